Context: an optimization exercise on an open-source flow, tuned for small area. The choices shown serve that exercise and are no tape-out recipe. The RTL was checked by simulation tests, not by an equivalence proof against the original design. Order is by start time. A run may have started before the one above it ended, and the first run may already hold edits. Not every run is shown, and edits may drop behaviour that the tests do not exercise. In runs 8 and 9 the design's own scripts or RTL, not TritonCTS, make the clock network. The clock input has no modelled driver; a real chip could not lean on it and would need a root buffer or a full tree. No activity file was given, so power comes from the tool's default toggle rates.

===== flow/config.mk =====
export PLATFORM = sky130hd
export DESIGN_NAME = TrafficLight
export DESIGN_NICKNAME = TrafficLight
export VERILOG_FILES = /design/flow/design.v
export SDC_FILE = /design/flow/constraint.sdc
export NUM_CORES = 4
export LEC_CHECK = 0
export CAP_MARGIN = 20
export CORE_MARGIN = 2
export CORE_UTILIZATION = 40
export SLEW_MARGIN = 20

===== flow/constraint.sdc =====
create_clock -name core_clock -period 10.0 [get_ports {clk}]
set_input_delay 2.0000 -clock core_clock [delete_from_list [all_inputs] [get_ports {clk}]]
set_output_delay 2.0000 -clock core_clock [all_outputs]
set_load 0.01 [all_outputs]

===== flow/design.v =====
module Oneshot_Universal(clk, rst, btn, btn_trig);
parameter WIDTH = 1;
input clk, rst;
input [WIDTH-1:0] btn;
reg [WIDTH-1:0] btn_reg;
output reg [WIDTH-1:0] btn_trig;
always @(negedge rst or posedge clk) begin
    if(!rst) begin
        btn_reg <= {WIDTH{1'b0}};
        btn_trig <= {WIDTH{1'b0}};
    end
    else begin
        btn_reg <= btn;
        btn_trig <= btn & ~btn_reg;
    end
end
endmodule
`timescale 1ns / 1ps
module Watch(
rst, clk, timescale, add_hour, day_or_night, watch_H_ten,watch_H_one,watch_M_ten,watch_M_one,watch_S_ten,watch_S_one,IT_to_sec_for_TL, dot_five_sec_for_TL 
    );
input rst, clk;
input add_hour;
input [1:0] timescale;
output reg day_or_night;
output reg dot_five_sec_for_TL;
output reg IT_to_sec_for_TL;
output reg [3:0] 
watch_H_ten,
watch_H_one,
watch_M_ten,
watch_M_one,
watch_S_ten,
watch_S_one;
reg  IT_to_sec, dot_five_sec, 
Sec_one_to_Sec_ten, Sec_ten_to_Min_one, 
Min_one_to_Min_ten, Min_ten_to_Hr_one, 
Hr_one_to_Hr_ten, Hr_clear;
wire IT_to_sec_t, dot_five_sec_t,
Sec_one_to_Sec_ten_t, Sec_ten_to_Min_one_t, 
Min_one_to_Min_ten_t, Min_ten_to_Hr_one_t,
Hr_one_to_Hr_ten_t, Hr_clear_t;
reg [16:0] Internal_Time;
parameter 
    one = 2'b00,
    ten = 2'b01,
    hundred = 2'b10,
    twohundred = 2'b11;
Oneshot_Universal #(.WIDTH(8)) OU1(clk, rst, 
{IT_to_sec, dot_five_sec,
Sec_one_to_Sec_ten, Sec_ten_to_Min_one, 
Min_one_to_Min_ten, Min_ten_to_Hr_one, 
Hr_one_to_Hr_ten, Hr_clear}, 
{IT_to_sec_t, dot_five_sec_t,
Sec_one_to_Sec_ten_t, Sec_ten_to_Min_one_t, 
Min_one_to_Min_ten_t, Min_ten_to_Hr_one_t,
Hr_one_to_Hr_ten_t, Hr_clear_t});
always @(negedge rst or posedge clk) begin   
    if(!rst) begin
    Internal_Time = 0;
    IT_to_sec = 0;
    end
    else begin
        case(timescale)
        one:
        if(Internal_Time >= 10000) begin
            IT_to_sec <= 1;
            Internal_Time <= 0;
            dot_five_sec <= 0;
        end 
        else if(Internal_Time >= 5000) begin
            IT_to_sec <= 0;
            dot_five_sec <= 1;
            Internal_Time <= Internal_Time +1;
        end else begin
            Internal_Time <= Internal_Time + 1;
            IT_to_sec <= 0;
        end
        ten:
        if(Internal_Time >= 1000) begin
            IT_to_sec <= 1;
            Internal_Time <= 0;
            dot_five_sec <= 0;
        end 
        else if(Internal_Time >= 500) begin
            IT_to_sec <= 0;
            dot_five_sec <= 1;
            Internal_Time <= Internal_Time +1;
        end else begin
            Internal_Time <= Internal_Time + 1;
            IT_to_sec <= 0;
        end
        hundred:
        if(Internal_Time >= 100) begin
            IT_to_sec <= 1;
            Internal_Time <= 0;
            dot_five_sec <= 0;
        end
        else if(Internal_Time >= 50) begin
            IT_to_sec <= 0;
            dot_five_sec <= 1;
            Internal_Time <= Internal_Time +1;
        end else begin
            Internal_Time <= Internal_Time + 1;
            IT_to_sec <= 0;
        end
        twohundred: 
        if(Internal_Time >= 50) begin
            IT_to_sec <= 1;
            Internal_Time <= 0;
            dot_five_sec <= 0;
        end
        else if(Internal_Time >= 25) begin
            IT_to_sec <= 0;
            dot_five_sec <= 1;
            Internal_Time <= Internal_Time +1;
        end else begin
            Internal_Time <= Internal_Time + 1;
            IT_to_sec <= 0;
        end
        endcase
    end
end
always @(negedge rst or posedge clk) begin
    if(!rst) begin
    IT_to_sec_for_TL = 0;
    dot_five_sec_for_TL = 0;
    end
    else begin
        if(IT_to_sec_t) begin
            IT_to_sec_for_TL <= 1;
        end
            else if (!IT_to_sec_t) begin
                IT_to_sec_for_TL <= 0;
        end
        if(dot_five_sec) begin
            dot_five_sec_for_TL <= 1;
        end
            else if (!dot_five_sec) begin
                dot_five_sec_for_TL <= 0;
            end
        end
    end
always @(negedge rst or posedge clk) begin
    if (!rst) begin
        watch_S_one = 4'b0000;
        Sec_one_to_Sec_ten = 0;
    end
    else begin
        if(IT_to_sec_t) begin
            if(watch_S_one == 4'b1001) begin
                watch_S_one <= 0;
                Sec_one_to_Sec_ten <= 1;
            end
            else begin
                watch_S_one <= watch_S_one + 1;
                Sec_one_to_Sec_ten <= 0;
            end
        end
    end
end
always @(negedge rst or posedge clk) begin
    if (!rst) begin
        watch_S_ten = 4'b0000;
        Sec_ten_to_Min_one = 0;
    end
    else begin
        if(Sec_one_to_Sec_ten_t) begin
            if(watch_S_ten == 4'b0101) begin
                watch_S_ten <= 0;
                Sec_ten_to_Min_one <= 1;
            end
            else begin
                watch_S_ten <= watch_S_ten + 1;
                Sec_ten_to_Min_one <= 0;
            end
        end
    end
end
always @(negedge rst or posedge clk) begin
    if (!rst) begin
        watch_M_one = 4'b0000;
        Min_one_to_Min_ten = 0;
    end
    else begin
        if(Sec_ten_to_Min_one_t) begin
            if(watch_M_one == 4'b1001) begin
                watch_M_one <= 0;
                Min_one_to_Min_ten <= 1;
            end
            else begin
                watch_M_one <= watch_M_one + 1;
                Min_one_to_Min_ten <= 0;
            end
        end
    end
end
always @(negedge rst or posedge clk) begin
    if (!rst) begin
        watch_M_ten = 4'b0000;
        Min_ten_to_Hr_one = 0;
    end
    else begin
        if(Min_one_to_Min_ten_t) begin
            if(watch_M_ten == 4'b0101) begin
                watch_M_ten <= 0;
                Min_ten_to_Hr_one <= 1;
            end
            else begin
                watch_M_ten <= watch_M_ten + 1;
                Min_ten_to_Hr_one <= 0;
            end
        end
    end
end
always @(negedge rst or posedge clk) begin
    if (!rst) begin
        watch_H_one = 4'b0000;
        Hr_one_to_Hr_ten = 0;
        Hr_clear = 0;
    end
    else begin
        if(Min_ten_to_Hr_one_t | add_hour) begin
            if(watch_H_one == 4'b1001) begin
                watch_H_one <= 0;
                Hr_clear <= 0;
                Hr_one_to_Hr_ten <= 1;
            end
            else begin
                if((watch_H_ten == 4'b0010) & (watch_H_one == 4'b0011)) begin
                    watch_H_one <= 0;
                    Hr_clear <= 1;
                    Hr_one_to_Hr_ten <=1;
                end
                else begin
                    watch_H_one <= watch_H_one +1;
                    Hr_clear <= 0;
                    Hr_one_to_Hr_ten <=0;
                end
            end
        end
    end
end
always @(negedge rst or posedge clk) begin
    if (!rst) begin
        watch_H_ten = 4'b0000;
    end
    else begin
        if(Hr_one_to_Hr_ten_t & Hr_clear == 1) begin
                watch_H_ten <= 0;
        end
        else if(Hr_one_to_Hr_ten_t & Hr_clear == 0) begin
                watch_H_ten <= watch_H_ten +1;
            end
        end
    end
always @(negedge rst or posedge clk) begin
    if (!rst) begin
        day_or_night = 1;  
    end
        else begin
            if((watch_H_ten == 0) & (watch_H_one >= 8)) begin
                day_or_night <= 0;
            end
            else if((watch_H_ten == 1) & (watch_H_one >=0)) begin
                day_or_night <= 0;
            end
            else if((watch_H_ten) == 2 & (watch_H_one <=2)) begin
                day_or_night <= 0;
            end
            else begin  
                day_or_night <= 1;
            end
        end
    end
endmodule
`timescale 1ns / 1ps
module LCD(rst, clk, watch_H_ten,
watch_H_one,
watch_M_ten,
watch_M_one,
watch_S_ten,
watch_S_one, day_or_night, t_state, LCD_RS, LCD_RW, LCD_DATA);
input rst, clk, day_or_night;
input [3:0] t_state;  
input [3:0]  
watch_H_ten,
watch_H_one,
watch_M_ten,
watch_M_one,
watch_S_ten,
watch_S_one;
output LCD_RS, LCD_RW;
output reg [7:0] LCD_DATA;
reg LCD_text;
reg LCD_RS, LCD_RW;
reg [3:0] state; 
parameter DELAY = 3'b000,
          FUNCTION_SET = 3'b001,
          ENTRY_MODE = 3'b010,
          DISP_ONOFF = 3'b011,
          LINE1 = 3'b100,
          LINE2 = 3'b101,
          DELAY_T = 3'b110,
          CLEAR_DISP = 3'b111;
integer cnt;
always @(posedge clk or negedge rst)
begin
    if(!rst) begin
        state <= DELAY;
        cnt <= 0;
    end
    else
    begin
        case(state)
            DELAY : begin
                if(cnt >= 70) begin
                    state <= FUNCTION_SET;
                    cnt <= 0;
                end
                else cnt <= cnt + 1;
            end
            FUNCTION_SET : begin
                if(cnt >= 30) begin
                    state <= DISP_ONOFF;
                    cnt <= 0;
                end
                else cnt <= cnt + 1;
            end
            DISP_ONOFF : begin
                if(cnt >= 30) begin
                    state <= ENTRY_MODE;
                    cnt <= 0;
                end
                else cnt <= cnt + 1;
            end
            ENTRY_MODE : begin
                if(cnt >= 30) begin
                    state <= LINE1;
                    cnt <= 0;
                end
                else cnt <= cnt + 1;
            end
            LINE1 : begin
                if(cnt >= 25) begin
                    state <= LINE2;
                    cnt <= 0;
                end
                else cnt <= cnt + 1;
            end
            LINE2 : begin
                if(cnt >= 25) begin
                    state <= DELAY_T;
                    cnt <= 0;
                end
                else cnt <= cnt + 1;
            end
            DELAY_T : begin
                if(cnt >= 800) begin
                    state <= CLEAR_DISP;
                    cnt <= 0;
                end
                else cnt <= cnt + 1;
            end
            CLEAR_DISP : begin
                if(cnt >= 15) begin
                    state <= LINE1;
                    cnt <= 0;
                end
                else cnt <= cnt + 1;
            end
            default : state <= DELAY;
        endcase
    end
end
always @(posedge clk or negedge rst)
begin
    if(!rst) 
        {LCD_RS, LCD_RW, LCD_DATA} <= 10'b1_1_00000000;
    else begin
        case(state)
            FUNCTION_SET :
                {LCD_RS, LCD_RW, LCD_DATA} <= 10'b0_0_0011_1000;
            DISP_ONOFF :
                {LCD_RS, LCD_RW, LCD_DATA} <= 10'b0_0_0000_1100;
            ENTRY_MODE :
                {LCD_RS, LCD_RW, LCD_DATA} <= 10'b0_0_0000_0110;
            LINE1 :
                begin
                    case(cnt)
                    00 : {LCD_RS, LCD_RW, LCD_DATA} <= 10'b0_0_1000_0000; 
                    01 : {LCD_RS, LCD_RW, LCD_DATA} <= 10'b1_0_0101_0100;  
                    02 : {LCD_RS, LCD_RW, LCD_DATA} <= 10'b1_0_0110_1001;  
                    03 : {LCD_RS, LCD_RW, LCD_DATA} <= 10'b1_0_0110_1101;  
                    04 : {LCD_RS, LCD_RW, LCD_DATA} <= 10'b1_0_0110_0101;  
                    05 : {LCD_RS, LCD_RW, LCD_DATA} <= 10'b1_0_0010_0000; 
                    06 : {LCD_RS, LCD_RW, LCD_DATA} <= 10'b1_0_0011_1010;  
                    07 : {LCD_RS, LCD_RW, LCD_DATA} <= 10'b1_0_0010_0000;
                    08 : case(watch_H_ten) 
                            0 : {LCD_RS, LCD_RW, LCD_DATA} <= 10'b1_0_0011_0000; 
                            1 : {LCD_RS, LCD_RW, LCD_DATA} <= 10'b1_0_0011_0001; 
                            2 : {LCD_RS, LCD_RW, LCD_DATA} <= 10'b1_0_0011_0010;
                            3 : {LCD_RS, LCD_RW, LCD_DATA} <= 10'b1_0_0011_0011;
                            4 : {LCD_RS, LCD_RW, LCD_DATA} <= 10'b1_0_0011_0100;
                            5 : {LCD_RS, LCD_RW, LCD_DATA} <= 10'b1_0_0011_0101;
                            6 : {LCD_RS, LCD_RW, LCD_DATA} <= 10'b1_0_0011_0110;
                            7 : {LCD_RS, LCD_RW, LCD_DATA} <= 10'b1_0_0011_0111;
                            8 : {LCD_RS, LCD_RW, LCD_DATA} <= 10'b1_0_0011_1000;
                            9 : {LCD_RS, LCD_RW, LCD_DATA} <= 10'b1_0_0011_1001;
                        endcase
                    09 : case(watch_H_one) 
                            0 : {LCD_RS, LCD_RW, LCD_DATA} <= 10'b1_0_0011_0000;
                            1 : {LCD_RS, LCD_RW, LCD_DATA} <= 10'b1_0_0011_0001;
                            2 : {LCD_RS, LCD_RW, LCD_DATA} <= 10'b1_0_0011_0010;
                            3 : {LCD_RS, LCD_RW, LCD_DATA} <= 10'b1_0_0011_0011;
                            4 : {LCD_RS, LCD_RW, LCD_DATA} <= 10'b1_0_0011_0100;
                            5 : {LCD_RS, LCD_RW, LCD_DATA} <= 10'b1_0_0011_0101;
                            6 : {LCD_RS, LCD_RW, LCD_DATA} <= 10'b1_0_0011_0110;
                            7 : {LCD_RS, LCD_RW, LCD_DATA} <= 10'b1_0_0011_0111;
                            8 : {LCD_RS, LCD_RW, LCD_DATA} <= 10'b1_0_0011_1000;
                            9 : {LCD_RS, LCD_RW, LCD_DATA} <= 10'b1_0_0011_1001;
                        endcase
                    10 : {LCD_RS, LCD_RW, LCD_DATA} <= 10'b1_0_0011_1010;  
                    11 : case(watch_M_ten) 
                            0 : {LCD_RS, LCD_RW, LCD_DATA} <= 10'b1_0_0011_0000;
                            1 : {LCD_RS, LCD_RW, LCD_DATA} <= 10'b1_0_0011_0001;
                            2 : {LCD_RS, LCD_RW, LCD_DATA} <= 10'b1_0_0011_0010;
                            3 : {LCD_RS, LCD_RW, LCD_DATA} <= 10'b1_0_0011_0011;
                            4 : {LCD_RS, LCD_RW, LCD_DATA} <= 10'b1_0_0011_0100;
                            5 : {LCD_RS, LCD_RW, LCD_DATA} <= 10'b1_0_0011_0101;
                            6 : {LCD_RS, LCD_RW, LCD_DATA} <= 10'b1_0_0011_0110;
                            7 : {LCD_RS, LCD_RW, LCD_DATA} <= 10'b1_0_0011_0111;
                            8 : {LCD_RS, LCD_RW, LCD_DATA} <= 10'b1_0_0011_1000;
                            9 : {LCD_RS, LCD_RW, LCD_DATA} <= 10'b1_0_0011_1001;
                        endcase
                    12 : case(watch_M_one) 
                            0 : {LCD_RS, LCD_RW, LCD_DATA} <= 10'b1_0_0011_0000;
                            1 : {LCD_RS, LCD_RW, LCD_DATA} <= 10'b1_0_0011_0001;
                            2 : {LCD_RS, LCD_RW, LCD_DATA} <= 10'b1_0_0011_0010;
                            3 : {LCD_RS, LCD_RW, LCD_DATA} <= 10'b1_0_0011_0011;
                            4 : {LCD_RS, LCD_RW, LCD_DATA} <= 10'b1_0_0011_0100;
                            5 : {LCD_RS, LCD_RW, LCD_DATA} <= 10'b1_0_0011_0101;
                            6 : {LCD_RS, LCD_RW, LCD_DATA} <= 10'b1_0_0011_0110;
                            7 : {LCD_RS, LCD_RW, LCD_DATA} <= 10'b1_0_0011_0111;
                            8 : {LCD_RS, LCD_RW, LCD_DATA} <= 10'b1_0_0011_1000;
                            9 : {LCD_RS, LCD_RW, LCD_DATA} <= 10'b1_0_0011_1001;
                         endcase
                     13 : {LCD_RS, LCD_RW, LCD_DATA} <= 10'b1_0_0011_1010;  
                     14 : case(watch_S_ten) 
                            0 : {LCD_RS, LCD_RW, LCD_DATA} <= 10'b1_0_0011_0000;
                            1 : {LCD_RS, LCD_RW, LCD_DATA} <= 10'b1_0_0011_0001;
                            2 : {LCD_RS, LCD_RW, LCD_DATA} <= 10'b1_0_0011_0010;
                            3 : {LCD_RS, LCD_RW, LCD_DATA} <= 10'b1_0_0011_0011;
                            4 : {LCD_RS, LCD_RW, LCD_DATA} <= 10'b1_0_0011_0100;
                            5 : {LCD_RS, LCD_RW, LCD_DATA} <= 10'b1_0_0011_0101;
                            6 : {LCD_RS, LCD_RW, LCD_DATA} <= 10'b1_0_0011_0110;
                            7 : {LCD_RS, LCD_RW, LCD_DATA} <= 10'b1_0_0011_0111;
                            8 : {LCD_RS, LCD_RW, LCD_DATA} <= 10'b1_0_0011_1000;
                            9 : {LCD_RS, LCD_RW, LCD_DATA} <= 10'b1_0_0011_1001;
                            10 : {LCD_RS, LCD_RW, LCD_DATA} <= 10'b1_0_0001_0110;
                        endcase
                    15 : case(watch_S_one) 
                            0 : {LCD_RS, LCD_RW, LCD_DATA} <= 10'b1_0_0011_0000;
                            1 : {LCD_RS, LCD_RW, LCD_DATA} <= 10'b1_0_0011_0001;
                            2 : {LCD_RS, LCD_RW, LCD_DATA} <= 10'b1_0_0011_0010;
                            3 : {LCD_RS, LCD_RW, LCD_DATA} <= 10'b1_0_0011_0011;
                            4 : {LCD_RS, LCD_RW, LCD_DATA} <= 10'b1_0_0011_0100;
                            5 : {LCD_RS, LCD_RW, LCD_DATA} <= 10'b1_0_0011_0101;
                            6 : {LCD_RS, LCD_RW, LCD_DATA} <= 10'b1_0_0011_0110;
                            7 : {LCD_RS, LCD_RW, LCD_DATA} <= 10'b1_0_0011_0111;
                            8 : {LCD_RS, LCD_RW, LCD_DATA} <= 10'b1_0_0011_1000;
                            9 : {LCD_RS, LCD_RW, LCD_DATA} <= 10'b1_0_0011_1001;
                        endcase
                    default : {LCD_RS, LCD_RW, LCD_DATA} <= 10'b1_0_0010_0000; 
                endcase
           end
           LINE2 :
                begin
                    case(cnt)
                    00 : {LCD_RS, LCD_RW, LCD_DATA} <= 10'b0_0_1100_0000; 
                    01 : {LCD_RS, LCD_RW, LCD_DATA} <= 10'b1_0_0101_0011;  
                    02 : {LCD_RS, LCD_RW, LCD_DATA} <= 10'b1_0_0111_0100;  
                    03 : {LCD_RS, LCD_RW, LCD_DATA} <= 10'b1_0_0110_0001;  
                    04 : {LCD_RS, LCD_RW, LCD_DATA} <= 10'b1_0_0111_0100;  
                    05 : {LCD_RS, LCD_RW, LCD_DATA} <= 10'b1_0_0110_0101;  
                    06 : {LCD_RS, LCD_RW, LCD_DATA} <= 10'b1_0_0010_0000; 
                    07 : {LCD_RS, LCD_RW, LCD_DATA} <= 10'b1_0_0011_1010;  
                    08 : {LCD_RS, LCD_RW, LCD_DATA} <= 10'b1_0_0010_0000; 
                    09 : case(t_state)
                            0 : {LCD_RS, LCD_RW, LCD_DATA} <= 10'b1_0_0100_0001;  
                            1 : {LCD_RS, LCD_RW, LCD_DATA} <= 10'b1_0_0100_0010;  
                            2 : {LCD_RS, LCD_RW, LCD_DATA} <= 10'b1_0_0100_0011;  
                            3 : {LCD_RS, LCD_RW, LCD_DATA} <= 10'b1_0_0100_0100;  
                            4 : {LCD_RS, LCD_RW, LCD_DATA} <= 10'b1_0_0100_0101;  
                            5 : {LCD_RS, LCD_RW, LCD_DATA} <= 10'b1_0_0100_0110;  
                            6 : {LCD_RS, LCD_RW, LCD_DATA} <= 10'b1_0_0100_0111;  
                            7 : {LCD_RS, LCD_RW, LCD_DATA} <= 10'b1_0_0100_1000;  
                            8 : {LCD_RS, LCD_RW, LCD_DATA} <= 10'b1_0_0100_0001;  
                        endcase
                    10 : {LCD_RS, LCD_RW, LCD_DATA} <= 10'b1_0_0010_1000;  
                    11 : {LCD_RS, LCD_RW, LCD_DATA} <= day_or_night? 10'b1_0_0100_1110 : 10'b1_0_0100_0100; 
                    12 : {LCD_RS, LCD_RW, LCD_DATA} <= day_or_night? 10'b1_0_0110_1001 : 10'b1_0_0110_0001; 
                    13 : {LCD_RS, LCD_RW, LCD_DATA} <= day_or_night? 10'b1_0_0110_0111 : 10'b1_0_0111_1001; 
                    14 : {LCD_RS, LCD_RW, LCD_DATA} <= day_or_night? 10'b1_0_0110_1000 : 10'b1_0_0010_1001; 
                    15 : {LCD_RS, LCD_RW, LCD_DATA} <= day_or_night? 10'b1_0_0111_0100 : 10'b1_0_0010_0000; 
                    16 : {LCD_RS, LCD_RW, LCD_DATA} <= day_or_night? 10'b1_0_0010_1001 : 10'b1_0_0010_0000; 
                    default : {LCD_RS, LCD_RW, LCD_DATA} <= 10'b1_0_0010_0000; 
                endcase
           end
            DELAY_T : 
                {LCD_RS, LCD_RW, LCD_DATA} <= 10'b0_0_0000_0010;
            CLEAR_DISP :
                {LCD_RS, LCD_RW, LCD_DATA} <= 10'b0_0_0000_0001;
            default :
                {LCD_RS, LCD_RW, LCD_DATA} <= 10'b1_1_0010_0000;
         endcase
     end
end
endmodule
module TrafficLight(
rst, clk, timescale, add_hour, emergency, LCD_RS, LCD_RW, LCD_DATA, pedestrian, E_T, W_T, S_T, N_T
    );
input rst, clk;  
input add_hour, emergency;  
input [1:0] timescale; 
output LCD_RS, LCD_RW;
output wire [7:0] LCD_DATA;
output reg [3:0] E_T, W_T, S_T, N_T;  
output reg [7:0] pedestrian;  
wire day_or_night;  
wire add_hour_t, emergency_t;  
wire [3:0] watch_H_one,watch_H_ten,watch_M_one,watch_M_ten,watch_S_one,watch_S_ten; 
reg [3:0] t_state;  
reg [2:0] t_state_for_saving_previous;  
reg [6:0] time_cnt;  
reg emergency_active;  
integer emergency_cnt;  
wire emergency_trigger, IT_to_sec_for_TL, dot_five_sec_for_TL;
parameter 
A = 4'b0000,
B = 4'b0001,
C = 4'b0010,
D = 4'b0011,
E = 4'b0100,
F = 4'b0101,
G = 4'b0110,
H = 4'b0111,
emergency_A = 4'b1000,
TL_A     = 24'b01_10_01_10_1000_0001_1000_0001,
TL_A_F   = 24'b01_00_01_00_1000_0001_1000_0001,
TL_A_Y   = 24'b01_10_01_10_1010_0011_1010_0011,
TL_A_Y_F = 24'b01_00_01_00_1010_0011_1010_0011,
TL_B     = 24'b01_10_01_01_1100_0001_0001_0001,
TL_B_F   = 24'b01_00_01_01_1100_0001_0001_0001,
TL_B_Y   = 24'b01_10_01_01_1110_0011_0011_0011,
TL_B_Y_F = 24'b01_00_01_01_1110_0011_0011_0011,
TL_C     = 24'b01_01_01_10_0001_0001_1100_0001,
TL_C_F   = 24'b01_01_01_00_0001_0001_1100_0001,
TL_C_Y   = 24'b01_01_01_10_0011_0011_1110_0011,
TL_C_Y_F = 24'b01_01_01_00_0011_0011_1110_0011,
TL_D     = 24'b01_01_01_01_0100_0001_0100_0001,
TL_D_Y   = 24'b01_01_01_01_0110_0011_0110_0011,
TL_E     = 24'b10_01_10_01_0001_1000_0001_1000,
TL_E_F   = 24'b00_01_00_01_0001_1000_0001_1000,
TL_E_Y   = 24'b10_01_10_01_0011_1010_0011_1010,
TL_E_Y_F = 24'b00_01_00_01_0011_1010_0011_1010,
TL_F     = 24'b10_01_01_01_0001_1100_0001_0001,
TL_F_F   = 24'b00_01_01_01_0001_1100_0001_0001,
TL_F_Y   = 24'b10_01_01_01_0011_1110_0011_0011,
TL_F_Y_F = 24'b00_01_01_01_0011_1110_0011_0011,
TL_G     = 24'b01_01_10_01_0001_1100_0001_0001,
TL_G_F   = 24'b01_01_00_01_0001_1100_0001_0001,
TL_G_Y   = 24'b01_01_10_01_0011_1110_0011_0011,
TL_G_Y_F = 24'b01_01_00_01_0011_1110_0011_0011,
TL_H     = 24'b01_01_01_01_0001_0100_0001_0100,
TL_H_Y   = 24'b01_01_01_01_0011_0110_0011_0110;
Oneshot_Universal #(.WIDTH(2)) OU2(clk,rst,{add_hour,emergency}, {add_hour_t, emergency_trigger});
Watch C1(rst, clk, timescale, add_hour_t, day_or_night, watch_H_ten,watch_H_one,watch_M_ten,watch_M_one,watch_S_ten,watch_S_one,IT_to_sec_for_TL, dot_five_sec_for_TL);
LCD l1(rst, clk,watch_H_ten,watch_H_one,watch_M_ten,watch_M_one,watch_S_ten,watch_S_one, day_or_night, t_state, LCD_RS,LCD_RW,LCD_DATA);
always @(posedge clk or negedge rst) begin  
    if(!rst) begin
        t_state = B;
        time_cnt = 0;
        emergency_cnt = 0;
        emergency_active = 0;
    end else begin
        if ( day_or_night & emergency_active ==0 ) begin
        if(time_cnt >= 0 & time_cnt < 10) begin
            t_state <= B;
        end
        if(time_cnt >= 10 & time_cnt < 20) begin
            t_state <= A;
        end
        if(time_cnt >= 20 & time_cnt < 30) begin
            t_state <= C;
        end
        if(time_cnt >= 30 & time_cnt < 40) begin
            t_state <= A;
        end
        if(time_cnt >= 40 & time_cnt < 50) begin
            t_state <= E;
        end
        if(time_cnt >= 50 & time_cnt < 60) begin
            t_state <= H;
        end
        if(time_cnt == 60) begin
            t_state <= B;
            time_cnt <= 0;
        end
        end
        if ( !day_or_night & emergency_active ==0 ) begin
        if(time_cnt >= 0 & time_cnt < 5) begin
            t_state <= A;
        end
        if(time_cnt >= 5 & time_cnt < 10) begin
            t_state <= D;
        end
        if(time_cnt >= 10 & time_cnt < 15) begin
            t_state <= F;
        end
        if(time_cnt >= 15 & time_cnt < 20) begin
            t_state <= E;
        end
        if(time_cnt >= 20 & time_cnt < 25) begin
            t_state <= G;
        end
        if(time_cnt >= 25 & time_cnt < 30) begin
            t_state <= E;
        end
        if(time_cnt == 30) begin
            t_state <= A;
            time_cnt <= 0;
        end
        end
        if(IT_to_sec_for_TL & emergency_active == 0) begin
        time_cnt <= time_cnt +1;
        end
        if( ({watch_H_ten,watch_H_one,watch_M_ten,watch_M_one,watch_S_ten,watch_S_one} == 24'b0000_1000_0000_0000_0000_0000) |
    {watch_H_ten,watch_H_one,watch_M_ten,watch_M_one,watch_S_ten,watch_S_one} == 24'b0010_0011_0000_0000_0000_0000) begin
        time_cnt <= 0;  
    end
        if((watch_H_ten == 4'b0000 & watch_H_one == 4'b0111) | watch_H_ten == 4'b0010 & watch_H_one == 4'b0010  ) begin
        if(add_hour_t) begin
            time_cnt <=0;  
        end
    end
    if (emergency_trigger == 1 && !emergency_active) begin
            emergency_active <= 1;  
            t_state_for_saving_previous <= t_state;  
            t_state <= emergency_A;  
        end
        if (emergency_active == 1) begin
            if(IT_to_sec_for_TL) begin
                if (emergency_cnt < 15) begin
                    emergency_cnt <= emergency_cnt + 1;
                end else begin
                    emergency_active <= 0;  
                    emergency_cnt <= 0;  
                    t_state <= t_state_for_saving_previous;
                end
            end
        end 
end
end
always @(posedge clk or negedge rst)
begin
    if(!rst) begin
        {pedestrian, E_T, W_T, S_T, N_T} <= 24'b10_00_00_00_1000_0000_0000_0000;
    end else begin
            if(day_or_night & !emergency_active ) begin  
                if((time_cnt <=5))  {pedestrian, E_T, W_T, S_T, N_T} <= TL_B;
                else if((time_cnt ==5 & dot_five_sec_for_TL == 1))  {pedestrian, E_T, W_T, S_T, N_T} <= TL_B_F;
                else if((time_cnt ==6 & dot_five_sec_for_TL == 0))  {pedestrian, E_T, W_T, S_T, N_T} <= TL_B;
                else if((time_cnt ==6 & dot_five_sec_for_TL == 1))  {pedestrian, E_T, W_T, S_T, N_T} <= TL_B_F;
                else if((time_cnt ==7 & dot_five_sec_for_TL == 0))  {pedestrian, E_T, W_T, S_T, N_T} <= TL_B;
                else if((time_cnt ==7 & dot_five_sec_for_TL == 1))  {pedestrian, E_T, W_T, S_T, N_T} <= TL_B_F;
                else if((time_cnt ==8 & dot_five_sec_for_TL == 0))  {pedestrian, E_T, W_T, S_T, N_T} <= TL_B;
                else if((time_cnt ==8 & dot_five_sec_for_TL == 1))  {pedestrian, E_T, W_T, S_T, N_T} <= TL_B_F;
                else if((time_cnt ==9 & dot_five_sec_for_TL == 0))  {pedestrian, E_T, W_T, S_T, N_T} <= TL_B_Y;
                else if((time_cnt ==9 & dot_five_sec_for_TL == 1))  {pedestrian, E_T, W_T, S_T, N_T} <= TL_B_Y_F;
                else if((time_cnt <=15 & time_cnt >= 10))  {pedestrian, E_T, W_T, S_T, N_T} <= TL_A;
                else if((time_cnt ==15 & dot_five_sec_for_TL == 1))  {pedestrian, E_T, W_T, S_T, N_T} <= TL_A_F;
                else if((time_cnt ==16 & dot_five_sec_for_TL == 0))  {pedestrian, E_T, W_T, S_T, N_T} <= TL_A;
                else if((time_cnt ==16 & dot_five_sec_for_TL == 1))  {pedestrian, E_T, W_T, S_T, N_T} <= TL_A_F;
                else if((time_cnt ==17 & dot_five_sec_for_TL == 0))  {pedestrian, E_T, W_T, S_T, N_T} <= TL_A;
                else if((time_cnt ==17 & dot_five_sec_for_TL == 1))  {pedestrian, E_T, W_T, S_T, N_T} <= TL_A_F;
                else if((time_cnt ==18 & dot_five_sec_for_TL == 0))  {pedestrian, E_T, W_T, S_T, N_T} <= TL_A;
                else if((time_cnt ==18 & dot_five_sec_for_TL == 1))  {pedestrian, E_T, W_T, S_T, N_T} <= TL_A_F;
                else if((time_cnt ==19 & dot_five_sec_for_TL == 0))  {pedestrian, E_T, W_T, S_T, N_T} <= TL_A_Y;
                else if((time_cnt ==19 & dot_five_sec_for_TL == 1))  {pedestrian, E_T, W_T, S_T, N_T} <= TL_A_Y_F;
                else if((time_cnt <=25 & time_cnt >= 20))  {pedestrian, E_T, W_T, S_T, N_T} <= TL_C;
                else if((time_cnt ==25 & dot_five_sec_for_TL == 1))  {pedestrian, E_T, W_T, S_T, N_T} <= TL_C_F;
                else if((time_cnt ==26 & dot_five_sec_for_TL == 0))  {pedestrian, E_T, W_T, S_T, N_T} <= TL_C;
                else if((time_cnt ==26 & dot_five_sec_for_TL == 1))  {pedestrian, E_T, W_T, S_T, N_T} <= TL_C_F;
                else if((time_cnt ==27 & dot_five_sec_for_TL == 0))  {pedestrian, E_T, W_T, S_T, N_T} <= TL_C;
                else if((time_cnt ==27 & dot_five_sec_for_TL == 1))  {pedestrian, E_T, W_T, S_T, N_T} <= TL_C_F;
                else if((time_cnt ==28 & dot_five_sec_for_TL == 0))  {pedestrian, E_T, W_T, S_T, N_T} <= TL_C;
                else if((time_cnt ==28 & dot_five_sec_for_TL == 1))  {pedestrian, E_T, W_T, S_T, N_T} <= TL_C_F;
                else if((time_cnt ==29 & dot_five_sec_for_TL == 0))  {pedestrian, E_T, W_T, S_T, N_T} <= TL_C_Y;
                else if((time_cnt ==29 & dot_five_sec_for_TL == 1))  {pedestrian, E_T, W_T, S_T, N_T} <= TL_C_Y_F;
                else if((time_cnt <=35 & time_cnt >= 30))  {pedestrian, E_T, W_T, S_T, N_T} <= TL_A;
                else if((time_cnt ==35 & dot_five_sec_for_TL == 1))  {pedestrian, E_T, W_T, S_T, N_T} <= TL_A_F;
                else if((time_cnt ==36 & dot_five_sec_for_TL == 0))  {pedestrian, E_T, W_T, S_T, N_T} <= TL_A;
                else if((time_cnt ==36 & dot_five_sec_for_TL == 1))  {pedestrian, E_T, W_T, S_T, N_T} <= TL_A_F;
                else if((time_cnt ==37 & dot_five_sec_for_TL == 0))  {pedestrian, E_T, W_T, S_T, N_T} <= TL_A;
                else if((time_cnt ==37 & dot_five_sec_for_TL == 1))  {pedestrian, E_T, W_T, S_T, N_T} <= TL_A_F;
                else if((time_cnt ==38 & dot_five_sec_for_TL == 0))  {pedestrian, E_T, W_T, S_T, N_T} <= TL_A;
                else if((time_cnt ==38 & dot_five_sec_for_TL == 1))  {pedestrian, E_T, W_T, S_T, N_T} <= TL_A_F;
                else if((time_cnt ==39 & dot_five_sec_for_TL == 0))  {pedestrian, E_T, W_T, S_T, N_T} <= TL_A_Y;
                else if((time_cnt ==39 & dot_five_sec_for_TL == 1))  {pedestrian, E_T, W_T, S_T, N_T} <= TL_A_Y_F;
                else if((time_cnt <=45 & time_cnt >= 40))  {pedestrian, E_T, W_T, S_T, N_T} <= TL_E;
                else if((time_cnt ==45 & dot_five_sec_for_TL == 1))  {pedestrian, E_T, W_T, S_T, N_T} <= TL_E_F;
                else if((time_cnt ==46 & dot_five_sec_for_TL == 0))  {pedestrian, E_T, W_T, S_T, N_T} <= TL_E;
                else if((time_cnt ==46 & dot_five_sec_for_TL == 1))  {pedestrian, E_T, W_T, S_T, N_T} <= TL_E_F;
                else if((time_cnt ==47 & dot_five_sec_for_TL == 0))  {pedestrian, E_T, W_T, S_T, N_T} <= TL_E;
                else if((time_cnt ==47 & dot_five_sec_for_TL == 1))  {pedestrian, E_T, W_T, S_T, N_T} <= TL_E_F;
                else if((time_cnt ==48 & dot_five_sec_for_TL == 0))  {pedestrian, E_T, W_T, S_T, N_T} <= TL_E;
                else if((time_cnt ==48 & dot_five_sec_for_TL == 1))  {pedestrian, E_T, W_T, S_T, N_T} <= TL_E_F;
                else if((time_cnt ==49 & dot_five_sec_for_TL == 0))  {pedestrian, E_T, W_T, S_T, N_T} <= TL_E_Y;
                else if((time_cnt ==49 & dot_five_sec_for_TL == 1))  {pedestrian, E_T, W_T, S_T, N_T} <= TL_E_Y_F;
                else if((time_cnt <=55 & time_cnt >= 50))  {pedestrian, E_T, W_T, S_T, N_T} <= TL_H;
                else if((time_cnt ==55 & dot_five_sec_for_TL == 1))  {pedestrian, E_T, W_T, S_T, N_T} <= TL_H;
                else if((time_cnt ==56 & dot_five_sec_for_TL == 0))  {pedestrian, E_T, W_T, S_T, N_T} <= TL_H;
                else if((time_cnt ==56 & dot_five_sec_for_TL == 1))  {pedestrian, E_T, W_T, S_T, N_T} <= TL_H;
                else if((time_cnt ==57 & dot_five_sec_for_TL == 0))  {pedestrian, E_T, W_T, S_T, N_T} <= TL_H;
                else if((time_cnt ==57 & dot_five_sec_for_TL == 1))  {pedestrian, E_T, W_T, S_T, N_T} <= TL_H;
                else if((time_cnt ==58 & dot_five_sec_for_TL == 0))  {pedestrian, E_T, W_T, S_T, N_T} <= TL_H;
                else if((time_cnt ==58 & dot_five_sec_for_TL == 1))  {pedestrian, E_T, W_T, S_T, N_T} <= TL_H;
                else if((time_cnt ==59 & dot_five_sec_for_TL == 0))  {pedestrian, E_T, W_T, S_T, N_T} <= TL_H_Y;
                else if((time_cnt ==59 & dot_five_sec_for_TL == 1))  {pedestrian, E_T, W_T, S_T, N_T} <= TL_H_Y;
                end
            if (!day_or_night & !emergency_active) begin  
                if((time_cnt <=2)) {pedestrian, E_T, W_T, S_T, N_T} <= TL_A;
                else if((time_cnt ==2) & dot_five_sec_for_TL == 1) {pedestrian, E_T, W_T, S_T, N_T} <= TL_A_F;
                else if((time_cnt ==3) & dot_five_sec_for_TL == 0) {pedestrian, E_T, W_T, S_T, N_T} <= TL_A;
                else if((time_cnt ==3) & dot_five_sec_for_TL == 1) {pedestrian, E_T, W_T, S_T, N_T} <= TL_A_F;
                else if((time_cnt ==4) & dot_five_sec_for_TL == 0) {pedestrian, E_T, W_T, S_T, N_T} <= TL_A_Y;
                else if((time_cnt ==4) & dot_five_sec_for_TL == 1) {pedestrian, E_T, W_T, S_T, N_T} <= TL_A_Y_F;
                else if((time_cnt <=7 & time_cnt >= 5)) {pedestrian, E_T, W_T, S_T, N_T} <= TL_D;
                else if((time_cnt ==7) & dot_five_sec_for_TL == 1) {pedestrian, E_T, W_T, S_T, N_T} <= TL_D;
                else if((time_cnt ==8) & dot_five_sec_for_TL == 0) {pedestrian, E_T, W_T, S_T, N_T} <= TL_D;
                else if((time_cnt ==8) & dot_five_sec_for_TL == 1) {pedestrian, E_T, W_T, S_T, N_T} <= TL_D;
                else if((time_cnt ==9) & dot_five_sec_for_TL == 0) {pedestrian, E_T, W_T, S_T, N_T} <= TL_D_Y;
                else if((time_cnt ==9) & dot_five_sec_for_TL == 1) {pedestrian, E_T, W_T, S_T, N_T} <= TL_D_Y;
                else if((time_cnt <=12 & time_cnt >= 10)) {pedestrian, E_T, W_T, S_T, N_T} <= TL_F;
                else if((time_cnt ==12) & dot_five_sec_for_TL == 1) {pedestrian, E_T, W_T, S_T, N_T} <= TL_F_F;
                else if((time_cnt ==13) & dot_five_sec_for_TL == 0) {pedestrian, E_T, W_T, S_T, N_T} <= TL_F;
                else if((time_cnt ==13) & dot_five_sec_for_TL == 1) {pedestrian, E_T, W_T, S_T, N_T} <= TL_F_F;
                else if((time_cnt ==14) & dot_five_sec_for_TL == 0) {pedestrian, E_T, W_T, S_T, N_T} <= TL_F_Y;
                else if((time_cnt ==14) & dot_five_sec_for_TL == 1) {pedestrian, E_T, W_T, S_T, N_T} <= TL_F_Y_F;
                else if((time_cnt <=17 & time_cnt >= 15)) {pedestrian, E_T, W_T, S_T, N_T} <= TL_E;
                else if((time_cnt ==17) & dot_five_sec_for_TL == 1) {pedestrian, E_T, W_T, S_T, N_T} <= TL_E_F;
                else if((time_cnt ==18) & dot_five_sec_for_TL == 0) {pedestrian, E_T, W_T, S_T, N_T} <= TL_E;
                else if((time_cnt ==18) & dot_five_sec_for_TL == 1) {pedestrian, E_T, W_T, S_T, N_T} <= TL_E_F;
                else if((time_cnt ==19) & dot_five_sec_for_TL == 0) {pedestrian, E_T, W_T, S_T, N_T} <= TL_E_Y;
                else if((time_cnt ==19) & dot_five_sec_for_TL == 1) {pedestrian, E_T, W_T, S_T, N_T} <= TL_E_Y_F;
                else if((time_cnt <=22 & time_cnt >= 20)) {pedestrian, E_T, W_T, S_T, N_T} <= TL_G;
                else if((time_cnt ==22) & dot_five_sec_for_TL == 1) {pedestrian, E_T, W_T, S_T, N_T} <= TL_G_F;
                else if((time_cnt ==23) & dot_five_sec_for_TL == 0) {pedestrian, E_T, W_T, S_T, N_T} <= TL_G;
                else if((time_cnt ==23) & dot_five_sec_for_TL == 1) {pedestrian, E_T, W_T, S_T, N_T} <= TL_G_F;
                else if((time_cnt ==24) & dot_five_sec_for_TL == 0) {pedestrian, E_T, W_T, S_T, N_T} <= TL_G_Y;
                else if((time_cnt ==24) & dot_five_sec_for_TL == 1) {pedestrian, E_T, W_T, S_T, N_T} <= TL_G_Y_F;
                else if((time_cnt <=27 & time_cnt >= 25)) {pedestrian, E_T, W_T, S_T, N_T} <= TL_E;
                else if((time_cnt ==27) & dot_five_sec_for_TL == 1) {pedestrian, E_T, W_T, S_T, N_T} <= TL_E_F;
                else if((time_cnt ==28) & dot_five_sec_for_TL == 0) {pedestrian, E_T, W_T, S_T, N_T} <= TL_E;
                else if((time_cnt ==28) & dot_five_sec_for_TL == 1) {pedestrian, E_T, W_T, S_T, N_T} <= TL_E_F;
                else if((time_cnt ==29) & dot_five_sec_for_TL == 0) {pedestrian, E_T, W_T, S_T, N_T} <= TL_E_Y;
                else if((time_cnt ==29) & dot_five_sec_for_TL == 1) {pedestrian, E_T, W_T, S_T, N_T} <= TL_E_Y_F;
        end
        if (emergency_active) begin  
            if(emergency_cnt <= 7) {pedestrian, E_T, W_T, S_T, N_T} <= TL_A;
            else if ((emergency_cnt == 7) & (dot_five_sec_for_TL == 1)) {pedestrian, E_T, W_T, S_T, N_T} <= TL_A;
            else if ((emergency_cnt == 8) & (dot_five_sec_for_TL == 0)) {pedestrian, E_T, W_T, S_T, N_T} <= TL_A;
            else if ((emergency_cnt == 8) & (dot_five_sec_for_TL == 1)) {pedestrian, E_T, W_T, S_T, N_T} <= TL_A_F;
            else if ((emergency_cnt == 9) & (dot_five_sec_for_TL == 0)) {pedestrian, E_T, W_T, S_T, N_T} <= TL_A;
            else if ((emergency_cnt == 9) & (dot_five_sec_for_TL == 1)) {pedestrian, E_T, W_T, S_T, N_T} <= TL_A_F;
            else if ((emergency_cnt == 10) & (dot_five_sec_for_TL == 0)) {pedestrian, E_T, W_T, S_T, N_T} <= TL_A;
            else if ((emergency_cnt == 10) & (dot_five_sec_for_TL == 1)) {pedestrian, E_T, W_T, S_T, N_T} <= TL_A_F;
            else if ((emergency_cnt == 11) & (dot_five_sec_for_TL == 0)) {pedestrian, E_T, W_T, S_T, N_T} <= TL_A;
            else if ((emergency_cnt == 11) & (dot_five_sec_for_TL == 1)) {pedestrian, E_T, W_T, S_T, N_T} <= TL_A_F;
            else if ((emergency_cnt == 12) & (dot_five_sec_for_TL == 0)) {pedestrian, E_T, W_T, S_T, N_T} <= TL_A;
            else if ((emergency_cnt == 12) & (dot_five_sec_for_TL == 1)) {pedestrian, E_T, W_T, S_T, N_T} <= TL_A_F;
            else if ((emergency_cnt == 13) & (dot_five_sec_for_TL == 0)) {pedestrian, E_T, W_T, S_T, N_T} <= TL_A;
            else if ((emergency_cnt == 13) & (dot_five_sec_for_TL == 1)) {pedestrian, E_T, W_T, S_T, N_T} <= TL_A_F;
            else if ((emergency_cnt == 14) & (dot_five_sec_for_TL == 0)) {pedestrian, E_T, W_T, S_T, N_T} <= TL_A_Y;
            else if ((emergency_cnt == 14) & (dot_five_sec_for_TL == 1)) {pedestrian, E_T, W_T, S_T, N_T} <= TL_A_Y_F;
        end
end
end
endmodule

===== flow/run.sh =====
#!/bin/bash
# synth_recipe.tcl (not shown) runs the flow's synth.tcl, then flattens the netlist and writes it again
# the make line also repeats each setting of config.mk as NAME=value (left out here)
make -C /OpenROAD-flow-scripts/flow DESIGN_CONFIG=/design/flow/config.mk WORK_HOME=/design/flow/orfs CLKGATE_MAP_FILE= SYNTH_SCRIPT=/design/flow/synth_recipe.tcl finish

==> impl_results.rst, run 1 <==
.. list-table::
   :header-rows: 1

   * - Metric
     - Value
   * - Count of cell types in the netlist
     - 80
   * - Global router's overall resource usage
     - 21.8%
   * - Reg-to-Reg Start
     - time_cnt[1]
   * - Number of maximum-capacitance violations
     - 0
   * - Number of gates given a new drive strength after cts
     - 0
   * - Static Leakage
     - 5.40 nW
   * - Core region area
     - 29600 sq um
   * - Die Y
     - 177 microns
   * - Number of filler cells placed in the layout
     - approximately 3.0k
   * - Cell Pwr Density
     - 160 nW/um^2
   * - Maximum count of clock buffers along a single path
     - 2
   * - Clk Latency, worst-skew pair
     - 0.45 ns
   * - CTS hold repair buffers
     - 0
   * - Min cycle time layout
     - 3.96 ns
   * - Routed wire per std cell
     - 18.4 microns
   * - Endpoint of the worst hold path
     - C1.OU1.btn_reg[6]
   * - Total wire length after detailed routing
     - approximately 34000 microns
   * - Final hold violations
     - 0
   * - Critical path class
     - reg -> reg
   * - Row count
     - 63
   * - Fin cells
     - 1836
   * - Number of cells produced by synthesis
     - 1456
   * - Leading cell types in the layout, fill and taps excluded
     - 174 x sky130_fd_sc_hd__dfrtp_1, 165 x sky130_fd_sc_hd__nor2_1, 129 x sky130_fd_sc_hd__nand2_1
   * - Vias in the first global route
     - 10.4k
   * - Clock skew
     - 0.0139 ns
   * - Worst R2R Path Depth
     - 9
   * - Share of the yosys chip area belonging to registers
     - 38.5%
   * - Top FF cell, synth
     - sky130_fd_sc_hd__dfrtp_1
   * - Commonest non-fill, non-tap cell in the layout
     - sky130_fd_sc_hd__dfrtp_1
   * - Total negative slack for setup checks
     - 0 ns
   * - Number of pins exceeding their max-slew limit in the final report
     - 0
   * - Ys Warns
     - 5
   * - Achievable clock frequency
     - roughly 250 MHz
   * - Total power
     - between 2 and 2.5 mW
   * - Average instance area after synthesis
     - about 8.3 sq um
   * - Regs by FF count
     - emergency_cnt: 32 flops, l1.cnt: 32 flops, C1.Internal_Time: 17 flops
   * - Antenna viol nets, final
     - 0
   * - Crit path DAT
     - around 4.3 ns
   * - TritonRoute pass-1 iters
     - 6
   * - Async S/R FF share, synth
     - 97.8%
   * - IO Pins
     - 40
   * - Number of port buffers
     - 39
   * - Total clock buffers created by CTS
     - 17
   * - Number of flops mapped to enable cells by yosys
     - 4
   * - Startpoint of the tightest hold check path
     - C1.dot_five_sec
   * - Cell type with the highest aggregate area in the netlist
     - sky130_fd_sc_hd__dfrtp_1
   * - Antenna violations before repair
     - 0
   * - Starting DRC count in detailed routing
     - roughly 1.2k
   * - Required time of the critical path
     - 10.32 ns
   * - Die X
     - ~180 microns
   * - Number of cells traversed by the worst hold path
     - 0
   * - Clock-pin slew of the registers on the worst-case setup and hold paths
     - 0.07 ns
   * - CTS tree
     - yes
   * - Worst-path maximum fanout
     - 23
   * - Combined area of all synthesized cells
     - 12000 sq um
   * - First-pass GRT wire length
     - 55200 microns
   * - Setup-violating endpoint count in the final report
     - 0
   * - Critical Path End Type
     - register
   * - Max-slew headroom at the worst pin
     - between 30% and 40%
   * - Final Cycle Share
     - 39.6%
   * - Startpoint class of the critical path
     - register
   * - Total number of clock tree sinks
     - 184
   * - Status
     - finished clean
   * - Overall die area
     - 31400 sq um
   * - Yosys top cell area share
     - 36.2%
   * - Area taken by flip-flops and latches
     - 4630 sq um
   * - Average via count per standard cell
     - around 6
   * - Actual slew at the worst max-slew pin
     - 1.00 ns
   * - Overall via count from detail_route
     - 11.0k
   * - Signed area change from the synthesized netlist to the final layout
     - 9.59%
   * - Diode insertion count for antenna repair
     - 0
   * - Clock Root Buffer
     - sky130_fd_sc_hd__clkbuf_16
   * - Peak supply drop
     - 0.118 mV
   * - Share of post-route cells with drive strength above 1
     - 5.74%
   * - Post-route DRC
     - 0
   * - Largest net degree at the start of global routing
     - 68
   * - Weighted congestion reported at the end of routability-driven placement
     - 0.956
   * - Share of the core filled with cells in the final layout
     - between 40% and 50%
   * - Synth top area cells
     - sky130_fd_sc_hd__dfrtp_1 36%, sky130_fd_sc_hd__nor2_1 5.2%, sky130_fd_sc_hd__nand2_1 4.0%, sky130_fd_sc_hd__o21ai_0 3.9%, sky130_fd_sc_hd__nand3_1 3.7%
   * - FF-to-FF setup slack
     - between 6 and 7 ns
   * - DP Cell Count
     - 1804
   * - Min-Delay Path Class
     - reg -> reg
   * - Endpoint of the worst-slack reg-to-reg timing path
     - W_T[0]
   * - Starting density of the core
     - 40.5%
   * - H-tree depth
     - 4
   * - Seq cells post-synth
     - 184
   * - HPWL after detailed placement
     - 23700 microns
   * - GR Overflow Total
     - 0
   * - # nets final
     - 1463
   * - Unrepaired setup endpoints after global routing
     - false
   * - Multi-input gate area in the final layout
     - 6850 sq um
   * - Minimum hold slack
     - 0.346 ns
   * - Post-CTS Repair Setup Buffers
     - 0
final cells by class:
cell class | count | area share [%]
clock buffer | 23 | 3.55
multi-input combinational | 1135 | 52.0
inverter | 46 | 1.31
sequential | 184 | 35.2
tap | 390 | 3.71
timing repair buffer | 49 | 3.56
clock inverter | 9 | 0.684
metrics by stage:
step | worst slack (ns) | area [sq um]
after floorplan | 6.59 | 12000
final | 6.04 | 13200
after detailed placement | 6.05 | 12600
after global routing | 5.87 | 13200
after global placement | 6.09 | 12600
after CTS | 6.15 | 13200
logic make-up (layout without fill, tap and decap cells):
family          count (synthesis)  in the layout  share of synthesized area, %
buf+inv                       139            127                          4.57
flops                         184            184                          38.5
other cells                     1              3                        0.0312
simple gates                  665            665                          28.1
fa+ha+maj                      24             24                          2.50
mux                            15             15                          1.30
xor+xnor                       78             78                          5.69
compound gates                350            350                          19.3
worst max path at each step:
stage	depth (start not counted)	endpoint	from	slack [ns]
after global routing	9	N_T[0]	time_cnt[1]	5.87
after detailed placement	5	C1.dot_five_sec	timescale[0]	6.05
after global placement	5	C1.dot_five_sec	timescale[0]	6.09
after floorplan	4	C1.dot_five_sec	timescale[0]	6.59
after CTS	9	W_T[0]	time_cnt[1]	6.15
final	9	W_T[0]	time_cnt[1]	6.04
synthesized netlist by cell type (10+ instances only):
| cell type | n |
|---|---|
| sky130_fd_sc_hd__a21oi_1 | 66 |
| sky130_fd_sc_hd__or2_2 | 18 |
| sky130_fd_sc_hd__nor2b_1 | 24 |
| sky130_fd_sc_hd__o21ai_0 | 93 |
| sky130_fd_sc_hd__nand3b_1 | 10 |
| sky130_fd_sc_hd__nor4_1 | 29 |
| sky130_fd_sc_hd__o31ai_1 | 11 |
| sky130_fd_sc_hd__nand2_1 | 129 |
| sky130_fd_sc_hd__and3_1 | 27 |
| sky130_fd_sc_hd__and2_1 | 15 |
| sky130_fd_sc_hd__nor3_1 | 51 |
| sky130_fd_sc_hd__inv_1 | 46 |
| sky130_fd_sc_hd__nor2_1 | 165 |
| sky130_fd_sc_hd__or3_1 | 12 |
| sky130_fd_sc_hd__nand2b_1 | 14 |
| sky130_fd_sc_hd__nor3b_1 | 10 |
| sky130_fd_sc_hd__mux2i_1 | 10 |
| sky130_fd_sc_hd__xor2_1 | 49 |
| sky130_fd_sc_hd__ha_1 | 24 |
| sky130_fd_sc_hd__nand4_1 | 33 |
| sky130_fd_sc_hd__a31oi_1 | 29 |
| sky130_fd_sc_hd__a21o_1 | 23 |
| sky130_fd_sc_hd__dfrtp_1 | 174 |
| sky130_fd_sc_hd__nand3_1 | 90 |
| sky130_fd_sc_hd__clkbuf_1 | 80 |
| sky130_fd_sc_hd__o211ai_1 | 16 |
| sky130_fd_sc_hd__xnor2_1 | 29 |
critical path: stages (launching register included):
cell and delay (ns):
sky130_fd_sc_hd__dfrtp_1 0.79, sky130_fd_sc_hd__inv_1 0.23, sky130_fd_sc_hd__ha_1 0.52, sky130_fd_sc_hd__or3_1 0.52
sky130_fd_sc_hd__nand3_1 0.15, sky130_fd_sc_hd__nand3_1 0.20, sky130_fd_sc_hd__or4_1 0.67, sky130_fd_sc_hd__nor2_1 0.29
sky130_fd_sc_hd__nand2_1 0.12, sky130_fd_sc_hd__a311o_1 0.35
power by group:
part           switching, mW  total (mW)  internal, mW
clock                  0.304       0.663         0.359
sequential             0.143       0.963         0.819
combinational          0.292       0.478         0.186
per-layer routing:
metal | up-vias | track usage, % | share of wire, %
li1 | 5228 | - | -
met1 | 5314 | 29.5 | 44
met2 | 403 | 34.9 | 47
met3 | 64 | 4.05 | 5.9
met4 | 0 | 7.82 | 2.8
met5 | - | 0 | 0
==> inputs of run 2 (changes only) <==
==> flow/design.v (replaced) <==
module Oneshot_Universal(clk, rst, btn, btn_trig);
parameter WIDTH = 1;
input clk, rst;
input [WIDTH-1:0] btn;
reg [WIDTH-1:0] btn_reg;
output reg [WIDTH-1:0] btn_trig;
always @(negedge rst or posedge clk) begin
    if(!rst) begin
        btn_reg <= {WIDTH{1'b0}};
        btn_trig <= {WIDTH{1'b0}};
    end
    else begin
        btn_reg <= btn;
        btn_trig <= btn & ~btn_reg;
    end
end
endmodule
`timescale 1ns / 1ps
module Watch(rst, clk, timescale, add_hour, day_or_night,
             watch_H_ten, watch_H_one, watch_M_ten, watch_M_one, watch_S_ten, watch_S_one,
             sec_tick, half_sec);
input rst, clk;
input add_hour;               
input [1:0] timescale;
output reg day_or_night;      
output reg [3:0] watch_H_ten, watch_H_one, watch_M_one, watch_S_one;
output reg [2:0] watch_M_ten, watch_S_ten;
output sec_tick;
output reg half_sec;
reg [13:0] it;
reg ticked;
reg dot;
reg hc1, hc2;                 
reg tick, half;
always @* begin
    case (timescale)
    2'd0: begin tick = it >= 14'd10000; half = it >= 14'd5000; end
    2'd1: begin tick = it >= 14'd1000;  half = it >= 14'd500;  end
    2'd2: begin tick = it >= 14'd100;   half = it >= 14'd50;   end
    default: begin tick = it >= 14'd50; half = it >= 14'd25;   end
    endcase
end
wire lo = ticked & (it[13:4] == 10'd0);
wire p1 = lo & (it[3:0] == 4'd1);
assign sec_tick = lo & (it[3:0] == 4'd2);
wire s0  = (watch_S_one == 4'd0);
wire s00 = s0 & (watch_S_ten == 3'd0);
wire m0  = (watch_M_one == 4'd0);
wire p3 = lo & (it[3:0] == 4'd3) & s0;
wire p5 = lo & (it[3:0] == 4'd5) & s00;
wire p7 = lo & (it[3:0] == 4'd7) & s00 & m0;
wire p9 = lo & (it[3:0] == 4'd9) & s00 & m0 & (watch_M_ten == 3'd0);
wire hev = p9 | add_hour;
wire h23 = (watch_H_ten == 4'd2) & (watch_H_one == 4'd3);
wire hwrap = (watch_H_one == 4'd9) | h23;
always @(negedge rst or posedge clk) begin
    if (!rst) begin
        it <= 14'd0;
        ticked <= 1'b0;
        watch_S_one <= 4'd0;
        watch_S_ten <= 3'd0;
        watch_M_one <= 4'd0;
        watch_M_ten <= 3'd0;
        watch_H_one <= 4'd0;
        watch_H_ten <= 4'd0;
        hc1 <= 1'b0;
        hc2 <= 1'b0;
        day_or_night <= 1'b1;
    end else begin
        if (tick) begin
            it <= 14'd0;
            ticked <= 1'b1;
        end else
            it <= it + 14'd1;
        if (p1) watch_S_one <= (watch_S_one == 4'd9) ? 4'd0 : watch_S_one + 4'd1;
        if (p3) watch_S_ten <= (watch_S_ten == 3'd5) ? 3'd0 : watch_S_ten + 3'd1;
        if (p5) watch_M_one <= (watch_M_one == 4'd9) ? 4'd0 : watch_M_one + 4'd1;
        if (p7) watch_M_ten <= (watch_M_ten == 3'd5) ? 3'd0 : watch_M_ten + 3'd1;
        if (hev) watch_H_one <= hwrap ? 4'd0 : watch_H_one + 4'd1;
        hc1 <= hev & hwrap;
        hc2 <= hc1;
        if (hc2) watch_H_ten <= ((watch_H_ten == 4'd2) & ~watch_H_one[0]) ? 4'd0 : watch_H_ten + 4'd1;
        day_or_night <= ~(((watch_H_ten == 4'd0) & (watch_H_one >= 4'd8)) |
                          (watch_H_ten == 4'd1) |
                          ((watch_H_ten == 4'd2) & (watch_H_one <= 4'd2)));
    end
end
always @(posedge clk) begin
    if (tick) dot <= 1'b0;
    else if (half) dot <= 1'b1;
    half_sec <= dot;
end
endmodule
`timescale 1ns / 1ps
module LCD(rst, clk, watch_H_ten, watch_H_one, watch_M_ten, watch_M_one, watch_S_ten, watch_S_one,
           day_or_night, t_state, LCD_RS, LCD_RW, LCD_DATA, in_reset);
input rst, clk, day_or_night;
input [2:0] t_state;
input [3:0] watch_H_ten, watch_H_one, watch_M_one, watch_S_one;
input [2:0] watch_M_ten, watch_S_ten;
output reg LCD_RS, LCD_RW;
output reg [7:0] LCD_DATA;
output in_reset;
localparam DELAY = 3'b000,
           FUNCTION_SET = 3'b001,
           ENTRY_MODE = 3'b010,
           DISP_ONOFF = 3'b011,
           LINE1 = 3'b100,
           LINE2 = 3'b101,
           DELAY_T = 3'b110,
           CLEAR_DISP = 3'b111;
reg [2:0] state;
reg [9:0] cnt;
reg [3:0] cap;
wire end71  = cnt[6] & cnt[2] & cnt[1] & cnt[0];
wire end30  = cnt[4] & cnt[3] & cnt[2] & cnt[1];
wire end25  = cnt[4] & cnt[3] & cnt[0];
wire end800 = cnt[9] & cnt[8] & cnt[5];
wire end15  = cnt[3] & cnt[2] & cnt[1] & cnt[0];
reg done;
reg [2:0] next;
always @* begin
    case (state)
    DELAY:        begin done = end71;  next = FUNCTION_SET; end
    FUNCTION_SET: begin done = end30;  next = DISP_ONOFF; end
    DISP_ONOFF:   begin done = end30;  next = ENTRY_MODE; end
    ENTRY_MODE:   begin done = end30;  next = LINE1; end
    LINE1:        begin done = end25;  next = LINE2; end
    LINE2:        begin done = end25;  next = DELAY_T; end
    DELAY_T:      begin done = end800; next = CLEAR_DISP; end
    default:      begin done = end15;  next = LINE1; end
    endcase
end
always @(posedge clk or negedge rst) begin
    if (!rst) begin
        state <= DELAY;
        cnt <= 10'd0;
    end else if (done) begin
        state <= next;
        cnt <= 10'd0;
    end else
        cnt <= cnt + 10'd1;
end
always @(posedge clk) begin
    if (state[0]) begin
        if (cnt[4:0] == 5'd8) cap <= {1'b0, t_state} + 4'd1;
        else cap <= {3'b000, day_or_night};
    end else begin
        case (cnt[4:0])
        5'd7:  cap <= watch_H_ten;
        5'd8:  cap <= watch_H_one;
        5'd10: cap <= {1'b0, watch_M_ten};
        5'd11: cap <= watch_M_one;
        5'd13: cap <= {1'b0, watch_S_ten};
        default: cap <= watch_S_one;
        endcase
    end
end
assign in_reset = (state == DELAY) & (cnt == 10'd0);
wire n = cap[0];
always @* begin
    case (state)
    DELAY:        {LCD_RS, LCD_RW, LCD_DATA} = in_reset ? 10'b1_1_0000_0000 : 10'b1_1_0010_0000;
    FUNCTION_SET: {LCD_RS, LCD_RW, LCD_DATA} = 10'b0_0_0011_1000;
    DISP_ONOFF:   {LCD_RS, LCD_RW, LCD_DATA} = 10'b0_0_0000_1100;
    ENTRY_MODE:   {LCD_RS, LCD_RW, LCD_DATA} = 10'b0_0_0000_0110;
    LINE1:
        case (cnt[4:0])
        5'd0:  {LCD_RS, LCD_RW, LCD_DATA} = 10'b0_0_1000_0000;
        5'd1:  {LCD_RS, LCD_RW, LCD_DATA} = 10'b1_0_0101_0100;  
        5'd2:  {LCD_RS, LCD_RW, LCD_DATA} = 10'b1_0_0110_1001;  
        5'd3:  {LCD_RS, LCD_RW, LCD_DATA} = 10'b1_0_0110_1101;  
        5'd4:  {LCD_RS, LCD_RW, LCD_DATA} = 10'b1_0_0110_0101;  
        5'd6:  {LCD_RS, LCD_RW, LCD_DATA} = 10'b1_0_0011_1010;  
        5'd8:  {LCD_RS, LCD_RW, LCD_DATA} = (cap[3] & (cap[2] | cap[1])) ? 10'b1_0_0010_0000
                                                                         : {6'b1_0_0011, cap};
        5'd9, 5'd11, 5'd12, 5'd14, 5'd15:
               {LCD_RS, LCD_RW, LCD_DATA} = {6'b1_0_0011, cap};
        5'd10, 5'd13:
               {LCD_RS, LCD_RW, LCD_DATA} = 10'b1_0_0011_1010;  
        default: {LCD_RS, LCD_RW, LCD_DATA} = 10'b1_0_0010_0000;
        endcase
    LINE2:
        case (cnt[4:0])
        5'd0:  {LCD_RS, LCD_RW, LCD_DATA} = 10'b0_0_1100_0000;
        5'd1:  {LCD_RS, LCD_RW, LCD_DATA} = 10'b1_0_0101_0011;  
        5'd2:  {LCD_RS, LCD_RW, LCD_DATA} = 10'b1_0_0111_0100;  
        5'd3:  {LCD_RS, LCD_RW, LCD_DATA} = 10'b1_0_0110_0001;  
        5'd4:  {LCD_RS, LCD_RW, LCD_DATA} = 10'b1_0_0111_0100;  
        5'd5:  {LCD_RS, LCD_RW, LCD_DATA} = 10'b1_0_0110_0101;  
        5'd7:  {LCD_RS, LCD_RW, LCD_DATA} = 10'b1_0_0011_1010;  
        5'd9:  {LCD_RS, LCD_RW, LCD_DATA} = {6'b1_0_0100, cap};  
        5'd10: {LCD_RS, LCD_RW, LCD_DATA} = 10'b1_0_0010_1000;  
        5'd11: {LCD_RS, LCD_RW, LCD_DATA} = n ? 10'b1_0_0100_1110 : 10'b1_0_0100_0100;
        5'd12: {LCD_RS, LCD_RW, LCD_DATA} = n ? 10'b1_0_0110_1001 : 10'b1_0_0110_0001;
        5'd13: {LCD_RS, LCD_RW, LCD_DATA} = n ? 10'b1_0_0110_0111 : 10'b1_0_0111_1001;
        5'd14: {LCD_RS, LCD_RW, LCD_DATA} = n ? 10'b1_0_0110_1000 : 10'b1_0_0010_1001;
        5'd15: {LCD_RS, LCD_RW, LCD_DATA} = n ? 10'b1_0_0111_0100 : 10'b1_0_0010_0000;
        5'd16: {LCD_RS, LCD_RW, LCD_DATA} = n ? 10'b1_0_0010_1001 : 10'b1_0_0010_0000;
        default: {LCD_RS, LCD_RW, LCD_DATA} = 10'b1_0_0010_0000;
        endcase
    DELAY_T:      {LCD_RS, LCD_RW, LCD_DATA} = 10'b0_0_0000_0010;
    default:      {LCD_RS, LCD_RW, LCD_DATA} = 10'b0_0_0000_0001;
    endcase
end
endmodule
module TrafficLight(
rst, clk, timescale, add_hour, emergency, LCD_RS, LCD_RW, LCD_DATA, pedestrian, E_T, W_T, S_T, N_T
    );
input rst, clk;
input add_hour, emergency;
input [1:0] timescale;
output LCD_RS, LCD_RW;
output [7:0] LCD_DATA;
output [3:0] E_T, W_T, S_T, N_T;
output [7:0] pedestrian;
localparam A = 3'd0, B = 3'd1, C = 3'd2, D = 3'd3,
           E = 3'd4, F = 3'd5, G = 3'd6, H = 3'd7;
wire day_or_night;                  
wire add_hour_t, emergency_trigger;
wire [3:0] watch_H_ten, watch_H_one, watch_M_one, watch_S_one;
wire [2:0] watch_M_ten, watch_S_ten;
wire sec_tick, half_sec, in_reset;
reg [2:0] t_state;
reg [2:0] t_state_for_saving_previous;
reg [6:0] time_cnt;
reg [3:0] emergency_cnt;
reg emergency_active;
reg [2:0] l_phase;
reg l_yellow, l_flash;
Oneshot_Universal #(.WIDTH(2)) OU2(clk, rst, {add_hour, emergency}, {add_hour_t, emergency_trigger});
Watch C1(rst, clk, timescale, add_hour_t, day_or_night,
         watch_H_ten, watch_H_one, watch_M_ten, watch_M_one, watch_S_ten, watch_S_one,
         sec_tick, half_sec);
LCD l1(rst, clk, watch_H_ten, watch_H_one, watch_M_ten, watch_M_one, watch_S_ten, watch_S_one,
       day_or_night, t_state, LCD_RS, LCD_RW, LCD_DATA, in_reset);
wire at_0800_2300 = ({watch_H_ten, watch_H_one} == 8'h08 | {watch_H_ten, watch_H_one} == 8'h23) &
                    ({watch_M_ten, watch_M_one, watch_S_ten, watch_S_one} == 14'd0);
wire at_07_22 = ({watch_H_ten, watch_H_one} == 8'h07) | ({watch_H_ten, watch_H_one} == 8'h22);
reg [2:0] night_phase, day_phase;
always @* begin
    if (time_cnt < 10) night_phase = B;
    else if (time_cnt < 20) night_phase = A;
    else if (time_cnt < 30) night_phase = C;
    else if (time_cnt < 40) night_phase = A;
    else if (time_cnt < 50) night_phase = E;
    else night_phase = H;
    if (time_cnt < 5) day_phase = A;
    else if (time_cnt < 10) day_phase = D;
    else if (time_cnt < 15) day_phase = F;
    else if (time_cnt < 20) day_phase = E;
    else if (time_cnt < 25) day_phase = G;
    else day_phase = E;
end
always @(posedge clk or negedge rst) begin
    if (!rst) begin
        time_cnt <= 7'd0;
        emergency_cnt <= 4'd0;
        emergency_active <= 1'b0;
    end else begin
        if (day_or_night & !emergency_active & (time_cnt == 7'd60)) time_cnt <= 7'd0;
        if (!day_or_night & !emergency_active & (time_cnt == 7'd30)) time_cnt <= 7'd0;
        if (sec_tick & !emergency_active) time_cnt <= time_cnt + 7'd1;
        if (at_0800_2300) time_cnt <= 7'd0;
        if (at_07_22 & add_hour_t) time_cnt <= 7'd0;
        if (emergency_trigger & !emergency_active) emergency_active <= 1'b1;
        if (emergency_active & sec_tick) begin
            if (emergency_cnt != 4'd15) emergency_cnt <= emergency_cnt + 4'd1;
            else begin
                emergency_active <= 1'b0;
                emergency_cnt <= 4'd0;
            end
        end
    end
end
always @(posedge clk) begin
    if (day_or_night & !emergency_active) begin
        if (time_cnt < 60) t_state <= night_phase;
        if (time_cnt == 60) t_state <= B;
    end
    if (!day_or_night & !emergency_active) begin
        if (time_cnt < 30) t_state <= day_phase;
        if (time_cnt == 30) t_state <= A;
    end
    if (emergency_trigger & !emergency_active) begin
        t_state_for_saving_previous <= t_state;
        t_state <= A;
    end
    if (emergency_active & sec_tick & (emergency_cnt == 4'd15))
        t_state <= t_state_for_saving_previous;
end
reg [3:0] tn;    
reg [2:0] td;    
always @* begin
    tn = time_cnt % 10;
    td = time_cnt % 5;
end
always @(posedge clk) begin
    if (emergency_active) begin
        if (emergency_cnt != 4'd15) begin
            l_phase <= A;
            l_yellow <= emergency_cnt == 4'd14;
            l_flash <= half_sec & (emergency_cnt >= 4'd8);
        end
    end else if (day_or_night) begin
        if (time_cnt < 60) begin
            l_phase <= night_phase;
            l_yellow <= tn == 4'd9;
            l_flash <= half_sec & (tn >= 4'd6);
        end
    end else begin
        if (time_cnt < 30) begin
            l_phase <= day_phase;
            l_yellow <= td == 3'd4;
            l_flash <= half_sec & (td >= 3'd3);
        end
    end
end
wire pA = l_phase == A, pB = l_phase == B, pC = l_phase == C, pD = l_phase == D,
     pE = l_phase == E, pF = l_phase == F, pG = l_phase == G, pH = l_phase == H;
wire r = in_reset, nr = ~in_reset;
wire y = l_yellow & nr;
wire fl = l_flash;
assign E_T = {(pA | pB) | r, (pB | pD) & nr, y, (pC | pE | pF | pG | pH) & nr};
assign W_T = {(pE | pF | pG) & nr, (pF | pG | pH) & nr, y, (pA | pB | pC | pD) & nr};
assign S_T = {(pA | pC) & nr, (pC | pD) & nr, y, (pB | pE | pF | pG | pH) & nr};
assign N_T = {pE & nr, pH & nr, y, (pA | pB | pC | pD | pF | pG) & nr};
assign pedestrian = {((pE | pF) & ~fl) | r, ~(pE | pF) & nr,
                     (pA | pB) & ~fl & nr, ~(pA | pB) & nr,
                     (pE | pG) & ~fl & nr, ~(pE | pG) & nr,
                     (pA | pC) & ~fl & nr, ~(pA | pC) & nr};
endmodule
==> impl_results.rst, run 2 <==
.. list-table::
   :header-rows: 1

   * - Metric
     - Value
   * - Ranking of synthesized cells by instance count
     - 91 x sky130_fd_sc_hd__nor2_1, 87 x sky130_fd_sc_hd__nand2_1, 68 x sky130_fd_sc_hd__dfrtp_1, 60 x sky130_fd_sc_hd__o21ai_0, 46 x sky130_fd_sc_hd__a21oi_1
   * - Routed wire per std cell
     - 15.7 microns
   * - Die Y
     - 134 microns
   * - Cell with the most instances after synthesis
     - sky130_fd_sc_hd__nor2_1
   * - Fraction of met3 tracks used by global routing
     - roughly 4.5%
   * - Average via count per standard cell
     - 5.76
   * - Share of post-route cells with drive strength above 1
     - between 6 and 7%
   * - Min-Delay Path Class
     - reg -> reg
   * - CTS tree
     - yes
   * - Met2 track demand over resource in global routing
     - 28.1%
   * - Synth top area cells
     - sky130_fd_sc_hd__dfrtp_1 25%, sky130_fd_sc_hd__ha_1 5.8%, sky130_fd_sc_hd__nor2_1 5.1%, sky130_fd_sc_hd__nand2_1 4.8%, sky130_fd_sc_hd__o21ai_0 4.5%
   * - GR peak layer
     - met2
   * - Worst-case setup slack after placement
     - 4.52 ns
   * - Row count
     - 47
   * - Total power
     - 1.16 mW
   * - Share of the yosys chip area belonging to registers
     - 31.9%
   * - Maximum count of clock buffers along a single path
     - 2
   * - Number of filler cells placed in the layout
     - 1672
   * - Clock-pin slew of the registers on the worst-case setup and hold paths
     - 0.07 ns
   * - Number of cells produced by synthesis
     - 835
   * - Setup-violating endpoint count in the final report
     - 0
   * - Number of maximum-capacitance violations
     - 0
   * - Number of port buffers
     - 39
   * - Overall die area
     - ~18000 sq um
   * - Vias in the first global route
     - between 5k and 6k
   * - H-tree depth
     - 3
   * - IO Pins
     - 40
   * - Max-slew headroom at the worst pin
     - around 41%
   * - Total negative slack for setup checks
     - 0 ns
   * - Clk Latency, worst-skew pair
     - 0.35 ns
   * - Antenna violations before repair
     - 0
   * - Commonest non-fill, non-tap cell in the layout
     - sky130_fd_sc_hd__nor2_1
   * - Top FF cell, synth
     - sky130_fd_sc_hd__dfrtp_1
   * - Antenna viol nets, final
     - 0
   * - Cell Pwr Density
     - 155 nW/um^2
   * - Core region area
     - 16500 sq um
   * - Startpoint class of the critical path
     - register
   * - Async S/R FF share, synth
     - 80.2%
   * - Peak supply drop
     - roughly 0.15 mV
   * - HPWL after detailed placement
     - about 12000 microns
   * - Number of pins exceeding their max-slew limit in the final report
     - 0
   * - Top reg by flops
     - C1.it
   * - Status
     - finished clean
   * - Ys Warns
     - 4
   * - Final hold violations
     - 0
   * - Starting density of the core
     - ~41%
   * - Starting DRC count in detailed routing
     - ~750
   * - First-pass GRT wire length
     - 27800 microns
   * - Number of flops mapped to enable cells by yosys
     - 8
   * - Diode insertion count for antenna repair
     - 0
   * - TritonRoute pass-1 iters
     - 5
   * - GR Overflow Total
     - 0
   * - Minimum setup slack in the final design
     - 4.39 ns
   * - Seq cells post-synth
     - 86
   * - Weighted congestion reported at the end of routability-driven placement
     - 0.909
   * - Cell type with the highest aggregate area in the netlist
     - sky130_fd_sc_hd__dfrtp_1
   * - Final Cycle Share
     - a little under three fifths
   * - Static Leakage
     - a little over 3 nW
   * - Number of flip-flops in the largest register
     - 14
   * - Count of cell types in the netlist
     - 88
   * - Clock Root Buffer
     - sky130_fd_sc_hd__clkbuf_16
   * - Signed area change from the synthesized netlist to the final layout
     - 11.0%
   * - CTS hold repair buffers
     - 0
   * - Actual slew at the worst max-slew pin
     - slightly below 0.9 ns
   * - Number of gates given a new drive strength after cts
     - 0
   * - Worst-path maximum fanout
     - 8
   * - Min cycle time layout
     - 5.61 ns
   * - # nets final
     - ~870
   * - Clock skew
     - 0.00913 ns
   * - Die X
     - 134 microns
   * - Post-CTS Repair Setup Buffers
     - 0
   * - Critical Path End Type
     - output port
   * - Post-route DRC
     - 0
   * - Overall via count from detail_route
     - 6096
   * - Leading cell types in the layout, fill and taps excluded
     - 91 x sky130_fd_sc_hd__nor2_1, 87 x sky130_fd_sc_hd__nand2_1, 68 x sky130_fd_sc_hd__dfrtp_1
   * - Total number of clock tree sinks
     - 86
   * - Achievable clock frequency
     - roughly 180 MHz
   * - Unrepaired setup endpoints after global routing
     - false
   * - Total wire length after detailed routing
     - around 17000 microns
   * - Crit path DAT
     - 3.61 ns
   * - Average instance area after synthesis
     - between 8 and 9 sq um
   * - Combined area of all synthesized cells
     - 6740 sq um
   * - Total clock buffers created by CTS
     - 9
   * - Required time of the critical path
     - 8.00 ns
   * - Critical path class
     - reg -> out
   * - Global-route met1 utilization
     - around 28%
   * - Global router's overall resource usage
     - 18.9%
   * - Minimum hold slack
     - between 0.3 and 0.4 ns
   * - Largest net degree at the start of global routing
     - 70
   * - Yosys top cell area share
     - 25.2%
   * - Regs by FF count
     - C1.it: 14 flops, l1.cnt: 10 flops, time_cnt: 7 flops
run 2: cell count changes after synthesis, sizes merged, moves of 25 or more:
cell | previous run | this run
dfrtp | 174 | 68
nor2 | 165 | 92
nand3 | 90 | 32
nand2 | 129 | 87
clkbuf | 80 | 39
xor2 | 49 | 15
o21ai | 95 | 62
nand4 | 33 | 8
run 2: kinds of logic (layout without fill, tap and decap cells):
family | Yosys count | after routing | synth area share (%)
buf+inv | 91 | 95 | 5.92
flops | 86 | 86 | 31.9
compound gates | 235 | 235 | 24.2
mux | 13 | 13 | 2.13
fa+ha+maj | 33 | 33 | 6.05
xor+xnor | 35 | 35 | 4.55
simple gates | 342 | 342 | 25.3
run 2: area by class of cell:
class	count	area [sq um]	area share, %
sequential	86	2150	28.7
tap	220	275	3.68
timing repair buffer	42	410	5.48
inverter	37	139	1.86
clock buffer	10	229	3.06
clock inverter	6	86.3	1.15
multi-input combinational	658	4200	56.1
run 2: stage by stage:
step / utilization (%) / std cells / cell area (sq um)
2_1_floorplan: - / 835 / 6740
3_3_place_gp: 43.4 / 1043 / 7170
3_5_place_dp: 43.4 / 1043 / 7170
4_1_cts: 45.3 / 1059 / 7480
5_1_grt: 45.3 / 1059 / 7480
6_report: 45.3 / 1059 / 7480
run 2: metal layers:
metal	wire length [microns]	vias to the layer above
met5	0	-
met4	304	0
met3	1080	27
met2	7120	221
met1	8080	2832
li1	-	3016
run 2: power by group:
group	internal (mW)	switching, mW	leakage (nW)
combinational	0.117	0.144	1.86
clock	0.218	0.139	0.152
sequential	0.424	0.117	1.06
total	0.759	0.400	3.07
run 2: final timing paths:
kind | depth (start not counted) | slack, ns | start | end
max | 11 | 4.39 | l1.cnt[0] | LCD_DATA[3]
max reg2reg | 20 | 4.44 | time_cnt[4] | l_yellow
max in group asynchronous | 1 | 7.64 | rst | time_cnt[3]
min | 0 | 0.35 | C1.hc1 | C1.hc2
min reg2reg | 0 | 0.35 | C1.hc1 | C1.hc2
min in group asynchronous | 1 | 1.76 | rst | l1.cnt[8]
run 2: critical path: stages (launching register included):
cell                              delay (ns)
sky130_fd_sc_hd__dfrtp_1                0.43
sky130_fd_sc_hd__inv_1                  0.12
sky130_fd_sc_hd__ha_1                   0.33
sky130_fd_sc_hd__nand2b_1               0.17
sky130_fd_sc_hd__o31a_1                 0.25
sky130_fd_sc_hd__a21o_1                 0.11
sky130_fd_sc_hd__a21o_1                 0.20
sky130_fd_sc_hd__nor3_1                 0.09
sky130_fd_sc_hd__a211oi_1               0.68
sky130_fd_sc_hd__o21ai_0                0.22
sky130_fd_sc_hd__nand3_1                0.12
sky130_fd_sc_hd__clkdlybuf4s50_1        0.54
==> inputs of run 3 (changes only) <==
--- a/flow/design.v
+++ b/flow/design.v
@@ -225,3 +225,4 @@
 reg [2:0] t_state_for_saving_previous;
-reg [6:0] time_cnt;
+reg [3:0] tq;
+reg [2:0] tr;
 reg [3:0] emergency_cnt;
@@ -239,20 +240,37 @@
 wire at_07_22 = ({watch_H_ten, watch_H_one} == 8'h07) | ({watch_H_ten, watch_H_one} == 8'h22);
+wire tr0 = ~tr[0] & ~tr[2];         
+wire tr4 = tr[2] & ~tr[1];          
+wire tr_ge1 = tr[0] | tr[2];
+wire tr_ge3 = tr[2];
+wire tc_is60 = tq[3] & tq[2] & tr0;
+wire tc_lt60 = ~(tq[3] & tq[2]);
+wire tc_is30 = tq[2] & tq[1] & ~tq[0] & tr0;
+wire tc_lt30 = ~tq[3] & ~(tq[2] & tq[1]);
 reg [2:0] night_phase, day_phase;
 always @* begin
-    if (time_cnt < 10) night_phase = B;
-    else if (time_cnt < 20) night_phase = A;
-    else if (time_cnt < 30) night_phase = C;
-    else if (time_cnt < 40) night_phase = A;
-    else if (time_cnt < 50) night_phase = E;
-    else night_phase = H;
-    if (time_cnt < 5) day_phase = A;
-    else if (time_cnt < 10) day_phase = D;
-    else if (time_cnt < 15) day_phase = F;
-    else if (time_cnt < 20) day_phase = E;
-    else if (time_cnt < 25) day_phase = G;
-    else day_phase = E;
+    case (tq[3:1])
+    3'd0: night_phase = B;
+    3'd1: night_phase = A;
+    3'd2: night_phase = C;
+    3'd3: night_phase = A;
+    3'd4: night_phase = E;
+    default: night_phase = H;
+    endcase
+    case (tq)
+    4'd0: day_phase = A;
+    4'd1: day_phase = D;
+    4'd2: day_phase = F;
+    4'd3: day_phase = E;
+    4'd4: day_phase = G;
+    default: day_phase = E;
+    endcase
 end
+wire night = day_or_night & !emergency_active;
+wire day = !day_or_night & !emergency_active;
+wire tc_inc = sec_tick & !emergency_active;
+wire tc_clr = (night & tc_is60) | (day & tc_is30) | at_0800_2300 | (at_07_22 & add_hour_t);
 always @(posedge clk or negedge rst) begin
     if (!rst) begin
-        time_cnt <= 7'd0;
+        tq <= 4'd0;
+        tr <= 3'd0;
         emergency_cnt <= 4'd0;
@@ -260,14 +278,13 @@
     end else begin
-        if (day_or_night & !emergency_active & (time_cnt == 7'd60)) time_cnt <= 7'd0;
-        if (!day_or_night & !emergency_active & (time_cnt == 7'd30)) time_cnt <= 7'd0;
-        if (sec_tick & !emergency_active) time_cnt <= time_cnt + 7'd1;
-        if (at_0800_2300) time_cnt <= 7'd0;
-        if (at_07_22 & add_hour_t) time_cnt <= 7'd0;
+        if (tc_clr & !(tc_inc & !at_0800_2300 & !(at_07_22 & add_hour_t))) begin
+            tq <= 4'd0;
+            tr <= 3'd0;
+        end else if (tc_inc) begin
+            tr <= {tr[1], tr[0], ~tr[2] & ~tr[1]};
+            if (tr4) tq <= tq + 4'd1;
+        end
         if (emergency_trigger & !emergency_active) emergency_active <= 1'b1;
         if (emergency_active & sec_tick) begin
-            if (emergency_cnt != 4'd15) emergency_cnt <= emergency_cnt + 4'd1;
-            else begin
-                emergency_active <= 1'b0;
-                emergency_cnt <= 4'd0;
-            end
+            emergency_cnt <= emergency_cnt + 4'd1;
+            if (emergency_cnt == 4'd15) emergency_active <= 1'b0;
         end
@@ -276,9 +293,9 @@
 always @(posedge clk) begin
-    if (day_or_night & !emergency_active) begin
-        if (time_cnt < 60) t_state <= night_phase;
-        if (time_cnt == 60) t_state <= B;
+    if (night) begin
+        if (tc_lt60) t_state <= night_phase;
+        if (tc_is60) t_state <= B;
     end
-    if (!day_or_night & !emergency_active) begin
-        if (time_cnt < 30) t_state <= day_phase;
-        if (time_cnt == 30) t_state <= A;
+    if (day) begin
+        if (tc_lt30) t_state <= day_phase;
+        if (tc_is30) t_state <= A;
     end
@@ -291,8 +308,2 @@
 end
-reg [3:0] tn;    
-reg [2:0] td;    
-always @* begin
-    tn = time_cnt % 10;
-    td = time_cnt % 5;
-end
 always @(posedge clk) begin
@@ -302,15 +313,15 @@
             l_yellow <= emergency_cnt == 4'd14;
-            l_flash <= half_sec & (emergency_cnt >= 4'd8);
+            l_flash <= half_sec & emergency_cnt[3];
         end
     end else if (day_or_night) begin
-        if (time_cnt < 60) begin
+        if (tc_lt60) begin
             l_phase <= night_phase;
-            l_yellow <= tn == 4'd9;
-            l_flash <= half_sec & (tn >= 4'd6);
+            l_yellow <= tq[0] & tr4;
+            l_flash <= half_sec & tq[0] & tr_ge1;
         end
     end else begin
-        if (time_cnt < 30) begin
+        if (tc_lt30) begin
             l_phase <= day_phase;
-            l_yellow <= td == 3'd4;
-            l_flash <= half_sec & (td >= 3'd3);
+            l_yellow <= tr4;
+            l_flash <= half_sec & tr_ge3;
         end
@@ -318,15 +329,16 @@
 end
-wire pA = l_phase == A, pB = l_phase == B, pC = l_phase == C, pD = l_phase == D,
-     pE = l_phase == E, pF = l_phase == F, pG = l_phase == G, pH = l_phase == H;
-wire r = in_reset, nr = ~in_reset;
+wire p2 = l_phase[2], p1 = l_phase[1], p0 = l_phase[0];
+wire nr = ~in_reset;
 wire y = l_yellow & nr;
 wire fl = l_flash;
-assign E_T = {(pA | pB) | r, (pB | pD) & nr, y, (pC | pE | pF | pG | pH) & nr};
-assign W_T = {(pE | pF | pG) & nr, (pF | pG | pH) & nr, y, (pA | pB | pC | pD) & nr};
-assign S_T = {(pA | pC) & nr, (pC | pD) & nr, y, (pB | pE | pF | pG | pH) & nr};
-assign N_T = {pE & nr, pH & nr, y, (pA | pB | pC | pD | pF | pG) & nr};
-assign pedestrian = {((pE | pF) & ~fl) | r, ~(pE | pF) & nr,
-                     (pA | pB) & ~fl & nr, ~(pA | pB) & nr,
-                     (pE | pG) & ~fl & nr, ~(pE | pG) & nr,
-                     (pA | pC) & ~fl & nr, ~(pA | pC) & nr};
+wire e_g = ~p2 & ~p1, s_g = ~p2 & ~p0;
+wire ep_w = p2 & ~p1, sp_w = p2 & ~p0;
+assign E_T = {e_g | in_reset, ~p2 & p0 & nr, y, (p2 | (p1 & ~p0)) & nr};
+assign W_T = {p2 & ~(p1 & p0) & nr, p2 & (p1 | p0) & nr, y, ~p2 & nr};
+assign S_T = {s_g & nr, ~p2 & p1 & nr, y, (p2 | (~p1 & p0)) & nr};
+assign N_T = {p2 & ~p1 & ~p0 & nr, p2 & p1 & p0 & nr, y, (~p2 | (p1 ^ p0)) & nr};
+assign pedestrian = {(ep_w & ~fl) | in_reset, ~ep_w & nr,
+                     e_g & ~fl & nr, ~e_g & nr,
+                     sp_w & ~fl & nr, ~sp_w & nr,
+                     s_g & ~fl & nr, ~s_g & nr};
 endmodule
==> flow/flow/run.sh (new file) <==
#!/bin/bash
# Own layout flow: the standard flow with three changes that cut cell area.
#  1. Synthesis is the standard flow's (synth_recipe.tcl) with a stronger area-only ABC
#     script (area.abc) for the combinational logic; flip-flops are mapped
#     before ABC runs, so registers, their names and cells are unchanged.
#  2. Port buffers are buf_1 cells.
#  3. Clock tree built from small clock buffers, without dummy loads.
# Each step's full output goes to a log file in the work folder.
set -euo pipefail
W=$PWD
export MY_ABC_SCRIPT=$W/flow/area.abc
export BUFFER_PORTS_ARGS="-buffer_cell sky130_fd_sc_hd__buf_1"
export CTS_ARGS="-sink_clustering_enable -repair_clock_nets -buf_list {sky130_fd_sc_hd__clkbuf_4 sky130_fd_sc_hd__clkbuf_8} -sink_clustering_size 16 -sink_clustering_max_diameter 50 -dont_use_dummy_load"
sed -e "s#SYNTH_SCRIPT=[^ ]*#SYNTH_SCRIPT=$W/flow/my_synth.tcl #" standard.sh > own_synth.sh
bash own_synth.sh synth > synth.log 2>&1
bash standard.sh > layout.log 2>&1
==> flow/flow/area.abc (new file) <==
strash
&get -n
&deepsyn -T 60
&put
dch -f
map -a
topo
==> flow/flow/my_synth.tcl (new file) <==
proc synth {args} { yosys synth -nofsm -noshare {*}$args }
proc abc {args} {
  set out {}
  set skip 0
  foreach a $args {
    if {$skip} { set skip 0; continue }
    if {$a eq "-script"} { lappend out -script $::env(MY_ABC_SCRIPT); set skip 1; continue }
    lappend out $a
  }
  yosys abc {*}$out
}
source $::env(SCRIPTS_DIR)/synth.tcl
# left out here: clear keep_hierarchy, flatten, clean up, hide names made inside functions, write 1_2_yosys.v
==> flow/standard.sh (new file) <==
#!/bin/bash
# synth_recipe.tcl (not shown) runs the flow's synth.tcl, then flattens the netlist and writes it again
# the make line also repeats each setting of config.mk as NAME=value (left out here)
make -C /OpenROAD-flow-scripts/flow DESIGN_CONFIG=/design/flow/config.mk WORK_HOME=/design/flow/orfs CLKGATE_MAP_FILE= SYNTH_SCRIPT=/design/flow/synth_recipe.tcl "${@:-finish}"
--- a/flow/config.mk
+++ b/flow/config.mk
@@ -7,2 +7,3 @@
 export LEC_CHECK = 0
+export ABC_AREA = 1
 export CAP_MARGIN = 20
removed: flow/run.sh
==> impl_results.rst, run 3 <==
.. list-table::
   :header-rows: 1

   * - Metric
     - Value
   * - H-tree depth
     - 3
   * - Number of gates given a new drive strength after cts
     - 0
   * - IO Pins
     - 40
   * - Cell with the most instances after synthesis
     - sky130_fd_sc_hd__clkinv_1
   * - Number of port buffers
     - 39
   * - Ys Warns
     - 4
   * - Post-layout instance area
     - 5560 sq um
   * - Crit path DAT
     - 3.10 ns
   * - Peak supply drop
     - roughly 0.05 mV
   * - Clk Latency, worst-skew pair
     - 0.37 ns
   * - Unrepaired setup endpoints after global routing
     - false
   * - Seq cells post-synth
     - 86
   * - TritonRoute pass-1 iters
     - 5
   * - Minimum setup slack in the final design
     - 4.90 ns
   * - Number of cells produced by synthesis
     - 662
   * - Max-slew headroom at the worst pin
     - 40.0%
   * - Leading cell types in the layout, fill and taps excluded
     - 120 x sky130_fd_sc_hd__clkinv_1, 119 x sky130_fd_sc_hd__nor2_1, 69 x sky130_fd_sc_hd__nand2_1
   * - FF-to-FF setup slack
     - between 6 and 7 ns
   * - Routed wire per std cell
     - 14.3 microns
   * - Cell Pwr Density
     - 118 nW/um^2
   * - Antenna violations before repair
     - 0
   * - Average via count per standard cell
     - 5.24
   * - Startpoint class of the critical path
     - register
   * - Min cycle time layout
     - slightly above 5 ns
   * - Number of maximum-capacitance violations
     - 0
   * - Overall via count from detail_route
     - 4602
   * - Total power
     - 658 uW
   * - Multi-input gate area in the final layout
     - 2460 sq um
   * - Reg-to-Reg Start
     - C1.it[11]
   * - Top FF cell, synth
     - sky130_fd_sc_hd__dfrtp_1
   * - Number of pins exceeding their max-slew limit in the final report
     - 0
   * - Combined area of all synthesized cells
     - 5090 sq um
   * - Synth top area cells
     - sky130_fd_sc_hd__dfrtp_1 33%, sky130_fd_sc_hd__clkinv_1 8.8%, sky130_fd_sc_hd__nor2_1 8.8%, sky130_fd_sc_hd__ha_1 7.1%, sky130_fd_sc_hd__a21oi_1 5.2%
   * - Final hold violations
     - 0
   * - Number of flops mapped to enable cells by yosys
     - 8
   * - Row count
     - between 40 and 50
   * - Critical Path End Type
     - output port
   * - Async S/R FF share, synth
     - between 80% and 90%
   * - Regs by FF count
     - C1.it: 14 flops, l1.cnt: 10 flops
   * - Setup-violating endpoint count in the final report
     - 0
   * - Die Y
     - 117 microns
   * - Count of cell types in the netlist
     - 39
   * - HPWL after detailed placement
     - 9840 microns
   * - Status
     - finished clean
   * - Signed area change from the synthesized netlist to the final layout
     - 9.11%
   * - Overall die area
     - 13700 sq um
   * - CTS tree
     - yes
   * - Worst-path maximum fanout
     - 6
   * - Share of the core filled with cells in the final layout
     - 44.4%
   * - Top reg by flops
     - C1.it
   * - Post-route DRC
     - 0
   * - GR Overflow Total
     - 0
   * - Actual slew at the worst max-slew pin
     - approximately 0.90 ns
   * - Weighted congestion reported at the end of routability-driven placement
     - 0.945
   * - Post-CTS Repair Setup Buffers
     - 0
   * - Global router's overall resource usage
     - 19.3%
   * - Fin cells
     - 879
   * - Total negative slack for setup checks
     - 0 ns
   * - Clock skew
     - 0.0276 ns
   * - # nets final
     - 744
   * - End point of the critical path
     - LCD_DATA[3]
   * - Number of flip-flops in the largest register
     - 14
   * - Worst-case setup slack after placement
     - 5.34 ns
   * - Total number of clock tree sinks
     - 86
   * - Largest net degree at the start of global routing
     - 70
   * - Share of the yosys chip area belonging to registers
     - 42.2%
   * - Total clock buffers created by CTS
     - 9
   * - Vias in the first global route
     - 4283
   * - Cell type with the highest aggregate area in the netlist
     - sky130_fd_sc_hd__dfrtp_1
   * - Yosys top cell area share
     - 33.4%
   * - Endpoint of the worst-slack reg-to-reg timing path
     - tq[3]
   * - Achievable clock frequency
     - around 200 MHz
   * - Worst R2R Path Depth
     - 16
   * - Clock-pin slew of the registers on the worst-case setup and hold paths
     - around 0.08 ns
   * - Area taken by flip-flops and latches
     - 2150 sq um
   * - Clock Root Buffer
     - sky130_fd_sc_hd__clkbuf_8
   * - Critical path class
     - reg -> out
   * - Min-Delay Path Class
     - reg -> reg
   * - Diode insertion count for antenna repair
     - 0
   * - Core region area
     - 12500 sq um
   * - Starting density of the core
     - 40.7%
   * - Minimum hold slack
     - between 0.3 and 0.4 ns
   * - Average instance area after synthesis
     - a little under 8 sq um
   * - Static Leakage
     - 2.21 nW
   * - DP Cell Count
     - 870
   * - Number of filler cells placed in the layout
     - 1323
   * - Maximum count of clock buffers along a single path
     - 2
   * - Starting DRC count in detailed routing
     - between 200 and 300
   * - Commonest non-fill, non-tap cell in the layout
     - sky130_fd_sc_hd__clkinv_1
   * - Required time of the critical path
     - 8.00 ns
   * - Ranking of synthesized cells by instance count
     - 120 x sky130_fd_sc_hd__clkinv_1, 119 x sky130_fd_sc_hd__nor2_1, 69 x sky130_fd_sc_hd__nand2_1, 68 x sky130_fd_sc_hd__dfrtp_1, 53 x sky130_fd_sc_hd__a21oi_1
   * - First-pass GRT wire length
     - between 20000 and 25000 microns
   * - CTS hold repair buffers
     - 0
   * - Antenna viol nets, final
     - 0
   * - Crit. Startpoint
     - l1.cnt[0]
   * - Placed instance area
     - 5430 sq um
   * - Share of post-route cells with drive strength above 1
     - 2.69%
   * - Final Cycle Share
     - 51.0%
   * - Die X
     - about 120 microns
   * - Total wire length after detailed routing
     - between 10000 and 15000 microns
-- run 3: cell count changes in the layout (fill, tap and decap cells not counted), sizes merged, moves of 18 or more --
cell	before	now
buf	4	40
clkinv	3	120
nor2b	20	0
inv	37	0
clkdlybuf4s50	38	0
nand2	87	69
o21ai	62	38
nor2	92	119
-- run 3: area by class of cell --
class	count	share of cell area, %
Timing Repair Buffer	40	2.79
Multi-Input combinational cell	452	44.3
Sequential cell	86	38.7
Clock buffer	9	2.23
Tap cell	172	3.87
Inverter	120	8.10
-- run 3: cell families (layout without fill, tap and decap cells) --
kind of cell / Yosys count / count (layout) / share of synthesized area [%]
AOI/OAI and AO/OA: 148 / 148 / 17.4
xor gates and xnor gates: 11 / 11 / 1.89
adders and majority gates: 29 / 29 / 7.12
buffers and inverters: 124 / 169 / 9.43
DFF: 86 / 86 / 42.2
and+or+nand+nor: 264 / 264 / 22.0
-- run 3: worst min path at each step --
stage | to | cells after the start | start
after floorplan | C1.half_sec | 0 | C1.dot
after global placement | C1.hc2 | 0 | C1.hc1
after detailed placement | C1.hc2 | 0 | C1.hc1
after CTS | C1.hc2 | 0 | C1.hc1
after global routing | C1.half_sec | 0 | C1.dot
final | C1.hc2 | 0 | C1.hc1
-- run 3: power by group --
group,switching [mW],total [mW],internal (mW)
clock,0.113,0.194,0.0806
sequential,0.0213,0.392,0.371
combinational,0.0483,0.0726,0.0242
total,0.183,0.658,0.476
-- run 3: worst max-delay path, cell delays in order (launching register included) --
cell and delay (ns):
sky130_fd_sc_hd__dfrtp_1 0.45, sky130_fd_sc_hd__ha_1 0.24, sky130_fd_sc_hd__clkinv_1 0.16, sky130_fd_sc_hd__nor2_1 0.20
sky130_fd_sc_hd__clkinv_1 0.12, sky130_fd_sc_hd__nor3_1 0.42, sky130_fd_sc_hd__clkinv_1 0.27, sky130_fd_sc_hd__nand2_1 0.16
sky130_fd_sc_hd__nor3_1 0.06, sky130_fd_sc_hd__o2111ai_1 0.10, sky130_fd_sc_hd__a21oi_1 0.10, sky130_fd_sc_hd__a311oi_1 0.27
sky130_fd_sc_hd__buf_1 0.21
-- run 3: routing by layer --
| layer | global-route usage [%] | up-vias | share of wire, % |
|---|---|---|---|
| met2 | 31.4 | 129 | 46 |
| met5 | 0 | - | 0 |
| met1 | 25.2 | 2127 | 46 |
| met4 | 9.41 | 0 | 3.2 |
| met3 | 3.30 | 29 | 4.9 |
| li1 | - | 2317 | - |
==> inputs of run 4 (changes only) <==
--- a/flow/design.v
+++ b/flow/design.v
@@ -29,3 +29,6 @@
 output reg half_sec;
-reg [13:0] it;
+reg [4:0] d0;
+reg d1, d2, d4;
+reg [2:0] d3, d5;
+reg [1:0] d6;
 reg ticked;
@@ -33,2 +36,8 @@
 reg hc1, hc2;                 
+wire z6 = d6[1] | d6[0];                  
+wire z5 = z6 | d5[0] | d5[2];             
+wire z4 = z5 | d4;                        
+wire z3 = z4 | d3[0] | d3[2];             
+wire z2 = z3 | d2;                        
+wire z1 = z2 | d1;                        
 reg tick, half;
@@ -36,11 +45,17 @@
     case (timescale)
-    2'd0: begin tick = it >= 14'd10000; half = it >= 14'd5000; end
-    2'd1: begin tick = it >= 14'd1000;  half = it >= 14'd500;  end
-    2'd2: begin tick = it >= 14'd100;   half = it >= 14'd50;   end
-    default: begin tick = it >= 14'd50; half = it >= 14'd25;   end
+    2'd0: begin tick = d6[1]; half = z6; end
+    2'd1: begin tick = z5;    half = z4; end
+    2'd2: begin tick = z3;    half = z2; end
+    default: begin tick = z2; half = z1; end
     endcase
 end
-wire lo = ticked & (it[13:4] == 10'd0);
-wire p1 = lo & (it[3:0] == 4'd1);
-assign sec_tick = lo & (it[3:0] == 4'd2);
+wire c0 = d0[4] & d0[3];                  
+wire c1 = c0 & d1;
+wire c2 = c1 & d2;
+wire c3 = c2 & d3[2] & ~d3[1];            
+wire c4 = c3 & d4;
+wire c5 = c4 & d5[2] & ~d5[1];
+wire lo = ticked & ~z1;
+wire p1 = lo & (d0 == 5'd1);
+assign sec_tick = lo & (d0 == 5'd2);
 wire s0  = (watch_S_one == 4'd0);
@@ -48,6 +63,6 @@
 wire m0  = (watch_M_one == 4'd0);
-wire p3 = lo & (it[3:0] == 4'd3) & s0;
-wire p5 = lo & (it[3:0] == 4'd5) & s00;
-wire p7 = lo & (it[3:0] == 4'd7) & s00 & m0;
-wire p9 = lo & (it[3:0] == 4'd9) & s00 & m0 & (watch_M_ten == 3'd0);
+wire p3 = lo & (d0 == 5'd3) & s0;
+wire p5 = lo & (d0 == 5'd5) & s00;
+wire p7 = lo & (d0 == 5'd7) & s00 & m0;
+wire p9 = lo & (d0 == 5'd9) & s00 & m0 & (watch_M_ten == 3'd0);
 wire hev = p9 | add_hour;
@@ -57,3 +72,3 @@
     if (!rst) begin
-        it <= 14'd0;
+        d0 <= 5'd0; d1 <= 1'b0; d2 <= 1'b0; d3 <= 3'd0; d4 <= 1'b0; d5 <= 3'd0; d6 <= 2'd0;
         ticked <= 1'b0;
@@ -70,6 +85,13 @@
         if (tick) begin
-            it <= 14'd0;
+            d0 <= 5'd0; d1 <= 1'b0; d2 <= 1'b0; d3 <= 3'd0; d4 <= 1'b0; d5 <= 3'd0; d6 <= 2'd0;
             ticked <= 1'b1;
-        end else
-            it <= it + 14'd1;
+        end else begin
+            d0 <= c0 ? 5'd0 : d0 + 5'd1;
+            if (c0) d1 <= ~d1;
+            if (c1) d2 <= ~d2;
+            if (c2) d3 <= {d3[1], d3[0], ~d3[2] & ~d3[1]};
+            if (c3) d4 <= ~d4;
+            if (c4) d5 <= {d5[1], d5[0], ~d5[2] & ~d5[1]};
+            if (c5) d6 <= d6 + 2'd1;
+        end
         if (p1) watch_S_one <= (watch_S_one == 4'd9) ? 4'd0 : watch_S_one + 4'd1;
@@ -223,4 +245,3 @@
 wire sec_tick, half_sec, in_reset;
-reg [2:0] t_state;
-reg [2:0] t_state_for_saving_previous;
+reg [2:0] t_saved;
 reg [3:0] tq;
@@ -229,2 +250,3 @@
 reg emergency_active;
+wire [2:0] t_state = emergency_active ? A : t_saved;
 reg [2:0] l_phase;
@@ -293,16 +315,11 @@
 always @(posedge clk) begin
-    if (night) begin
-        if (tc_lt60) t_state <= night_phase;
-        if (tc_is60) t_state <= B;
-    end
-    if (day) begin
-        if (tc_lt30) t_state <= day_phase;
-        if (tc_is30) t_state <= A;
-    end
-    if (emergency_trigger & !emergency_active) begin
-        t_state_for_saving_previous <= t_state;
-        t_state <= A;
+    if (!(emergency_trigger | emergency_active)) begin
+        if (day_or_night) begin
+            if (tc_lt60) t_saved <= night_phase;
+            if (tc_is60) t_saved <= B;
+        end else begin
+            if (tc_lt30) t_saved <= day_phase;
+            if (tc_is30) t_saved <= A;
+        end
     end
-    if (emergency_active & sec_tick & (emergency_cnt == 4'd15))
-        t_state <= t_state_for_saving_previous;
 end
==> flow/flow/run.sh (replaced) <==
#!/bin/bash
# Own layout flow: the standard flow with these changes to cut cell area.
#  2. Port buffers are buf_1 cells.
#  3. Clock tree built from small clock buffers, without dummy loads.
# Each step's full output goes to a log file in the work folder.
set -euo pipefail
W=$PWD
export MY_ABC_SCRIPT=$W/flow/area.abc
export BUFFER_PORTS_ARGS="-buffer_cell sky130_fd_sc_hd__buf_1"
export CTS_ARGS="-sink_clustering_enable -repair_clock_nets -buf_list {sky130_fd_sc_hd__clkbuf_4 sky130_fd_sc_hd__clkbuf_8} -sink_clustering_size 10 -sink_clustering_max_diameter 30 -dont_use_dummy_load"
RES=orfs/results/${FLOW_PLATFORM}/TrafficLight/base
REF=ref/results/${FLOW_PLATFORM}/TrafficLight/base
flops() { grep -oE "sky130_fd_sc_hd__(df|edf|sdf|dl)[a-z0-9_]+ +[^ ]+" "$1" | sed -E 's/_[0-9]+ / /' | sort; }
# The standard flow's own synthesis, for reference
sed -e "s#WORK_HOME=[^ ]*#WORK_HOME=$W/ref #" standard.sh > ref_synth.sh
bash ref_synth.sh synth > ref_synth.log 2>&1
# own synthesis
sed -e "s#SYNTH_SCRIPT=[^ ]*#SYNTH_SCRIPT=$W/flow/my_synth.tcl #" standard.sh > own_synth.sh
bash own_synth.sh synth > synth.log 2>&1
if ! diff <(flops $REF/1_2_yosys.v) <(flops $RES/1_2_yosys.v) > flops.diff; then
  echo "registers differ from bench's synthesis; using bench's synthesis" | tee -a synth.log
  rm -rf orfs
  bash standard.sh synth > synth_fallback.log 2>&1
fi
bash standard.sh > layout.log 2>&1
==> flow/flow/area.abc (replaced) <==
strash
&get -n
&deepsyn -T 60
&nf -a -R 1000
&put
topo
--- a/flow/flow/my_synth.tcl
+++ b/flow/flow/my_synth.tcl
@@ -1 +1,5 @@
+# synth_recipe.tcl with two changes for area:
+#  - abc runs area.abc (MY_ABC_SCRIPT) in place of ORFS's abc script
+#  - full/half adders are not extracted, so abc optimises adder logic too
+# Flip-flops are mapped before abc, so registers and their cells are unchanged.
 proc synth {args} { yosys synth -nofsm -noshare {*}$args }
@@ -11,2 +15,3 @@
 }
+proc extract_fa {args} { puts "extract_fa skipped" }
 source $::env(SCRIPTS_DIR)/synth.tcl
==> impl_results.rst, run 4 <==
.. list-table::
   :header-rows: 1

   * - Metric
     - Value
   * - Post-route DRC
     - 0
   * - Starting DRC count in detailed routing
     - 269
   * - Critical path class
     - reg -> out
   * - Number of port buffers
     - 39
   * - Total clock buffers created by CTS
     - 9
   * - GR Overflow Total
     - 0
   * - Static Leakage
     - 1.96 nW
   * - IO Pins
     - 40
   * - TritonRoute pass-1 iters
     - 5
   * - Minimum hold slack
     - around 0.34 ns
   * - Startpoint class of the critical path
     - register
   * - Clock skew
     - 0.0257 ns
   * - First-pass GRT wire length
     - 17000 microns
   * - Ys Warns
     - 4
   * - Cell Pwr Density
     - about 180 nW/um^2
   * - Largest net degree at the start of global routing
     - 72
   * - Core region area
     - 10700 sq um
   * - Fin cells
     - 670
   * - Row count
     - 38
   * - Required time of the critical path
     - roughly 8 ns
   * - Count of cell types in the netlist
     - 57
   * - Status
     - finished clean
   * - # nets final
     - 538
   * - Clock-pin slew of the registers on the worst-case setup and hold paths
     - 0.09 ns
   * - Share of the core filled with cells in the final layout
     - 44.7%
   * - Total number of clock tree sinks
     - 85
   * - Peak supply drop
     - 0.0944 mV
   * - Actual slew at the worst max-slew pin
     - 0.931 ns
   * - CTS tree
     - yes
   * - Maximum count of clock buffers along a single path
     - 2
   * - Antenna violations before repair
     - 0
   * - Share of post-route cells with drive strength above 1
     - 2.45%
   * - Overall via count from detail_route
     - about 3.8k
   * - Yosys top cell area share
     - 40.0%
   * - Regs by FF count
     - l1.cnt: 10 flops, C1.d0: 5 flops
   * - Combined area of all synthesized cells
     - roughly 4400 sq um
   * - Number of flip-flops in the largest register
     - 10
   * - Number of filler cells placed in the layout
     - between 1k and 1.5k
   * - Seq cells post-synth
     - 85
   * - Weighted congestion reported at the end of routability-driven placement
     - 0.873
   * - Clock Root Buffer
     - sky130_fd_sc_hd__clkbuf_8
   * - Overall die area
     - 11800 sq um
   * - Critical Path End Type
     - output port
   * - Worst-path maximum fanout
     - 16
   * - Final hold violations
     - 0
   * - Cell type with the highest aggregate area in the netlist
     - sky130_fd_sc_hd__dfrtp_1
   * - Async S/R FF share, synth
     - 83.5%
   * - Ranking of synthesized cells by instance count
     - 75 x sky130_fd_sc_hd__nor2_1, 70 x sky130_fd_sc_hd__dfrtp_1, 48 x sky130_fd_sc_hd__a21oi_1, 37 x sky130_fd_sc_hd__nand2_1, 36 x sky130_fd_sc_hd__nor3_1
   * - Routed wire per std cell
     - ~15 microns
   * - Leading cell types in the layout, fill and taps excluded
     - 75 x sky130_fd_sc_hd__nor2_1, 70 x sky130_fd_sc_hd__dfrtp_1, 48 x sky130_fd_sc_hd__a21oi_1
   * - Diode insertion count for antenna repair
     - 0
   * - Signed area change from the synthesized netlist to the final layout
     - 9.87%
   * - Number of maximum-capacitance violations
     - 0
   * - Cell with the most instances after synthesis
     - sky130_fd_sc_hd__nor2_1
   * - Synth top area cells
     - sky130_fd_sc_hd__dfrtp_1 40%, sky130_fd_sc_hd__nor2_1 6.4%, sky130_fd_sc_hd__a21oi_1 5.5%, sky130_fd_sc_hd__edfxtp_1 5.5%, sky130_fd_sc_hd__nor3_1 4.1%
   * - Min-Delay Path Class
     - reg -> reg
   * - Die Y
     - 109 microns
   * - Number of gates given a new drive strength after cts
     - 0
   * - Average via count per standard cell
     - 5.64
   * - Number of flops mapped to enable cells by yosys
     - 8
   * - Top reg by flops
     - l1.cnt
   * - Max-slew headroom at the worst pin
     - between 30 and 40%
   * - Placed instance area
     - ~4700 sq um
   * - Final Cycle Share
     - 53.6%
   * - Share of the yosys chip area belonging to registers
     - 48.9%
   * - Setup-violating endpoint count in the final report
     - 0
   * - Clk Latency, worst-skew pair
     - 0.37 ns
   * - Average instance area after synthesis
     - 9.04 sq um
   * - Crit path DAT
     - 3.36 ns
   * - Achievable clock frequency
     - 187 MHz
   * - H-tree depth
     - 3
   * - Commonest non-fill, non-tap cell in the layout
     - sky130_fd_sc_hd__nor2_1
   * - HPWL after detailed placement
     - 7010 microns
   * - Top FF cell, synth
     - sky130_fd_sc_hd__dfrtp_1
   * - Antenna viol nets, final
     - 0
   * - Die X
     - 109 microns
   * - Post-layout instance area
     - 4810 sq um
   * - Total wire length after detailed routing
     - 9870 microns
   * - DP Cell Count
     - around 660
   * - Number of cells produced by synthesis
     - a little under 500
   * - Min cycle time layout
     - between 5 and 6 ns
   * - Unrepaired setup endpoints after global routing
     - false
   * - Starting density of the core
     - between 40% and 50%
   * - Total negative slack for setup checks
     - 0 ns
   * - Vias in the first global route
     - 3618
   * - Number of pins exceeding their max-slew limit in the final report
     - 0
   * - Post-CTS Repair Setup Buffers
     - 0
   * - Global router's overall resource usage
     - approximately 18%
   * - CTS hold repair buffers
     - 0
## run 4: changes by cell type after synthesis, moves of 13 or more
cell / delta
sky130_fd_sc_hd__clkinv_1: -106
sky130_fd_sc_hd__nor2_1: -44
sky130_fd_sc_hd__nand2_1: -32
sky130_fd_sc_hd__ha_1: -29
sky130_fd_sc_hd__o21ai_0: -25
sky130_fd_sc_hd__and3_1: +15
sky130_fd_sc_hd__nor2b_1: +13
## run 4: cell type report
type | instances | area, sq um | share of cell area, %
Clock buffer | 9 | 124 | 2.58
Multi-Input combinational cell | 381 | 2150 | 44.8
Inverter | 14 | 52.6 | 1.09
Tap cell | 140 | 175 | 3.64
Sequential cell | 85 | 2140 | 44.5
Timing Repair Buffer | 41 | 163 | 3.38
## run 4: through the flow
stage / worst slack, ns / total power, mW
floorplan: 5.33 / 0.625
global placement: 5.13 / 0.681
detailed placement: 5.04 / 0.687
CTS: 4.63 / 0.883
global route: 4.33 / 0.937
finish: 4.64 / 0.871
## run 4: kinds of logic (layout without fill, tap and decap cells)
family                    after synthesis  after routing  synth area share (%)
and+or+nand+nor                       241            241                  27.3
muxes                                   3              3                 0.715
xor gates and xnor gates               15             15                  3.00
AOI/OAI and AO/OA                     122            122                  18.2
DFF                                    85             85                  48.9
buffers and inverters                  18             64                  1.89
## run 4: final timing paths
check	start	cells past startpoint	to	slack, ns
worst max-delay path	l1.cnt[2]	10	E_T[0]	4.64
worst min register to register	C1.dot	0	C1.half_sec	0.34
worst min-delay path	C1.dot	0	C1.half_sec	0.34
max in group asynchronous	rst	2	l1.state[1]	7.51
min in group asynchronous	rst	2	l1.cnt[5]	1.83
worst max register to register	C1.d6[0]	11	tq[3]	6.54
## run 4: report_power, final
group | internal, mW | leakage [nW] | switching, mW
clock network | 0.0806 | 0.0647 | 0.110
logic | 0.0800 | 0.839 | 0.0935
registers | 0.418 | 1.06 | 0.0887
## run 4: critical path, cell delays in order (launching register included)
cell	delay (ns)
sky130_fd_sc_hd__dfrtp_1	0.54
sky130_fd_sc_hd__nor3_1	0.57
sky130_fd_sc_hd__nand2_1	0.18
sky130_fd_sc_hd__or4_1	0.57
sky130_fd_sc_hd__or3_1	0.41
sky130_fd_sc_hd__nand2b_1	0.18
sky130_fd_sc_hd__clkinv_1	0.10
sky130_fd_sc_hd__nand2_1	0.12
sky130_fd_sc_hd__clkinv_1	0.08
sky130_fd_sc_hd__nor2_1	0.08
sky130_fd_sc_hd__buf_1	0.15
## run 4: metal layers
layer,vias up,track usage (%),wire length (microns)
met1,1774,23.7,4700
li1,1877,-,-
met4,0,7.42,184
met5,-,0,0
met3,18,4.82,563
met2,111,28.7,4420
==> inputs of run 5 (changes only) <==
--- a/flow/design.v
+++ b/flow/design.v
@@ -24,3 +24,3 @@
 input [1:0] timescale;
-output reg day_or_night;      
+output day_or_night;          
 output reg [3:0] watch_H_ten, watch_H_one, watch_M_one, watch_S_one;
@@ -30,14 +30,15 @@
 reg [4:0] d0;
-reg d1, d2, d4;
-reg [2:0] d3, d5;
-reg [1:0] d6;
+reg [8:0] u;
 reg ticked;
+reg is_day;                   
+assign day_or_night = ~is_day;
 reg dot;
 reg hc1, hc2;                 
-wire z6 = d6[1] | d6[0];                  
-wire z5 = z6 | d5[0] | d5[2];             
-wire z4 = z5 | d4;                        
-wire z3 = z4 | d3[0] | d3[2];             
-wire z2 = z3 | d2;                        
-wire z1 = z2 | d1;                        
+wire z1 = |u;                                     
+wire z2 = |u[8:1];                                
+wire z3 = |u[8:2];                                
+wire z4 = |u[8:5] | (u[4] & (u[3] | u[2]));       
+wire z5 = |u[8:6] | (u[5] & (u[4] | u[3]));       
+wire z6 = u[8] | (u[7] & u[6] & (u[5] | u[4] | u[3]));   
+wire z7 = u[8] & u[7] & u[4];                     
 reg tick, half;
@@ -45,5 +46,5 @@
     case (timescale)
-    2'd0: begin tick = d6[1]; half = z6; end
-    2'd1: begin tick = z5;    half = z4; end
-    2'd2: begin tick = z3;    half = z2; end
+    2'd0: begin tick = z7; half = z6; end
+    2'd1: begin tick = z5; half = z4; end
+    2'd2: begin tick = z3; half = z2; end
     default: begin tick = z2; half = z1; end
@@ -52,7 +53,2 @@
 wire c0 = d0[4] & d0[3];                  
-wire c1 = c0 & d1;
-wire c2 = c1 & d2;
-wire c3 = c2 & d3[2] & ~d3[1];            
-wire c4 = c3 & d4;
-wire c5 = c4 & d5[2] & ~d5[1];
 wire lo = ticked & ~z1;
@@ -72,3 +68,3 @@
     if (!rst) begin
-        d0 <= 5'd0; d1 <= 1'b0; d2 <= 1'b0; d3 <= 3'd0; d4 <= 1'b0; d5 <= 3'd0; d6 <= 2'd0;
+        d0 <= 5'd0; u <= 9'd0;
         ticked <= 1'b0;
@@ -82,6 +78,6 @@
         hc2 <= 1'b0;
-        day_or_night <= 1'b1;
+        is_day <= 1'b0;
     end else begin
         if (tick) begin
-            d0 <= 5'd0; d1 <= 1'b0; d2 <= 1'b0; d3 <= 3'd0; d4 <= 1'b0; d5 <= 3'd0; d6 <= 2'd0;
+            d0 <= 5'd0; u <= 9'd0;
             ticked <= 1'b1;
@@ -89,8 +85,3 @@
             d0 <= c0 ? 5'd0 : d0 + 5'd1;
-            if (c0) d1 <= ~d1;
-            if (c1) d2 <= ~d2;
-            if (c2) d3 <= {d3[1], d3[0], ~d3[2] & ~d3[1]};
-            if (c3) d4 <= ~d4;
-            if (c4) d5 <= {d5[1], d5[0], ~d5[2] & ~d5[1]};
-            if (c5) d6 <= d6 + 2'd1;
+            if (c0) u <= u + 9'd1;
         end
@@ -104,5 +95,5 @@
         if (hc2) watch_H_ten <= ((watch_H_ten == 4'd2) & ~watch_H_one[0]) ? 4'd0 : watch_H_ten + 4'd1;
-        day_or_night <= ~(((watch_H_ten == 4'd0) & (watch_H_one >= 4'd8)) |
-                          (watch_H_ten == 4'd1) |
-                          ((watch_H_ten == 4'd2) & (watch_H_one <= 4'd2)));
+        is_day <= ((watch_H_ten == 4'd0) & (watch_H_one >= 4'd8)) |
+                  (watch_H_ten == 4'd1) |
+                  ((watch_H_ten == 4'd2) & (watch_H_one <= 4'd2));
     end
@@ -134,9 +125,10 @@
 reg [2:0] state;
-reg [9:0] cnt;
+reg [4:0] lo, hi;
 reg [3:0] cap;
-wire end71  = cnt[6] & cnt[2] & cnt[1] & cnt[0];
-wire end30  = cnt[4] & cnt[3] & cnt[2] & cnt[1];
-wire end25  = cnt[4] & cnt[3] & cnt[0];
-wire end800 = cnt[9] & cnt[8] & cnt[5];
-wire end15  = cnt[3] & cnt[2] & cnt[1] & cnt[0];
+wire [9:0] cnt = {5'd0, lo};
+wire end71  = hi[1] & lo[2] & lo[1] & lo[0];           
+wire end30  = lo[4] & lo[3] & lo[2] & lo[1];
+wire end25  = lo[4] & lo[3] & lo[0];
+wire end800 = (hi == 5'b01001);                       
+wire end15  = lo[3] & lo[2] & lo[1] & lo[0];
 reg done;
@@ -158,8 +150,12 @@
         state <= DELAY;
-        cnt <= 10'd0;
+        lo <= 5'd0;
+        hi <= 5'd0;
     end else if (done) begin
         state <= next;
-        cnt <= 10'd0;
-    end else
-        cnt <= cnt + 10'd1;
+        lo <= 5'd0;
+        hi <= 5'd0;
+    end else begin
+        lo <= lo + 5'd1;
+        if (&lo) hi <= {hi[3:0], ~(hi[4] ^ hi[2])};
+    end
 end
@@ -180,3 +176,3 @@
 end
-assign in_reset = (state == DELAY) & (cnt == 10'd0);
+assign in_reset = (state == DELAY) & (lo == 5'd0) & (hi == 5'd0);
 wire n = cap[0];
==> impl_results.rst, run 5 <==
.. list-table::
   :header-rows: 1

   * - Metric
     - Value
   * - Status
     - finished clean
   * - Number of flops mapped to enable cells by yosys
     - 8
   * - Total number of clock tree sinks
     - 83
   * - IO Pins
     - 40
   * - Number of cells produced by synthesis
     - around 480
   * - Commonest non-fill, non-tap cell in the layout
     - sky130_fd_sc_hd__dfrtp_1
   * - First-pass GRT wire length
     - 16900 microns
   * - TritonRoute pass-1 iters
     - 5
   * - Max-slew headroom at the worst pin
     - ~37%
   * - Core region area
     - approximately 11000 sq um
   * - Post-layout instance area
     - 4780 sq um
   * - Share of the yosys chip area belonging to registers
     - 48.1%
   * - Total clock buffers created by CTS
     - 9
   * - Antenna viol nets, final
     - 0
   * - Overall via count from detail_route
     - 3764
   * - Post-CTS Repair Setup Buffers
     - 0
   * - Clock-pin slew of the registers on the worst-case setup and hold paths
     - approximately 0.080 ns
   * - Setup-violating endpoint count in the final report
     - 0
   * - Average via count per standard cell
     - about 5.7
   * - Combined area of all synthesized cells
     - 4340 sq um
   * - Count of cell types in the netlist
     - 52
   * - Clk Latency, worst-skew pair
     - 0.36 ns
   * - Crit path top cell by count
     - sky130_fd_sc_hd__clkinv_1
   * - Global router's overall resource usage
     - 18.1%
   * - Antenna violations before repair
     - 0
   * - Post-route DRC
     - 0
   * - H-tree depth
     - 3
   * - Top reg by flops
     - C1.u
   * - Achievable clock frequency
     - about 210 MHz
   * - Actual slew at the worst max-slew pin
     - 0.939 ns
   * - GR Overflow Total
     - 0
   * - Total wire length after detailed routing
     - about 10000 microns
   * - Weighted congestion reported at the end of routability-driven placement
     - 0.909
   * - HPWL after detailed placement
     - approximately 7000 microns
   * - Synth top area cells
     - sky130_fd_sc_hd__dfrtp_1 40%, sky130_fd_sc_hd__edfxtp_1 5.5%, sky130_fd_sc_hd__nor2_1 5.5%, sky130_fd_sc_hd__a21oi_1 5.2%, sky130_fd_sc_hd__xnor2_1 3.6%
   * - Overall die area
     - between 10000 and 15000 sq um
   * - Routed wire per std cell
     - 15.1 microns
   * - Leading cell types in the layout, fill and taps excluded
     - 69 x sky130_fd_sc_hd__dfrtp_1, 64 x sky130_fd_sc_hd__nor2_1, 45 x sky130_fd_sc_hd__a21oi_1
   * - Share of the core filled with cells in the final layout
     - about 45%
   * - Unrepaired setup endpoints after global routing
     - false
   * - Number of maximum-capacitance violations
     - 0
   * - Clock skew
     - 0.0218 ns
   * - CP top delay family
     - simple AND/OR/NAND/NOR gates
   * - Final hold violations
     - 0
   * - Signed area change from the synthesized netlist to the final layout
     - 10.1%
   * - Critical path class
     - reg -> out
   * - Internal power summed over all cells
     - ~470 uW
   * - Cell Pwr Density
     - 135 nW/um^2
   * - Number of flip-flops in the largest register
     - 9
   * - Die Y
     - about 110 microns
   * - Diode insertion count for antenna repair
     - 0
   * - Switching power summed over all nets
     - between 150 and 200 uW
   * - Yosys top cell area share
     - a little under 40%
   * - Final Cycle Share
     - 48.1%
   * - Static Leakage
     - approximately 1.9 nW
   * - Clock Root Buffer
     - sky130_fd_sc_hd__clkbuf_8
   * - Worst-path maximum fanout
     - 22
   * - Number of gates given a new drive strength after cts
     - 0
   * - Number of port buffers
     - 39
   * - Number of pins exceeding their max-slew limit in the final report
     - 0
   * - Largest net degree at the start of global routing
     - 70
   * - Die X
     - 108 microns
   * - CTS hold repair buffers
     - 0
   * - Ranking of synthesized cells by instance count
     - 69 x sky130_fd_sc_hd__dfrtp_1, 64 x sky130_fd_sc_hd__nor2_1, 45 x sky130_fd_sc_hd__a21oi_1, 30 x sky130_fd_sc_hd__nor3_1, 28 x sky130_fd_sc_hd__nand2_1
   * - Number of filler cells placed in the layout
     - 1069
   * - Crit path DAT
     - 2.81 ns
   * - Maximum count of clock buffers along a single path
     - 2
   * - Cell type with the highest aggregate area in the netlist
     - sky130_fd_sc_hd__dfrtp_1
   * - Proportion of power drawn by flip-flops and latches
     - ~62%
   * - Startpoint class of the critical path
     - register
   * - Clock power frac
     - 29.0%
   * - Multi-input gate area in the final layout
     - 2170 sq um
   * - Area taken by flip-flops and latches
     - ~2100 sq um
   * - Buffers and inverters on the worst path
     - 4
   * - # nets final
     - between 500 and 600
   * - Critical path's largest stage delay
     - 0.63 ns
   * - Cell with the most instances after synthesis
     - sky130_fd_sc_hd__dfrtp_1
   * - Top FF cell, synth
     - sky130_fd_sc_hd__dfrtp_1
   * - Average instance area after synthesis
     - just over 9 sq um
   * - Critical-path cell list
     - nor3_1, nand3_1, nor4_1, buf_4, or2_0, clkinv_1, nand2_1, clkinv_1, nor2_1, buf_1
   * - Min cycle time layout
     - 4.81 ns
   * - CTS tree
     - yes
   * - Min-Delay Path Class
     - reg -> reg
   * - Ys Warns
     - 4
   * - Required time of the critical path
     - 8.00 ns
   * - Starting DRC count in detailed routing
     - approximately 290
   * - Power share of the combinational group
     - about a tenth
   * - Vias in the first global route
     - 3454
   * - Async S/R FF share, synth
     - 83.1%
   * - Share of post-route cells with drive strength above 1
     - 2.49%
   * - Placed instance area
     - 4650 sq um
   * - Critical Path End Type
     - output port
   * - Seq cells post-synth
     - 83
   * - Starting density of the core
     - 40.6%
   * - Total negative slack for setup checks
     - 0 ns
   * - Row count
     - 38
   * - Slowest library cell on the worst path
     - sky130_fd_sc_hd__dfrtp_1
   * - Peak supply drop
     - about 0.062 mV
   * - Switching fraction of total power
     - 27.2%
==> run 5: changes by cell type after synthesis, sizes merged, moves of 4 or more <==
cell / change
a221oi: +4
and2: -6
nand2: -9
nor4: +5
xnor2: +7
nor2: -11
nor3: -6
a22o: +4
nand3b: +5
o21ai: +6
or4: -6
nor2b: +5
==> run 5: layout make-up <==
type,count,share of cell area (%)
inverter,14,1.10
tap,140,3.67
multi-input combinational,374,45.4
sequential,83,43.7
timing repair buffer,42,3.56
clock buffer,9,2.59
==> run 5: layer usage <==
layer,vias to the layer above,wire length (microns),global-route usage (%)
met3,17,503,3.74
met2,113,4650,28.0
met5,-,0,0
met1,1777,4640,24.7
met4,0,201,7.60
li1,1857,-,-
==> run 5: power groups by stage <==
| stage | Combinational [mW] | Sequential (mW) | Clock, mW |
|---|---|---|---|
| 6_report | 0.0603 | 0.398 | 0.187 |
| 5_1_grt | 0.0678 | 0.402 | 0.210 |
| 4_1_cts | 0.0613 | 0.397 | 0.195 |
| 3_5_place_dp | 0.0610 | 0.404 | 0 |
| 3_3_place_gp | 0.0592 | 0.403 | 0 |
| 2_1_floorplan | 0.0464 | 0.391 | 0 |
==> run 5: cells by family (layout without fill, tap and decap cells) <==
| logic type | Yosys count | after routing | synth area share (%) |
|---|---|---|---|
| AOI/OAI and AO/OA | 131 | 131 | 19.5 |
| xor gates and xnor gates | 21 | 21 | 4.24 |
| buffers and inverters | 18 | 65 | 1.90 |
| DFF | 83 | 83 | 48.1 |
| muxes | 3 | 3 | 0.721 |
| and+or+nand+nor | 219 | 219 | 25.6 |
==> run 5: worst paths after layout <==
check | cells past startpoint | from | end | slack, ns
worst min register to register | 0 | C1.dot | C1.half_sec | 0.35
worst min-delay path | 0 | C1.dot | C1.half_sec | 0.35
worst max-delay path | 10 | l1.state[0] | E_T[0] | 5.19
min in group asynchronous | 2 | rst | l1.hi[1] | 1.85
max in group asynchronous | 2 | rst | l1.lo[2] | 7.56
worst max register to register | 10 | C1.u[6] | tq[3] | 7.18
==> run 5: metrics by stage <==
stage          hold WS, ns  instances  worst slack, ns  power, mW
2_1_floorplan        0.328        475             5.44      0.437
3_3_place_gp         0.336        653             5.70      0.462
3_5_place_dp         0.337        653             5.65      0.465
4_1_cts              0.348        662             5.24      0.653
5_1_grt              0.355        662             4.91      0.679
6_report             0.350        662             5.19      0.645
==> inputs of run 6 (changes only) <==
==> flow/flow/area.abc (replaced) <==
strash
&get -n
&deepsyn -T 60
&dch -f -r
&nf -a -R 1000 -E 10
&put
topo
--- a/flow/config.mk
+++ b/flow/config.mk
@@ -10,3 +10,4 @@
 export CORE_MARGIN = 2
-export CORE_UTILIZATION = 40
+export CORE_UTILIZATION = 60
+export PLACE_DENSITY = 0.72
 export SLEW_MARGIN = 20
==> impl_results.rst, run 6 <==
.. list-table::
   :header-rows: 1

   * - Metric
     - Value
   * - # nets final
     - 544
   * - Overall die area
     - 7910 sq um
   * - Clk Latency, worst-skew pair
     - 0.36 ns
   * - Yosys top cell area share
     - 39.9%
   * - Ranking of synthesized cells by instance count
     - 74 x sky130_fd_sc_hd__nor2_1, 69 x sky130_fd_sc_hd__dfrtp_1, 42 x sky130_fd_sc_hd__a21oi_1, 42 x sky130_fd_sc_hd__nand2_1, 36 x sky130_fd_sc_hd__nor3_1
   * - Total wire length after detailed routing
     - 9780 microns
   * - Number of flops mapped to enable cells by yosys
     - 8
   * - Critical path's largest stage delay
     - 0.53 ns
   * - CTS hold repair buffers
     - 0
   * - Antenna viol nets, final
     - 0
   * - Number of filler cells placed in the layout
     - 577
   * - Final hold violations
     - 0
   * - Status
     - finished clean
   * - Number of maximum-capacitance violations
     - 0
   * - Diode insertion count for antenna repair
     - 0
   * - Total clock buffers created by CTS
     - 9
   * - GR Overflow Total
     - 0
   * - Total negative slack for setup checks
     - 0 ns
   * - Global router's overall resource usage
     - 25.8%
   * - Starting density of the core
     - 62.7%
   * - Average instance area after synthesis
     - 8.84 sq um
   * - Total number of clock tree sinks
     - between 80 and 90
   * - Row count
     - 30
   * - Number of port buffers
     - 39
   * - Core region area
     - 6910 sq um
   * - Overall via count from detail_route
     - 3888
   * - Crit path DAT
     - approximately 2.8 ns
   * - Largest net degree at the start of global routing
     - 70
   * - Synth top area cells
     - sky130_fd_sc_hd__dfrtp_1 40%, sky130_fd_sc_hd__nor2_1 6.4%, sky130_fd_sc_hd__edfxtp_1 5.5%, sky130_fd_sc_hd__a21oi_1 4.9%, sky130_fd_sc_hd__nor3_1 4.2%
   * - Average via count per standard cell
     - 6.15
   * - Area taken by flip-flops and latches
     - 2090 sq um
   * - Critical path class
     - reg -> out
   * - Worst-path maximum fanout
     - 17
   * - Post-route DRC
     - 0
   * - Startpoint class of the critical path
     - register
   * - IO Pins
     - 40
   * - Seq cells post-synth
     - 83
   * - First-pass GRT wire length
     - 15800 microns
   * - Achievable clock frequency
     - 211 MHz
   * - Routed wire per std cell
     - between 15 and 20 microns
   * - Worst-case setup slack after placement
     - 5.63 ns
   * - Static Leakage
     - 1.87 nW
   * - Ys Warns
     - 4
   * - Unrepaired setup endpoints after global routing
     - false
   * - Actual slew at the worst max-slew pin
     - 0.857 ns
   * - Clock skew
     - 0.0235 ns
   * - Number of flip-flops in the largest register
     - 9
   * - Leading cell types in the layout, fill and taps excluded
     - 74 x sky130_fd_sc_hd__nor2_1, 69 x sky130_fd_sc_hd__dfrtp_1, 42 x sky130_fd_sc_hd__nand2_1, 42 x sky130_fd_sc_hd__a21oi_1, 38 x sky130_fd_sc_hd__buf_1
   * - Final Cycle Share
     - 47.5%
   * - Share of post-route cells with drive strength above 1
     - 2.24%
   * - Clock-pin slew of the registers on the worst-case setup and hold paths
     - 0.07 ns
   * - Number of cells produced by synthesis
     - just under 500
   * - Number of gates given a new drive strength after cts
     - 0
   * - H-tree depth
     - 3
   * - Slowest library cell on the worst path
     - sky130_fd_sc_hd__dfrtp_1
   * - Top FF cell, synth
     - sky130_fd_sc_hd__dfrtp_1
   * - Critical Path End Type
     - output port
   * - Number of pins exceeding their max-slew limit in the final report
     - 0
   * - Antenna violations before repair
     - 0
   * - Clock Root Buffer
     - sky130_fd_sc_hd__clkbuf_8
   * - Signed area change from the synthesized netlist to the final layout
     - 8.70%
   * - Weighted congestion reported at the end of routability-driven placement
     - 0.970
   * - Worst R2R Path Depth
     - 9
   * - Peak supply drop
     - 0.117 mV
   * - CTS tree
     - yes
   * - Commonest non-fill, non-tap cell in the layout
     - sky130_fd_sc_hd__nor2_1
   * - Critical-path cell list
     - or3_1, nor3_1, nand4_1, nand2b_1, clkinv_1, nand2_1, clkinv_1, nor2_1, buf_1
   * - Async S/R FF share, synth
     - 83.1%
   * - Combined area of all synthesized cells
     - 4330 sq um
   * - Vias in the first global route
     - 3442
   * - Multi-input gate area in the final layout
     - 2160 sq um
   * - Min-Delay Path Class
     - reg -> reg
   * - Count of cell types in the netlist
     - 48
   * - Min cycle time layout
     - 4.75 ns
   * - Top reg by flops
     - C1.u
   * - Setup-violating endpoint count in the final report
     - 0
   * - Starting DRC count in detailed routing
     - 227
   * - Max-slew headroom at the worst pin
     - a little over two fifths
   * - HPWL after detailed placement
     - 7050 microns
   * - Post-CTS Repair Setup Buffers
     - 0
   * - Cell with the most instances after synthesis
     - sky130_fd_sc_hd__nor2_1
   * - TritonRoute pass-1 iters
     - 7
   * - Cell type with the highest aggregate area in the netlist
     - sky130_fd_sc_hd__dfrtp_1
   * - Number of cells traversed by the worst hold path
     - 0
   * - Minimum setup slack in the final design
     - 5.25 ns
   * - Die Y
     - a little under 90 microns
   * - Die X
     - 88.9 microns
   * - Maximum count of clock buffers along a single path
     - 2
   * - Required time of the critical path
     - 8.00 ns
   * - Cell Pwr Density
     - 136 nW/um^2
   * - Crit path top cell by count
     - sky130_fd_sc_hd__clkinv_1
   * - Share of the yosys chip area belonging to registers
     - 48.2%
==> run 6: cell count changes after synthesis, moves of 5 or more <==
cell,delta
sky130_fd_sc_hd__nand2_1,+14
sky130_fd_sc_hd__nor2_1,+10
sky130_fd_sc_hd__and2_0,+6
sky130_fd_sc_hd__nor3_1,+6
sky130_fd_sc_hd__o21ai_0,+6
sky130_fd_sc_hd__nor2b_1,-5
==> run 6: report_power, final <==
group	leakage, nW	total (mW)	internal, mW	switching [mW]
logic	0.773	0.0666	0.0297	0.0369
registers	1.03	0.392	0.359	0.0328
clock network	0.0647	0.183	0.0805	0.103
total	1.87	0.642	0.469	0.172
==> run 6: final timing paths <==
kind                                   start          end  slack (ns)
hold / removal                        C1.hc1       C1.hc2        0.36
hold reg to reg                       C1.hc1       C1.hc2        0.36
min in group asynchronous                rst     l1.lo[1]        1.83
max in group asynchronous                rst  l1.state[0]        7.58
setup / recovery                    l1.lo[2]       E_T[0]        5.25
setup reg to reg           C1.watch_S_one[1]        tr[0]        7.02
==> run 6: kinds of logic (layout without fill, tap and decap cells) <==
logic type	after synthesis	after routing	synth area share [%]
XOR/XNOR	19	19	3.84
AO/OA/AOI/OAI	129	129	19.1
AND/OR/NAND/NOR	242	242	27.1
flip-flops	83	83	48.2
buffers and inverters	17	63	1.82
==> run 6: final cells by class <==
| type | count | share of cell area [%] |
|---|---|---|
| tap | 96 | 2.55 |
| multi-input combinational | 390 | 46.0 |
| sequential | 83 | 44.3 |
| clock buffer | 9 | 2.63 |
| inverter | 13 | 1.04 |
| timing repair buffer | 41 | 3.46 |
==> run 6: metrics by stage <==
step           total power [mW]  hold slack, ns  instance area [sq um]  util [%]  std cells
3_5_place_dp              0.464           0.340                   4580      66.3        623
4_1_cts                   0.645           0.367                   4710      68.1        632
3_3_place_gp              0.462           0.336                   4580      66.3        623
6_report                  0.642           0.362                   4710      68.1        632
5_1_grt                   0.672           0.370                   4710      68.1        632
2_1_floorplan             0.438           0.328                   4330         -        490
==> run 6: worst max-delay path, delay by kind of cell, from the launching register on <==
kind                   cells  cell delay [ns]
and+or+nand+nor            6             1.53
buffers and inverters      3             0.35
DFF                        1             0.53
==> run 6: metal layers <==
metal / global-route usage (%) / part of all wire (%)
met1: 35.7 / 44
met4: 10.9 / 2.1
met3: 4.80 / 6.0
met2: 40.6 / 48
met5: 0 / 0
==> inputs of run 7 (changes only) <==
--- a/flow/flow/run.sh
+++ b/flow/flow/run.sh
@@ -9,3 +9,3 @@
 export BUFFER_PORTS_ARGS="-buffer_cell sky130_fd_sc_hd__buf_1"
-export CTS_ARGS="-sink_clustering_enable -repair_clock_nets -buf_list {sky130_fd_sc_hd__clkbuf_4 sky130_fd_sc_hd__clkbuf_8} -sink_clustering_size 10 -sink_clustering_max_diameter 30 -dont_use_dummy_load"
+export CTS_ARGS="-sink_clustering_enable -repair_clock_nets -buf_list {sky130_fd_sc_hd__clkbuf_8} -sink_clustering_size 20 -sink_clustering_max_diameter 60 -dont_use_dummy_load"
 RES=orfs/results/${FLOW_PLATFORM}/TrafficLight/base
==> impl_results.rst, run 7 <==
.. list-table::
   :header-rows: 1

   * - Metric
     - Value
   * - Achievable clock frequency
     - between 200 and 250 MHz
   * - Commonest non-fill, non-tap cell in the layout
     - sky130_fd_sc_hd__nor2_1
   * - Clock Root Buffer
     - sky130_fd_sc_hd__clkbuf_8
   * - Count of cell types in the netlist
     - 48
   * - IO Pins
     - 40
   * - Top FF cell, synth
     - sky130_fd_sc_hd__dfrtp_1
   * - Vias in the first global route
     - 3442
   * - Total clock buffers created by CTS
     - 9
   * - Crit path DAT
     - 2.75 ns
   * - Switching power summed over all nets
     - 172 uW
   * - TritonRoute pass-1 iters
     - 7
   * - Worst-path maximum fanout
     - 17
   * - Antenna violations before repair
     - 0
   * - Switching fraction of total power
     - 26.9%
   * - Weighted congestion reported at the end of routability-driven placement
     - 0.970
   * - Area taken by flip-flops and latches
     - 2090 sq um
   * - Synth top area cells
     - sky130_fd_sc_hd__dfrtp_1 40%, sky130_fd_sc_hd__nor2_1 6.4%, sky130_fd_sc_hd__edfxtp_1 5.5%, sky130_fd_sc_hd__a21oi_1 4.9%, sky130_fd_sc_hd__nor3_1 4.2%
   * - Global router's overall resource usage
     - 25.8%
   * - Seq cells post-synth
     - 83
   * - Leading cell types in the layout, fill and taps excluded
     - 74 x sky130_fd_sc_hd__nor2_1, 69 x sky130_fd_sc_hd__dfrtp_1, 42 x sky130_fd_sc_hd__nand2_1, 42 x sky130_fd_sc_hd__a21oi_1, 38 x sky130_fd_sc_hd__buf_1
   * - H-tree depth
     - 3
   * - Min cycle time layout
     - 4.75 ns
   * - Clock-pin slew of the registers on the worst-case setup and hold paths
     - 0.07 ns
   * - CTS tree
     - yes
   * - GR Overflow Total
     - 0
   * - Row count
     - 30
   * - Unrepaired setup endpoints after global routing
     - false
   * - Overall via count from detail_route
     - 3888
   * - Final Cycle Share
     - 47.5%
   * - Total power
     - 642 uW
   * - Number of flops mapped to enable cells by yosys
     - 8
   * - FF-to-FF setup slack
     - 7.02 ns
   * - CTS hold repair buffers
     - 0
   * - Required time of the critical path
     - 8.00 ns
   * - Average instance area after synthesis
     - 8.84 sq um
   * - Min-Delay Path Class
     - reg -> reg
   * - Proportion of power drawn by flip-flops and latches
     - 61.1%
   * - Startpoint class of the critical path
     - register
   * - Ys Warns
     - 4
   * - First-pass GRT wire length
     - ~16000 microns
   * - Maximum count of clock buffers along a single path
     - 2
   * - Cell Pwr Density
     - between 100 and 150 nW/um^2
   * - Overall die area
     - ~7900 sq um
   * - Number of gates given a new drive strength after cts
     - 0
   * - Combined area of all synthesized cells
     - 4330 sq um
   * - Internal power summed over all cells
     - 469 uW
   * - Number of port buffers
     - 39
   * - Critical Path End Type
     - output port
   * - Share of post-route cells with drive strength above 1
     - 2.24%
   * - Top reg by flops
     - C1.u
   * - Core region area
     - 6910 sq um
   * - Async S/R FF share, synth
     - 83.1%
   * - # nets final
     - 544
   * - Diode insertion count for antenna repair
     - 0
   * - Yosys top cell area share
     - 39.9%
   * - Status
     - finished clean
   * - Clock skew
     - between 0.02 and 0.025 ns
   * - Clk Latency, worst-skew pair
     - around 0.36 ns
   * - Average via count per standard cell
     - 6.15
   * - Final hold violations
     - 0
   * - Static Leakage
     - about 1.9 nW
   * - Die Y
     - roughly 89 microns
   * - Max-slew headroom at the worst pin
     - 42.9%
   * - Starting DRC count in detailed routing
     - 227
   * - Number of filler cells placed in the layout
     - 577
   * - Actual slew at the worst max-slew pin
     - 0.857 ns
   * - Cell with the most instances after synthesis
     - sky130_fd_sc_hd__nor2_1
   * - Total negative slack for setup checks
     - 0 ns
   * - Post-route DRC
     - 0
   * - Number of maximum-capacitance violations
     - 0
   * - Multi-input gate area in the final layout
     - 2160 sq um
   * - Post-layout instance area
     - 4710 sq um
   * - HPWL after detailed placement
     - 7050 microns
   * - Post-CTS Repair Setup Buffers
     - 0
   * - Power share of the combinational group
     - a little over a tenth
   * - Critical path class
     - reg -> out
   * - Ranking of synthesized cells by instance count
     - 74 x sky130_fd_sc_hd__nor2_1, 69 x sky130_fd_sc_hd__dfrtp_1, 42 x sky130_fd_sc_hd__a21oi_1, 42 x sky130_fd_sc_hd__nand2_1, 36 x sky130_fd_sc_hd__nor3_1
   * - Cell type with the highest aggregate area in the netlist
     - sky130_fd_sc_hd__dfrtp_1
   * - Total number of clock tree sinks
     - 83
   * - Signed area change from the synthesized netlist to the final layout
     - 8.70%
   * - Largest net degree at the start of global routing
     - 70
   * - Routed wire per std cell
     - 15.5 microns
   * - Number of cells produced by synthesis
     - 490
   * - Starting density of the core
     - 62.7%
   * - Setup-violating endpoint count in the final report
     - 0
   * - Number of pins exceeding their max-slew limit in the final report
     - 0
   * - Number of flip-flops in the largest register
     - 9
   * - Antenna viol nets, final
     - 0
   * - Peak supply drop
     - 0.117 mV
   * - Die X
     - 88.9 microns
   * - Share of the yosys chip area belonging to registers
     - 48.2%
   * - Clock power frac
     - 28.5%
   * - Total wire length after detailed routing
     - between 9000 and 10000 microns
   * - Placed instance area
     - ~4600 sq um
[run 7: cell counts in the layout (fill, tap and decap cells not counted)]
Identical to the previous run, type by type.
[run 7: worst paths after layout]
check / startpoint / end / cells past startpoint
worst max-delay path: l1.lo[2] / E_T[0] / 9
worst min-delay path: C1.hc1 / C1.hc2 / 0
worst max register to register: C1.watch_S_one[1] / tr[0] / 9
worst min register to register: C1.hc1 / C1.hc2 / 0
max in group asynchronous: rst / l1.state[0] / 2
min in group asynchronous: rst / l1.lo[1] / 2
[run 7: power by group through the flow]
| stage | clock [mW] | sequential, mW | combinational (mW) |
|---|---|---|---|
| 3_3_place_gp | 0 | 0.397 | 0.0646 |
| 2_1_floorplan | 0 | 0.388 | 0.0503 |
| 5_1_grt | 0.199 | 0.396 | 0.0767 |
| 4_1_cts | 0.187 | 0.391 | 0.0672 |
| 6_report | 0.183 | 0.392 | 0.0666 |
| 3_5_place_dp | 0 | 0.398 | 0.0664 |
[run 7: cell type report]
class	instances	share of cell area, %
repair buffers	41	3.46
multi-input cells	390	46.0
inverters	13	1.04
clock buffers	9	2.63
well taps	96	2.55
flip-flops and latches	83	44.3
[run 7: through the flow]
stage | setup WS, ns | hold WS, ns | util, % | instances
detailed placement | 5.63 | 0.340 | 66.3 | 623
finish | 5.25 | 0.362 | 68.1 | 632
CTS | 5.26 | 0.367 | 68.1 | 632
global route | 4.97 | 0.370 | 68.1 | 632
floorplan | 5.86 | 0.328 | - | 490
global placement | 5.69 | 0.336 | 66.3 | 623
[run 7: kinds of logic (layout without fill, tap and decap cells)]
family | Yosys count | in the layout | share of synthesized area [%]
simple gates | 242 | 242 | 27.1
flops | 83 | 83 | 48.2
compound gates | 129 | 129 | 19.1
xor+xnor | 19 | 19 | 3.84
buf+inv | 17 | 63 | 1.82
[run 7: critical path: stages, from the launching register on]
cell and delay, ns:
sky130_fd_sc_hd__dfrtp_1 0.53, sky130_fd_sc_hd__or3_1 0.52, sky130_fd_sc_hd__nor3_1 0.26, sky130_fd_sc_hd__nand4_1 0.29, sky130_fd_sc_hd__nand2b_1 0.27, sky130_fd_sc_hd__clkinv_1 0.11, sky130_fd_sc_hd__nand2_1 0.11, sky130_fd_sc_hd__clkinv_1 0.08
sky130_fd_sc_hd__nor2_1 0.08, sky130_fd_sc_hd__buf_1 0.16
[run 7: routing by layer]
layer  vias to the layer above  wire length, microns  GRT usage (%)
met5                         -                     0              0
met4                         0                   201           10.9
met3                        21                   589           4.80
met2                       149                  4670           40.6
met1                      1833                  4320           35.7
li1                       1885                     -              -
==> inputs of run 8 (changes only) <==
--- a/flow/flow/run.sh
+++ b/flow/flow/run.sh
@@ -3,3 +3,5 @@
 #  2. Port buffers are buf_1 cells.
-#  3. Clock tree built from small clock buffers, without dummy loads.
+#  3. Clock tree: after CTS, the tree is replaced by four buffers fed from the
+#     clock port, each driving one cluster of flip-flops (clock_fix.tcl), if
+#     the estimated clock-pin slew stays well under the limit.
 # Each step's full output goes to a log file in the work folder.
@@ -7,5 +9,5 @@
 W=$PWD
-export MY_ABC_SCRIPT=$W/flow/area.abc
+export MY_ABC_SCRIPTS="$W/flow/area1.abc $W/flow/area2.abc $W/flow/area3.abc"
 export BUFFER_PORTS_ARGS="-buffer_cell sky130_fd_sc_hd__buf_1"
-export CTS_ARGS="-sink_clustering_enable -repair_clock_nets -buf_list {sky130_fd_sc_hd__clkbuf_8} -sink_clustering_size 20 -sink_clustering_max_diameter 60 -dont_use_dummy_load"
+export CTS_ARGS="-sink_clustering_enable -repair_clock_nets -buf_list {sky130_fd_sc_hd__clkbuf_4 sky130_fd_sc_hd__clkbuf_8} -sink_clustering_size 10 -sink_clustering_max_diameter 30 -dont_use_dummy_load"
 RES=orfs/results/${FLOW_PLATFORM}/TrafficLight/base
@@ -24,2 +26,6 @@
 fi
+bash standard.sh cts > cts.log 2>&1
+RES=$W/$RES LIB=$(ls $FLOW_HOME/platforms/$FLOW_PLATFORM/lib/sky130_fd_sc_hd__tt_025C_1v80.lib) \
+  PLATFORM_DIR=$FLOW_HOME/platforms/$FLOW_PLATFORM FLOWDIR=$W/flow NB=4 BUF=sky130_fd_sc_hd__buf_12 MAX_SLEW_NS=0.110 \
+  openroad -no_init -exit $W/flow/clock_fix.tcl > clock_fix.log 2>&1 || echo "clock_fix failed; keeping the CTS tree" >> clock_fix.log
 bash standard.sh > layout.log 2>&1
==> flow/flow/area1.abc (new file) <==
strash
&get -n
&deepsyn -T 60
&dch -f -r
&nf -a -R 1000 -E 10
&put
topo
==> flow/flow/area2.abc (new file) <==
strash
&get -n
&deepsyn -T 60
&put
amap
topo
==> flow/flow/area3.abc (new file) <==
strash
&get -n
&deepsyn -T 60
&dch -f
&nf -a -R 1000
&put
topo
==> flow/flow/clock_fix.tcl (new file) <==
set res $::env(RES)
read_liberty $::env(LIB)
read_db $res/4_cts.odb
read_sdc $res/4_cts.sdc
source $::env(PLATFORM_DIR)/setRC.tcl
source $::env(FLOWDIR)/clock_tree.tcl
manual_clock_tree $::env(NB) $::env(BUF)
detailed_placement
check_placement
set_propagated_clock [all_clocks]
estimate_parasitics -placement
set mx 0
foreach pin [get_pins -hierarchical */CLK] {
  set s [get_property $pin slew_max]
  if {$s > $mx} { set mx $s }
}
puts "clock_fix: worst flip-flop clock slew $mx ns"
report_clock_skew
if {$mx < $::env(MAX_SLEW_NS)} {
  write_db $res/4_cts.odb
  puts "clock_fix: written"
} else {
  puts "clock_fix: kept the CTS tree"
}
==> flow/flow/clock_tree.tcl (new file) <==
# Replace the clock tree with NB buffers of type BUF, each driving one
# k-means cluster of the clock sinks; the clock port drives the buffers.
proc manual_clock_tree {nb buf {root ""}} {
  set block [ord::get_db_block]
  set clk_net [$block findNet clk]
  # sinks: flip-flop clock pins reachable through the existing tree
  set sinks {}
  set tree_insts {}
  set todo [list $clk_net]
  while {[llength $todo]} {
    set n [lindex $todo 0]; set todo [lrange $todo 1 end]
    foreach it [$n getITerms] {
      if {![$it isInputSignal]} { continue }
      set inst [$it getInst]
      set m [$inst getMaster]
      if {[string match "*clkbuf*" [$m getName]] || [string match "*clkinv*" [$m getName]]} {
        lappend tree_insts $inst
        foreach o [$inst getITerms] { if {[$o isOutputSignal]} { lappend todo [$o getNet] } }
      } else {
        lappend sinks $it
      }
    }
  }
  # remove the old tree
  foreach inst $tree_insts {
    foreach o [$inst getITerms] {
      if {[$o isOutputSignal]} { set on [$o getNet]; foreach it [$on getITerms] { $it disconnect } ; odb::dbNet_destroy $on }
    }
    odb::dbInst_destroy $inst
  }
  # sink locations
  set pts {}
  foreach it $sinks {
    set inst [$it getInst]
    set bb [$inst getBBox]
    lappend pts [list [expr {([$bb xMin]+[$bb xMax])/2}] [expr {([$bb yMin]+[$bb yMax])/2}]]
  }
  # k-means, seeds spread along the sorted x+y order
  set n [llength $pts]
  set order [lsort -integer -indices [lmap p $pts {expr {[lindex $p 0]+[lindex $p 1]}}]]
  set cents {}
  for {set k 0} {$k < $nb} {incr k} { lappend cents [lindex $pts [lindex $order [expr {int(($k+0.5)*$n/$nb)}]]] }
  for {set iter 0} {$iter < 50} {incr iter} {
    set asg {}
    foreach p $pts {
      set best 0; set bd 1e30
      for {set k 0} {$k < $nb} {incr k} {
        set c [lindex $cents $k]
        set d [expr {abs([lindex $p 0]-[lindex $c 0]) + abs([lindex $p 1]-[lindex $c 1])}]
        if {$d < $bd} { set bd $d; set best $k }
      }
      lappend asg $best
    }
    set new {}
    for {set k 0} {$k < $nb} {incr k} {
      set sx 0; set sy 0; set c 0
      foreach p $pts a $asg { if {$a == $k} { set sx [expr {$sx+[lindex $p 0]}]; set sy [expr {$sy+[lindex $p 1]}]; incr c } }
      if {$c} { lappend new [list [expr {$sx/$c}] [expr {$sy/$c}]] } else { lappend new [lindex $cents $k] }
    }
    set cents $new
  }
  set master [[ord::get_db] findMaster $buf]
  set drv_net $clk_net
  if {$root ne ""} {
    set rinst [odb::dbInst_create $block [[ord::get_db] findMaster $root] "clkbuf_man_root"]
    set sx 0; set sy 0
    foreach c $cents { set sx [expr {$sx+[lindex $c 0]}]; set sy [expr {$sy+[lindex $c 1]}] }
    $rinst setLocation [expr {int($sx/$nb)}] [expr {int($sy/$nb)}]
    $rinst setPlacementStatus PLACED
    set drv_net [odb::dbNet_create $block "clknet_man_root"]
    $drv_net setSigType CLOCK
    [$rinst findITerm A] connect $clk_net
    [$rinst findITerm X] connect $drv_net
  }
  for {set k 0} {$k < $nb} {incr k} {
    set inst [odb::dbInst_create $block $master "clkbuf_man_$k"]
    set c [lindex $cents $k]
    $inst setLocation [expr {int([lindex $c 0])}] [expr {int([lindex $c 1])}]
    $inst setPlacementStatus PLACED
    set net [odb::dbNet_create $block "clknet_man_$k"]
    $net setSigType CLOCK
    [$inst findITerm A] connect $drv_net
    [$inst findITerm X] connect $net
    foreach it $sinks a $asg { if {$a == $k} { $it disconnect; $it connect $net } }
  }
}
--- a/flow/flow/my_synth.tcl
+++ b/flow/flow/my_synth.tcl
@@ -1,3 +1,4 @@
 # synth_recipe.tcl with two changes for area:
-#  - abc runs area.abc (MY_ABC_SCRIPT) in place of ORFS's abc script
+#  - abc runs each script in MY_ABC_SCRIPTS in place of ORFS's abc script and
+#    keeps the smallest result
 #  - full/half adders are not extracted, so abc optimises adder logic too
@@ -7,9 +8,31 @@
   set out {}
+  set libs {}
   set skip 0
+  set prev ""
   foreach a $args {
     if {$skip} { set skip 0; continue }
-    if {$a eq "-script"} { lappend out -script $::env(MY_ABC_SCRIPT); set skip 1; continue }
+    if {$a eq "-script"} { set skip 1; continue }
+    if {$prev eq "-liberty"} { lappend libs -liberty $a }
     lappend out $a
+    set prev $a
   }
-  yosys abc {*}$out
+  yosys design -save my_pre_abc
+  set best 1e30
+  foreach s $::env(MY_ABC_SCRIPTS) {
+    yosys design -load my_pre_abc
+    yosys abc {*}$out -script $s
+    yosys tee -q -o $::env(OBJECTS_DIR)/abc_pick_stat.txt stat {*}$libs
+    set fh [open $::env(OBJECTS_DIR)/abc_pick_stat.txt r]
+    set txt [read $fh]
+    close $fh
+    set a 1e30
+    regexp {Chip area for module[^:]*:\s*([0-9.]+)} $txt -> a
+    puts "abc script $s: area $a"
+    if {$a < $best} {
+      set best $a
+      yosys design -save my_best_abc
+    }
+  }
+  yosys design -load my_best_abc
+  puts "abc: kept area $best"
 }
removed: flow/flow/area.abc
==> impl_results.rst, run 8 <==
.. list-table::
   :header-rows: 1

   * - Metric
     - Value
   * - Signed area change from the synthesized netlist to the final layout
     - 7.69%
   * - Number of flops mapped to enable cells by yosys
     - 8
   * - Top reg by flops
     - C1.u
   * - Min cycle time layout
     - 4.53 ns
   * - Setup-violating endpoint count in the final report
     - 0
   * - Cell with the most instances after synthesis
     - sky130_fd_sc_hd__nor2_1
   * - Async S/R FF share, synth
     - 83.1%
   * - Largest net degree at the start of global routing
     - 70
   * - Row count
     - 30
   * - Worst R2R Path Depth
     - 9
   * - IO Pins
     - 40
   * - Worst-path maximum fanout
     - 17
   * - Clk Latency, worst-skew pair
     - 0.13 ns
   * - Crit path DAT
     - 2.53 ns
   * - Critical path's largest stage delay
     - 0.54 ns
   * - Critical Path End Type
     - output port
   * - Post-route DRC
     - 0
   * - HPWL after detailed placement
     - 7050 microns
   * - Clock skew
     - about 0.019 ns
   * - Cell type with the highest aggregate area in the netlist
     - sky130_fd_sc_hd__dfrtp_1
   * - Number of pins exceeding their max-slew limit in the final report
     - 0
   * - Share of the yosys chip area belonging to registers
     - between 40% and 50%
   * - Startpoint of the tightest hold check path
     - C1.dot
   * - FF-to-FF setup slack
     - about 7.1 ns
   * - Achievable clock frequency
     - ~220 MHz
   * - Seq cells post-synth
     - 83
   * - Final Cycle Share
     - 45.3%
   * - Average instance area after synthesis
     - approximately 9 sq um
   * - Final hold violations
     - 0
   * - Die X
     - between 80 and 90 microns
   * - Diode insertion count for antenna repair
     - 0
   * - Power share of the combinational group
     - 11.0%
   * - Number of cells traversed by the worst hold path
     - 0
   * - Post-CTS Repair Setup Buffers
     - 0
   * - Number of flip-flops in the largest register
     - 9
   * - Static Leakage
     - 1.84 nW
   * - Antenna violations before repair
     - 0
   * - Number of filler cells placed in the layout
     - 582
   * - TritonRoute pass-1 iters
     - 5
   * - Average via count per standard cell
     - 6.20
   * - Min-Delay Path Class
     - reg -> reg
   * - Required time of the critical path
     - 8.00 ns
   * - Peak supply drop
     - roughly 0.17 mV
   * - Leading cell types in the layout, fill and taps excluded
     - 74 x sky130_fd_sc_hd__nor2_1, 69 x sky130_fd_sc_hd__dfrtp_1, 42 x sky130_fd_sc_hd__nand2_1, 42 x sky130_fd_sc_hd__a21oi_1, 38 x sky130_fd_sc_hd__buf_1
   * - Actual slew at the worst max-slew pin
     - 0.863 ns
   * - GR Overflow Total
     - 0
   * - Yosys top cell area share
     - 39.9%
   * - Overall die area
     - between 7000 and 8000 sq um
   * - CTS hold repair buffers
     - 0
   * - Unrepaired setup endpoints after global routing
     - false
   * - Number of cells produced by synthesis
     - 490
   * - Total negative slack for setup checks
     - 0 ns
   * - Internal power summed over all cells
     - 454 uW
   * - Starting DRC count in detailed routing
     - 233
   * - Overall via count from detail_route
     - 3886
   * - Number of gates given a new drive strength after cts
     - 0
   * - Number of maximum-capacitance violations
     - 0
   * - Critical path class
     - reg -> out
   * - Top FF cell, synth
     - sky130_fd_sc_hd__dfrtp_1
   * - Weighted congestion reported at the end of routability-driven placement
     - ~0.97
   * - Endpoint of the worst hold path
     - C1.half_sec
   * - Core region area
     - 6910 sq um
   * - # nets final
     - 539
   * - Slowest library cell on the worst path
     - sky130_fd_sc_hd__dfrtp_1
   * - Share of the core filled with cells in the final layout
     - 67.5%
   * - Startpoint class of the critical path
     - register
   * - Count of cell types in the netlist
     - 48
   * - DP Cell Count
     - 623
   * - Commonest non-fill, non-tap cell in the layout
     - sky130_fd_sc_hd__nor2_1
   * - Endpoint of the worst-slack reg-to-reg timing path
     - tr[0]
   * - Switching fraction of total power
     - 24.7%
   * - Vias in the first global route
     - 3378
   * - Clock-pin slew of the registers on the worst-case setup and hold paths
     - 0.09 ns
   * - Cell Pwr Density
     - ~130 nW/um^2
   * - Critical-path cell list
     - or3_1, nor3_1, nand4_1, nand2b_1, clkinv_1, nand2_1, clkinv_1, nor2_1, buf_1
   * - Combined area of all synthesized cells
     - 4330 sq um
   * - Antenna viol nets, final
     - 0
   * - Clock power frac
     - 24.0%
   * - Die Y
     - 88.9 microns
   * - Ranking of synthesized cells by instance count
     - 74 x sky130_fd_sc_hd__nor2_1, 69 x sky130_fd_sc_hd__dfrtp_1, 42 x sky130_fd_sc_hd__a21oi_1, 42 x sky130_fd_sc_hd__nand2_1, 36 x sky130_fd_sc_hd__nor3_1
   * - Minimum setup slack in the final design
     - ~5.5 ns
   * - Worst-case setup slack after placement
     - 5.63 ns
   * - Switching power summed over all nets
     - 149 uW
   * - Share of post-route cells with drive strength above 1
     - 1.32%
   * - Proportion of power drawn by flip-flops and latches
     - 65.0%
   * - Ys Warns
     - 4
   * - Status
     - finished clean
   * - Starting density of the core
     - 62.7%
   * - Total number of clock tree sinks
     - 83
   * - Crit path top cell by count
     - sky130_fd_sc_hd__clkinv_1
   * - First-pass GRT wire length
     - 15600 microns
   * - Total wire length after detailed routing
     - 9560 microns
   * - Max-slew headroom at the worst pin
     - approximately 42%
   * - Reg-to-Reg Start
     - C1.watch_S_one[1]
   * - Number of port buffers
     - 39
   * - Synth top area cells
     - sky130_fd_sc_hd__dfrtp_1 40%, sky130_fd_sc_hd__nor2_1 6.4%, sky130_fd_sc_hd__edfxtp_1 5.5%, sky130_fd_sc_hd__a21oi_1 4.9%, sky130_fd_sc_hd__nor3_1 4.2%
   * - Routed wire per std cell
     - around 15 microns
   * - Global router's overall resource usage
     - 25.0%
   * - Fin cells
     - 627
## run 8: layout make-up
class,instances,area (sq um),area share (%)
sequential,83,2090,44.8
inverter,13,48.8,1.05
buffer,4,80.1,1.72
timing repair buffer,41,163,3.49
multi-input combinational,390,2160,46.4
tap,96,120,2.58
## run 8: logic make-up (layout without fill, tap and decap cells)
kind of cell              after synthesis  count (layout)  share of synthesized area [%]
and+or+nand+nor                       242             242                           27.1
buffers and inverters                  17              58                           1.82
xor gates and xnor gates               19              19                           3.84
DFF                                    83              83                           48.2
AOI/OAI and AO/OA                     129             129                           19.1
## run 8: worst max-delay path, delay by kind of cell, from the launching register on
kind / cells / cell delay [ns]
and+or+nand+nor: 6 / 1.51
DFF: 1 / 0.54
buffers and inverters: 3 / 0.35
## run 8: per-layer routing
metal	part of all wire (%)	global-route usage, %
met1	44	35.5
met2	47	40.0
met3	6.2	4.25
met4	2.4	7.19
met5	0	0
## run 8: power by group through the flow
stage / logic [mW] / clock network [mW] / registers, mW
6_report: 0.0665 / 0.145 / 0.392
5_1_grt: 0.0767 / 0.160 / 0.396
4_1_cts: 0.0672 / 0.187 / 0.391
3_5_place_dp: 0.0664 / 0 / 0.398
3_3_place_gp: 0.0646 / 0 / 0.397
2_1_floorplan: 0.0503 / 0 / 0.388
## run 8: through the flow
stage	cell area [sq um]	total power, mW	hold WS [ns]
after CTS	4710	0.645	0.367
final	4660	0.603	0.356
after global routing	4660	0.633	0.366
after detailed placement	4580	0.464	0.340
after floorplan	4330	0.438	0.328
after global placement	4580	0.462	0.336
## run 8: how the worst max path moves through the flow
stage	startpoint	slack, ns	endpoint
2_1_floorplan	l1.lo[2]	5.86	E_T[0]
3_3_place_gp	l1.lo[2]	5.69	E_T[0]
3_5_place_dp	l1.lo[2]	5.63	E_T[0]
4_1_cts	l1.lo[2]	5.26	E_T[0]
5_1_grt	l1.lo[2]	5.19	E_T[0]
6_report	l1.lo[2]	5.47	E_T[0]
==> inputs of run 9 (changes only) <==
--- a/flow/flow/run.sh
+++ b/flow/flow/run.sh
@@ -9,3 +9,3 @@
 W=$PWD
-export MY_ABC_SCRIPTS="$W/flow/area1.abc $W/flow/area2.abc $W/flow/area3.abc"
+export MY_ABC_SCRIPTS="$W/flow/area1.abc $W/flow/area2.abc $W/flow/area3.abc $W/flow/area4.abc $W/flow/area5.abc $W/flow/area6.abc"
 export BUFFER_PORTS_ARGS="-buffer_cell sky130_fd_sc_hd__buf_1"
==> flow/flow/area4.abc (new file) <==
strash
&get -n
&deepsyn -T 60
&dch -f -r
&nf -a -R 1000 -E 100
&put
topo
==> flow/flow/area5.abc (new file) <==
strash
&get -n
&deepsyn -T 60
&put
dch -f
map -a
topo
==> flow/flow/area6.abc (new file) <==
strash
&get -n
&deepsyn -T 60
&put
dch -f
amap
topo
==> impl_results.rst, run 9 <==
.. list-table::
   :header-rows: 1

   * - Metric
     - Value
   * - Routed wire per std cell
     - 15.4 microns
   * - Ranking of synthesized cells by instance count
     - 75 x sky130_fd_sc_hd__nor2_1, 69 x sky130_fd_sc_hd__dfrtp_1, 41 x sky130_fd_sc_hd__a21oi_1, 39 x sky130_fd_sc_hd__nand2_1, 33 x sky130_fd_sc_hd__nor3_1
   * - Global router's overall resource usage
     - 25.4%
   * - Share of post-route cells with drive strength above 1
     - ~1.5%
   * - Overall via count from detail_route
     - 3803
   * - Min-Delay Path Class
     - reg -> reg
   * - Placed instance area
     - 4550 sq um
   * - Die Y
     - 88.7 microns
   * - Antenna viol nets, final
     - 0
   * - Average instance area after synthesis
     - 8.87 sq um
   * - Max-slew headroom at the worst pin
     - 42.9%
   * - Cell type with the highest aggregate area in the netlist
     - sky130_fd_sc_hd__dfrtp_1
   * - Combinational family with the most area after synthesis
     - simple AND/OR/NAND/NOR gates
   * - Clock power frac
     - 23.6%
   * - Power share of the combinational group
     - between 10 and 15%
   * - Largest net degree at the start of global routing
     - 70
   * - Average via count per standard cell
     - between 6 and 7
   * - Endpoint of the worst-slack reg-to-reg timing path
     - tr[0]
   * - Static Leakage
     - 1.82 nW
   * - Actual slew at the worst max-slew pin
     - about 0.86 ns
   * - Minimum hold slack
     - 0.354 ns
   * - Row count
     - 30
   * - Reg-to-Reg Start
     - C1.watch_S_one[2]
   * - Status
     - finished clean
   * - Multi-input gate area in the final layout
     - 2130 sq um
   * - Overall die area
     - 7860 sq um
   * - Clock-pin slew of the registers on the worst-case setup and hold paths
     - 0.08 ns
   * - Post-route DRC
     - 0
   * - Peak supply drop
     - 0.152 mV
   * - Final hold violations
     - 0
   * - Total number of clock tree sinks
     - 83
   * - Top FF cell, synth
     - sky130_fd_sc_hd__dfrtp_1
   * - Commonest non-fill, non-tap cell in the layout
     - sky130_fd_sc_hd__nor2_1
   * - Min cycle time layout
     - roughly 4.6 ns
   * - Antenna violations before repair
     - 0
   * - Total negative slack for setup checks
     - 0 ns
   * - Cell with the most instances after synthesis
     - sky130_fd_sc_hd__nor2_1
   * - Post-synthesis compound-gate area fraction
     - between 20% and 30%
   * - XOR/XNOR share of the synthesized area
     - about 3.9%
   * - Core region area
     - about 6900 sq um
   * - Yosys top cell area share
     - 40.1%
   * - Area taken by flip-flops and latches
     - 2090 sq um
   * - Simple-gate area share of the yosys netlist
     - 25.5%
   * - Setup-violating endpoint count in the final report
     - 0
   * - Cell Pwr Density
     - 130 nW/um^2
   * - Required time of the critical path
     - about 8.0 ns
   * - Achievable clock frequency
     - 216 MHz
   * - Ys Warns
     - 4
   * - Weighted congestion reported at the end of routability-driven placement
     - between 0.9 and 1
   * - Starting DRC count in detailed routing
     - between 200 and 250
   * - Count of cell types in the netlist
     - 48
   * - Number of port buffers
     - 39
   * - Crit. Startpoint
     - l1.lo[0]
   * - FF-to-FF setup slack
     - 7.02 ns
   * - Number of pins exceeding their max-slew limit in the final report
     - 0
   * - Clk Latency, worst-skew pair
     - 0.13 ns
   * - Share of the core filled with cells in the final layout
     - between 60 and 70%
   * - Number of cells produced by synthesis
     - 485
   * - Post-layout instance area
     - roughly 4600 sq um
   * - Combined area of all synthesized cells
     - about 4300 sq um
   * - Leading cell types in the layout, fill and taps excluded
     - 75 x sky130_fd_sc_hd__nor2_1, 69 x sky130_fd_sc_hd__dfrtp_1, 41 x sky130_fd_sc_hd__a21oi_1
   * - CTS hold repair buffers
     - 0
   * - Top reg by flops
     - C1.u
   * - Critical Path End Type
     - output port
   * - Signed area change from the synthesized netlist to the final layout
     - 7.88%
   * - Crit path DAT
     - 2.62 ns
   * - End point of the critical path
     - LCD_DATA[4]
   * - Switching power summed over all nets
     - ~150 uW
   * - Seq cells post-synth
     - just over 80
   * - Worst R2R Path Depth
     - 9
   * - Startpoint class of the critical path
     - register
   * - Die X
     - roughly 90 microns
   * - First-pass GRT wire length
     - 15700 microns
   * - Total wire length after detailed routing
     - 9590 microns
   * - Number of gates given a new drive strength after cts
     - 0
   * - Synth top area cells
     - sky130_fd_sc_hd__dfrtp_1 40%, sky130_fd_sc_hd__nor2_1 6.5%, sky130_fd_sc_hd__edfxtp_1 5.6%, sky130_fd_sc_hd__a21oi_1 4.8%, sky130_fd_sc_hd__nor3_1 3.8%
   * - Number of filler cells placed in the layout
     - 558
   * - Internal power summed over all cells
     - 454 uW
   * - GR Overflow Total
     - 0
   * - Async S/R FF share, synth
     - a little over 80%
   * - Critical path class
     - reg -> out
   * - # nets final
     - ~530
   * - Clock skew
     - 0.0164 ns
   * - Number of flip-flops in the largest register
     - 9
   * - HPWL after detailed placement
     - between 7000 and 8000 microns
   * - Worst-path maximum fanout
     - 21
   * - Switching fraction of total power
     - 24.7%
   * - Share of synthesized cell area in full adder, half adder and majority cells
     - 0%
   * - Unrepaired setup endpoints after global routing
     - false
   * - Final Cycle Share
     - 46.2%
   * - Vias in the first global route
     - between 3k and 4k
   * - IO Pins
     - 40
   * - Post-CTS Repair Setup Buffers
     - 0
   * - Diode insertion count for antenna repair
     - 0
   * - Share of the yosys chip area belonging to registers
     - 48.5%
   * - TritonRoute pass-1 iters
     - 4
   * - Starting density of the core
     - 62.6%
   * - Number of maximum-capacitance violations
     - 0
   * - Multiplexer share of the synthesized area
     - 0%
   * - Proportion of power drawn by flip-flops and latches
     - 65.2%
   * - Number of flops mapped to enable cells by yosys
     - 8
[run 9: cell types whose count changed after synthesis, moves of 3 or more]
cell and change:
sky130_fd_sc_hd__nand2_1 -3, sky130_fd_sc_hd__nand3_1 -3, sky130_fd_sc_hd__nor2b_1 -4, sky130_fd_sc_hd__nor3_1 -3, sky130_fd_sc_hd__o21ai_0 +7
[run 9: logic make-up after synthesis]
group,count (synthesis)
xor+xnor,19
flops,83
simple gates,228
compound gates,136
buf+inv,19
[run 9: cell type report]
cell class | instances | area share [%]
buffer | 4 | 1.73
inverter | 15 | 1.21
multi-input combinational | 383 | 46.0
sequential | 83 | 45.0
tap | 96 | 2.59
timing repair buffer | 41 | 3.50
[run 9: worst min path at each step]
stage / from / to / cells past startpoint
2_1_floorplan: C1.dot / C1.half_sec / 0
3_3_place_gp: C1.hc1 / C1.hc2 / 0
3_5_place_dp: C1.hc1 / C1.hc2 / 0
4_1_cts: C1.hc1 / C1.hc2 / 0
5_1_grt: C1.hc1 / C1.hc2 / 0
6_report: C1.hc1 / C1.hc2 / 0
[run 9: per-layer routing]
| layer | vias up | GRT usage, % | routed length [microns] |
|---|---|---|---|
| met4 | 0 | 6.47 | 121 |
| met1 | 1792 | 34.7 | 4390 |
| met2 | 132 | 41.8 | 4480 |
| li1 | 1867 | - | - |
| met3 | 12 | 5.04 | 595 |
| met5 | - | 0 | 0 |
[run 9: critical path, stage by stage, from the launching register on]
cell	delay [ns]
sky130_fd_sc_hd__dfrtp_1	0.72
sky130_fd_sc_hd__nand3_1	0.27
sky130_fd_sc_hd__nor3_1	0.69
sky130_fd_sc_hd__nor2_1	0.07
sky130_fd_sc_hd__o21ai_0	0.23
sky130_fd_sc_hd__o32ai_1	0.12
sky130_fd_sc_hd__a211oi_1	0.22
sky130_fd_sc_hd__buf_1	0.18
[run 9: power by group through the flow]
stage	Clock, mW	Combinational (mW)	Sequential [mW]
global route	0.159	0.0765	0.397
CTS	0.184	0.0682	0.392
detailed placement	0	0.0676	0.399
finish	0.142	0.0676	0.393
floorplan	0	0.0500	0.388
global placement	0	0.0656	0.397
[run 9: through the flow]
stage,worst slack [ns],std cells,power (mW)
after floorplan,5.84,485,0.438
after global placement,5.64,618,0.463
after detailed placement,5.54,618,0.467
after CTS,5.18,627,0.645
after global routing,5.09,622,0.632
final,5.38,622,0.603

-- afterwards: timing with drivers on the ports --
Ports are ideal in the flow. The routed layouts listed here were re-timed in OpenROAD.
Step 1: set_driving_cell puts a clkbuf_16 on clk and a buf_2 on each other input, an assumption about the parent block.
Step 2 times the ports against the registers' clock, not the clock port: input delays grow and output delays shrink by t, the midpoint of the rising clock arrivals with the driver on.
a / b / c = ideal / step 1 / step 2; a / b = the first two.
run	t, ns	setup slack, ns	clock arrival spread, ns
run 1	0.487	6.036 / 6.036 / 6.027	0.014 / 0.014
run 2	0.380	4.386 / 4.348 / 4.439	0.009 / 0.009
run 3	0.388	4.895 / 4.863 / 5.251	0.028 / 0.028
run 4	0.388	4.644 / 4.612 / 5.000	0.031 / 0.031
run 5	0.376	5.194 / 5.162 / 5.538	0.022 / 0.022
run 6	0.377	5.250 / 5.218 / 5.595	0.031 / 0.030
run 7	0.377	5.250 / 5.218 / 5.595	0.031 / 0.030
run 8	0.203	5.474 / 5.391 / 5.594	0.020 / 0.019
run 9	0.201	5.376 / 5.292 / 5.493	0.017 / 0.017
After both steps every run listed still meets setup and hold. The setup slack of run 1, which loses most, moves by 0.000 ns with the drivers and by -0.009 ns with both steps.
